This is an optimization exercise on Yosys and OpenROAD, whose aim is small area, not a production implementation. Only simulation tests tie the RTL to the original design; equivalence was not proved. Order is by start time. A run may have started before the one above it ended, and the first run may already hold edits. Some runs may be left out. An edit can pass the tests and still lose a function that they never use. Power is estimated from default activity; no workload was simulated.

<file path="flow/constraint.sdc">
create_clock -name core_clock -period 8.0 [get_ports {clk}]
set_input_delay 1.6000 -clock core_clock [delete_from_list [all_inputs] [get_ports {clk}]]
set_output_delay 1.6000 -clock core_clock [all_outputs]
set_load 0.01 [all_outputs]
</file>
<file path="flow/config.mk">
export PLATFORM = sky130hd
export DESIGN_NAME = MDC_NTT
export DESIGN_NICKNAME = MDC_NTT
export VERILOG_FILES = /design/flow/design.v
export SDC_FILE = /design/flow/constraint.sdc
export NUM_CORES = 4
export LEC_CHECK = 0
export CAP_MARGIN = 20
export CORE_MARGIN = 2
export CORE_UTILIZATION = 40
export SLEW_MARGIN = 20
</file>
<file path="flow/design.v">
module MDC_NTT(
    input clk,
    input rst,
    input mode,
    input en,
    input [11:0] i1,
    input [11:0] i2,
    output [11:0] o1,
    output [11:0] o2,
    output done
    );
    integer i;
    reg [119:0] count;
    (* max_fanout = 5 *) reg reg_count111;
    (* max_fanout = 5 *) reg reg_count117;
    always @(posedge clk) begin
        if(!rst) begin
            for (i=0; i<119 ;i=i+1 ) begin
                count[i] <= 0;
            end
            reg_count111 <= 0;
            reg_count117 <= 0;
        end
        else begin
            if(mode==0) begin
                count[0] <= en;
                for (i=0; i<110; i=i+1) begin
                    count[i+1] <= count[i];
                end
                reg_count111 <= count[110];
            end
            else begin
                count[0] <= en;
                for (i=0; i<116; i=i+1) begin
                    count[i+1] <= count[i];
                end
                reg_count117 <= count[116];
            end
        end
    end
    assign done = (mode==0)?reg_count111:reg_count117;
    wire [11:0] pipe0_o1, pipe0_o2;
    PIPE#(32) PIPE0(clk, rst, mode, en|done,i1, i2, pipe0_o1, pipe0_o2);
    wire [11:0] pipe1_i1,pipe1_i2, pipe1_o1, pipe1_o2;
    assign pipe1_i1 = pipe0_o1;
    assign pipe1_i2 = pipe0_o2;
    PIPE#(16) PIPE1(clk, rst, mode, en|done,pipe1_i1, pipe1_i2, pipe1_o1, pipe1_o2);
    wire [11:0] pipe2_i1,pipe2_i2, pipe2_o1, pipe2_o2;
    assign pipe2_i1 = pipe1_o1;
    assign pipe2_i2 = pipe1_o2;
    PIPE#(8) PIPE2(clk, rst, mode, en|done,pipe2_i1, pipe2_i2, pipe2_o1, pipe2_o2);
    wire [11:0] pipe3_i1,pipe3_i2, pipe3_o1, pipe3_o2;
    assign pipe3_i1 = pipe2_o1;
    assign pipe3_i2 = pipe2_o2;
    PIPE#(4) PIPE3(clk, rst, mode,en|done, pipe3_i1, pipe3_i2, pipe3_o1, pipe3_o2);
    wire [11:0] pipe4_i1,pipe4_i2, pipe4_o1, pipe4_o2;
    assign pipe4_i1 = pipe3_o1;
    assign pipe4_i2 = pipe3_o2;
    PIPE#(2) PIPE4(clk, rst, mode,en|done, pipe4_i1, pipe4_i2, pipe4_o1, pipe4_o2);
    wire [11:0] pipe5_i1,pipe5_i2, pipe5_o1, pipe5_o2;
    assign pipe5_i1 = pipe4_o1;
    assign pipe5_i2 = pipe4_o2;
    PIPE#(1) PIPE5(clk, rst, mode,en|done, pipe5_i1, pipe5_i2, pipe5_o1, pipe5_o2);
    wire [11:0] pipeEND_i1, pipeEND_i2;
    assign pipeEND_i1 = pipe5_o1;
    assign pipeEND_i2 = pipe5_o2;
    PIPE_END PIPE_END(clk, rst, mode,en|done, pipeEND_i1, pipeEND_i2, o1, o2);
endmodule
module PIPE#(
    parameter  PARA_D_NUM=32
)(
    input clk,
    input rst,
    input mode,  
    input en,
    input [11:0] i1,
    input [11:0] i2,
    output [11:0] o1,
    output [11:0] o2
    );
    localparam integer PN = (PARA_D_NUM==32)?0:(PARA_D_NUM==16)?1:(PARA_D_NUM==8)?2:
                            (PARA_D_NUM==4)?3:(PARA_D_NUM==2)?4:5;
    localparam [5:0] DN_NTT  = PARA_D_NUM;
    localparam [5:0] DN_INTT = (PN==0)?1:(PN==1)?1:(PN==2)?2:(PN==3)?4:(PN==4)?8:16;
    localparam [6:0] CS_NTT  = (PN==0)?7:(PN==1)?(7+32+7):(PN==2)?(7+32+7+16+7):
                               (PN==3)?(7+32+7+16+7+8+7):(PN==4)?(7+32+7+16+7+8+7+4+7):
                               (7+32+7+16+7+8+7+4+7+2+7);
    localparam [6:0] CS_INTT = (PN==0)?7:(PN==1)?(7+1+7):(PN==2)?(7+1+7+2+7):
                               (PN==3)?(7+1+7+2+7+4+7):(PN==4)?(7+1+7+2+7+4+7+8+7):
                               (7+1+7+2+7+4+7+8+7+16+7);
    localparam [6:0] LO_N = 7'd1 << PN;
    localparam [6:0] HI_N = (7'd2 << PN) - 7'd1;
    localparam [6:0] LO_I = 7'd64 >> PN;
    localparam [6:0] HI_I = (8'd128 >> PN) - 8'd1;
    reg [6:0] w_raddr;
    wire [11:0] BF_w;
    wire [11:0] BF_o1, BF_o2;
    wire [11:0] D_ntt_1i, D_ntt_1o;  
    wire [11:0] D_ntt_2i, D_ntt_2o;
    wire [11:0] D_intt_1i, D_intt_1o;
    wire [11:0] D_intt_2i, D_intt_2o;
    reg C2_mode;
    wire [11:0] C2_i1, C2_i2, C2_o1, C2_o2;
    reg[5:0] D_NUM;
    always @(posedge clk) begin
        if(!rst) begin
            D_NUM <= (mode==0)?DN_NTT:DN_INTT;
        end
    end
    reg[6:0] COUNT_START_C2;
    always @(posedge clk) begin
        if(!rst) begin
            COUNT_START_C2 <= (mode==0)?CS_NTT:CS_INTT;
        end
    end
    reg [6:0] begin_C2;  
    reg [6:0] begin_BF2;  
    reg [6:0] count_C2; 
    reg [5:0] count_BF2;
    always @(posedge clk) begin
        if(!rst) begin
            begin_C2 <= 0;
            count_C2 <= 0;
            C2_mode <= 0;
        end
        else begin
            if(en==1) begin
                if(begin_C2==COUNT_START_C2) begin  
                        begin_C2 <= begin_C2;
                        if(mode==0) begin
                            if(count_C2==D_NUM-1) count_C2<=0;
                            else count_C2 <= count_C2 + 1; 
                            if(count_C2==D_NUM-1) C2_mode <= ~C2_mode;
                            else C2_mode <= C2_mode;
                        end
                        else begin
                            if(PARA_D_NUM==32) C2_mode <= ~C2_mode;
                            else begin
                                if(count_C2==2*D_NUM-1) count_C2<=0;
                                else count_C2 <= count_C2 + 1; 
                                if(count_C2==2*D_NUM-1) C2_mode <= ~C2_mode;
                                else C2_mode <= C2_mode;
                            end
                        end
                end
                else begin_C2 <= begin_C2 + 1;
            end
        end
    end
    assign D_ntt_1i = (mode==0)?BF_o2:0;
    assign D_ntt_2i = (mode==0)?C2_o1:0;
    assign D_intt_1i = (mode==0)?0:BF_o2;
    assign D_intt_2i = (mode==0)?0:C2_o1;
    assign C2_i1 = BF_o1;
    assign C2_i2 = (mode==0)?D_ntt_1o:D_intt_1o;
    assign o1 = (mode==0)?D_ntt_2o:D_intt_2o;
    assign o2 = C2_o2;
    wire cnt_hit = (count_BF2==D_NUM*2-2);
    wire [6:0] w_inc = w_raddr + 7'd1;
    wire [6:0] w_dec = w_raddr - 7'd1;
    wire [6:0] w_next_ntt = (w_raddr==HI_N & cnt_hit) ? LO_N : (cnt_hit ? w_inc : w_raddr);
    wire [6:0] w_next_intt;
    generate
        if (PN==0) begin : g_first
            assign w_next_intt = (w_raddr==7'd64) ? 7'd127 : w_dec;
        end else begin : g_other
            assign w_next_intt = (w_raddr==LO_I & cnt_hit) ? HI_I : (cnt_hit ? w_dec : w_raddr);
        end
    endgenerate
    always @(posedge clk) begin
        if(!rst) begin
            begin_BF2 <= 0;
            count_BF2 <= 0;
            w_raddr <= (mode==0)?LO_N:HI_I;
        end
        else begin
            if(en==1) begin
                if(begin_BF2==(COUNT_START_C2-7)) begin
                    if(count_BF2==D_NUM*2-1) count_BF2 <= 0;
                    else count_BF2 <= count_BF2 + 1;
                    begin_BF2 <= begin_BF2;
                    w_raddr <= (mode==0)?w_next_ntt:w_next_intt;
                end
                else begin 
                    w_raddr <= w_raddr;
                    count_BF2 <= count_BF2;
                    begin_BF2 <= begin_BF2 + 1;
                end
            end
        end
    end
    wire bug;
    assign bug = (mode==1&PARA_D_NUM==32)?1:0;  
    BROM BROM(clk, w_raddr,BF_w);
    BF BF(bug,clk,rst,mode, en,BF_w, i1, i2, BF_o1, BF_o2);
    D#(PARA_D_NUM) ntt_D1(clk, en,D_ntt_1i, D_ntt_1o);
    D#(PARA_D_NUM) ntt_D2(clk, en,D_ntt_2i, D_ntt_2o);
    D#(32/PARA_D_NUM) intt_D1(clk,en, D_intt_1i, D_intt_1o);
    D#(32/PARA_D_NUM) intt_D2(clk, en,D_intt_2i, D_intt_2o);
    C2 C2(C2_mode, C2_i1, C2_i2, C2_o1, C2_o2);
endmodule
`timescale 1ns / 1ps
module PIPE_END(
    input clk,
    input rst,
    input mode,
    input en,
    input [11:0] i1,
    input [11:0] i2,
    output [11:0] o1,
    output [11:0] o2
);
    reg [6:0] w_raddr;
    wire [11:0] BF_w;
    reg [6:0] begin_BF2, count_BF2;
    always @(posedge clk) begin
        if(!rst) begin
            begin_BF2 <= 0;
            count_BF2 <= 0;
            w_raddr <= (mode==0)?64:1;
        end
        else begin
            if(en==1) begin
                if(mode==0) begin
                    if(begin_BF2==(7*6+32+16+8+4+2)) begin
                        begin_BF2 <= begin_BF2;
                        if(w_raddr == 127) w_raddr <= 64;
                        else w_raddr <= w_raddr + 1;
                    end
                    else begin_BF2 <= begin_BF2 + 1;
                end
                else w_raddr <= w_raddr;
            end
        end
    end
    BROM BROM(clk, w_raddr,BF_w);
    wire [11:0] ntt_o1, ntt_o2;
    BF BF(1'b0,clk, rst, mode, en,BF_w, i1, i2, ntt_o1, ntt_o2);
    reg [11:0] intt_i1, intt_i2;
    wire [11:0] intt_o1, intt_o2;
    always @(posedge clk) begin
        if(en==1) begin
            intt_i1 <= ntt_o1;
            intt_i2 <= ntt_o2;
        end
    end
    modmul modmul1(clk, en, 12'd3303, intt_i1, intt_o1);
    modmul modmul2(clk, en, 12'd3303, intt_i2, intt_o2);
    assign o1 = (mode==0)?ntt_o1:intt_o1;
    assign o2 = (mode==0)?ntt_o2:intt_o2;
endmodule
module BF(
    input bug, 
    input clk,
    input rst,
    input mode,  
    input en,
    input [11:0] w,
    input [11:0] i1,
    input [11:0] i2,
    output [11:0] o1,
    output [11:0] o2
    );
    reg [11:0] add_sub1, add_sub2;
    wire [11:0] add_tmp, sub_tmp;
    reg [11:0] mul1,mul2;
    wire [11:0] mul_tmp;
    reg [11:0] tmp_w;
    reg [11:0] tmp0,tmp1,tmp2,tmp3,tmp4,tmp5;
    always @(posedge clk) begin
        if(!rst) begin
        end
        else begin
            if(en==1) begin
                if(mode==0) begin
                    mul1 <= i2;
                    mul2 <= w; 
                    add_sub1 <= tmp5;
                    add_sub2 <= mul_tmp;
                end
                else begin
                    add_sub1 <= i2;
                    add_sub2 <= i1;
                    mul1 <= (bug==1)?w:tmp_w;
                    mul2 <= sub_tmp;
                end
            end
        end
    end
    assign o1 = (mode==0)?add_tmp:tmp5;
    assign o2 = (mode==0)?sub_tmp:mul_tmp;
    always @(posedge clk) begin
        if(!rst) tmp_w <= 0;
        else begin
            if(en==1) tmp_w <= w;
        end
    end
    always @(posedge clk) begin
        if(!rst) begin
            tmp0 <= 0;
            tmp1 <= 0;
            tmp2 <= 0;
            tmp3 <= 0;
            tmp4 <= 0;
            tmp5 <= 0;
        end
        else begin
            if(en==1) begin
                if(mode==0) begin
                    tmp0 <= i1;
                    tmp1 <= tmp0;
                    tmp2 <= tmp1;
                    tmp3 <= tmp2;
                    tmp4 <= tmp3;
                    tmp5 <= tmp4;
                end
                else begin
                    tmp0 <= add_tmp;
                    tmp1 <= tmp0;
                    tmp2 <= tmp1;
                    tmp3 <= tmp2;
                    tmp4 <= tmp3;
                    tmp5 <= tmp4;
                end
            end
        end
    end
    modadd modadd(add_sub1, add_sub2, add_tmp);
    modsub modsub(add_sub1, add_sub2, sub_tmp);
    modmul modmul(clk, en,mul1, mul2, mul_tmp);
endmodule
module BROM(
    input clk,
    input [6:0] raddr,
    output [11:0] w
    );
    (* ram_style="distributed"*) reg [11:0] Mem_w[0:127];
    reg [11:0] reg_w;
    always @(posedge clk) begin
        reg_w <= Mem_w[raddr];
    end
    assign w = reg_w;
    initial $readmemh("twiddle.hex", Mem_w);
endmodule
`timescale 1ns / 1ps
module C2(
    input mode,
    input [11:0] i1,
    input [11:0] i2,
    output [11:0] o1,
    output [11:0] o2
    );
    assign o1 = (mode==0)?i1:i2;
    assign o2 = (mode==0)?i2:i1;
endmodule
`timescale 1ns / 1ps
module D#(
    parameter LEN=32
)(
    input clk,
    input en,
    input [11:0] D_i,
    output [11:0] D_o
    );
    reg [11:0] D_store[0:LEN-1];
    integer i;
    always @(posedge clk) begin
        if(en==1) begin
            D_store[0] <= D_i;
            for (i = 0; i< LEN-1; i=i+1) begin
                D_store[i+1] <= D_store[i];
            end
        end
    end
    assign D_o = D_store[LEN-1];
endmodule
module modadd(input [11:0] A,B,
              output[11:0] C);
wire        [12:0] R;
wire signed [13:0] Rq;
assign R = A + B;
assign Rq= R - 13'd3329;
assign C = (Rq[13] == 0) ? Rq[11:0] : R[11:0];
endmodule
module modsub(input [11:0] A,B,
              output[11:0] C);
wire signed [12:0] R;
wire signed [12:0] Rq;
assign R = A - B;
assign Rq= R + 13'd3329;
assign C = (R[12] == 0) ? R[11:0] : Rq[11:0];
endmodule
module modmul(
    input clk,
    input en,
    input [11:0] a,
    input [11:0] b,
    output [11:0] c
);
    wire [11:0] q;
    wire [23:0] w_tmp;
    reg [23:0] r_tmp;
    always @(posedge clk) begin
        if(en==1) r_tmp <= w_tmp; 
    end
    mul mul(clk, a, b, w_tmp);
    reduc reduc(clk,en, r_tmp, c, q);
endmodule
module reduc(
	input clk,
	input en,
	input [23:0] c,
	output reg [11:0] d,
	output reg [10:0] q
);
wire [11:0] c0;
wire [9:0] c1;
wire [5:0] c2;
wire [3:0] c3;
reg [14:0] c_reg;
reg [12:0] sum;
reg [14:0] p_mux;
reg [14:0] diff;
reg [12:0] diff2;
wire [12:0] diff2p;
reg [10:0] sum_r1, sum_r2, sum_r3;
reg [2:0] delta_r2, delta_r3;
wire [11:0] q_d;
assign c0 = c[23:12];
assign c1 = c[23:14];
assign c2 = c[23:18];
assign c3 = c[23:20];
always @(posedge clk) begin
	if(en==1) begin
		sum <= c0+c1-c2-c3;
		c_reg <= c[14:0];
	end
end
always @(posedge clk) begin
	if(en==1) begin
		diff <= c_reg - sum - {sum[6:0],8'h0} - {sum[4:0],10'h0} - {sum[3:0],11'h0};
		sum_r1 <= sum[10:0];
	end
end
always @* begin
		case(diff[14:12])
			3'h 0 : p_mux = 0;
			3'h 1 : p_mux = 15'h 72ff;
			3'h 5 : p_mux = 15'h 2703;
			3'h 6 : p_mux = 15'h 2703;
			3'h 7 : p_mux = 15'h 1a02;
			default : p_mux = 0;
		endcase
end
always @(posedge clk) begin
	if(en==1) begin
		diff2 <= diff + p_mux;
		sum_r2 <= sum_r1;
		delta_r2 <= {diff[14],diff[13]&diff[12],diff[13]^diff[12]};
	end
end
assign diff2p = diff2 - 12'h d01;
always @(posedge clk) begin
	if(en==1) begin
		if(diff2p[12])
			d <= diff2;
		else
			d <= diff2p;
		sum_r3 <= sum_r2;
		delta_r3 <= delta_r2 + {2'b0,~diff2p[12]};
	end
end
assign q_d = 12'h 680 - d;
always @(posedge clk) begin
	if(en==1)
		q <= sum_r3 + {{9{delta_r3[2]}},delta_r3[1:0]} + q_d[11];
end
endmodule
(*use_dsp="no"*)
module mul(
    input clk,
    input [11:0] a,
    input [11:0] b,
    output [23:0] c
    );
    assign c = a*b;
endmodule
</file>
<file path="flow/twiddle.hex">
001
6c1
a14
cd9
a52
276
769
350
426
77f
0c1
31d
ae2
cbc
239
6d2
128
98f
53b
5c4
be6
038
8c0
535
592
82e
217
b42
959
b3f
7b6
335
121
14b
cb5
6dc
4ad
900
8e5
807
28a
7b9
9d1
278
b31
021
528
77b
90f
59b
327
1c4
59e
b34
5fe
962
a57
a39
5c9
288
9aa
c26
4cb
38e
011
ac9
247
a59
665
2d3
8f0
44c
581
a66
cd1
0e9
2f4
86c
bc7
bea
6a7
673
ae5
6fd
737
3b8
5b5
a7f
3ab
904
985
954
2dd
921
10c
281
630
8fa
7f5
c94
177
9f5
82a
66d
427
13f
ad5
2f5
833
231
9a2
a22
af4
444
193
402
477
866
ad7
376
6ba
4bc
752
405
83e
b77
375
86a
</file>
<file path="flow/run.sh">
#!/bin/bash
# synth_recipe.tcl (not shown) runs the flow's synth.tcl, then flattens the netlist and writes it again
# the make line also repeats each setting of config.mk as NAME=value (left out here)
make -C /OpenROAD-flow-scripts/flow DESIGN_CONFIG=/design/flow/config.mk WORK_HOME=/design/flow/orfs CLKGATE_MAP_FILE= SYNTH_SCRIPT=/design/flow/synth_recipe.tcl finish
</file>
==> results.json, run 1 <==
{
  "status": "finished clean",
  "numCtsBuffers": 550,
  "fin_setup_tns_ps": 0,
  "vdd_drop_max_mv": 0.892,
  "hold_depth": 0,
  "final_cells": 30100,
  "cts.sinks": 5217,
  "grtUsageTotal": 0.177,
  "io_buffers": 52,
  "layout-drive-gt1-share": 0.0621,
  "clk_pin_slew_worst_paths_ps": 60,
  "cts.repair.resized": 0,
  "grt_overflow": 0,
  "syn_inst": 21200,
  "nNetsFinal": 23500,
  "rsz0062_at_grt": "no",
  "dp_hpwl_microns": 415000,
  "clk_latency_ps": 1070,
  "reg2regPathDepth": 20,
  "drtPass1Iterations": 6,
  "dieArea_sq_mm": 0.658,
  "place_congestion": 0.901,
  "drc": 0,
  "hp-class": "register to register",
  "finalClockSkew_ps": 59.8,
  "synth_area_sq_mm": 0.261,
  "start_util": 0.401,
  "r2r-start": "PIPE_END.BF.mul1[5]",
  "critPathCaptureType": "primary output",
  "fp-row-count": 296,
  "wl_per_cell_microns": 19.9,
  "final_area_sq_mm": 0.289,
  "critical-path-top-delay-family": "compound AO/OA/AOI/OAI gates",
  "fin_crit_ps": 7050,
  "worstMarginPinSlew_ps": 1100,
  "cts_root_buffer": "clkbuf_16",
  "grt_pass1_wl_microns": 925000,
  "die_w_microns": 811,
  "grt_pass1_vias": 156000,
  "post-cts-setup-buffers": 0,
  "antenna_left": 0,
  "yosys_warnings": 25,
  "ys_seq_area_frac": 0.564,
  "critical_path_class": "register to primary output",
  "synth.avg_cell_area_sq_um": 12.3,
  "synth-seq-cells": 5217,
  "min-delay-start": "PIPE3.intt_D2.D_store[5][1]",
  "maxSlewViolCount": 0,
  "reg2reg_slack_ps": 1690,
  "coreArea_sq_mm": 0.650,
  "max_cap_violations": 0,
  "cp_num_buf_inv": 1,
  "leakage_nw": 112,
  "num_vias": 157000,
  "placed_cell_area_sq_mm": 0.270,
  "grt_max_degree": 215,
  "clock_path_buffers": 4,
  "synth_cell_type_count": 124,
  "finalSetupViolCount": 0,
  "crit_fanout": 9,
  "holdBufCountCts": 0,
  "crit_chain": "ha_1 -> fa_1 -> nand2b_1 -> a2111oi_0 -> nand4b_1 -> a41o_1 -> a221oi_1 -> nand2_1 -> nand2_1 -> xor2_1 -> mux2_2 -> clkdlybuf4s50_1",
  "hold_violations": 0,
  "nFillCells": 59100,
  "slowest_stage": "a221oi_1",
  "r2r_end": "PIPE_END.BF.modmul.r_tmp[22]",
  "async_flop_share": 0,
  "die_y_microns": 811,
  "ys.flop_type": "edfxtp_1",
  "io_pins": 53,
  "avgViaCountPerCell": 5.20,
  "crit_path_start_kind": "register",
  "htreeDepth": 6,
  "dp.cells": 29100,
  "crit_end": "o1[2]",
  "timing.final.crit_share": 0.882,
  "drt_iter0_markers": 13200,
  "wl_microns": 598000,
  "area_growth_pct": 10.7,
  "finalPower_mw": 119,
  "cts_tree": "yes",
  "antenna_found_initial": 14,
  "worstPathArrival_ps": 5450,
  "crit_top_cell": "nand2_1",
  "max_freq_mhz": 142,
  "crit_required_ps": 6400,
  "power_density_mw_per_mm2": 412,
  "cp.depth": 12,
  "synth_edf_count": 4263,
  "slowest_delay_ps": 730,
  "maxSlewHeadroom": 0.268,
  "crit_start": "PIPE_END.BF.add_sub1[0]"
}
cells in the final DEF (no fill, tap or decap), types with 678 or more instances in the layout:
| cell type | instances |
|---|---|
| o21ai_0 | 753 |
| xnor2_1 | 678 |
| inv_1 | 2069 |
| fa_1 | 1022 |
| nand2_1 | 1574 |
| a21oi_1 | 986 |
| ha_1 | 1431 |
| edfxtp_1 | 4263 |
| dfxtp_1 | 949 |
| nor2_1 | 1450 |
layer usage:
| layer | track usage | vias up | share of wire |
|---|---|---|---|
| met5 | 0 | - | 0.000040 |
| met4 | 0.0580 | 4 | 0.034 |
| met3 | 0.0208 | 959 | 0.046 |
| met2 | 0.301 | 3824 | 0.48 |
| met1 | 0.238 | 77500 | 0.44 |
| li1 | - | 74400 | - |
cells by family after synthesis:
logic type      count (synthesis)  synth area share
compound gates               3794            0.0985
fa+ha+maj                    2454             0.147
buf+inv                      3041            0.0441
simple gates                 5218            0.0943
xor+xnor                     1038            0.0349
mux                           404            0.0170
flops                        5217             0.564
worst min-delay path by stage:
stage / slack, ps / endpoint
5_1_grt: 390 / PIPE3.intt_D2.D_store[6][1]
2_1_floorplan: 400 / PIPE0.BF.modmul.reduc.c_reg[0]
3_5_place_dp: 400 / PIPE0.BF.modmul.reduc.c_reg[4]
4_1_cts: 380 / PIPE3.intt_D2.D_store[6][1]
3_3_place_gp: 400 / PIPE5.intt_D2.D_store[12][4]
6_report: 380 / PIPE3.intt_D2.D_store[6][1]
power breakdown:
group	leakage [nW]	internal, mW	switching, mW	total (mW)
Combinational	53.8	23.8	29.7	53.6
Clock	8.84	14.6	10.9	25.6
Sequential	49.6	37.1	2.55	39.7
Total	112	75.6	43.2	119
through the flow:
step / hold WS (ps) / setup WS (ps) / util
after floorplan: 400 / -4130 / -
after global placement: 400 / 1500 / 0.416
after detailed placement: 405 / 1690 / 0.416
after CTS: 382 / 607 / 0.444
after global routing: 388 / 569 / 0.444
final: 381 / 947 / 0.444
Yosys cell counts, types with 125 or more instances:
cell type | number | area [sq um]
o211ai_1 | 125 | 938
a21oi_1 | 986 | 4930
dfxtp_1 | 954 | 19100
xnor2_1 | 678 | 5940
ha_1 | 1431 | 17900
a21o_1 | 176 | 1320
and2_1 | 665 | 4160
mux2_2 | 153 | 1720
xor2_1 | 359 | 3140
nand2_1 | 1575 | 5910
a211oi_1 | 128 | 961
clkbuf_1 | 801 | 3010
inv_1 | 2072 | 7780
nand3_1 | 285 | 1430
nand2b_1 | 153 | 957
a22o_1 | 520 | 4550
nor2_1 | 1456 | 5470
fa_1 | 1022 | 20500
mux2i_1 | 235 | 2350
nor3_1 | 335 | 1680
nor2b_1 | 198 | 1240
edfxtp_1 | 4263 | 128000
o21ai_0 | 759 | 3800
final cells by class:
class,instances,area (sq um),area share
clock buffer,697,14800,0.0512
inverter,2088,7870,0.0273
tap,8642,10800,0.0375
multi-input combinational,12900,102000,0.354
timing repair buffer,248,2390,0.00827
sequential,5217,147000,0.510
antenna,5,12.5,0.0000434
clock inverter,304,3420,0.0118
==> run 2: changes to the inputs <==
==> flow/design.v (replaced) <==
module MDC_NTT(
    input clk,
    input rst,
    input mode,
    input en,
    input [11:0] i1,
    input [11:0] i2,
    output [11:0] o1,
    output [11:0] o2,
    output done
    );
    reg [6:0] cnt;
    reg       run;
    reg       done_r;
    reg       m;         
    always @(posedge clk) begin
        if (!rst) m <= mode;
    end
    always @(posedge clk) begin
        if (!rst) begin
            cnt    <= 7'd0;
            run    <= 1'b0;
            done_r <= 1'b0;
        end else begin
            if (run | en) cnt <= cnt + 7'd1;
            run <= run | en;
            if (cnt == LAST) done_r <= en;
        end
    end
    assign done = done_r;
    localparam integer LAT = 3;
    function [5:0] s_ntt(input integer L);
        s_ntt = LAT*L + 64 - (64 >> L);
    endfunction
    function [5:0] s_intt(input integer L);
        s_intt = LAT*L + (1 << L) - 1;
    endfunction
    function [5:0] bf_off(input integer k, input m);
        bf_off = m ? s_intt(6 - k) : s_ntt(k);
    endfunction
    function [5:0] c_off(input integer k, input m);
        c_off = m ? s_intt(5 - k) + LAT : s_ntt(k) + LAT;
    endfunction
    localparam [6:0] LAST = 7*LAT + 63 - 1;    
    wire [11:0] bf_i1 [0:6];
    wire [11:0] bf_i2 [0:6];
    wire [11:0] bf_o1 [0:6];
    wire [11:0] bf_o2 [0:6];
    wire [11:0] c_i1 [0:5];
    wire [11:0] c_i2 [0:5];
    wire [11:0] c_o1 [0:5];
    wire [11:0] c_o2 [0:5];
    genvar k;
    generate
        for (k = 0; k < 7; k = k + 1) begin : g_bf
            wire [5:0] ph  = cnt[5:0] - bf_off(k, m);
            wire [5:0] g   = ph >> (6 - k);
            wire [5:0] idx = m ? ~g : g;
            if (k == 0) begin : g_in0
                assign bf_i1[k] = m ? c_o1[0] : i1;
                assign bf_i2[k] = m ? c_o2[0] : i2;
            end else if (k == 6) begin : g_in6
                assign bf_i1[k] = m ? i1 : c_o1[5];
                assign bf_i2[k] = m ? i2 : c_o2[5];
            end else begin : g_in
                assign bf_i1[k] = m ? c_o1[k] : c_o1[k-1];
                assign bf_i2[k] = m ? c_o2[k] : c_o2[k-1];
            end
            BF #(k) bf(.clk(clk), .mode(m), .widx(idx),
                       .a1(bf_i1[k]), .a2(bf_i2[k]), .o1(bf_o1[k]), .o2(bf_o2[k]));
        end
        for (k = 0; k < 6; k = k + 1) begin : g_c
            wire [5:0] ph = cnt[5:0] - c_off(k, m);
            wire sel = ph[5 - k];
            assign c_i1[k] = m ? bf_o1[k+1] : bf_o1[k];
            assign c_i2[k] = m ? bf_o2[k+1] : bf_o2[k];
            C2 #(32 >> k) c(.clk(clk), .sel(sel), .i1(c_i1[k]), .i2(c_i2[k]),
                            .o1(c_o1[k]), .o2(c_o2[k]));
        end
    endgenerate
    assign o1 = m ? bf_o1[0] : bf_o1[6];
    assign o2 = m ? bf_o2[0] : bf_o2[6];
endmodule
module BF #(
    parameter K = 1
)(
    input             clk,
    input             mode,
    input      [5:0]  widx,
    input      [11:0] a1,
    input      [11:0] a2,
    output reg [11:0] o1,
    output reg [11:0] o2
);
    reg  [11:0] x_r, side_r, side2_r;
    reg  [12:0] plo_r;
    reg  [11:0] qe_r;
    wire [11:0] t, s, d;
    modadd add(.h(mode), .a(mode ? a1 : side2_r), .b(mode ? a2 : t), .c(s));
    modsub sub(.h(mode), .a(mode ? a2 : side2_r), .b(mode ? a1 : t), .c(d));
    wire [11:0] w_r;
    generate
        if (K == 0) begin : g_w0
            assign w_r = 12'd1729;
        end else if (K <= 3) begin : g_wi
            reg [K-1:0] i_q;
            always @(posedge clk) i_q <= widx[K-1:0];
            tw_rom #(K) rom(.idx({{(6-K){1'b0}}, i_q}), .w(w_r));
        end else begin : g_w
            reg [11:0] w_q;
            wire [11:0] w;
            tw_rom #(K) rom(.idx(widx), .w(w));
            always @(posedge clk) w_q <= w;
            assign w_r = w_q;
        end
    endgenerate
    always @(posedge clk) begin
        x_r    <= mode ? d : a2;
        side_r <= mode ? s : a1;
    end
    wire [23:0] p = x_r * w_r;
    wire [11:0] qe;
    reduc_q rq(.p(p), .qe(qe));
    always @(posedge clk) begin
        plo_r   <= p[12:0];
        qe_r    <= qe;
        side2_r <= side_r;
    end
    reduc_r rr(.plo(plo_r), .qe(qe_r), .r(t));
    always @(posedge clk) begin
        o1 <= mode ? side2_r : s;
        o2 <= mode ? t : d;
    end
endmodule
module tw_rom #(parameter K = 1) (
    input  [5:0]  idx,
    output reg [11:0] w
);
    generate
        if (K == 1) begin : g_k1
            always @* begin
                case (idx[0:0])
                    1'd0: w = 12'd2580;
                    1'd1: w = 12'd3289;
                    default: w = 12'd0;
                endcase
            end
        end
        else if (K == 2) begin : g_k2
            always @* begin
                case (idx[1:0])
                    2'd0: w = 12'd2642;
                    2'd1: w = 12'd630;
                    2'd2: w = 12'd1897;
                    2'd3: w = 12'd848;
                    default: w = 12'd0;
                endcase
            end
        end
        else if (K == 3) begin : g_k3
            always @* begin
                case (idx[2:0])
                    3'd0: w = 12'd1062;
                    3'd1: w = 12'd1919;
                    3'd2: w = 12'd193;
                    3'd3: w = 12'd797;
                    3'd4: w = 12'd2786;
                    3'd5: w = 12'd3260;
                    3'd6: w = 12'd569;
                    3'd7: w = 12'd1746;
                    default: w = 12'd0;
                endcase
            end
        end
        else if (K == 4) begin : g_k4
            always @* begin
                case (idx[3:0])
                    4'd0: w = 12'd296;
                    4'd1: w = 12'd2447;
                    4'd2: w = 12'd1339;
                    4'd3: w = 12'd1476;
                    4'd4: w = 12'd3046;
                    4'd5: w = 12'd56;
                    4'd6: w = 12'd2240;
                    4'd7: w = 12'd1333;
                    4'd8: w = 12'd1426;
                    4'd9: w = 12'd2094;
                    4'd10: w = 12'd535;
                    4'd11: w = 12'd2882;
                    4'd12: w = 12'd2393;
                    4'd13: w = 12'd2879;
                    4'd14: w = 12'd1974;
                    4'd15: w = 12'd821;
                    default: w = 12'd0;
                endcase
            end
        end
        else if (K == 5) begin : g_k5
            always @* begin
                case (idx[4:0])
                    5'd0: w = 12'd289;
                    5'd1: w = 12'd331;
                    5'd2: w = 12'd3253;
                    5'd3: w = 12'd1756;
                    5'd4: w = 12'd1197;
                    5'd5: w = 12'd2304;
                    5'd6: w = 12'd2277;
                    5'd7: w = 12'd2055;
                    5'd8: w = 12'd650;
                    5'd9: w = 12'd1977;
                    5'd10: w = 12'd2513;
                    5'd11: w = 12'd632;
                    5'd12: w = 12'd2865;
                    5'd13: w = 12'd33;
                    5'd14: w = 12'd1320;
                    5'd15: w = 12'd1915;
                    5'd16: w = 12'd2319;
                    5'd17: w = 12'd1435;
                    5'd18: w = 12'd807;
                    5'd19: w = 12'd452;
                    5'd20: w = 12'd1438;
                    5'd21: w = 12'd2868;
                    5'd22: w = 12'd1534;
                    5'd23: w = 12'd2402;
                    5'd24: w = 12'd2647;
                    5'd25: w = 12'd2617;
                    5'd26: w = 12'd1481;
                    5'd27: w = 12'd648;
                    5'd28: w = 12'd2474;
                    5'd29: w = 12'd3110;
                    5'd30: w = 12'd1227;
                    5'd31: w = 12'd910;
                    default: w = 12'd0;
                endcase
            end
        end
        else if (K == 6) begin : g_k6
            always @* begin
                case (idx[5:0])
                    6'd0: w = 12'd17;
                    6'd1: w = 12'd2761;
                    6'd2: w = 12'd583;
                    6'd3: w = 12'd2649;
                    6'd4: w = 12'd1637;
                    6'd5: w = 12'd723;
                    6'd6: w = 12'd2288;
                    6'd7: w = 12'd1100;
                    6'd8: w = 12'd1409;
                    6'd9: w = 12'd2662;
                    6'd10: w = 12'd3281;
                    6'd11: w = 12'd233;
                    6'd12: w = 12'd756;
                    6'd13: w = 12'd2156;
                    6'd14: w = 12'd3015;
                    6'd15: w = 12'd3050;
                    6'd16: w = 12'd1703;
                    6'd17: w = 12'd1651;
                    6'd18: w = 12'd2789;
                    6'd19: w = 12'd1789;
                    6'd20: w = 12'd1847;
                    6'd21: w = 12'd952;
                    6'd22: w = 12'd1461;
                    6'd23: w = 12'd2687;
                    6'd24: w = 12'd939;
                    6'd25: w = 12'd2308;
                    6'd26: w = 12'd2437;
                    6'd27: w = 12'd2388;
                    6'd28: w = 12'd733;
                    6'd29: w = 12'd2337;
                    6'd30: w = 12'd268;
                    6'd31: w = 12'd641;
                    6'd32: w = 12'd1584;
                    6'd33: w = 12'd2298;
                    6'd34: w = 12'd2037;
                    6'd35: w = 12'd3220;
                    6'd36: w = 12'd375;
                    6'd37: w = 12'd2549;
                    6'd38: w = 12'd2090;
                    6'd39: w = 12'd1645;
                    6'd40: w = 12'd1063;
                    6'd41: w = 12'd319;
                    6'd42: w = 12'd2773;
                    6'd43: w = 12'd757;
                    6'd44: w = 12'd2099;
                    6'd45: w = 12'd561;
                    6'd46: w = 12'd2466;
                    6'd47: w = 12'd2594;
                    6'd48: w = 12'd2804;
                    6'd49: w = 12'd1092;
                    6'd50: w = 12'd403;
                    6'd51: w = 12'd1026;
                    6'd52: w = 12'd1143;
                    6'd53: w = 12'd2150;
                    6'd54: w = 12'd2775;
                    6'd55: w = 12'd886;
                    6'd56: w = 12'd1722;
                    6'd57: w = 12'd1212;
                    6'd58: w = 12'd1874;
                    6'd59: w = 12'd1029;
                    6'd60: w = 12'd2110;
                    6'd61: w = 12'd2935;
                    6'd62: w = 12'd885;
                    6'd63: w = 12'd2154;
                    default: w = 12'd0;
                endcase
            end
        end
    endgenerate
endmodule
module C2 #(
    parameter LEN = 32
)(
    input         clk,
    input         sel,
    input  [11:0] i1,
    input  [11:0] i2,
    output [11:0] o1,
    output [11:0] o2
);
    wire [11:0] u, c1;
    D #(LEN) d1(.clk(clk), .D_i(i2), .D_o(u));
    assign c1 = sel ? u : i1;
    assign o2 = sel ? i1 : u;
    D #(LEN) d2(.clk(clk), .D_i(c1), .D_o(o1));
endmodule
module D #(
    parameter LEN = 32
)(
    input         clk,
    input  [11:0] D_i,
    output [11:0] D_o
);
    reg [11:0] D_store [0:LEN-1];
    integer i;
    always @(posedge clk) begin
        D_store[0] <= D_i;
        for (i = 0; i < LEN-1; i = i + 1)
            D_store[i+1] <= D_store[i];
    end
    assign D_o = D_store[LEN-1];
endmodule
module modadd(
    input         h,
    input  [11:0] a,
    input  [11:0] b,
    output [11:0] c
);
    wire [12:0] s  = a + b;
    wire [13:0] sm = {1'b0, s} - 14'd3329;
    wire [13:0] sp = {1'b0, s} + 14'd3329;
    wire [11:0] cf = sm[13] ? s[11:0] : sm[11:0];
    wire [11:0] ch = !s[0] ? s[12:1] : (sm[13] ? sp[12:1] : sm[12:1]);
    assign c = h ? ch : cf;
endmodule
module modsub(
    input         h,
    input  [11:0] a,
    input  [11:0] b,
    output [11:0] c
);
    wire [12:0] d   = {1'b0, a} - {1'b0, b};
    wire [13:0] dp  = {d[12], d} + 14'd3329;
    wire [13:0] dpp = {d[12], d} + 14'd6658;
    wire [11:0] cf  = d[12] ? dp[11:0] : d[11:0];
    wire [11:0] ch  = d[0] ? dp[12:1] : (d[12] ? dpp[12:1] : d[12:1]);
    assign c = h ? ch : cf;
endmodule
module reduc_q(
    input  [23:0] p,
    output [11:0] qe
);
    wire [14:0] acc = p[23:10] + p[23:12] - p[23:16] - p[23:18] + 15'd1;
    assign qe = acc[13:2];
endmodule
module reduc_r(
    input  [12:0] plo,
    input  [11:0] qe,
    output [11:0] r
);
    wire [12:0] rr = plo - qe - {qe[4:0], 8'd0} - {qe[2:0], 10'd0} - {qe[1:0], 11'd0};
    wire [12:0] rq = rr + 13'd3329;
    assign r = rr[12] ? rq[11:0] : rr[11:0];
endmodule
--- a/flow/config.mk
+++ b/flow/config.mk
@@ -7,5 +7,8 @@
 export LEC_CHECK = 0
 export CAP_MARGIN = 20
 export CORE_MARGIN = 2
-export CORE_UTILIZATION = 40
+export CORE_UTILIZATION = 65
+export CTS_BUF_LIST = sky130_fd_sc_hd__clkbuf_8
+export PLACE_DENSITY = 0.75
+export SETUP_SLACK_MARGIN = 0.3
 export SLEW_MARGIN = 20
removed: flow/twiddle.hex
==> results.json, run 2 <==
{
  "dp_hpwl_microns": 239000,
  "dp.cells": 14500,
  "hp-class": "register to register",
  "final_util": 0.743,
  "slowest_stage": "fa_1",
  "critPathCaptureType": "register",
  "cts.sinks": 2168,
  "clk_pin_slew_worst_paths_ps": 70,
  "final_common_cell": "dfxtp_1",
  "maxSlewHeadroom": 0.291,
  "fp-row-count": 155,
  "multi_input_area_sq_mm": 0.0687,
  "finalClockSkew_ps": 124,
  "synth.avg_cell_area_sq_um": 9.75,
  "synth_area_leaders": "dfxtp_1 (37%), fa_1 (12%), ha_1 (11%), inv_1 (4.7%), xnor2_1 (3.9%)",
  "slowest_delay_ps": 600,
  "synth_cell_type_count": 114,
  "failed_checks": "setup timing",
  "crit_top_cell": "fa_1",
  "synth_edf_count": 1,
  "holdBufCountCts": 0,
  "htreeDepth": 5,
  "die_w_microns": 428,
  "nFillCells": 12400,
  "numCtsBuffers": 338,
  "yosys.area.top_type": "dfxtp_1",
  "regArea_sq_mm": 0.0435,
  "area_growth_pct": 13.5,
  "grt_pass1_wl_microns": 492000,
  "clk_latency_ps": 1090,
  "yosysMostFrequentCell": "dfxtp_1",
  "fin_ws_ps": -171,
  "place_congestion": 0.969,
  "clock_path_buffers": 4,
  "coreArea_sq_mm": 0.179,
  "start_util": 0.655,
  "rsz0062_at_grt": "yes",
  "max_freq_mhz": 122,
  "grt_max_degree": 172,
  "max_cap_violations": 0,
  "worstMarginPinSlew_ps": 1060,
  "ys.flop_type": "dfxtp_1",
  "critical_path_class": "register to register",
  "drc": 0,
  "hold_violations": 0,
  "io_buffers": 52,
  "antenna_found_initial": 29,
  "yosys_warnings": 26,
  "grt_pass1_vias": 88600,
  "antenna_left": 0,
  "cts_tree": "yes",
  "ys_seq_area_frac": 0.371,
  "yosys-top-cells-count": "dfxtp_1 (2167), inv_1 (1476), nand2_1 (1142)",
  "grtUsageTotal": 0.340,
  "maxSlewViolCount": 0,
  "drtPass1Iterations": 6,
  "cts_root_buffer": "clkbuf_8",
  "synth_area_sq_mm": 0.117,
  "synth-seq-cells": 2168,
  "grt_overflow": 0,
  "syn_inst": 12000,
  "async_flop_share": 0,
  "final_cells": 15200,
  "die_y_microns": 428,
  "finalSetupViolCount": 11,
  "drt_iter0_markers": 6946,
  "crit_required_ps": 8990,
  "top_regs": "g_c.c.d1.D_store x756, g_c.c.d2.D_store x756, g_bf.bf.plo_r x91",
  "avgViaCountPerCell": 5.71,
  "num_vias": 86700,
  "layout-drive-gt1-share": 0.142,
  "status": "failed layout checks",
  "timing.final.crit_share": 1.02,
  "dieArea_sq_mm": 0.183,
  "fin_crit_ps": 8170,
  "wl_microns": 317000,
  "worstPathArrival_ps": 9160,
  "crit_path_start_kind": "register",
  "yosysTopAreaCellShare": 0.371,
  "crit_fanout": 26,
  "final_cell_mix": "dfxtp_1 (2110), inv_1 (1521), nand2_1 (1131)",
  "io_pins": 53,
  "nNetsFinal": 14400,
  "wl_per_cell_microns": 20.9
}
## run 2: cell type report
cell class                 count  area share
tap                         2355      0.0222
sequential                  2168       0.328
antenna                       15    0.000283
inverter                    1486      0.0421
clock inverter               158     0.00837
multi-input combinational   7965       0.518
timing repair buffer         614      0.0378
clock buffer                 420      0.0435
## run 2: kinds of logic after synthesis
kind of cell               share of synthesized area
and+or+nand+nor                                0.116
DFF                                            0.371
AOI/OAI and AO/OA                              0.116
buffers and inverters                         0.0605
adders and majority gates                      0.235
xor gates and xnor gates                      0.0590
muxes                                         0.0416
other                                      0.0000642
## run 2: critical path, delay by kind of cell, from the launching register on
kind | cells | cell delay [ps]
AO/OA/AOI/OAI | 10 | 2350
XOR/XNOR | 3 | 490
adder cells (fa/ha/maj) | 9 | 4110
buffers and inverters | 6 | 440
flip-flops | 1 | 330
AND/OR/NAND/NOR | 4 | 400
## run 2: worst paths after layout
| path | slack, ps | from | cells after the start | to |
|---|---|---|---|---|
| setup / recovery | -170 | g_bf[1].bf.genblk1.g_wi.i_q | 32 | g_bf[1].bf.qe_r[11] |
| hold / removal | 260 | g_c[1].c.d1.D_store[14][3] | 0 | g_c[1].c.d1.D_store[15][3] |
| setup reg to reg | -170 | g_bf[1].bf.genblk1.g_wi.i_q | 32 | g_bf[1].bf.qe_r[11] |
| hold reg to reg | 260 | g_c[1].c.d1.D_store[14][3] | 0 | g_c[1].c.d1.D_store[15][3] |
## run 2: metrics by stage
step / setup TNS (ps) / hold slack, ps / area (sq um) / worst slack, ps
floorplan: 0 / 310 / 117000 / 47.6
global placement: -443 / 310 / 123000 / -215
detailed placement: -2560 / 312 / 123000 / -419
CTS: -20.5 / 249 / 131000 / -20.5
global route: -8940 / 250 / 133000 / -670
finish: -656 / 262 / 133000 / -171
## run 2: what timing repair did
| action | CTS | global route |
|---|---|---|
| pin swaps | 125 | 154 |
| setup endpoints to repair | 48 | 165 |
| gates resized for setup | 250 | 232 |
| setup buffers | 74 | 46 |
## run 2: per-layer routing
metal / up-vias / track usage / wire length, microns
met5: - / 0 / 84
met4: 14 / 0.164 / 16800
met3: 795 / 0.0496 / 19400
met2: 3020 / 0.568 / 151000
met1: 41900 / 0.434 / 130000
li1: 40900 / - / -
Power of run 2 is not shown: default switching activity piles up to over one toggle a cycle in this logic, so the estimate is an artifact.
==> run 3: changes to the inputs <==
--- a/flow/config.mk
+++ b/flow/config.mk
@@ -7,8 +7,6 @@
 export LEC_CHECK = 0
 export CAP_MARGIN = 20
 export CORE_MARGIN = 2
-export CORE_UTILIZATION = 65
-export CTS_BUF_LIST = sky130_fd_sc_hd__clkbuf_8
-export PLACE_DENSITY = 0.75
+export CORE_UTILIZATION = 50
 export SETUP_SLACK_MARGIN = 0.3
 export SLEW_MARGIN = 20
==> results.json, run 3 <==
{
  "cts_root_buffer": "clkbuf_16",
  "grt_max_degree": 157,
  "layout-drive-gt1-share": 0.144,
  "yosysMostFrequentCell": "dfxtp_1",
  "hp-class": "register to register",
  "htreeDepth": 4,
  "yosys.area.top_type": "dfxtp_1",
  "fin_ws_ps": -66.9,
  "ys_seq_area_frac": 0.371,
  "final_cell_mix": "dfxtp_1 (2099), inv_1 (1432), nand2_1 (1121)",
  "maxSlewViolCount": 0,
  "top_regs": "g_c.c.d1.D_store x756, g_c.c.d2.D_store x756, g_bf.bf.plo_r x91",
  "wl_per_cell_microns": 19.4,
  "area_growth_pct": 15.7,
  "critical_path_class": "register to register",
  "grt_overflow": 0,
  "crit_required_ps": 8800,
  "async_flop_share": 0,
  "clk_pin_slew_worst_paths_ps": 60,
  "worst_hold_slack_ps": 248,
  "wl_microns": 306000,
  "drc": 0,
  "grt_pass1_vias": 83900,
  "nNetsFinal": 14300,
  "failed_checks": "setup timing",
  "num_vias": 84000,
  "avgViaCountPerCell": 5.32,
  "timing.final.crit_share": 1.01,
  "cts_tree": "yes",
  "yosysTopAreaCellShare": 0.371,
  "grtUsageTotal": 0.255,
  "io_pins": 53,
  "finalClockSkew_ps": 108,
  "antenna_left": 0,
  "slowest_stage": "fa_1",
  "slowest_delay_ps": 560,
  "dieArea_sq_mm": 0.238,
  "clock_path_buffers": 3,
  "syn_inst": 12000,
  "dp_hpwl_microns": 241000,
  "io_buffers": 52,
  "coreArea_sq_mm": 0.233,
  "maxSlewHeadroom": 0.273,
  "max_freq_mhz": 124,
  "crit_top_cell": "fa_1",
  "antenna_found_initial": 16,
  "crit_fanout": 3,
  "fin_crit_ps": 8070,
  "cts.sinks": 2168,
  "worstPathArrival_ps": 8870,
  "start_util": 0.503,
  "critPathCaptureType": "register",
  "max_cap_violations": 0,
  "status": "failed layout checks",
  "post-place-ws_ps": -240,
  "critical-path-top-delay-family": "adder cells",
  "rsz0062_at_grt": "yes",
  "crit_path_start_kind": "register",
  "drt_iter0_markers": 5720,
  "yosys_warnings": 26,
  "synth.avg_cell_area_sq_um": 9.75,
  "drtPass1Iterations": 8,
  "synth_area_sq_mm": 0.117,
  "yosys-top-cells-count": "dfxtp_1 (2167), inv_1 (1476), nand2_1 (1142)",
  "clk_latency_ps": 910,
  "synth_area_leaders": "dfxtp_1 (37%), fa_1 (12%), ha_1 (11%), inv_1 (4.7%), xnor2_1 (3.9%)",
  "hold_violations": 0,
  "numCtsBuffers": 215,
  "worstMarginPinSlew_ps": 1090,
  "place_congestion": 0.933,
  "die_y_microns": 488,
  "grt_pass1_wl_microns": 477000,
  "final_common_cell": "dfxtp_1",
  "finalSetupViolCount": 2,
  "fp-row-count": 177,
  "die_w_microns": 488,
  "cp_num_buf_inv": 7,
  "synth_edf_count": 1,
  "synth-seq-cells": 2168,
  "synth_cell_type_count": 114,
  "ys.flop_type": "dfxtp_1",
  "nFillCells": 20000
}
## run 3: routing by layer
metal  global-route usage  wire [microns]  vias up
met4               0.0807            9910        8
li1                     -               -    40800
met2                0.415          141000     1869
met1                0.351          140000    40800
met3               0.0343           15200      476
met5                    0              44        -
## run 3: repair_timing
item,in CTS,in global routing
resized for setup,235,308
cloned,2,1
pin swaps,130,202
setup endpoints to repair,50,181
buffers inserted,59,57
hold buffers,0,0
## run 3: kinds of logic after synthesis
group / Yosys count / synth area share
AND/OR/NAND/NOR: 2888 / 0.116
adder cells (fa/ha/maj): 1762 / 0.235
other: 2 / 0.0000642
AO/OA/AOI/OAI: 2070 / 0.116
flip-flops: 2168 / 0.371
XOR/XNOR: 783 / 0.0590
buffers and inverters: 1870 / 0.0605
multiplexers: 451 / 0.0416
## run 3: path summary, 6_finish.rpt
kind,cells after the start,startpoint,end,slack [ps]
min,0,g_c[3].c.d2.D_store[2][11],g_c[3].c.d2.D_store[3][11],250
max reg2reg,33,g_bf[3].bf.w_r[5],g_bf[3].bf.qe_r[11],-70
min reg2reg,0,g_c[3].c.d2.D_store[2][11],g_c[3].c.d2.D_store[3][11],250
max,33,g_bf[3].bf.w_r[5],g_bf[3].bf.qe_r[11],-70
## run 3: stage by stage
stage / util / instances / cell area, sq um / setup TNS, ps
2_1_floorplan: - / 12000 / 117000 / 0
3_3_place_gp: 0.535 / 15200 / 124000 / -421
3_5_place_dp: 0.535 / 15200 / 124000 / -1640
4_1_cts: 0.574 / 15700 / 133000 / -132
5_1_grt: 0.582 / 15800 / 135000 / -3280
6_report: 0.582 / 15800 / 135000 / -116
## run 3: layout make-up
type / instances / area [sq um] / share of cell area
flip-flops and latches: 2168 / 43600 / 0.322
diodes: 13 / 32.5 / 0.000240
inverters: 1486 / 5590 / 0.0413
multi-input cells: 7965 / 69000 / 0.509
repair buffers: 701 / 5710 / 0.0422
clock buffers: 282 / 6050 / 0.0447
well taps: 3043 / 3810 / 0.0281
clock inverters: 120 / 1650 / 0.0122
Power of run 3 is left out for the same reason.
==> run 4: changes to the inputs <==
--- a/flow/design.v
+++ b/flow/design.v
@@ -28,7 +28,7 @@
         end
     end
     assign done = done_r;
-    localparam integer LAT = 3;
+    localparam integer LAT = 4;
     function [5:0] s_ntt(input integer L);
         s_ntt = LAT*L + 64 - (64 >> L);
     endfunction
@@ -92,43 +92,62 @@
     output reg [11:0] o1,
     output reg [11:0] o2
 );
-    reg  [11:0] x_r, side_r, side2_r;
-    reg  [12:0] plo_r;
-    reg  [11:0] qe_r;
+    reg  [11:0] x_r, side_r, side2_r, side3_r;
+    reg  [23:0] p_r;
+    reg  [12:0] rr_r;
     wire [11:0] t, s, d;
-    modadd add(.h(mode), .a(mode ? a1 : side2_r), .b(mode ? a2 : t), .c(s));
-    modsub sub(.h(mode), .a(mode ? a2 : side2_r), .b(mode ? a1 : t), .c(d));
-    wire [11:0] w_r;
+    modadd add(.a(mode ? a1 : side3_r), .b(mode ? a2 : t), .c(s));
+    modsub sub(.a(mode ? a2 : side3_r), .b(mode ? a1 : t), .c(d));
+    wire [11:0] w;
     generate
         if (K == 0) begin : g_w0
-            assign w_r = 12'd1729;
-        end else if (K <= 3) begin : g_wi
+            reg m_q;                         
+            always @(posedge clk) m_q <= mode;
+            assign w = m_q ? 12'd1652 : 12'd1729;
+        end else begin : g_wi
             reg [K-1:0] i_q;
             always @(posedge clk) i_q <= widx[K-1:0];
-            tw_rom #(K) rom(.idx({{(6-K){1'b0}}, i_q}), .w(w_r));
-        end else begin : g_w
-            reg [11:0] w_q;
-            wire [11:0] w;
-            tw_rom #(K) rom(.idx(widx), .w(w));
-            always @(posedge clk) w_q <= w;
-            assign w_r = w_q;
+            tw_rom #(K) rom(.idx({{(6-K){1'b0}}, i_q}), .w(w));
         end
     endgenerate
     always @(posedge clk) begin
         x_r    <= mode ? d : a2;
         side_r <= mode ? s : a1;
     end
-    wire [23:0] p = x_r * w_r;
-    wire [11:0] qe;
-    reduc_q rq(.p(p), .qe(qe));
     always @(posedge clk) begin
-        plo_r   <= p[12:0];
-        qe_r    <= qe;
+        p_r     <= x_r * w;
         side2_r <= side_r;
     end
-    reduc_r rr(.plo(plo_r), .qe(qe_r), .r(t));
+    wire [11:0] qe;
+    wire [12:0] rr;
+    reduc_q rq(.p(p_r), .qe(qe));
+    reduc_d rd(.plo(p_r[12:0]), .qe(qe), .rr(rr));
+    always @(posedge clk) begin
+        rr_r    <= rr;
+        side3_r <= side2_r;
+    end
+    reduc_c rc(.rr(rr_r), .r(t));
+    wire [11:0] o1_intt;
+    generate
+        if (K == 0) begin : g_sc
+            wire [23:0] v = 24'd86554 - {side2_r, 4'd0} - {side2_r, 3'd0} - {side2_r, 1'b0};
+            wire [11:0] qv;
+            reduc_q rqv(.p(v), .qe(qv));
+            reg  [12:0] vlo_r;
+            reg  [4:0]  qv_r;
+            always @(posedge clk) begin
+                vlo_r <= v[12:0];
+                qv_r  <= qv[4:0];
+            end
+            wire [12:0] rv;
+            reduc_d rdv(.plo(vlo_r), .qe({7'd0, qv_r}), .rr(rv));
+            reduc_c rcv(.rr(rv), .r(o1_intt));
+        end else begin : g_nsc
+            assign o1_intt = side3_r;
+        end
+    endgenerate
     always @(posedge clk) begin
-        o1 <= mode ? side2_r : s;
+        o1 <= mode ? o1_intt : s;
         o2 <= mode ? t : d;
     end
 endmodule
@@ -340,30 +359,22 @@
     assign D_o = D_store[LEN-1];
 endmodule
 module modadd(
-    input         h,
     input  [11:0] a,
     input  [11:0] b,
     output [11:0] c
 );
     wire [12:0] s  = a + b;
-    wire [13:0] sm = {1'b0, s} - 14'd3329;
-    wire [13:0] sp = {1'b0, s} + 14'd3329;
-    wire [11:0] cf = sm[13] ? s[11:0] : sm[11:0];
-    wire [11:0] ch = !s[0] ? s[12:1] : (sm[13] ? sp[12:1] : sm[12:1]);
-    assign c = h ? ch : cf;
+    wire [13:0] sq = {1'b0, s} - 14'd3329;
+    assign c = sq[13] ? s[11:0] : sq[11:0];
 endmodule
 module modsub(
-    input         h,
     input  [11:0] a,
     input  [11:0] b,
     output [11:0] c
 );
-    wire [12:0] d   = {1'b0, a} - {1'b0, b};
-    wire [13:0] dp  = {d[12], d} + 14'd3329;
-    wire [13:0] dpp = {d[12], d} + 14'd6658;
-    wire [11:0] cf  = d[12] ? dp[11:0] : d[11:0];
-    wire [11:0] ch  = d[0] ? dp[12:1] : (d[12] ? dpp[12:1] : d[12:1]);
-    assign c = h ? ch : cf;
+    wire [12:0] d  = {1'b0, a} - {1'b0, b};
+    wire [12:0] dq = d + 13'd3329;
+    assign c = d[12] ? dq[11:0] : d[11:0];
 endmodule
 module reduc_q(
     input  [23:0] p,
@@ -372,12 +383,17 @@
     wire [14:0] acc = p[23:10] + p[23:12] - p[23:16] - p[23:18] + 15'd1;
     assign qe = acc[13:2];
 endmodule
-module reduc_r(
+module reduc_d(
     input  [12:0] plo,
     input  [11:0] qe,
+    output [12:0] rr
+);
+    assign rr = plo - qe - {qe[4:0], 8'd0} - {qe[2:0], 10'd0} - {qe[1:0], 11'd0};
+endmodule
+module reduc_c(
+    input  [12:0] rr,
     output [11:0] r
 );
-    wire [12:0] rr = plo - qe - {qe[4:0], 8'd0} - {qe[2:0], 10'd0} - {qe[1:0], 11'd0};
     wire [12:0] rq = rr + 13'd3329;
     assign r = rr[12] ? rq[11:0] : rr[11:0];
 endmodule
--- a/flow/config.mk
+++ b/flow/config.mk
@@ -7,6 +7,7 @@
 export LEC_CHECK = 0
 export CAP_MARGIN = 20
 export CORE_MARGIN = 2
-export CORE_UTILIZATION = 50
-export SETUP_SLACK_MARGIN = 0.3
+export CORE_UTILIZATION = 65
+export CTS_BUF_LIST = sky130_fd_sc_hd__clkbuf_8
+export PLACE_DENSITY = 0.75
 export SLEW_MARGIN = 20
==> results.json, run 4 <==
{
  "final_common_cell": "dfxtp_1",
  "critical-path-top-delay-family": "compound AO/OA/AOI/OAI gates",
  "synth.avg_cell_area_sq_um": 10.0,
  "final_area_sq_mm": 0.129,
  "regArea_sq_mm": 0.0471,
  "drtPass1Iterations": 7,
  "maxSlewViolCount": 0,
  "cts.repair.resized": 0,
  "grtUsageTotal": 0.316,
  "yosys-top-cells-count": "dfxtp_1 (2352), inv_1 (1524), nand2_1 (1116)",
  "worstPathArrival_ps": 7490,
  "finalSetupViolCount": 0,
  "grt_overflow": 0,
  "critPathCaptureType": "register",
  "post-cts-setup-buffers": 0,
  "fin_crit_ps": 6620,
  "holdBufCountCts": 0,
  "synth_area_sq_mm": 0.119,
  "drc": 0,
  "antenna_left": 0,
  "clk_latency_ps": 1110,
  "timing.final.crit_share": 0.828,
  "cts_root_buffer": "clkbuf_8",
  "io_pins": 53,
  "numCtsBuffers": 370,
  "cts.sinks": 2353,
  "synth_cell_type_count": 111,
  "num_vias": 81300,
  "yosys_warnings": 26,
  "max_freq_mhz": 151,
  "clock_path_buffers": 4,
  "nNetsFinal": 13800,
  "wl_met1_microns": 125000,
  "slowest_stage": "buf_4",
  "ys_seq_area_frac": 0.397,
  "wl_microns": 291000,
  "synth-seq-cells": 2353,
  "yosysMostFrequentCell": "dfxtp_1",
  "wl_met2_microns": 134000,
  "area_growth_pct": 8.99,
  "clk_pin_slew_worst_paths_ps": 70,
  "crit_path_start_kind": "register",
  "crit_fanout": 69,
  "slowest_delay_ps": 750,
  "ys.flop_type": "dfxtp_1",
  "fp-row-count": 156,
  "dieArea_sq_mm": 0.186,
  "cts_tree": "yes",
  "synth_edf_count": 1,
  "yosys.area.top_type": "dfxtp_1",
  "finalClockSkew_ps": 146,
  "drt_iter0_markers": 6035,
  "critical_path_class": "register to register",
  "highest_layer": "met5",
  "placed_cell_area_sq_mm": 0.121,
  "hold_violations": 0,
  "wl_met3_microns": 17700,
  "syn_inst": 11800,
  "top_regs": "g_c.c.d1.D_store x756, g_c.c.d2.D_store x756, g_bf.bf.p_r x167",
  "layout-drive-gt1-share": 0.0812,
  "fin_setup_tns_ps": 0,
  "avgViaCountPerCell": 5.56,
  "async_flop_share": 0,
  "maxSlewHeadroom": 0.269,
  "die_y_microns": 431,
  "multi_input_area_sq_mm": 0.0646,
  "grt_pass1_vias": 82300,
  "wl_per_cell_microns": 19.9,
  "yosysTopAreaCellShare": 0.397,
  "io_buffers": 52,
  "hp-class": "register to register",
  "crit_required_ps": 8870,
  "final_cell_mix": "dfxtp_1 (2351), inv_1 (1610), nand2_1 (1116)",
  "worstMarginPinSlew_ps": 1090,
  "coreArea_sq_mm": 0.181,
  "rsz0062_at_grt": "no",
  "place_congestion": 0.990,
  "status": "finished clean",
  "start_util": 0.655,
  "crit_chain": "buf_4 -> fa_1 -> nand2b_1 -> a21oi_1 -> xor2_4 -> nand2_1 -> nand3_1 -> o21ai_0 -> ha_1 -> inv_1 -> fa_1 -> a211oi_1 -> o21ai_0 -> a21oi_1 -> o21ai_0 -> o41ai_2 -> inv_1 -> a211oi_1 -> xnor2_1 -> a21oi_1",
  "grt_pass1_wl_microns": 458000,
  "cp_num_buf_inv": 3,
  "max_cap_violations": 0,
  "htreeDepth": 5,
  "antenna_found_initial": 27,
  "synth_area_leaders": "dfxtp_1 (40%), fa_1 (13%), ha_1 (11%), inv_1 (4.8%), nand2_1 (3.5%)",
  "die_w_microns": 431,
  "dp_hpwl_microns": 226000,
  "grt_max_degree": 177,
  "nFillCells": 13200
}
## run 4: metrics by stage
step           cells  hold WS [ps]   util  setup slack [ps]
6_report       14600           255  0.714              1380
4_1_cts        14600           244  0.714              1420
3_3_place_gp   13900           310  0.670              1610
3_5_place_dp   13900           312  0.670              1470
2_1_floorplan  11800           310      -              1700
5_1_grt        14600           259  0.714               917
## run 4: cell type report
type,instances,share of cell area
diodes,13,0.000252
clock buffers,467,0.0498
clock inverters,182,0.0107
inverters,1528,0.0445
multi-input cells,7589,0.500
flip-flops and latches,2353,0.365
well taps,2370,0.0230
repair buffers,103,0.00734
## run 4: logic make-up (layout without fill, tap and decap cells)
logic type	after synthesis	count (layout)	synth area share
multiplexers	381	381	0.0348
XOR/XNOR	722	722	0.0535
buffers and inverters	1875	2280	0.0595
adder cells (fa/ha/maj)	1870	1870	0.247
other	2	26	0.0000634
AO/OA/AOI/OAI	1787	1787	0.0977
AND/OR/NAND/NOR	2816	2816	0.110
flip-flops	2353	2353	0.397
## run 4: path summary, 6_finish.rpt
check / to / slack [ps] / startpoint / cells after the start
worst min-delay path: g_bf[1].bf.side2_r[0] / 250 / g_bf[1].bf.side_r[0] / 0
worst min register to register: g_bf[1].bf.side2_r[0] / 250 / g_bf[1].bf.side_r[0] / 0
worst max-delay path: g_bf[1].bf.o2[11] / 1380 / m / 20
worst max register to register: g_bf[1].bf.o2[11] / 1380 / m / 20
## run 4: per-layer routing
layer | global-route usage | vias to the layer above
li1 | - | 38900
met1 | 0.416 | 39200
met2 | 0.512 | 2518
met3 | 0.0479 | 610
met4 | 0.151 | 10
met5 | 0 | -
Power of run 4 is left out for the same reason.
==> run 5: changes to the inputs <==
--- a/flow/config.mk
+++ b/flow/config.mk
@@ -7,7 +7,7 @@
 export LEC_CHECK = 0
 export CAP_MARGIN = 20
 export CORE_MARGIN = 2
-export CORE_UTILIZATION = 65
+export CORE_UTILIZATION = 75
 export CTS_BUF_LIST = sky130_fd_sc_hd__clkbuf_8
-export PLACE_DENSITY = 0.75
+export PLACE_DENSITY = 0.85
 export SLEW_MARGIN = 20
==> results.json, run 5 <==
{
  "max_cap_violations": 0,
  "nFillCells": 9023,
  "num_vias": 84600,
  "yosysMostFrequentCell": "dfxtp_1",
  "antenna_left": 0,
  "synth_xor_area_frac": 0.0535,
  "dieArea_sq_mm": 0.161,
  "final_common_cell": "dfxtp_1",
  "min-delay-start": "g_c[1].c.d2.D_store[12][11]",
  "final_area_sq_mm": 0.129,
  "reg2regPathDepth": 20,
  "finalClockSkew_ps": 99.5,
  "synth_simple_gate_area_frac": 0.110,
  "yosys.area.top_type": "dfxtp_1",
  "synth_area_sq_mm": 0.119,
  "final_cells": 14200,
  "clock_path_buffers": 4,
  "synth_cell_type_count": 111,
  "drtPass1Iterations": 7,
  "ys.flop_type": "dfxtp_1",
  "slowest_delay_ps": 760,
  "drt_iter0_markers": 8358,
  "start_util": 0.757,
  "post-cts-setup-buffers": 0,
  "cts.repair.resized": 0,
  "crit_chain": "inv_8 -> ha_1 -> a21o_1 -> a21o_1 -> a21oi_1 -> xnor2_2 -> buf_4 -> nand2_1 -> a31oi_1 -> ha_1 -> fa_1 -> a21o_1 -> a221oi_1 -> xnor2_1 -> nand3b_1 -> a2111oi_2 -> o41ai_4 -> nand4_1 -> xnor2_1 -> mux2i_1",
  "top_regs": "g_c.c.d1.D_store x756, g_c.c.d2.D_store x756, g_bf.bf.p_r x167",
  "fin_setup_tns_ps": 0,
  "grt_pass1_wl_microns": 478000,
  "grt_pass1_vias": 87000,
  "r2r_end": "g_bf[0].bf.o1[4]",
  "synth_area_leaders": "dfxtp_1 (40%), fa_1 (13%), ha_1 (11%), inv_1 (4.8%), nand2_1 (3.5%)",
  "hold_depth": 0,
  "synth_top_family_by_area": "adder cells",
  "slowest_stage": "a21oi_1",
  "crit_start": "m",
  "hold_path_end": "g_c[1].c.d2.D_store[13][11]",
  "maxSlewHeadroom": 0.165,
  "syn_inst": 11800,
  "yosys-top-cells-count": "dfxtp_1 (2352), inv_1 (1524), nand2_1 (1116)",
  "crit_top_cell": "a21o_1",
  "grt_max_degree": 175,
  "wl_per_cell_microns": 21.6,
  "synth-seq-cells": 2353,
  "place_congestion": 0.998,
  "cts_root_buffer": "clkbuf_8",
  "status": "finished clean",
  "critical-path-top-delay-family": "compound AO/OA/AOI/OAI gates",
  "holdBufCountCts": 0,
  "yosys_warnings": 26,
  "numCtsBuffers": 359,
  "htreeDepth": 5,
  "io_pins": 53,
  "worstMarginPinSlew_ps": 1250,
  "cp_num_buf_inv": 2,
  "placed_cell_area_sq_mm": 0.121,
  "grt_overflow": 0,
  "ys_seq_area_frac": 0.397,
  "die_w_microns": 402,
  "timing.final.crit_share": 0.859,
  "synth_edf_count": 1,
  "avgViaCountPerCell": 5.94,
  "hold_violations": 0,
  "final_cell_mix": "dfxtp_1 (2351), inv_1 (1604), nand2_1 (1116)",
  "synth_adder_area_share": 0.247,
  "crit_fanout": 108,
  "grtUsageTotal": 0.380,
  "rsz0062_at_grt": "no",
  "fin_ws_ps": 1130,
  "layout-drive-gt1-share": 0.0784,
  "cts.sinks": 2353,
  "clk_pin_slew_worst_paths_ps": 70,
  "io_buffers": 52,
  "synth.avg_cell_area_sq_um": 10.0,
  "worstPathArrival_ps": 7760,
  "area_growth_pct": 8.49,
  "hp-class": "register to register",
  "critical_path_class": "register to register",
  "max_freq_mhz": 146,
  "drc": 0,
  "fp-row-count": 145,
  "antenna_found_initial": 26,
  "finalSetupViolCount": 0,
  "crit_required_ps": 8890,
  "dp.cells": 13600,
  "multi_input_area_sq_mm": 0.0646,
  "nNetsFinal": 13800,
  "reg2reg_slack_ps": 1130,
  "regArea_sq_mm": 0.0471,
  "r2r-start": "m",
  "die_y_microns": 402,
  "async_flop_share": 0,
  "crit_path_start_kind": "register",
  "coreArea_sq_mm": 0.157,
  "critPathCaptureType": "register",
  "synth_mux_area_frac": 0.0348,
  "wl_microns": 307000,
  "maxSlewViolCount": 0,
  "clk_latency_ps": 1100,
  "fin_crit_ps": 6870,
  "cts_tree": "yes",
  "yosysTopAreaCellShare": 0.397,
  "synth-compound-area-share": 0.0977,
  "dp_hpwl_microns": 230000,
  "post-place-ws_ps": 1260
}
[run 5: logic make-up after synthesis]
kind of cell / Yosys count
AND/OR/NAND/NOR: 2816
flip-flops: 2353
buffers and inverters: 1875
adder cells (fa/ha/maj): 1870
AO/OA/AOI/OAI: 1787
XOR/XNOR: 722
multiplexers: 381
other: 2
[run 5: cell type report]
cell class	count	area share
repair buffers	87	0.00638
well taps	2058	0.0200
multi-input cells	7589	0.502
clock buffers	453	0.0485
inverters	1528	0.0447
clock inverters	166	0.0115
flip-flops and latches	2353	0.366
diodes	13	0.000253
[run 5: worst max-delay path by stage]
stage	end	slack (ps)	cells after the start
2_1_floorplan	g_bf[0].bf.o2[7]	1700	27
3_3_place_gp	g_bf[0].bf.side_r[5]	1460	20
3_5_place_dp	g_bf[0].bf.o1[4]	1260	20
4_1_cts	g_bf[0].bf.o1[4]	1210	20
5_1_grt	g_bf[1].bf.o2[7]	780	20
6_report	g_bf[0].bf.o1[4]	1130	20
[run 5: routing by layer]
metal / global-route usage / up-vias / wire [microns]
met1: 0.488 / 40700 / 120000
met4: 0.204 / 18 / 18100
met5: 0 / - / 110
li1: - / 38800 / -
met2: 0.605 / 4030 / 140000
met3: 0.0795 / 1053 / 28300
[run 5: stage by stage]
stage,hold slack (ps),util
final,271,0.821
after global routing,280,0.821
after CTS,259,0.821
after detailed placement,312,0.772
after global placement,309,0.772
after floorplan,310,-
Power of run 5 is left out for the same reason.
==> run 6: changes to the inputs <==
--- a/flow/config.mk
+++ b/flow/config.mk
@@ -7,7 +7,9 @@
 export LEC_CHECK = 0
 export CAP_MARGIN = 20
 export CORE_MARGIN = 2
-export CORE_UTILIZATION = 75
-export CTS_BUF_LIST = sky130_fd_sc_hd__clkbuf_8
-export PLACE_DENSITY = 0.85
+export CORE_UTILIZATION = 70
+export CTS_BUF_LIST = sky130_fd_sc_hd__clkbuf_16
+export CTS_CLUSTER_DIAMETER = 100
+export CTS_CLUSTER_SIZE = 30
+export PLACE_DENSITY = 0.8
 export SLEW_MARGIN = 20
==> results.json, run 6 <==
{
  "status": "finished clean",
  "drc": 0,
  "syn_inst": 11800,
  "dieArea_sq_mm": 0.173,
  "layout-drive-gt1-share": 0.0465,
  "avgViaCountPerCell": 5.82,
  "numCtsBuffers": 93,
  "maxSlewHeadroom": 0.212,
  "antenna_left": 0,
  "critical-path-top-delay-family": "adder cells",
  "cp_num_buf_inv": 3,
  "grtUsageTotal": 0.346,
  "clock_path_buffers": 3,
  "fin_setup_tns_ps": 0,
  "maxSlewViolCount": 0,
  "max_cap_violations": 0,
  "synth.avg_cell_area_sq_um": 10.0,
  "wl_per_cell_microns": 21.4,
  "final_area_sq_mm": 0.124,
  "crit_path_start_kind": "register",
  "yosys_warnings": 26,
  "slowest_stage": "a2111oi_0",
  "synth-seq-cells": 2353,
  "final_common_cell": "dfxtp_1",
  "io_buffers": 52,
  "num_vias": 81000,
  "place_congestion": 1.00,
  "area_growth_pct": 4.55,
  "timing.final.crit_share": 0.863,
  "drtPass1Iterations": 8,
  "finalSetupViolCount": 0,
  "ys.flop_type": "dfxtp_1",
  "grt_max_degree": 186,
  "cts_root_buffer": "clkbuf_16",
  "hp-class": "register to register",
  "top_regs": "g_c.c.d1.D_store x756, g_c.c.d2.D_store x756, g_bf.bf.p_r x167",
  "post-cts-setup-buffers": 0,
  "fin_crit_ps": 6910,
  "nNetsFinal": 13600,
  "rsz0062_at_grt": "no",
  "yosysTopAreaCellShare": 0.397,
  "cts_tree": "yes",
  "yosys.area.top_type": "dfxtp_1",
  "clk_latency_ps": 800,
  "synth_area_leaders": "dfxtp_1 (40%), fa_1 (13%), ha_1 (11%), inv_1 (4.8%), nand2_1 (3.5%)",
  "critical_path_class": "register to register",
  "slowest_delay_ps": 540,
  "die_y_microns": 415,
  "finalClockSkew_ps": 44.1,
  "coreArea_sq_mm": 0.169,
  "wl_microns": 298000,
  "crit_required_ps": 8660,
  "synth_cell_type_count": 111,
  "antenna_found_initial": 23,
  "yosys-top-cells-count": "dfxtp_1 (2352), inv_1 (1524), nand2_1 (1116)",
  "hold_violations": 0,
  "final_cell_mix": "dfxtp_1 (2351), inv_1 (1527), nand2_1 (1116)",
  "die_w_microns": 415,
  "nFillCells": 11800,
  "synth_edf_count": 1,
  "cts.repair.resized": 0,
  "grt_pass1_wl_microns": 464000,
  "grt_pass1_vias": 82300,
  "yosysMostFrequentCell": "dfxtp_1",
  "cts.sinks": 2353,
  "ys_seq_area_frac": 0.397,
  "io_pins": 53,
  "synth_area_sq_mm": 0.119,
  "dp_hpwl_microns": 235000,
  "htreeDepth": 3,
  "crit_top_cell": "fa_1",
  "worstMarginPinSlew_ps": 1170,
  "clk_pin_slew_worst_paths_ps": 120,
  "fp-row-count": 151,
  "holdBufCountCts": 0,
  "max_freq_mhz": 145,
  "worstPathArrival_ps": 7570,
  "start_util": 0.703,
  "drt_iter0_markers": 7048,
  "async_flop_share": 0,
  "critPathCaptureType": "register",
  "grt_overflow": 0,
  "crit_fanout": 7,
  "placed_cell_area_sq_mm": 0.121,
  "crit_chain": "ha_1 -> fa_1 -> inv_1 -> ha_1 -> a21o_1 -> a21o_1 -> a21oi_1 -> o21ai_0 -> a41oi_1 -> o21ai_0 -> nor4_1 -> nor3_1 -> xnor2_1 -> fa_1 -> fa_1 -> inv_1 -> fa_1 -> inv_1 -> ha_1 -> and4_1 -> a2111oi_0 -> xnor2_1"
}
==> run 6: final timing paths <==
| kind | from | to | slack, ps | cells after the start |
|---|---|---|---|---|
| worst max-delay path | g_bf[0].bf.p_r[18] | g_bf[0].bf.rr_r[12] | 1090 | 22 |
| worst min register to register | g_c[0].c.d1.D_store[12][6] | g_c[0].c.d1.D_store[13][6] | 310 | 0 |
| worst max register to register | g_bf[0].bf.p_r[18] | g_bf[0].bf.rr_r[12] | 1090 | 22 |
| worst min-delay path | g_c[0].c.d1.D_store[12][6] | g_c[0].c.d1.D_store[13][6] | 310 | 0 |
==> run 6: kinds of logic after synthesis <==
| kind of cell | after synthesis | share of synthesized area |
|---|---|---|
| other cells | 2 | 0.0000634 |
| fa+ha+maj | 1870 | 0.247 |
| flops | 2353 | 0.397 |
| xor+xnor | 722 | 0.0535 |
| compound gates | 1787 | 0.0977 |
| mux | 381 | 0.0348 |
| simple gates | 2816 | 0.110 |
| buf+inv | 1875 | 0.0595 |
==> run 6: final cells by class <==
cell class,count,area [sq um],share of cell area
flip-flops and latches,2353,47100,0.380
multi-input cells,7589,64600,0.521
well taps,2218,2780,0.0224
inverters,1528,5740,0.0463
clock buffers,95,2380,0.0192
diodes,7,17.5,0.000141
clock inverters,24,344,0.00278
repair buffers,103,957,0.00772
==> run 6: metrics by stage <==
| step | util | setup slack [ps] | hold WS (ps) | cells |
|---|---|---|---|---|
| global route | 0.734 | 799 | 319 | 13900 |
| finish | 0.734 | 1090 | 307 | 13900 |
| floorplan | - | 1700 | 310 | 11800 |
| CTS | 0.734 | 1110 | 313 | 13900 |
| detailed placement | 0.718 | 1390 | 312 | 13800 |
| global placement | 0.718 | 1580 | 309 | 13800 |
==> run 6: worst reg2reg max path, cell delays in order (launching register included) <==
cell	delay (ps)
dfxtp_1	470
ha_1	310
fa_1	490
inv_1	40
ha_1	270
a21o_1	160
a21o_1	190
a21oi_1	280
o21ai_0	230
a41oi_1	470
o21ai_0	280
nor4_1	400
nor3_1	140
xnor2_1	210
fa_1	470
fa_1	500
inv_1	50
fa_1	470
inv_1	50
ha_1	370
and4_1	220
a2111oi_0	540
xnor2_1	160
==> run 6: routing by layer <==
layer | wire (microns) | global-route usage | part of all wire | up-vias
li1 | - | - | - | 38100
met1 | 124000 | 0.457 | 0.42 | 39400
met2 | 140000 | 0.575 | 0.47 | 2798
met3 | 18900 | 0.0437 | 0.063 | 604
met4 | 15100 | 0.152 | 0.051 | 10
met5 | 79 | 0 | 0.00027 | -
Power of run 6 is left out for the same reason.
==> run 7: changes to the inputs <==
--- a/flow/config.mk
+++ b/flow/config.mk
@@ -10,6 +10,6 @@
 export CORE_UTILIZATION = 70
 export CTS_BUF_LIST = sky130_fd_sc_hd__clkbuf_16
 export CTS_CLUSTER_DIAMETER = 100
-export CTS_CLUSTER_SIZE = 30
+export CTS_CLUSTER_SIZE = 24
 export PLACE_DENSITY = 0.8
 export SLEW_MARGIN = 20
==> results.json, run 7 <==
{
  "rsz0062_at_grt": "no",
  "max_freq_mhz": 146,
  "synth_area_leaders": "dfxtp_1 (40%), fa_1 (13%), ha_1 (11%), inv_1 (4.8%), nand2_1 (3.5%)",
  "die_y_microns": 415,
  "grt.busiest_layer": "met2",
  "worstMarginPinSlew_ps": 1110,
  "dp_hpwl_microns": 235000,
  "critPathCaptureType": "register",
  "coreArea_sq_mm": 0.169,
  "cts_root_buffer": "clkbuf_16",
  "slowest_delay_ps": 560,
  "final_cells": 13900,
  "max_cap_violations": 0,
  "grt_use_met3": 0.0458,
  "drc": 0,
  "status": "finished clean",
  "dp.cells": 13800,
  "synth-seq-cells": 2353,
  "maxSlewViolCount": 0,
  "crit_path_start_kind": "register",
  "grt_pass1_vias": 82600,
  "start_util": 0.703,
  "finalClockSkew_ps": 78.8,
  "place_congestion": 1.00,
  "die_w_microns": 415,
  "grt_overflow": 0,
  "drtPass1Iterations": 8,
  "critical_path_class": "register to register",
  "synth_edf_count": 1,
  "finalSetupViolCount": 0,
  "async_flop_share": 0,
  "antenna_found_initial": 24,
  "worstPathArrival_ps": 7560,
  "area_growth_pct": 4.88,
  "yosys_warnings": 26,
  "dieArea_sq_mm": 0.173,
  "fin_crit_ps": 6870,
  "use_met2": 0.576,
  "synth_cell_type_count": 111,
  "clk_latency_ps": 840,
  "final_cell_mix": "dfxtp_1 (2351), inv_1 (1525), nand2_1 (1116)",
  "synth.avg_cell_area_sq_um": 10.0,
  "io_pins": 53,
  "cts_tree": "yes",
  "ys.flop_type": "dfxtp_1",
  "syn_inst": 11800,
  "hold_violations": 0,
  "clk_pin_slew_worst_paths_ps": 110,
  "multi_input_area_sq_mm": 0.0646,
  "crit_fanout": 7,
  "cts.repair.resized": 0,
  "use_met1": 0.453,
  "wl_per_cell_microns": 21.4,
  "hp-class": "register to register",
  "yosys-top-cells-count": "dfxtp_1 (2352), inv_1 (1524), nand2_1 (1116)",
  "numCtsBuffers": 111,
  "wl_microns": 298000,
  "yosys.area.top_type": "dfxtp_1",
  "fin_setup_tns_ps": 0,
  "antenna_left": 0,
  "top_regs": "g_c.c.d1.D_store x756, g_c.c.d2.D_store x756, g_bf.bf.p_r x167",
  "drt_iter0_markers": 6850,
  "yosysTopAreaCellShare": 0.397,
  "cts.sinks": 2353,
  "nNetsFinal": 13600,
  "grtUsageTotal": 0.345,
  "layout-drive-gt1-share": 0.0477,
  "regArea_sq_mm": 0.0471,
  "synth_area_sq_mm": 0.119,
  "fp-row-count": 151,
  "ys_seq_area_frac": 0.397,
  "nFillCells": 11800,
  "yosysMostFrequentCell": "dfxtp_1",
  "holdBufCountCts": 0,
  "crit_required_ps": 8690,
  "worst_hold_slack_ps": 284,
  "grt_pass1_wl_microns": 463000,
  "maxSlewHeadroom": 0.258,
  "htreeDepth": 3,
  "post-cts-setup-buffers": 0,
  "avgViaCountPerCell": 5.83,
  "slowest_stage": "a2111oi_0",
  "clock_path_buffers": 3,
  "final_common_cell": "dfxtp_1",
  "crit_chain": "ha_1 -> fa_1 -> inv_1 -> ha_1 -> a21o_1 -> a21o_1 -> a21oi_1 -> o21ai_0 -> a41oi_1 -> o21ai_0 -> nor4_1 -> nor3_1 -> xnor2_1 -> fa_1 -> fa_1 -> inv_1 -> fa_1 -> inv_1 -> ha_1 -> and4_1 -> a2111oi_0 -> xnor2_1",
  "io_buffers": 52,
  "num_vias": 81200,
  "timing.final.crit_share": 0.859,
  "grt_max_degree": 186,
  "crit_top_cell": "fa_1"
}
run 7: cell counts after synthesis:
Identical to the previous run, type by type.
run 7: layer usage:
layer | share of wire | wire, microns
met3 | 0.066 | 19700
met5 | 0.00021 | 63
met2 | 0.47 | 140000
met1 | 0.41 | 123000
met4 | 0.050 | 14800
run 7: cells by family after synthesis:
logic type,synth area share
fa+ha+maj,0.247
buf+inv,0.0595
simple gates,0.110
compound gates,0.0977
flops,0.397
other cells,0.0000634
xor+xnor,0.0535
mux,0.0348
run 7: cell type report:
class / instances / area share
clock inverter: 20 / 0.00266
timing repair buffer: 103 / 0.00770
antenna: 12 / 0.000242
tap: 2218 / 0.0223
clock buffer: 111 / 0.0223
multi-input combinational: 7589 / 0.520
sequential: 2353 / 0.379
inverter: 1528 / 0.0462
run 7: worst paths after layout:
kind	start	end	slack, ps	depth (start not counted)
setup / recovery	g_bf[0].bf.p_r[18]	g_bf[0].bf.rr_r[12]	1130	22
hold / removal	g_c[1].c.d2.D_store[5][0]	g_c[1].c.d2.D_store[6][0]	280	0
setup reg to reg	g_bf[0].bf.p_r[18]	g_bf[0].bf.rr_r[12]	1130	22
hold reg to reg	g_c[1].c.d2.D_store[5][0]	g_c[1].c.d2.D_store[6][0]	280	0
run 7: through the flow:
stage                     area (sq um)  setup slack, ps  utilization
after floorplan                 119000             1700            -
after global placement          121000             1580        0.718
after detailed placement        121000             1390        0.718
after CTS                       124000             1180        0.736
after global routing            124000              749        0.737
final                           124000             1130        0.737
run 7: critical path, delay by kind of cell, from the launching register on:
family / cells / cell delay (ps)
AOI/OAI and AO/OA: 7 / 2090
adders and majority gates: 7 / 2880
xor gates and xnor gates: 2 / 380
DFF: 1 / 470
and+or+nand+nor: 3 / 790
buffers and inverters: 3 / 140
Power of run 7 is left out for the same reason.
==> run 8: changes to the inputs <==
--- a/flow/design.v
+++ b/flow/design.v
@@ -28,6 +28,7 @@
         end
     end
     assign done = done_r;
+    wire [6:0] cnt_nx = !rst ? 7'd0 : ((run | en) ? cnt + 7'd1 : cnt);
     localparam integer LAT = 4;
     function [5:0] s_ntt(input integer L);
         s_ntt = LAT*L + 64 - (64 >> L);
@@ -42,12 +43,10 @@
         c_off = m ? s_intt(5 - k) + LAT : s_ntt(k) + LAT;
     endfunction
     localparam [6:0] LAST = 7*LAT + 63 - 1;    
+    wire [11:0] bf_n1 [0:6];
+    wire [11:0] bf_n2 [0:6];
     wire [11:0] bf_i1 [0:6];
     wire [11:0] bf_i2 [0:6];
-    wire [11:0] bf_o1 [0:6];
-    wire [11:0] bf_o2 [0:6];
-    wire [11:0] c_i1 [0:5];
-    wire [11:0] c_i2 [0:5];
     wire [11:0] c_o1 [0:5];
     wire [11:0] c_o2 [0:5];
     genvar k;
@@ -56,30 +55,45 @@
             wire [5:0] ph  = cnt[5:0] - bf_off(k, m);
             wire [5:0] g   = ph >> (6 - k);
             wire [5:0] idx = m ? ~g : g;
+            wire [11:0] a1n, a2n, a1i, a2i;
             if (k == 0) begin : g_in0
-                assign bf_i1[k] = m ? c_o1[0] : i1;
-                assign bf_i2[k] = m ? c_o2[0] : i2;
-            end else if (k == 6) begin : g_in6
-                assign bf_i1[k] = m ? i1 : c_o1[5];
-                assign bf_i2[k] = m ? i2 : c_o2[5];
-            end else begin : g_in
-                assign bf_i1[k] = m ? c_o1[k] : c_o1[k-1];
-                assign bf_i2[k] = m ? c_o2[k] : c_o2[k-1];
+                assign a1n = i1;
+                assign a2n = i2;
+            end else begin : g_inn
+                assign a1n = c_o1[k-1];
+                assign a2n = c_o2[k-1];
+            end
+            if (k == 6) begin : g_in6
+                assign a1i = i1;
+                assign a2i = i2;
+            end else begin : g_ini
+                assign a1i = c_o1[k];
+                assign a2i = c_o2[k];
             end
             BF #(k) bf(.clk(clk), .mode(m), .widx(idx),
-                       .a1(bf_i1[k]), .a2(bf_i2[k]), .o1(bf_o1[k]), .o2(bf_o2[k]));
+                       .a1n(a1n), .a2n(a2n), .a1i(a1i), .a2i(a2i),
+                       .n1(bf_n1[k]), .n2(bf_n2[k]), .i1(bf_i1[k]), .i2(bf_i2[k]));
         end
         for (k = 0; k < 6; k = k + 1) begin : g_c
-            wire [5:0] ph = cnt[5:0] - c_off(k, m);
-            wire sel = ph[5 - k];
-            assign c_i1[k] = m ? bf_o1[k+1] : bf_o1[k];
-            assign c_i2[k] = m ? bf_o2[k+1] : bf_o2[k];
-            C2 #(32 >> k) c(.clk(clk), .sel(sel), .i1(c_i1[k]), .i2(c_i2[k]),
+            wire [5:0] ph = cnt_nx[5:0] - c_off(k, m);
+            reg sel;
+            always @(posedge clk) sel <= ph[5 - k];
+            reg [11:0] y1, y2;
+            always @(posedge clk) begin
+                y1 <= m ? bf_i1[k+1] : bf_n1[k];
+                y2 <= m ? bf_i2[k+1] : bf_n2[k];
+            end
+            C2 #(32 >> k) c(.clk(clk), .sel(sel), .i1(y1), .i2(y2),
                             .o1(c_o1[k]), .o2(c_o2[k]));
         end
     endgenerate
-    assign o1 = m ? bf_o1[0] : bf_o1[6];
-    assign o2 = m ? bf_o2[0] : bf_o2[6];
+    reg [11:0] r1, r2;
+    always @(posedge clk) begin
+        r1 <= m ? bf_i1[0] : bf_n1[6];
+        r2 <= m ? bf_i2[0] : bf_n2[6];
+    end
+    assign o1 = r1;
+    assign o2 = r2;
 endmodule
 module BF #(
     parameter K = 1
@@ -87,23 +101,27 @@
     input             clk,
     input             mode,
     input      [5:0]  widx,
-    input      [11:0] a1,
-    input      [11:0] a2,
-    output reg [11:0] o1,
-    output reg [11:0] o2
+    input      [11:0] a1n,
+    input      [11:0] a2n,
+    input      [11:0] a1i,
+    input      [11:0] a2i,
+    output     [11:0] n1,
+    output     [11:0] n2,
+    output     [11:0] i1,
+    output     [11:0] i2
 );
+    reg mb;
+    always @(posedge clk) mb <= mode;
     reg  [11:0] x_r, side_r, side2_r, side3_r;
     reg  [23:0] p_r;
     reg  [12:0] rr_r;
     wire [11:0] t, s, d;
-    modadd add(.a(mode ? a1 : side3_r), .b(mode ? a2 : t), .c(s));
-    modsub sub(.a(mode ? a2 : side3_r), .b(mode ? a1 : t), .c(d));
+    modadd add(.a(mb ? a1i : side3_r), .b(mb ? a2i : t), .c(s));
+    modsub sub(.a(mb ? a2i : side3_r), .b(mb ? a1i : t), .c(d));
     wire [11:0] w;
     generate
         if (K == 0) begin : g_w0
-            reg m_q;                         
-            always @(posedge clk) m_q <= mode;
-            assign w = m_q ? 12'd1652 : 12'd1729;
+            assign w = mb ? 12'd1652 : 12'd1729;
         end else begin : g_wi
             reg [K-1:0] i_q;
             always @(posedge clk) i_q <= widx[K-1:0];
@@ -111,11 +129,13 @@
         end
     endgenerate
     always @(posedge clk) begin
-        x_r    <= mode ? d : a2;
-        side_r <= mode ? s : a1;
+        x_r    <= mb ? d : a2n;
+        side_r <= mb ? s : a1n;
     end
+    wire [23:0] p;
+    mul12 mul(.a(x_r), .b(w), .p(p));
     always @(posedge clk) begin
-        p_r     <= x_r * w;
+        p_r     <= p;
         side2_r <= side_r;
     end
     wire [11:0] qe;
@@ -146,10 +166,10 @@
             assign o1_intt = side3_r;
         end
     endgenerate
-    always @(posedge clk) begin
-        o1 <= mode ? o1_intt : s;
-        o2 <= mode ? t : d;
-    end
+    assign n1 = s;
+    assign n2 = d;
+    assign i1 = o1_intt;
+    assign i2 = t;
 endmodule
 module tw_rom #(parameter K = 1) (
     input  [5:0]  idx,
@@ -397,3 +417,908 @@
     wire [12:0] rq = rr + 13'd3329;
     assign r = rr[12] ? rq[11:0] : rr[11:0];
 endmodule
+module mul12(input [11:0] a, input [11:0] b, output [23:0] p);
+  wire w1;
+  assign w1 = a[0] & b[0];
+  wire w2;
+  assign w2 = a[0] & b[1];
+  wire w3;
+  assign w3 = a[0] & b[2];
+  wire w4;
+  assign w4 = a[0] & b[3];
+  wire w5;
+  assign w5 = a[0] & b[4];
+  wire w6;
+  assign w6 = a[0] & b[5];
+  wire w7;
+  assign w7 = a[0] & b[6];
+  wire w8;
+  assign w8 = a[0] & b[7];
+  wire w9;
+  assign w9 = a[0] & b[8];
+  wire w10;
+  assign w10 = a[0] & b[9];
+  wire w11;
+  assign w11 = a[0] & b[10];
+  wire w12;
+  assign w12 = a[0] & b[11];
+  wire w13;
+  assign w13 = a[1] & b[0];
+  wire w14;
+  assign w14 = a[1] & b[1];
+  wire w15;
+  assign w15 = a[1] & b[2];
+  wire w16;
+  assign w16 = a[1] & b[3];
+  wire w17;
+  assign w17 = a[1] & b[4];
+  wire w18;
+  assign w18 = a[1] & b[5];
+  wire w19;
+  assign w19 = a[1] & b[6];
+  wire w20;
+  assign w20 = a[1] & b[7];
+  wire w21;
+  assign w21 = a[1] & b[8];
+  wire w22;
+  assign w22 = a[1] & b[9];
+  wire w23;
+  assign w23 = a[1] & b[10];
+  wire w24;
+  assign w24 = a[1] & b[11];
+  wire w25;
+  assign w25 = a[2] & b[0];
+  wire w26;
+  assign w26 = a[2] & b[1];
+  wire w27;
+  assign w27 = a[2] & b[2];
+  wire w28;
+  assign w28 = a[2] & b[3];
+  wire w29;
+  assign w29 = a[2] & b[4];
+  wire w30;
+  assign w30 = a[2] & b[5];
+  wire w31;
+  assign w31 = a[2] & b[6];
+  wire w32;
+  assign w32 = a[2] & b[7];
+  wire w33;
+  assign w33 = a[2] & b[8];
+  wire w34;
+  assign w34 = a[2] & b[9];
+  wire w35;
+  assign w35 = a[2] & b[10];
+  wire w36;
+  assign w36 = a[2] & b[11];
+  wire w37;
+  assign w37 = a[3] & b[0];
+  wire w38;
+  assign w38 = a[3] & b[1];
+  wire w39;
+  assign w39 = a[3] & b[2];
+  wire w40;
+  assign w40 = a[3] & b[3];
+  wire w41;
+  assign w41 = a[3] & b[4];
+  wire w42;
+  assign w42 = a[3] & b[5];
+  wire w43;
+  assign w43 = a[3] & b[6];
+  wire w44;
+  assign w44 = a[3] & b[7];
+  wire w45;
+  assign w45 = a[3] & b[8];
+  wire w46;
+  assign w46 = a[3] & b[9];
+  wire w47;
+  assign w47 = a[3] & b[10];
+  wire w48;
+  assign w48 = a[3] & b[11];
+  wire w49;
+  assign w49 = a[4] & b[0];
+  wire w50;
+  assign w50 = a[4] & b[1];
+  wire w51;
+  assign w51 = a[4] & b[2];
+  wire w52;
+  assign w52 = a[4] & b[3];
+  wire w53;
+  assign w53 = a[4] & b[4];
+  wire w54;
+  assign w54 = a[4] & b[5];
+  wire w55;
+  assign w55 = a[4] & b[6];
+  wire w56;
+  assign w56 = a[4] & b[7];
+  wire w57;
+  assign w57 = a[4] & b[8];
+  wire w58;
+  assign w58 = a[4] & b[9];
+  wire w59;
+  assign w59 = a[4] & b[10];
+  wire w60;
+  assign w60 = a[4] & b[11];
+  wire w61;
+  assign w61 = a[5] & b[0];
+  wire w62;
+  assign w62 = a[5] & b[1];
+  wire w63;
+  assign w63 = a[5] & b[2];
+  wire w64;
+  assign w64 = a[5] & b[3];
+  wire w65;
+  assign w65 = a[5] & b[4];
+  wire w66;
+  assign w66 = a[5] & b[5];
+  wire w67;
+  assign w67 = a[5] & b[6];
+  wire w68;
+  assign w68 = a[5] & b[7];
+  wire w69;
+  assign w69 = a[5] & b[8];
+  wire w70;
+  assign w70 = a[5] & b[9];
+  wire w71;
+  assign w71 = a[5] & b[10];
+  wire w72;
+  assign w72 = a[5] & b[11];
+  wire w73;
+  assign w73 = a[6] & b[0];
+  wire w74;
+  assign w74 = a[6] & b[1];
+  wire w75;
+  assign w75 = a[6] & b[2];
+  wire w76;
+  assign w76 = a[6] & b[3];
+  wire w77;
+  assign w77 = a[6] & b[4];
+  wire w78;
+  assign w78 = a[6] & b[5];
+  wire w79;
+  assign w79 = a[6] & b[6];
+  wire w80;
+  assign w80 = a[6] & b[7];
+  wire w81;
+  assign w81 = a[6] & b[8];
+  wire w82;
+  assign w82 = a[6] & b[9];
+  wire w83;
+  assign w83 = a[6] & b[10];
+  wire w84;
+  assign w84 = a[6] & b[11];
+  wire w85;
+  assign w85 = a[7] & b[0];
+  wire w86;
+  assign w86 = a[7] & b[1];
+  wire w87;
+  assign w87 = a[7] & b[2];
+  wire w88;
+  assign w88 = a[7] & b[3];
+  wire w89;
+  assign w89 = a[7] & b[4];
+  wire w90;
+  assign w90 = a[7] & b[5];
+  wire w91;
+  assign w91 = a[7] & b[6];
+  wire w92;
+  assign w92 = a[7] & b[7];
+  wire w93;
+  assign w93 = a[7] & b[8];
+  wire w94;
+  assign w94 = a[7] & b[9];
+  wire w95;
+  assign w95 = a[7] & b[10];
+  wire w96;
+  assign w96 = a[7] & b[11];
+  wire w97;
+  assign w97 = a[8] & b[0];
+  wire w98;
+  assign w98 = a[8] & b[1];
+  wire w99;
+  assign w99 = a[8] & b[2];
+  wire w100;
+  assign w100 = a[8] & b[3];
+  wire w101;
+  assign w101 = a[8] & b[4];
+  wire w102;
+  assign w102 = a[8] & b[5];
+  wire w103;
+  assign w103 = a[8] & b[6];
+  wire w104;
+  assign w104 = a[8] & b[7];
+  wire w105;
+  assign w105 = a[8] & b[8];
+  wire w106;
+  assign w106 = a[8] & b[9];
+  wire w107;
+  assign w107 = a[8] & b[10];
+  wire w108;
+  assign w108 = a[8] & b[11];
+  wire w109;
+  assign w109 = a[9] & b[0];
+  wire w110;
+  assign w110 = a[9] & b[1];
+  wire w111;
+  assign w111 = a[9] & b[2];
+  wire w112;
+  assign w112 = a[9] & b[3];
+  wire w113;
+  assign w113 = a[9] & b[4];
+  wire w114;
+  assign w114 = a[9] & b[5];
+  wire w115;
+  assign w115 = a[9] & b[6];
+  wire w116;
+  assign w116 = a[9] & b[7];
+  wire w117;
+  assign w117 = a[9] & b[8];
+  wire w118;
+  assign w118 = a[9] & b[9];
+  wire w119;
+  assign w119 = a[9] & b[10];
+  wire w120;
+  assign w120 = a[9] & b[11];
+  wire w121;
+  assign w121 = a[10] & b[0];
+  wire w122;
+  assign w122 = a[10] & b[1];
+  wire w123;
+  assign w123 = a[10] & b[2];
+  wire w124;
+  assign w124 = a[10] & b[3];
+  wire w125;
+  assign w125 = a[10] & b[4];
+  wire w126;
+  assign w126 = a[10] & b[5];
+  wire w127;
+  assign w127 = a[10] & b[6];
+  wire w128;
+  assign w128 = a[10] & b[7];
+  wire w129;
+  assign w129 = a[10] & b[8];
+  wire w130;
+  assign w130 = a[10] & b[9];
+  wire w131;
+  assign w131 = a[10] & b[10];
+  wire w132;
+  assign w132 = a[10] & b[11];
+  wire w133;
+  assign w133 = a[11] & b[0];
+  wire w134;
+  assign w134 = a[11] & b[1];
+  wire w135;
+  assign w135 = a[11] & b[2];
+  wire w136;
+  assign w136 = a[11] & b[3];
+  wire w137;
+  assign w137 = a[11] & b[4];
+  wire w138;
+  assign w138 = a[11] & b[5];
+  wire w139;
+  assign w139 = a[11] & b[6];
+  wire w140;
+  assign w140 = a[11] & b[7];
+  wire w141;
+  assign w141 = a[11] & b[8];
+  wire w142;
+  assign w142 = a[11] & b[9];
+  wire w143;
+  assign w143 = a[11] & b[10];
+  wire w144;
+  assign w144 = a[11] & b[11];
+  wire w145;
+  wire w146;
+  assign w145 = w3 ^ w14 ^ w25;
+  assign w146 = (w3 & w14) | (w3 & w25) | (w14 & w25);
+  wire w147;
+  wire w148;
+  assign w147 = w4 ^ w15 ^ w26;
+  assign w148 = (w4 & w15) | (w4 & w26) | (w15 & w26);
+  wire w149;
+  wire w150;
+  assign w149 = w5 ^ w16 ^ w27;
+  assign w150 = (w5 & w16) | (w5 & w27) | (w16 & w27);
+  wire w151;
+  wire w152;
+  assign w151 = w38 ^ w49;
+  assign w152 = w38 & w49;
+  wire w153;
+  wire w154;
+  assign w153 = w6 ^ w17 ^ w28;
+  assign w154 = (w6 & w17) | (w6 & w28) | (w17 & w28);
+  wire w155;
+  wire w156;
+  assign w155 = w39 ^ w50 ^ w61;
+  assign w156 = (w39 & w50) | (w39 & w61) | (w50 & w61);
+  wire w157;
+  wire w158;
+  assign w157 = w7 ^ w18 ^ w29;
+  assign w158 = (w7 & w18) | (w7 & w29) | (w18 & w29);
+  wire w159;
+  wire w160;
+  assign w159 = w40 ^ w51 ^ w62;
+  assign w160 = (w40 & w51) | (w40 & w62) | (w51 & w62);
+  wire w161;
+  wire w162;
+  assign w161 = w8 ^ w19 ^ w30;
+  assign w162 = (w8 & w19) | (w8 & w30) | (w19 & w30);
+  wire w163;
+  wire w164;
+  assign w163 = w41 ^ w52 ^ w63;
+  assign w164 = (w41 & w52) | (w41 & w63) | (w52 & w63);
+  wire w165;
+  wire w166;
+  assign w165 = w74 ^ w85;
+  assign w166 = w74 & w85;
+  wire w167;
+  wire w168;
+  assign w167 = w9 ^ w20 ^ w31;
+  assign w168 = (w9 & w20) | (w9 & w31) | (w20 & w31);
+  wire w169;
+  wire w170;
+  assign w169 = w42 ^ w53 ^ w64;
+  assign w170 = (w42 & w53) | (w42 & w64) | (w53 & w64);
+  wire w171;
+  wire w172;
+  assign w171 = w75 ^ w86 ^ w97;
+  assign w172 = (w75 & w86) | (w75 & w97) | (w86 & w97);
+  wire w173;
+  wire w174;
+  assign w173 = w10 ^ w21 ^ w32;
+  assign w174 = (w10 & w21) | (w10 & w32) | (w21 & w32);
+  wire w175;
+  wire w176;
+  assign w175 = w43 ^ w54 ^ w65;
+  assign w176 = (w43 & w54) | (w43 & w65) | (w54 & w65);
+  wire w177;
+  wire w178;
+  assign w177 = w76 ^ w87 ^ w98;
+  assign w178 = (w76 & w87) | (w76 & w98) | (w87 & w98);
+  wire w179;
+  wire w180;
+  assign w179 = w11 ^ w22 ^ w33;
+  assign w180 = (w11 & w22) | (w11 & w33) | (w22 & w33);
+  wire w181;
+  wire w182;
+  assign w181 = w44 ^ w55 ^ w66;
+  assign w182 = (w44 & w55) | (w44 & w66) | (w55 & w66);
+  wire w183;
+  wire w184;
+  assign w183 = w77 ^ w88 ^ w99;
+  assign w184 = (w77 & w88) | (w77 & w99) | (w88 & w99);
+  wire w185;
+  wire w186;
+  assign w185 = w110 ^ w121;
+  assign w186 = w110 & w121;
+  wire w187;
+  wire w188;
+  assign w187 = w12 ^ w23 ^ w34;
+  assign w188 = (w12 & w23) | (w12 & w34) | (w23 & w34);
+  wire w189;
+  wire w190;
+  assign w189 = w45 ^ w56 ^ w67;
+  assign w190 = (w45 & w56) | (w45 & w67) | (w56 & w67);
+  wire w191;
+  wire w192;
+  assign w191 = w78 ^ w89 ^ w100;
+  assign w192 = (w78 & w89) | (w78 & w100) | (w89 & w100);
+  wire w193;
+  wire w194;
+  assign w193 = w111 ^ w122 ^ w133;
+  assign w194 = (w111 & w122) | (w111 & w133) | (w122 & w133);
+  wire w195;
+  wire w196;
+  assign w195 = w24 ^ w35 ^ w46;
+  assign w196 = (w24 & w35) | (w24 & w46) | (w35 & w46);
+  wire w197;
+  wire w198;
+  assign w197 = w57 ^ w68 ^ w79;
+  assign w198 = (w57 & w68) | (w57 & w79) | (w68 & w79);
+  wire w199;
+  wire w200;
+  assign w199 = w90 ^ w101 ^ w112;
+  assign w200 = (w90 & w101) | (w90 & w112) | (w101 & w112);
+  wire w201;
+  wire w202;
+  assign w201 = w123 ^ w134;
+  assign w202 = w123 & w134;
+  wire w203;
+  wire w204;
+  assign w203 = w36 ^ w47 ^ w58;
+  assign w204 = (w36 & w47) | (w36 & w58) | (w47 & w58);
+  wire w205;
+  wire w206;
+  assign w205 = w69 ^ w80 ^ w91;
+  assign w206 = (w69 & w80) | (w69 & w91) | (w80 & w91);
+  wire w207;
+  wire w208;
+  assign w207 = w102 ^ w113 ^ w124;
+  assign w208 = (w102 & w113) | (w102 & w124) | (w113 & w124);
+  wire w209;
+  wire w210;
+  assign w209 = w48 ^ w59 ^ w70;
+  assign w210 = (w48 & w59) | (w48 & w70) | (w59 & w70);
+  wire w211;
+  wire w212;
+  assign w211 = w81 ^ w92 ^ w103;
+  assign w212 = (w81 & w92) | (w81 & w103) | (w92 & w103);
+  wire w213;
+  wire w214;
+  assign w213 = w114 ^ w125 ^ w136;
+  assign w214 = (w114 & w125) | (w114 & w136) | (w125 & w136);
+  wire w215;
+  wire w216;
+  assign w215 = w60 ^ w71 ^ w82;
+  assign w216 = (w60 & w71) | (w60 & w82) | (w71 & w82);
+  wire w217;
+  wire w218;
+  assign w217 = w93 ^ w104 ^ w115;
+  assign w218 = (w93 & w104) | (w93 & w115) | (w104 & w115);
+  wire w219;
+  wire w220;
+  assign w219 = w126 ^ w137;
+  assign w220 = w126 & w137;
+  wire w221;
+  wire w222;
+  assign w221 = w72 ^ w83 ^ w94;
+  assign w222 = (w72 & w83) | (w72 & w94) | (w83 & w94);
+  wire w223;
+  wire w224;
+  assign w223 = w105 ^ w116 ^ w127;
+  assign w224 = (w105 & w116) | (w105 & w127) | (w116 & w127);
+  wire w225;
+  wire w226;
+  assign w225 = w84 ^ w95 ^ w106;
+  assign w226 = (w84 & w95) | (w84 & w106) | (w95 & w106);
+  wire w227;
+  wire w228;
+  assign w227 = w117 ^ w128 ^ w139;
+  assign w228 = (w117 & w128) | (w117 & w139) | (w128 & w139);
+  wire w229;
+  wire w230;
+  assign w229 = w96 ^ w107 ^ w118;
+  assign w230 = (w96 & w107) | (w96 & w118) | (w107 & w118);
+  wire w231;
+  wire w232;
+  assign w231 = w129 ^ w140;
+  assign w232 = w129 & w140;
+  wire w233;
+  wire w234;
+  assign w233 = w108 ^ w119 ^ w130;
+  assign w234 = (w108 & w119) | (w108 & w130) | (w119 & w130);
+  wire w235;
+  wire w236;
+  assign w235 = w120 ^ w131 ^ w142;
+  assign w236 = (w120 & w131) | (w120 & w142) | (w131 & w142);
+  wire w237;
+  wire w238;
+  assign w237 = w146 ^ w147 ^ w37;
+  assign w238 = (w146 & w147) | (w146 & w37) | (w147 & w37);
+  wire w239;
+  wire w240;
+  assign w239 = w148 ^ w149 ^ w151;
+  assign w240 = (w148 & w149) | (w148 & w151) | (w149 & w151);
+  wire w241;
+  wire w242;
+  assign w241 = w150 ^ w152 ^ w153;
+  assign w242 = (w150 & w152) | (w150 & w153) | (w152 & w153);
+  wire w243;
+  wire w244;
+  assign w243 = w154 ^ w156 ^ w157;
+  assign w244 = (w154 & w156) | (w154 & w157) | (w156 & w157);
+  wire w245;
+  wire w246;
+  assign w245 = w159 ^ w73;
+  assign w246 = w159 & w73;
+  wire w247;
+  wire w248;
+  assign w247 = w158 ^ w160 ^ w161;
+  assign w248 = (w158 & w160) | (w158 & w161) | (w160 & w161);
+  wire w249;
+  wire w250;
+  assign w249 = w163 ^ w165;
+  assign w250 = w163 & w165;
+  wire w251;
+  wire w252;
+  assign w251 = w162 ^ w164 ^ w166;
+  assign w252 = (w162 & w164) | (w162 & w166) | (w164 & w166);
+  wire w253;
+  wire w254;
+  assign w253 = w167 ^ w169 ^ w171;
+  assign w254 = (w167 & w169) | (w167 & w171) | (w169 & w171);
+  wire w255;
+  wire w256;
+  assign w255 = w168 ^ w170 ^ w172;
+  assign w256 = (w168 & w170) | (w168 & w172) | (w170 & w172);
+  wire w257;
+  wire w258;
+  assign w257 = w173 ^ w175 ^ w177;
+  assign w258 = (w173 & w175) | (w173 & w177) | (w175 & w177);
+  wire w259;
+  wire w260;
+  assign w259 = w174 ^ w176 ^ w178;
+  assign w260 = (w174 & w176) | (w174 & w178) | (w176 & w178);
+  wire w261;
+  wire w262;
+  assign w261 = w179 ^ w181 ^ w183;
+  assign w262 = (w179 & w181) | (w179 & w183) | (w181 & w183);
+  wire w263;
+  wire w264;
+  assign w263 = w180 ^ w182 ^ w184;
+  assign w264 = (w180 & w182) | (w180 & w184) | (w182 & w184);
+  wire w265;
+  wire w266;
+  assign w265 = w186 ^ w187 ^ w189;
+  assign w266 = (w186 & w187) | (w186 & w189) | (w187 & w189);
+  wire w267;
+  wire w268;
+  assign w267 = w191 ^ w193;
+  assign w268 = w191 & w193;
+  wire w269;
+  wire w270;
+  assign w269 = w188 ^ w190 ^ w192;
+  assign w270 = (w188 & w190) | (w188 & w192) | (w190 & w192);
+  wire w271;
+  wire w272;
+  assign w271 = w194 ^ w195 ^ w197;
+  assign w272 = (w194 & w195) | (w194 & w197) | (w195 & w197);
+  wire w273;
+  wire w274;
+  assign w273 = w199 ^ w201;
+  assign w274 = w199 & w201;
+  wire w275;
+  wire w276;
+  assign w275 = w196 ^ w198 ^ w200;
+  assign w276 = (w196 & w198) | (w196 & w200) | (w198 & w200);
+  wire w277;
+  wire w278;
+  assign w277 = w202 ^ w203 ^ w205;
+  assign w278 = (w202 & w203) | (w202 & w205) | (w203 & w205);
+  wire w279;
+  wire w280;
+  assign w279 = w207 ^ w135;
+  assign w280 = w207 & w135;
+  wire w281;
+  wire w282;
+  assign w281 = w204 ^ w206 ^ w208;
+  assign w282 = (w204 & w206) | (w204 & w208) | (w206 & w208);
+  wire w283;
+  wire w284;
+  assign w283 = w209 ^ w211 ^ w213;
+  assign w284 = (w209 & w211) | (w209 & w213) | (w211 & w213);
+  wire w285;
+  wire w286;
+  assign w285 = w210 ^ w212 ^ w214;
+  assign w286 = (w210 & w212) | (w210 & w214) | (w212 & w214);
+  wire w287;
+  wire w288;
+  assign w287 = w215 ^ w217 ^ w219;
+  assign w288 = (w215 & w217) | (w215 & w219) | (w217 & w219);
+  wire w289;
+  wire w290;
+  assign w289 = w216 ^ w218 ^ w220;
+  assign w290 = (w216 & w218) | (w216 & w220) | (w218 & w220);
+  wire w291;
+  wire w292;
+  assign w291 = w221 ^ w223 ^ w138;
+  assign w292 = (w221 & w223) | (w221 & w138) | (w223 & w138);
+  wire w293;
+  wire w294;
+  assign w293 = w222 ^ w224 ^ w225;
+  assign w294 = (w222 & w224) | (w222 & w225) | (w224 & w225);
+  wire w295;
+  wire w296;
+  assign w295 = w226 ^ w228 ^ w229;
+  assign w296 = (w226 & w228) | (w226 & w229) | (w228 & w229);
+  wire w297;
+  wire w298;
+  assign w297 = w230 ^ w232 ^ w233;
+  assign w298 = (w230 & w232) | (w230 & w233) | (w232 & w233);
+  wire w299;
+  wire w300;
+  assign w299 = w236 ^ w132 ^ w143;
+  assign w300 = (w236 & w132) | (w236 & w143) | (w132 & w143);
+  wire w301;
+  wire w302;
+  assign w301 = w240 ^ w241 ^ w155;
+  assign w302 = (w240 & w241) | (w240 & w155) | (w241 & w155);
+  wire w303;
+  wire w304;
+  assign w303 = w242 ^ w243 ^ w245;
+  assign w304 = (w242 & w243) | (w242 & w245) | (w243 & w245);
+  wire w305;
+  wire w306;
+  assign w305 = w244 ^ w246 ^ w247;
+  assign w306 = (w244 & w246) | (w244 & w247) | (w246 & w247);
+  wire w307;
+  wire w308;
+  assign w307 = w248 ^ w250 ^ w251;
+  assign w308 = (w248 & w250) | (w248 & w251) | (w250 & w251);
+  wire w309;
+  wire w310;
+  assign w309 = w252 ^ w254 ^ w255;
+  assign w310 = (w252 & w254) | (w252 & w255) | (w254 & w255);
+  wire w311;
+  wire w312;
+  assign w311 = w257 ^ w109;
+  assign w312 = w257 & w109;
+  wire w313;
+  wire w314;
+  assign w313 = w256 ^ w258 ^ w259;
+  assign w314 = (w256 & w258) | (w256 & w259) | (w258 & w259);
+  wire w315;
+  wire w316;
+  assign w315 = w261 ^ w185;
+  assign w316 = w261 & w185;
+  wire w317;
+  wire w318;
+  assign w317 = w260 ^ w262 ^ w263;
+  assign w318 = (w260 & w262) | (w260 & w263) | (w262 & w263);
+  wire w319;
+  wire w320;
+  assign w319 = w265 ^ w267;
+  assign w320 = w265 & w267;
+  wire w321;
+  wire w322;
+  assign w321 = w264 ^ w266 ^ w268;
+  assign w322 = (w264 & w266) | (w264 & w268) | (w266 & w268);
+  wire w323;
+  wire w324;
+  assign w323 = w269 ^ w271 ^ w273;
+  assign w324 = (w269 & w271) | (w269 & w273) | (w271 & w273);
+  wire w325;
+  wire w326;
+  assign w325 = w270 ^ w272 ^ w274;
+  assign w326 = (w270 & w272) | (w270 & w274) | (w272 & w274);
+  wire w327;
+  wire w328;
+  assign w327 = w275 ^ w277 ^ w279;
+  assign w328 = (w275 & w277) | (w275 & w279) | (w277 & w279);
+  wire w329;
+  wire w330;
+  assign w329 = w276 ^ w278 ^ w280;
+  assign w330 = (w276 & w278) | (w276 & w280) | (w278 & w280);
+  wire w331;
+  wire w332;
+  assign w331 = w281 ^ w283;
+  assign w332 = w281 & w283;
+  wire w333;
+  wire w334;
+  assign w333 = w282 ^ w284 ^ w285;
+  assign w334 = (w282 & w284) | (w282 & w285) | (w284 & w285);
+  wire w335;
+  wire w336;
+  assign w335 = w286 ^ w288 ^ w289;
+  assign w336 = (w286 & w288) | (w286 & w289) | (w288 & w289);
+  wire w337;
+  wire w338;
+  assign w337 = w290 ^ w292 ^ w293;
+  assign w338 = (w290 & w292) | (w290 & w293) | (w292 & w293);
+  wire w339;
+  wire w340;
+  assign w339 = w294 ^ w295 ^ w231;
+  assign w340 = (w294 & w295) | (w294 & w231) | (w295 & w231);
+  wire w341;
+  wire w342;
+  assign w341 = w296 ^ w297 ^ w141;
+  assign w342 = (w296 & w297) | (w296 & w141) | (w297 & w141);
+  wire w343;
+  wire w344;
+  assign w343 = w298 ^ w234 ^ w235;
+  assign w344 = (w298 & w234) | (w298 & w235) | (w234 & w235);
+  wire w345;
+  wire w346;
+  assign w345 = w304 ^ w305 ^ w249;
+  assign w346 = (w304 & w305) | (w304 & w249) | (w305 & w249);
+  wire w347;
+  wire w348;
+  assign w347 = w306 ^ w307 ^ w253;
+  assign w348 = (w306 & w307) | (w306 & w253) | (w307 & w253);
+  wire w349;
+  wire w350;
+  assign w349 = w308 ^ w309 ^ w311;
+  assign w350 = (w308 & w309) | (w308 & w311) | (w309 & w311);
+  wire w351;
+  wire w352;
+  assign w351 = w310 ^ w312 ^ w313;
+  assign w352 = (w310 & w312) | (w310 & w313) | (w312 & w313);
+  wire w353;
+  wire w354;
+  assign w353 = w314 ^ w316 ^ w317;
+  assign w354 = (w314 & w316) | (w314 & w317) | (w316 & w317);
+  wire w355;
+  wire w356;
+  assign w355 = w318 ^ w320 ^ w321;
+  assign w356 = (w318 & w320) | (w318 & w321) | (w320 & w321);
+  wire w357;
+  wire w358;
+  assign w357 = w322 ^ w324 ^ w325;
+  assign w358 = (w322 & w324) | (w322 & w325) | (w324 & w325);
+  wire w359;
+  wire w360;
+  assign w359 = w326 ^ w328 ^ w329;
+  assign w360 = (w326 & w328) | (w326 & w329) | (w328 & w329);
+  wire w361;
+  wire w362;
+  assign w361 = w330 ^ w332 ^ w333;
+  assign w362 = (w330 & w332) | (w330 & w333) | (w332 & w333);
+  wire w363;
+  wire w364;
+  assign w363 = w334 ^ w335 ^ w291;
+  assign w364 = (w334 & w335) | (w334 & w291) | (w335 & w291);
+  wire w365;
+  wire w366;
+  assign w365 = w336 ^ w337 ^ w227;
+  assign w366 = (w336 & w337) | (w336 & w227) | (w337 & w227);
+  wire w367;
+  wire w368;
+  assign w367 = w350 ^ w351 ^ w315;
+  assign w368 = (w350 & w351) | (w350 & w315) | (w351 & w315);
+  wire w369;
+  wire w370;
+  assign w369 = w352 ^ w353 ^ w319;
+  assign w370 = (w352 & w353) | (w352 & w319) | (w353 & w319);
+  wire w371;
+  wire w372;
+  assign w371 = w354 ^ w355 ^ w323;
+  assign w372 = (w354 & w355) | (w354 & w323) | (w355 & w323);
+  wire w373;
+  wire w374;
+  assign w373 = w356 ^ w357 ^ w327;
+  assign w374 = (w356 & w357) | (w356 & w327) | (w357 & w327);
+  wire w375;
+  wire w376;
+  assign w375 = w358 ^ w359 ^ w331;
+  assign w376 = (w358 & w359) | (w358 & w331) | (w359 & w331);
+  wire w377;
+  wire w378;
+  assign w377 = w360 ^ w361 ^ w287;
+  assign w378 = (w360 & w361) | (w360 & w287) | (w361 & w287);
+  wire w379;
+  wire w380;
+  assign w379 = w366 ^ w338 ^ w339;
+  assign w380 = (w366 & w338) | (w366 & w339) | (w338 & w339);
+  wire w381;
+  wire w382;
+  assign w381 = w378 ^ w362 ^ w363;
+  assign w382 = (w378 & w362) | (w378 & w363) | (w362 & w363);
+  wire w383;
+  wire w384;
+  assign w383 = w380 ^ w340 ^ w341;
+  assign w384 = (w380 & w340) | (w380 & w341) | (w340 & w341);
+  wire w385;
+  wire w386;
+  assign w385 = w382 ^ w364 ^ w365;
+  assign w386 = (w382 & w364) | (w382 & w365) | (w364 & w365);
+  wire w387;
+  wire w388;
+  assign w387 = w384 ^ w342 ^ w343;
+  assign w388 = (w384 & w342) | (w384 & w343) | (w342 & w343);
+  wire w389;
+  wire w390;
+  assign w389 = w388 ^ w344 ^ w299;
+  assign w390 = (w388 & w344) | (w388 & w299) | (w344 & w299);
+  wire w391;
+  wire w392;
+  assign w391 = w390 ^ w300 ^ w144;
+  assign w392 = (w390 & w300) | (w390 & w144) | (w300 & w144);
+  wire [23:0] r0 = {w392,w391,w389,w387,w383,w386,w385,w381,w376,w374,w372,w370,w368,w367,w348,w346,w345,w302,w301,w238,w237,w145,w2,w1};
+  wire [23:0] r1 = {1'b0,1'b0,1'b0,1'b0,1'b0,w379,1'b0,1'b0,w377,w375,w373,w371,w369,1'b0,w349,w347,1'b0,w303,1'b0,w239,1'b0,1'b0,w13,1'b0};
+  wire co;
+  bk24 fa(.a(r0), .b(r1), .ci(1'b0), .s(p), .co(co));
+endmodule
+module bk24(input [23:0] a, input [23:0] b, input ci, output [23:0] s, output co);
+  wire [23:0] p = a ^ b;
+  wire [23:0] g0 = a & b;
+  wire gc0 = g0[0] | (p[0] & ci);
+  wire G1 = g0[1] | (p[1] & gc0);
+  wire P1 = p[1] & p[0];
+  wire G2 = g0[3] | (p[3] & g0[2]);
+  wire P2 = p[3] & p[2];
+  wire G3 = g0[5] | (p[5] & g0[4]);
+  wire P3 = p[5] & p[4];
+  wire G4 = g0[7] | (p[7] & g0[6]);
+  wire P4 = p[7] & p[6];
+  wire G5 = g0[9] | (p[9] & g0[8]);
+  wire P5 = p[9] & p[8];
+  wire G6 = g0[11] | (p[11] & g0[10]);
+  wire P6 = p[11] & p[10];
+  wire G7 = g0[13] | (p[13] & g0[12]);
+  wire P7 = p[13] & p[12];
+  wire G8 = g0[15] | (p[15] & g0[14]);
+  wire P8 = p[15] & p[14];
+  wire G9 = g0[17] | (p[17] & g0[16]);
+  wire P9 = p[17] & p[16];
+  wire G10 = g0[19] | (p[19] & g0[18]);
+  wire P10 = p[19] & p[18];
+  wire G11 = g0[21] | (p[21] & g0[20]);
+  wire P11 = p[21] & p[20];
+  wire G12 = g0[23] | (p[23] & g0[22]);
+  wire P12 = p[23] & p[22];
+  wire G13 = G2 | (P2 & G1);
+  wire P13 = P2 & P1;
+  wire G14 = G4 | (P4 & G3);
+  wire P14 = P4 & P3;
+  wire G15 = G6 | (P6 & G5);
+  wire P15 = P6 & P5;
+  wire G16 = G8 | (P8 & G7);
+  wire P16 = P8 & P7;
+  wire G17 = G10 | (P10 & G9);
+  wire P17 = P10 & P9;
+  wire G18 = G12 | (P12 & G11);
+  wire P18 = P12 & P11;
+  wire G19 = G14 | (P14 & G13);
+  wire P19 = P14 & P13;
+  wire G20 = G16 | (P16 & G15);
+  wire P20 = P16 & P15;
+  wire G21 = G18 | (P18 & G17);
+  wire P21 = P18 & P17;
+  wire G22 = G20 | (P20 & G19);
+  wire P22 = P20 & P19;
+  wire G23 = g0[2] | (p[2] & G1);
+  wire P23 = p[2] & P1;
+  wire G24 = g0[4] | (p[4] & G13);
+  wire P24 = p[4] & P13;
+  wire G25 = G3 | (P3 & G13);
+  wire P25 = P3 & P13;
+  wire G26 = g0[6] | (p[6] & G25);
+  wire P26 = p[6] & P25;
+  wire G27 = g0[8] | (p[8] & G19);
+  wire P27 = p[8] & P19;
+  wire G28 = G5 | (P5 & G19);
+  wire P28 = P5 & P19;
+  wire G29 = g0[10] | (p[10] & G28);
+  wire P29 = p[10] & P28;
+  wire G30 = G15 | (P15 & G19);
+  wire P30 = P15 & P19;
+  wire G31 = g0[12] | (p[12] & G30);
+  wire P31 = p[12] & P30;
+  wire G32 = G7 | (P7 & G30);
+  wire P32 = P7 & P30;
+  wire G33 = g0[14] | (p[14] & G32);
+  wire P33 = p[14] & P32;
+  wire G34 = g0[16] | (p[16] & G22);
+  wire P34 = p[16] & P22;
+  wire G35 = G9 | (P9 & G22);
+  wire P35 = P9 & P22;
+  wire G36 = g0[18] | (p[18] & G35);
+  wire P36 = p[18] & P35;
+  wire G37 = G17 | (P17 & G22);
+  wire P37 = P17 & P22;
+  wire G38 = g0[20] | (p[20] & G37);
+  wire P38 = p[20] & P37;
+  wire G39 = G11 | (P11 & G37);
+  wire P39 = P11 & P37;
+  wire G40 = g0[22] | (p[22] & G39);
+  wire P40 = p[22] & P39;
+  wire G41 = G21 | (P21 & G22);
+  wire P41 = P21 & P22;
+  wire [24:0] c;
+  assign c[0] = ci;
+  assign c[1] = gc0;
+  assign c[2] = G1;
+  assign c[3] = G23;
+  assign c[4] = G13;
+  assign c[5] = G24;
+  assign c[6] = G25;
+  assign c[7] = G26;
+  assign c[8] = G19;
+  assign c[9] = G27;
+  assign c[10] = G28;
+  assign c[11] = G29;
+  assign c[12] = G30;
+  assign c[13] = G31;
+  assign c[14] = G32;
+  assign c[15] = G33;
+  assign c[16] = G22;
+  assign c[17] = G34;
+  assign c[18] = G35;
+  assign c[19] = G36;
+  assign c[20] = G37;
+  assign c[21] = G38;
+  assign c[22] = G39;
+  assign c[23] = G40;
+  assign c[24] = G41;
+  assign s = p ^ c[23:0];
+  assign co = c[24];
+endmodule
==> results.json, run 8 <==
{
  "yosysTopAreaCellShare": 0.412,
  "post-place-ws_ps": 1470,
  "crit_required_ps": 8680,
  "num_vias": 74000,
  "reg2regPathDepth": 20,
  "maxSlewViolCount": 0,
  "crit_top_cell": "fa_1",
  "reg2reg_slack_ps": 990,
  "multi_input_area_sq_mm": 0.0604,
  "cts.sinks": 2359,
  "yosys_warnings": 26,
  "drt_iter0_markers": 5579,
  "hold_violations": 0,
  "cts.repair.resized": 0,
  "use_met1": 0.425,
  "timing.final.crit_share": 0.877,
  "fin_crit_ps": 7010,
  "numCtsBuffers": 112,
  "slowest_delay_ps": 840,
  "coreArea_sq_mm": 0.163,
  "wl_per_cell_microns": 20.7,
  "grt.busiest_layer": "met2",
  "synth.avg_cell_area_sq_um": 10.5,
  "die_y_microns": 408,
  "regArea_sq_mm": 0.0472,
  "critPathCaptureType": "register",
  "antenna_left": 0,
  "use_met2": 0.559,
  "grt_max_degree": 188,
  "ys.flop_type": "dfxtp_1",
  "grt_use_met3": 0.0370,
  "dp_hpwl_microns": 204000,
  "finalClockSkew_ps": 76.6,
  "final_util": 0.740,
  "area_growth_pct": 5.06,
  "grtUsageTotal": 0.326,
  "final_cell_mix": "dfxtp_1 (2356), inv_1 (1572), ha_1 (889)",
  "dieArea_sq_mm": 0.167,
  "syn_inst": 10900,
  "yosysMostFrequentCell": "dfxtp_1",
  "clk_latency_ps": 800,
  "fp-row-count": 148,
  "top_regs": "g_c.c.d1.D_store x756, g_c.c.d2.D_store x756, g_bf.bf.p_r x168",
  "synth_area_sq_mm": 0.115,
  "io_pins": 53,
  "finalSetupViolCount": 0,
  "crit_chain": "clkinv_1 -> nor2_1 -> fa_1 -> inv_1 -> fa_1 -> inv_1 -> fa_1 -> inv_1 -> fa_1 -> inv_1 -> fa_1 -> ha_1 -> a31o_2 -> a21o_1 -> a2111oi_0 -> nor3_1 -> a41oi_1 -> nor4b_1 -> ha_1 -> xnor2_1",
  "die_w_microns": 408,
  "rsz0062_at_grt": "no",
  "async_flop_share": 0,
  "clk_pin_slew_worst_paths_ps": 100,
  "worst_hold_slack_ps": 278,
  "yosys-top-cells-count": "dfxtp_1 (2358), inv_1 (1568), ha_1 (889)",
  "fin_ws_ps": 987,
  "cts_tree": "yes",
  "clock_path_buffers": 3,
  "worstPathArrival_ps": 7690,
  "grt_overflow": 0,
  "max_freq_mhz": 143,
  "synth_edf_count": 1,
  "holdBufCountCts": 0,
  "worstMarginPinSlew_ps": 1130,
  "slowest_stage": "a2111oi_0",
  "synth_cell_type_count": 96,
  "ys_seq_area_frac": 0.413,
  "start_util": 0.704,
  "drc": 0,
  "drtPass1Iterations": 6,
  "hold_depth": 0,
  "max_cap_violations": 0,
  "maxSlewHeadroom": 0.241,
  "synth-seq-cells": 2359,
  "hp-class": "register to register",
  "avgViaCountPerCell": 5.68,
  "crit_path_start_kind": "register",
  "wl_microns": 270000,
  "critical_path_class": "register to register",
  "antenna_found_initial": 10,
  "htreeDepth": 3,
  "yosys.area.top_type": "dfxtp_1",
  "grt_pass1_vias": 76800,
  "final_common_cell": "dfxtp_1",
  "nNetsFinal": 12600,
  "nFillCells": 11100,
  "grt_pass1_wl_microns": 426000,
  "crit_fanout": 17,
  "synth_area_leaders": "dfxtp_1 (41%), fa_1 (15%), ha_1 (9.7%), inv_1 (5.1%), xnor2_1 (3.2%)",
  "cts_root_buffer": "clkbuf_16",
  "layout-drive-gt1-share": 0.0462,
  "post-cts-setup-buffers": 0,
  "status": "finished clean",
  "place_congestion": 0.945,
  "io_buffers": 52,
  "fin_setup_tns_ps": 0
}
==> run 8: changes by cell type in the layout (fill, tap and decap cells not counted), moves of 36 or more <==
cell,delta
a31oi_1,-135
and2_1,+146
and3_1,-49
fa_1,+103
ha_1,-198
inv_1,+47
mux2i_1,+41
nand2_1,-472
nand2b_1,-36
nor2_1,-60
o21ai_0,-110
o21bai_1,-48
xnor2_1,-59
==> run 8: routing by layer <==
layer / wire [microns] / part of all wire
met1: 113000 / 0.42
met2: 132000 / 0.49
met3: 13700 / 0.051
met4: 11600 / 0.043
met5: 14 / 0.000052
==> run 8: critical path, delay by kind of cell (launching register included) <==
family / cells / cell delay [ps]
adders and majority gates: 7 / 2840
buffers and inverters: 5 / 720
xor gates and xnor gates: 1 / 120
DFF: 1 / 690
and+or+nand+nor: 3 / 850
AOI/OAI and AO/OA: 4 / 1680
==> run 8: final cells by class <==
class	instances	area share
clock buffer	112	0.0233
antenna	5	0.000104
timing repair buffer	94	0.00716
clock inverter	22	0.00312
sequential	2359	0.393
inverter	1573	0.0492
multi-input combinational	6705	0.502
tap	2175	0.0226
==> run 8: cells by family after synthesis <==
| group | count (synthesis) | synth area share |
|---|---|---|
| simple gates | 2348 | 0.101 |
| buf+inv | 1871 | 0.0614 |
| flops | 2359 | 0.413 |
| other cells | 2 | 0.0000656 |
| mux | 399 | 0.0375 |
| fa+ha+maj | 1775 | 0.252 |
| xor+xnor | 675 | 0.0516 |
| compound gates | 1495 | 0.0843 |
==> run 8: final timing paths <==
path / from / to
min: g_c[1].c.d2.D_store[10][2] / g_c[1].c.d2.D_store[11][2]
max reg2reg: g_bf[1].bf.g_wi.i_q / g_bf[1].bf.p_r[23]
max: g_bf[1].bf.g_wi.i_q / g_bf[1].bf.p_r[23]
min reg2reg: g_c[1].c.d2.D_store[10][2] / g_c[1].c.d2.D_store[11][2]
==> run 8: per-stage QoR <==
stage | cells | cell area (sq um)
global route | 13000 | 120000
floorplan | 10900 | 115000
detailed placement | 12900 | 117000
global placement | 12900 | 117000
CTS | 13000 | 120000
finish | 13000 | 120000
Power of run 8 is left out for the same reason.
==> run 9: changes to the inputs <==
--- a/flow/config.mk
+++ b/flow/config.mk
@@ -10,6 +10,6 @@
 export CORE_UTILIZATION = 70
 export CTS_BUF_LIST = sky130_fd_sc_hd__clkbuf_16
 export CTS_CLUSTER_DIAMETER = 100
-export CTS_CLUSTER_SIZE = 24
+export CTS_CLUSTER_SIZE = 27
 export PLACE_DENSITY = 0.8
 export SLEW_MARGIN = 20
==> results.json, run 9 <==
{
  "status": "finished clean",
  "final_common_cell": "dfxtp_1",
  "nNetsFinal": 12600,
  "synth_area_sq_mm": 0.115,
  "synth_adder_area_share": 0.252,
  "dieArea_sq_mm": 0.167,
  "holdBufCountCts": 0,
  "cts_root_buffer": "clkbuf_16",
  "crit_fanout": 4,
  "cp_num_buf_inv": 3,
  "grt_pass1_wl_microns": 425000,
  "max_freq_mhz": 136,
  "clk_latency_ps": 800,
  "synth-compound-area-share": 0.0843,
  "yosys_warnings": 26,
  "grt_max_degree": 188,
  "crit_chain": "ha_1 -> fa_1 -> inv_1 -> ha_1 -> a21o_1 -> a21oi_1 -> nor2b_1 -> o21ai_0 -> a211oi_1 -> o31ai_1 -> o21bai_1 -> a21oi_1 -> xnor2_1 -> fa_1 -> fa_1 -> inv_1 -> fa_1 -> inv_1 -> ha_1 -> and4_1 -> a2111oi_0 -> xnor2_1",
  "grtUsageTotal": 0.324,
  "synth_simple_gate_area_frac": 0.101,
  "io_pins": 53,
  "die_w_microns": 408,
  "crit_required_ps": 8660,
  "syn_inst": 10900,
  "wl_per_cell_microns": 20.6,
  "layout-drive-gt1-share": 0.0461,
  "cts.sinks": 2359,
  "synth_mux_area_frac": 0.0375,
  "async_flop_share": 0,
  "worstMarginPinSlew_ps": 1160,
  "hp-class": "register to register",
  "synth_cell_type_count": 96,
  "critPathCaptureType": "register",
  "crit_path_start_kind": "register",
  "fin_crit_ps": 7360,
  "yosysMostFrequentCell": "dfxtp_1",
  "synth_area_leaders": "dfxtp_1 (41%), fa_1 (15%), ha_1 (9.7%), inv_1 (5.1%), xnor2_1 (3.2%)",
  "critical-path-top-delay-family": "adder cells",
  "crit_top_cell": "fa_1",
  "grt_pass1_vias": 77100,
  "max_cap_violations": 0,
  "top_regs": "g_c.c.d1.D_store x756, g_c.c.d2.D_store x756, g_bf.bf.p_r x168",
  "antenna_left": 0,
  "place_congestion": 0.945,
  "wl_microns": 269000,
  "synth_top_family_by_area": "adder cells",
  "clock_path_buffers": 3,
  "num_vias": 73900,
  "start_util": 0.704,
  "finalSetupViolCount": 0,
  "maxSlewHeadroom": 0.223,
  "synth_xor_area_frac": 0.0516,
  "yosys-top-cells-count": "dfxtp_1 (2358), inv_1 (1568), ha_1 (889)",
  "die_y_microns": 408,
  "fp-row-count": 148,
  "grt_overflow": 0,
  "post-cts-setup-buffers": 0,
  "maxSlewViolCount": 0,
  "coreArea_sq_mm": 0.163,
  "dp_hpwl_microns": 204000,
  "finalClockSkew_ps": 66.4,
  "timing.final.crit_share": 0.920,
  "clk_pin_slew_worst_paths_ps": 110,
  "final_cell_mix": "dfxtp_1 (2356), inv_1 (1570), ha_1 (889)",
  "htreeDepth": 3,
  "fin_setup_tns_ps": 0,
  "worstPathArrival_ps": 8020,
  "hold_violations": 0,
  "antenna_found_initial": 14,
  "slowest_stage": "a2111oi_0",
  "ys_seq_area_frac": 0.413,
  "critical_path_class": "register to register",
  "synth.avg_cell_area_sq_um": 10.5,
  "drtPass1Iterations": 6,
  "synth-seq-cells": 2359,
  "ys.flop_type": "dfxtp_1",
  "cts_tree": "yes",
  "io_buffers": 52,
  "yosysTopAreaCellShare": 0.412,
  "cts.repair.resized": 0,
  "drc": 0,
  "drt_iter0_markers": 5612,
  "slowest_delay_ps": 760,
  "area_growth_pct": 4.88,
  "synth_edf_count": 1,
  "avgViaCountPerCell": 5.66,
  "numCtsBuffers": 103,
  "rsz0062_at_grt": "no",
  "yosys.area.top_type": "dfxtp_1"
}
## run 9: cell counts after synthesis
No cell type changed its count.
## run 9: layer usage
metal	track usage	vias to the layer above	wire (microns)
met1	0.418	36100	112000
met4	0.129	8	12200
met5	0	-	48
met3	0.0383	675	13800
li1	-	34800	-
met2	0.558	2221	131000
## run 9: logic make-up after synthesis
family                   Yosys count
adder cells (fa/ha/maj)         1775
multiplexers                     399
XOR/XNOR                         675
AO/OA/AOI/OAI                   1495
flip-flops                      2359
other                              2
buffers and inverters           1871
AND/OR/NAND/NOR                 2348
## run 9: worst reg2reg max path: stages, from the launching register on
cell and delay [ps]:
dfxtp_1 430, ha_1 300, fa_1 510, inv_1 50, ha_1 280, a21o_1 210
a21oi_1 290, nor2b_1 120, o21ai_0 320, a211oi_1 180, o31ai_1 540, o21bai_1 230
a21oi_1 270, xnor2_1 240, fa_1 530, fa_1 550, inv_1 80, fa_1 500
inv_1 50, ha_1 380, and4_1 240, a2111oi_0 760, xnor2_1 170
## run 9: cell type report
class,count,area (sq um)
diodes,3,7.51
multi-input cells,6705,60400
inverters,1573,5920
flip-flops and latches,2359,47200
clock buffers,103,2580
well taps,2175,2720
clock inverters,29,409
fillers,11200,42500
repair buffers,94,861
## run 9: path summary, 6_finish.rpt
kind / slack, ps / startpoint / cells after the start / endpoint
setup / recovery: 640 / g_bf[1].bf.p_r[18] / 22 / g_bf[1].bf.rr_r[12]
setup reg to reg: 640 / g_bf[1].bf.p_r[18] / 22 / g_bf[1].bf.rr_r[12]
hold reg to reg: 290 / g_c[2].c.d2.D_store[5][4] / 0 / g_c[2].c.d2.D_store[6][4]
hold / removal: 290 / g_c[2].c.d2.D_store[5][4] / 0 / g_c[2].c.d2.D_store[6][4]
## run 9: through the flow
| step | util | hold slack, ps | setup slack, ps | cells | instance area [sq um] |
|---|---|---|---|---|---|
| 6_report | 0.739 | 290 | 639 | 13000 | 120000 |
| 2_1_floorplan | - | 310 | 2350 | 10900 | 115000 |
| 3_3_place_gp | 0.720 | 310 | 1890 | 12900 | 117000 |
| 5_1_grt | 0.739 | 310 | 489 | 13000 | 120000 |
| 4_1_cts | 0.739 | 287 | 796 | 13000 | 120000 |
| 3_5_place_dp | 0.720 | 312 | 1470 | 12900 | 117000 |
Power of run 9 is left out for the same reason.
==> run 10: changes to the inputs <==
--- a/flow/design.v
+++ b/flow/design.v
@@ -384,8 +384,9 @@
     output [11:0] c
 );
     wire [12:0] s  = a + b;
-    wire [13:0] sq = {1'b0, s} - 14'd3329;
-    assign c = sq[13] ? s[11:0] : sq[11:0];
+    wire [12:0] sq = s + 13'd4863;                   
+    wire        ge = s[12] | (s[11:0] >= 12'd3329);
+    assign c = ge ? sq[11:0] : s[11:0];
 endmodule
 module modsub(
     input  [11:0] a,
@@ -400,7 +401,9 @@
     input  [23:0] p,
     output [11:0] qe
 );
-    wire [14:0] acc = p[23:10] + p[23:12] - p[23:16] - p[23:18] + 15'd1;
+    wire [14:0] a   = p[23:10] + p[23:12];
+    wire [14:0] b   = p[23:16] + p[23:18];
+    wire [14:0] acc = a + ~b + 15'd2;
     assign qe = acc[13:2];
 endmodule
 module reduc_d(
@@ -408,7 +411,8 @@
     input  [11:0] qe,
     output [12:0] rr
 );
-    assign rr = plo - qe - {qe[4:0], 8'd0} - {qe[2:0], 10'd0} - {qe[1:0], 11'd0};
+    wire [12:0] m = qe + {qe[4:0], 8'd0} + {qe[2:0], 10'd0} + {qe[1:0], 11'd0};
+    assign rr = plo + ~m + 13'd1;
 endmodule
 module reduc_c(
     input  [12:0] rr,
==> results.json, run 10 <==
{
  "final_area_sq_mm": 0.118,
  "timing.final.crit_share": 0.823,
  "yosys_warnings": 26,
  "holdBufCountCts": 0,
  "clk_latency_ps": 790,
  "crit_top_cell": "fa_1",
  "layout-drive-gt1-share": 0.0435,
  "max_cap_violations": 0,
  "start_util": 0.703,
  "cts_tree": "yes",
  "reg2regPathDepth": 21,
  "synth_cell_type_count": 90,
  "synth-seq-cells": 2359,
  "crit_fanout": 13,
  "grt_pass1_wl_microns": 409000,
  "clk_pin_slew_worst_paths_ps": 100,
  "rsz0062_at_grt": "no",
  "wl_microns": 260000,
  "crit_required_ps": 8680,
  "cts_root_buffer": "clkbuf_16",
  "reg2reg_slack_ps": 1420,
  "max_freq_mhz": 152,
  "hold_depth": 0,
  "numCtsBuffers": 102,
  "fin_crit_ps": 6580,
  "nFillCells": 11200,
  "num_vias": 73000,
  "area_growth_pct": 4.99,
  "critPathCaptureType": "register",
  "worstPathArrival_ps": 7260,
  "placed_cell_area_sq_mm": 0.115,
  "grt_pass1_vias": 74400,
  "htreeDepth": 3,
  "synth_top_family_by_area": "adder cells",
  "io_buffers": 52,
  "critical-path-top-delay-family": "adder cells",
  "r2r_end": "g_bf[2].bf.p_r[19]",
  "top_regs": "g_c.c.d1.D_store x756, g_c.c.d2.D_store x756, g_bf.bf.p_r x168",
  "r2r-start": "g_bf[2].bf.g_wi.i_q[0]",
  "wl_per_cell_microns": 20.3,
  "antenna_left": 0,
  "cts.sinks": 2359,
  "async_flop_share": 0,
  "coreArea_sq_mm": 0.160,
  "synth_mux_area_frac": 0.0367,
  "finalSetupViolCount": 0,
  "fp-row-count": 147,
  "final_util": 0.738,
  "synth_area_sq_mm": 0.113,
  "ys_seq_area_frac": 0.420,
  "worst_hold_slack_ps": 272,
  "yosysTopAreaCellShare": 0.419,
  "synth_simple_gate_area_frac": 0.0993,
  "crit_chain": "inv_1 -> ha_1 -> nor2_1 -> nor2_1 -> and2_1 -> fa_1 -> fa_1 -> fa_1 -> inv_1 -> fa_1 -> inv_1 -> fa_1 -> ha_1 -> o211ai_1 -> o21ai_0 -> o41ai_1 -> o21bai_1 -> a21o_1 -> and3_1 -> fa_1 -> xnor2_1",
  "dieArea_sq_mm": 0.164,
  "maxSlewHeadroom": 0.229,
  "die_w_microns": 405,
  "synth-compound-area-share": 0.0945,
  "drt_iter0_markers": 6014,
  "yosys-top-cells-count": "dfxtp_1 (2358), inv_1 (1310), ha_1 (843)",
  "hold_path_end": "g_c[2].c.d2.D_store[5][1]",
  "fin_setup_tns_ps": 0,
  "antenna_found_initial": 10,
  "crit_path_start_kind": "register",
  "slowest_stage": "o41ai_1",
  "min-delay-start": "g_c[2].c.d2.D_store[4][1]",
  "avgViaCountPerCell": 5.72,
  "synth_area_leaders": "dfxtp_1 (42%), fa_1 (15%), ha_1 (9.4%), inv_1 (4.4%), xnor2_1 (3.3%)",
  "hold_violations": 0,
  "grt_overflow": 0,
  "die_y_microns": 405,
  "hp-class": "register to register",
  "grtUsageTotal": 0.320,
  "synth_edf_count": 1,
  "syn_inst": 10700,
  "slowest_delay_ps": 600,
  "final_common_cell": "dfxtp_1",
  "status": "finished clean",
  "yosys.area.top_type": "dfxtp_1",
  "nNetsFinal": 12300,
  "maxSlewViolCount": 0,
  "synth.avg_cell_area_sq_um": 10.6,
  "place_congestion": 0.960,
  "cp_num_buf_inv": 3,
  "clock_path_buffers": 3,
  "post-cts-setup-buffers": 0,
  "yosysMostFrequentCell": "dfxtp_1",
  "drc": 0,
  "drtPass1Iterations": 9,
  "ys.flop_type": "dfxtp_1",
  "dp_hpwl_microns": 200000,
  "critical_path_class": "register to register",
  "final_cell_mix": "dfxtp_1 (2357), inv_1 (1312), ha_1 (843)",
  "worstMarginPinSlew_ps": 1140,
  "grt_max_degree": 159,
  "synth_adder_area_share": 0.243,
  "cts.repair.resized": 0,
  "io_pins": 53,
  "synth_xor_area_frac": 0.0532,
  "finalClockSkew_ps": 77.6
}
[run 10: changes by cell type after synthesis, moves of 21 or more]
cell      previous run  this run
nand2_1            644       672
o21bai_1            26        65
inv_1             1568      1310
fa_1               886       837
and3_1              55        33
or3_1               27        48
nor2_1             581       557
nor2b_1            119        93
a21oi_1            493       520
a21o_1              85       110
ha_1               889       843
[run 10: cell families (layout without fill, tap and decap cells)]
family	Yosys count	in the layout
muxes	381	381
buffers and inverters	1614	1535
DFF	2359	2359
AOI/OAI and AO/OA	1635	1635
xor gates and xnor gates	682	682
and+or+nand+nor	2312	2312
adders and majority gates	1680	1680
other	2	16
[run 10: metrics by stage]
step | std cells | setup WS, ps
4_1_cts | 12800 | 1460
6_report | 12800 | 1420
3_3_place_gp | 12600 | 1470
2_1_floorplan | 10700 | 1940
3_5_place_dp | 12600 | 1420
5_1_grt | 12800 | 1040
[run 10: layer usage]
metal | up-vias | track usage | routed length, microns
met5 | - | 0 | 16
met4 | 2 | 0.117 | 11000
met3 | 583 | 0.0444 | 16400
met2 | 2347 | 0.530 | 121000
met1 | 35600 | 0.429 | 111000
li1 | 34500 | - | -
[run 10: worst max-delay path by stage]
stage / from / to / slack, ps / cells after the start
final: g_bf[2].bf.g_wi.i_q[0] / g_bf[2].bf.p_r[19] / 1420 / 21
after global routing: g_bf[4].bf.p_r[18] / g_bf[4].bf.rr_r[12] / 1040 / 28
after CTS: g_bf[4].bf.p_r[18] / g_bf[4].bf.rr_r[12] / 1460 / 28
after detailed placement: g_bf[4].bf.p_r[18] / g_bf[4].bf.rr_r[12] / 1420 / 28
after global placement: g_bf[4].bf.p_r[18] / g_bf[4].bf.rr_r[12] / 1470 / 28
after floorplan: g_bf[4].bf.p_r[18] / g_bf[4].bf.rr_r[12] / 1940 / 28
[run 10: worst reg2reg max path, stage by stage (launching register included)]
cell	delay (ps)
dfxtp_1	340
inv_1	100
ha_1	500
nor2_1	190
nor2_1	480
and2_1	230
fa_1	440
fa_1	450
fa_1	510
inv_1	50
fa_1	470
inv_1	50
fa_1	450
ha_1	330
o211ai_1	100
o21ai_0	130
o41ai_1	600
o21bai_1	130
a21o_1	230
and3_1	190
fa_1	380
xnor2_1	140
[run 10: layout make-up]
| class | count | area [sq um] | share of cell area |
|---|---|---|---|
| clock buffers | 103 | 2580 | 0.0218 |
| multi-input cells | 6704 | 59400 | 0.502 |
| repair buffers | 93 | 891 | 0.00754 |
| inverters | 1315 | 4950 | 0.0419 |
| well taps | 2160 | 2700 | 0.0229 |
| diodes | 2 | 5.00 | 0.0000424 |
| flip-flops and latches | 2359 | 47200 | 0.400 |
| clock inverters | 24 | 423 | 0.00358 |
Power of run 10 is left out for the same reason.
==> run 11: changes to the inputs <==
--- a/flow/design.v
+++ b/flow/design.v
@@ -712,508 +712,459 @@
   assign w144 = a[11] & b[11];
   wire w145;
   wire w146;
-  assign w145 = w3 ^ w14 ^ w25;
-  assign w146 = (w3 & w14) | (w3 & w25) | (w14 & w25);
+  assign w145 = w10 ^ w21;
+  assign w146 = w10 & w21;
   wire w147;
   wire w148;
-  assign w147 = w4 ^ w15 ^ w26;
-  assign w148 = (w4 & w15) | (w4 & w26) | (w15 & w26);
+  assign w147 = w11 ^ w22 ^ w33;
+  assign w148 = (w11 & w22) | (w11 & w33) | (w22 & w33);
   wire w149;
   wire w150;
-  assign w149 = w5 ^ w16 ^ w27;
-  assign w150 = (w5 & w16) | (w5 & w27) | (w16 & w27);
+  assign w149 = w44 ^ w55;
+  assign w150 = w44 & w55;
   wire w151;
   wire w152;
-  assign w151 = w38 ^ w49;
-  assign w152 = w38 & w49;
+  assign w151 = w12 ^ w23 ^ w34;
+  assign w152 = (w12 & w23) | (w12 & w34) | (w23 & w34);
   wire w153;
   wire w154;
-  assign w153 = w6 ^ w17 ^ w28;
-  assign w154 = (w6 & w17) | (w6 & w28) | (w17 & w28);
+  assign w153 = w45 ^ w56 ^ w67;
+  assign w154 = (w45 & w56) | (w45 & w67) | (w56 & w67);
   wire w155;
   wire w156;
-  assign w155 = w39 ^ w50 ^ w61;
-  assign w156 = (w39 & w50) | (w39 & w61) | (w50 & w61);
+  assign w155 = w78 ^ w89;
+  assign w156 = w78 & w89;
   wire w157;
   wire w158;
-  assign w157 = w7 ^ w18 ^ w29;
-  assign w158 = (w7 & w18) | (w7 & w29) | (w18 & w29);
+  assign w157 = w24 ^ w35 ^ w46;
+  assign w158 = (w24 & w35) | (w24 & w46) | (w35 & w46);
   wire w159;
   wire w160;
-  assign w159 = w40 ^ w51 ^ w62;
-  assign w160 = (w40 & w51) | (w40 & w62) | (w51 & w62);
+  assign w159 = w57 ^ w68 ^ w79;
+  assign w160 = (w57 & w68) | (w57 & w79) | (w68 & w79);
   wire w161;
   wire w162;
-  assign w161 = w8 ^ w19 ^ w30;
-  assign w162 = (w8 & w19) | (w8 & w30) | (w19 & w30);
+  assign w161 = w90 ^ w101;
+  assign w162 = w90 & w101;
   wire w163;
   wire w164;
-  assign w163 = w41 ^ w52 ^ w63;
-  assign w164 = (w41 & w52) | (w41 & w63) | (w52 & w63);
+  assign w163 = w36 ^ w47 ^ w58;
+  assign w164 = (w36 & w47) | (w36 & w58) | (w47 & w58);
   wire w165;
   wire w166;
-  assign w165 = w74 ^ w85;
-  assign w166 = w74 & w85;
+  assign w165 = w69 ^ w80 ^ w91;
+  assign w166 = (w69 & w80) | (w69 & w91) | (w80 & w91);
   wire w167;
   wire w168;
-  assign w167 = w9 ^ w20 ^ w31;
-  assign w168 = (w9 & w20) | (w9 & w31) | (w20 & w31);
+  assign w167 = w48 ^ w59 ^ w70;
+  assign w168 = (w48 & w59) | (w48 & w70) | (w59 & w70);
   wire w169;
   wire w170;
-  assign w169 = w42 ^ w53 ^ w64;
-  assign w170 = (w42 & w53) | (w42 & w64) | (w53 & w64);
+  assign w169 = w7 ^ w18;
+  assign w170 = w7 & w18;
   wire w171;
   wire w172;
-  assign w171 = w75 ^ w86 ^ w97;
-  assign w172 = (w75 & w86) | (w75 & w97) | (w86 & w97);
+  assign w171 = w8 ^ w19 ^ w30;
+  assign w172 = (w8 & w19) | (w8 & w30) | (w19 & w30);
   wire w173;
   wire w174;
-  assign w173 = w10 ^ w21 ^ w32;
-  assign w174 = (w10 & w21) | (w10 & w32) | (w21 & w32);
+  assign w173 = w41 ^ w52;
+  assign w174 = w41 & w52;
   wire w175;
   wire w176;
-  assign w175 = w43 ^ w54 ^ w65;
-  assign w176 = (w43 & w54) | (w43 & w65) | (w54 & w65);
+  assign w175 = w9 ^ w20 ^ w31;
+  assign w176 = (w9 & w20) | (w9 & w31) | (w20 & w31);
   wire w177;
   wire w178;
-  assign w177 = w76 ^ w87 ^ w98;
-  assign w178 = (w76 & w87) | (w76 & w98) | (w87 & w98);
+  assign w177 = w42 ^ w53 ^ w64;
+  assign w178 = (w42 & w53) | (w42 & w64) | (w53 & w64);
   wire w179;
   wire w180;
-  assign w179 = w11 ^ w22 ^ w33;
-  assign w180 = (w11 & w22) | (w11 & w33) | (w22 & w33);
+  assign w179 = w75 ^ w86;
+  assign w180 = w75 & w86;
   wire w181;
   wire w182;
-  assign w181 = w44 ^ w55 ^ w66;
-  assign w182 = (w44 & w55) | (w44 & w66) | (w55 & w66);
+  assign w181 = w145 ^ w32 ^ w43;
+  assign w182 = (w145 & w32) | (w145 & w43) | (w32 & w43);
   wire w183;
   wire w184;
-  assign w183 = w77 ^ w88 ^ w99;
-  assign w184 = (w77 & w88) | (w77 & w99) | (w88 & w99);
+  assign w183 = w54 ^ w65 ^ w76;
+  assign w184 = (w54 & w65) | (w54 & w76) | (w65 & w76);
   wire w185;
   wire w186;
-  assign w185 = w110 ^ w121;
-  assign w186 = w110 & w121;
+  assign w185 = w87 ^ w98 ^ w109;
+  assign w186 = (w87 & w98) | (w87 & w109) | (w98 & w109);
   wire w187;
   wire w188;
-  assign w187 = w12 ^ w23 ^ w34;
-  assign w188 = (w12 & w23) | (w12 & w34) | (w23 & w34);
+  assign w187 = w147 ^ w149 ^ w66;
+  assign w188 = (w147 & w149) | (w147 & w66) | (w149 & w66);
   wire w189;
   wire w190;
-  assign w189 = w45 ^ w56 ^ w67;
-  assign w190 = (w45 & w56) | (w45 & w67) | (w56 & w67);
+  assign w189 = w77 ^ w88 ^ w99;
+  assign w190 = (w77 & w88) | (w77 & w99) | (w88 & w99);
   wire w191;
   wire w192;
-  assign w191 = w78 ^ w89 ^ w100;
-  assign w192 = (w78 & w89) | (w78 & w100) | (w89 & w100);
+  assign w191 = w110 ^ w121 ^ w146;
+  assign w192 = (w110 & w121) | (w110 & w146) | (w121 & w146);
   wire w193;
   wire w194;
-  assign w193 = w111 ^ w122 ^ w133;
-  assign w194 = (w111 & w122) | (w111 & w133) | (w122 & w133);
+  assign w193 = w151 ^ w153 ^ w155;
+  assign w194 = (w151 & w153) | (w151 & w155) | (w153 & w155);
   wire w195;
   wire w196;
-  assign w195 = w24 ^ w35 ^ w46;
-  assign w196 = (w24 & w35) | (w24 & w46) | (w35 & w46);
+  assign w195 = w100 ^ w111 ^ w122;
+  assign w196 = (w100 & w111) | (w100 & w122) | (w111 & w122);
   wire w197;
   wire w198;
-  assign w197 = w57 ^ w68 ^ w79;
-  assign w198 = (w57 & w68) | (w57 & w79) | (w68 & w79);
+  assign w197 = w133 ^ w148 ^ w150;
+  assign w198 = (w133 & w148) | (w133 & w150) | (w148 & w150);
   wire w199;
   wire w200;
-  assign w199 = w90 ^ w101 ^ w112;
-  assign w200 = (w90 & w101) | (w90 & w112) | (w101 & w112);
+  assign w199 = w157 ^ w159 ^ w161;
+  assign w200 = (w157 & w159) | (w157 & w161) | (w159 & w161);
   wire w201;
   wire w202;
-  assign w201 = w123 ^ w134;
-  assign w202 = w123 & w134;
+  assign w201 = w112 ^ w123 ^ w134;
+  assign w202 = (w112 & w123) | (w112 & w134) | (w123 & w134);
   wire w203;
   wire w204;
-  assign w203 = w36 ^ w47 ^ w58;
-  assign w204 = (w36 & w47) | (w36 & w58) | (w47 & w58);
+  assign w203 = w152 ^ w154 ^ w156;
+  assign w204 = (w152 & w154) | (w152 & w156) | (w154 & w156);
   wire w205;
   wire w206;
-  assign w205 = w69 ^ w80 ^ w91;
-  assign w206 = (w69 & w80) | (w69 & w91) | (w80 & w91);
+  assign w205 = w163 ^ w165 ^ w102;
+  assign w206 = (w163 & w165) | (w163 & w102) | (w165 & w102);
   wire w207;
   wire w208;
-  assign w207 = w102 ^ w113 ^ w124;
-  assign w208 = (w102 & w113) | (w102 & w124) | (w113 & w124);
+  assign w207 = w113 ^ w124 ^ w135;
+  assign w208 = (w113 & w124) | (w113 & w135) | (w124 & w135);
   wire w209;
   wire w210;
-  assign w209 = w48 ^ w59 ^ w70;
-  assign w210 = (w48 & w59) | (w48 & w70) | (w59 & w70);
+  assign w209 = w158 ^ w160 ^ w162;
+  assign w210 = (w158 & w160) | (w158 & w162) | (w160 & w162);
   wire w211;
   wire w212;
-  assign w211 = w81 ^ w92 ^ w103;
-  assign w212 = (w81 & w92) | (w81 & w103) | (w92 & w103);
+  assign w211 = w167 ^ w81 ^ w92;
+  assign w212 = (w167 & w81) | (w167 & w92) | (w81 & w92);
   wire w213;
   wire w214;
-  assign w213 = w114 ^ w125 ^ w136;
-  assign w214 = (w114 & w125) | (w114 & w136) | (w125 & w136);
+  assign w213 = w103 ^ w114 ^ w125;
+  assign w214 = (w103 & w114) | (w103 & w125) | (w114 & w125);
   wire w215;
   wire w216;
-  assign w215 = w60 ^ w71 ^ w82;
-  assign w216 = (w60 & w71) | (w60 & w82) | (w71 & w82);
+  assign w215 = w136 ^ w164 ^ w166;
+  assign w216 = (w136 & w164) | (w136 & w166) | (w164 & w166);
   wire w217;
   wire w218;
-  assign w217 = w93 ^ w104 ^ w115;
-  assign w218 = (w93 & w104) | (w93 & w115) | (w104 & w115);
+  assign w217 = w60 ^ w71 ^ w82;
+  assign w218 = (w60 & w71) | (w60 & w82) | (w71 & w82);
   wire w219;
   wire w220;
-  assign w219 = w126 ^ w137;
-  assign w220 = w126 & w137;
+  assign w219 = w93 ^ w104 ^ w115;
+  assign w220 = (w93 & w104) | (w93 & w115) | (w104 & w115);
   wire w221;
   wire w222;
-  assign w221 = w72 ^ w83 ^ w94;
-  assign w222 = (w72 & w83) | (w72 & w94) | (w83 & w94);
+  assign w221 = w126 ^ w137 ^ w168;
+  assign w222 = (w126 & w137) | (w126 & w168) | (w137 & w168);
   wire w223;
   wire w224;
-  assign w223 = w105 ^ w116 ^ w127;
-  assign w224 = (w105 & w116) | (w105 & w127) | (w116 & w127);
+  assign w223 = w72 ^ w83 ^ w94;
+  assign w224 = (w72 & w83) | (w72 & w94) | (w83 & w94);
   wire w225;
   wire w226;
-  assign w225 = w84 ^ w95 ^ w106;
-  assign w226 = (w84 & w95) | (w84 & w106) | (w95 & w106);
+  assign w225 = w105 ^ w116 ^ w127;
+  assign w226 = (w105 & w116) | (w105 & w127) | (w116 & w127);
   wire w227;
   wire w228;
-  assign w227 = w117 ^ w128 ^ w139;
-  assign w228 = (w117 & w128) | (w117 & w139) | (w128 & w139);
+  assign w227 = w84 ^ w95 ^ w106;
+  assign w228 = (w84 & w95) | (w84 & w106) | (w95 & w106);
   wire w229;
   wire w230;
-  assign w229 = w96 ^ w107 ^ w118;
-  assign w230 = (w96 & w107) | (w96 & w118) | (w107 & w118);
+  assign w229 = w5 ^ w16;
+  assign w230 = w5 & w16;
   wire w231;
   wire w232;
-  assign w231 = w129 ^ w140;
-  assign w232 = w129 & w140;
+  assign w231 = w6 ^ w17 ^ w28;
+  assign w232 = (w6 & w17) | (w6 & w28) | (w17 & w28);
   wire w233;
   wire w234;
-  assign w233 = w108 ^ w119 ^ w130;
-  assign w234 = (w108 & w119) | (w108 & w130) | (w119 & w130);
+  assign w233 = w39 ^ w50;
+  assign w234 = w39 & w50;
   wire w235;
   wire w236;
-  assign w235 = w120 ^ w131 ^ w142;
-  assign w236 = (w120 & w131) | (w120 & w142) | (w131 & w142);
+  assign w235 = w169 ^ w29 ^ w40;
+  assign w236 = (w169 & w29) | (w169 & w40) | (w29 & w40);
   wire w237;
   wire w238;
-  assign w237 = w146 ^ w147 ^ w37;
-  assign w238 = (w146 & w147) | (w146 & w37) | (w147 & w37);
+  assign w237 = w51 ^ w62 ^ w73;
+  assign w238 = (w51 & w62) | (w51 & w73) | (w62 & w73);
   wire w239;
   wire w240;
-  assign w239 = w148 ^ w149 ^ w151;
-  assign w240 = (w148 & w149) | (w148 & w151) | (w149 & w151);
+  assign w239 = w171 ^ w173 ^ w63;
+  assign w240 = (w171 & w173) | (w171 & w63) | (w173 & w63);
   wire w241;
   wire w242;
-  assign w241 = w150 ^ w152 ^ w153;
-  assign w242 = (w150 & w152) | (w150 & w153) | (w152 & w153);
+  assign w241 = w74 ^ w85 ^ w170;
+  assign w242 = (w74 & w85) | (w74 & w170) | (w85 & w170);
   wire w243;
   wire w244;
-  assign w243 = w154 ^ w156 ^ w157;
-  assign w244 = (w154 & w156) | (w154 & w157) | (w156 & w157);
+  assign w243 = w175 ^ w177 ^ w179;
+  assign w244 = (w175 & w177) | (w175 & w179) | (w177 & w179);
   wire w245;
   wire w246;
-  assign w245 = w159 ^ w73;
-  assign w246 = w159 & w73;
+  assign w245 = w97 ^ w172 ^ w174;
+  assign w246 = (w97 & w172) | (w97 & w174) | (w172 & w174);
   wire w247;
   wire w248;
-  assign w247 = w158 ^ w160 ^ w161;
-  assign w248 = (w158 & w160) | (w158 & w161) | (w160 & w161);
+  assign w247 = w181 ^ w183 ^ w185;
+  assign w248 = (w181 & w183) | (w181 & w185) | (w183 & w185);
   wire w249;
   wire w250;
-  assign w249 = w163 ^ w165;
-  assign w250 = w163 & w165;
+  assign w249 = w176 ^ w178 ^ w180;
+  assign w250 = (w176 & w178) | (w176 & w180) | (w178 & w180);
   wire w251;
   wire w252;
-  assign w251 = w162 ^ w164 ^ w166;
-  assign w252 = (w162 & w164) | (w162 & w166) | (w164 & w166);
+  assign w251 = w187 ^ w189 ^ w191;
+  assign w252 = (w187 & w189) | (w187 & w191) | (w189 & w191);
   wire w253;
   wire w254;
-  assign w253 = w167 ^ w169 ^ w171;
-  assign w254 = (w167 & w169) | (w167 & w171) | (w169 & w171);
+  assign w253 = w182 ^ w184 ^ w186;
+  assign w254 = (w182 & w184) | (w182 & w186) | (w184 & w186);
   wire w255;
   wire w256;
-  assign w255 = w168 ^ w170 ^ w172;
-  assign w256 = (w168 & w170) | (w168 & w172) | (w170 & w172);
+  assign w255 = w193 ^ w195 ^ w197;
+  assign w256 = (w193 & w195) | (w193 & w197) | (w195 & w197);
   wire w257;
   wire w258;
-  assign w257 = w173 ^ w175 ^ w177;
-  assign w258 = (w173 & w175) | (w173 & w177) | (w175 & w177);
+  assign w257 = w188 ^ w190 ^ w192;
+  assign w258 = (w188 & w190) | (w188 & w192) | (w190 & w192);
   wire w259;
   wire w260;
-  assign w259 = w174 ^ w176 ^ w178;
-  assign w260 = (w174 & w176) | (w174 & w178) | (w176 & w178);
+  assign w259 = w199 ^ w201 ^ w203;
+  assign w260 = (w199 & w201) | (w199 & w203) | (w201 & w203);
   wire w261;
   wire w262;
-  assign w261 = w179 ^ w181 ^ w183;
-  assign w262 = (w179 & w181) | (w179 & w183) | (w181 & w183);
+  assign w261 = w194 ^ w196 ^ w198;
+  assign w262 = (w194 & w196) | (w194 & w198) | (w196 & w198);
   wire w263;
   wire w264;
-  assign w263 = w180 ^ w182 ^ w184;
-  assign w264 = (w180 & w182) | (w180 & w184) | (w182 & w184);
+  assign w263 = w205 ^ w207 ^ w209;
+  assign w264 = (w205 & w207) | (w205 & w209) | (w207 & w209);
   wire w265;
   wire w266;
-  assign w265 = w186 ^ w187 ^ w189;
-  assign w266 = (w186 & w187) | (w186 & w189) | (w187 & w189);
+  assign w265 = w200 ^ w202 ^ w204;
+  assign w266 = (w200 & w202) | (w200 & w204) | (w202 & w204);
   wire w267;
   wire w268;
-  assign w267 = w191 ^ w193;
-  assign w268 = w191 & w193;
+  assign w267 = w211 ^ w213 ^ w215;
+  assign w268 = (w211 & w213) | (w211 & w215) | (w213 & w215);
   wire w269;
   wire w270;
-  assign w269 = w188 ^ w190 ^ w192;
-  assign w270 = (w188 & w190) | (w188 & w192) | (w190 & w192);
+  assign w269 = w206 ^ w208 ^ w210;
+  assign w270 = (w206 & w208) | (w206 & w210) | (w208 & w210);
   wire w271;
   wire w272;
-  assign w271 = w194 ^ w195 ^ w197;
-  assign w272 = (w194 & w195) | (w194 & w197) | (w195 & w197);
+  assign w271 = w217 ^ w219 ^ w221;
+  assign w272 = (w217 & w219) | (w217 & w221) | (w219 & w221);
   wire w273;
   wire w274;
-  assign w273 = w199 ^ w201;
-  assign w274 = w199 & w201;
+  assign w273 = w212 ^ w214 ^ w216;
+  assign w274 = (w212 & w214) | (w212 & w216) | (w214 & w216);
   wire w275;
   wire w276;
-  assign w275 = w196 ^ w198 ^ w200;
-  assign w276 = (w196 & w198) | (w196 & w200) | (w198 & w200);
+  assign w275 = w223 ^ w225 ^ w138;
+  assign w276 = (w223 & w225) | (w223 & w138) | (w225 & w138);
   wire w277;
   wire w278;
-  assign w277 = w202 ^ w203 ^ w205;
-  assign w278 = (w202 & w203) | (w202 & w205) | (w203 & w205);
+  assign w277 = w218 ^ w220 ^ w222;
+  assign w278 = (w218 & w220) | (w218 & w222) | (w220 & w222);
   wire w279;
   wire w280;
-  assign w279 = w207 ^ w135;
-  assign w280 = w207 & w135;
+  assign w279 = w227 ^ w117 ^ w128;
+  assign w280 = (w227 & w117) | (w227 & w128) | (w117 & w128);
   wire w281;
   wire w282;
-  assign w281 = w204 ^ w206 ^ w208;
-  assign w282 = (w204 & w206) | (w204 & w208) | (w206 & w208);
+  assign w281 = w139 ^ w224 ^ w226;
+  assign w282 = (w139 & w224) | (w139 & w226) | (w224 & w226);
   wire w283;
   wire w284;
-  assign w283 = w209 ^ w211 ^ w213;
-  assign w284 = (w209 & w211) | (w209 & w213) | (w211 & w213);
+  assign w283 = w96 ^ w107 ^ w118;
+  assign w284 = (w96 & w107) | (w96 & w118) | (w107 & w118);
   wire w285;
   wire w286;
-  assign w285 = w210 ^ w212 ^ w214;
-  assign w286 = (w210 & w212) | (w210 & w214) | (w212 & w214);
+  assign w285 = w129 ^ w140 ^ w228;
+  assign w286 = (w129 & w140) | (w129 & w228) | (w140 & w228);
   wire w287;
   wire w288;
-  assign w287 = w215 ^ w217 ^ w219;
-  assign w288 = (w215 & w217) | (w215 & w219) | (w217 & w219);
+  assign w287 = w108 ^ w119 ^ w130;
+  assign w288 = (w108 & w119) | (w108 & w130) | (w119 & w130);
   wire w289;
   wire w290;
-  assign w289 = w216 ^ w218 ^ w220;
-  assign w290 = (w216 & w218) | (w216 & w220) | (w218 & w220);
+  assign w289 = w4 ^ w15;
+  assign w290 = w4 & w15;
   wire w291;
   wire w292;
-  assign w291 = w221 ^ w223 ^ w138;
-  assign w292 = (w221 & w223) | (w221 & w138) | (w223 & w138);
+  assign w291 = w229 ^ w27 ^ w38;
+  assign w292 = (w229 & w27) | (w229 & w38) | (w27 & w38);
   wire w293;
   wire w294;
-  assign w293 = w222 ^ w224 ^ w225;
-  assign w294 = (w222 & w224) | (w222 & w225) | (w224 & w225);
+  assign w293 = w231 ^ w233 ^ w61;
+  assign w294 = (w231 & w233) | (w231 & w61) | (w233 & w61);
   wire w295;
   wire w296;
-  assign w295 = w226 ^ w228 ^ w229;
-  assign w296 = (w226 & w228) | (w226 & w229) | (w228 & w229);
+  assign w295 = w235 ^ w237 ^ w232;
+  assign w296 = (w235 & w237) | (w235 & w232) | (w237 & w232);
   wire w297;
   wire w298;
-  assign w297 = w230 ^ w232 ^ w233;
-  assign w298 = (w230 & w232) | (w230 & w233) | (w232 & w233);
+  assign w297 = w239 ^ w241 ^ w236;
+  assign w298 = (w239 & w241) | (w239 & w236) | (w241 & w236);
   wire w299;
   wire w300;
-  assign w299 = w236 ^ w132 ^ w143;
-  assign w300 = (w236 & w132) | (w236 & w143) | (w132 & w143);
+  assign w299 = w243 ^ w245 ^ w240;
+  assign w300 = (w243 & w245) | (w243 & w240) | (w245 & w240);
   wire w301;
   wire w302;
-  assign w301 = w240 ^ w241 ^ w155;
-  assign w302 = (w240 & w241) | (w240 & w155) | (w241 & w155);
+  assign w301 = w247 ^ w249 ^ w244;
+  assign w302 = (w247 & w249) | (w247 & w244) | (w249 & w244);
   wire w303;
   wire w304;
-  assign w303 = w242 ^ w243 ^ w245;
-  assign w304 = (w242 & w243) | (w242 & w245) | (w243 & w245);
+  assign w303 = w251 ^ w253 ^ w248;
+  assign w304 = (w251 & w253) | (w251 & w248) | (w253 & w248);
   wire w305;
   wire w306;
-  assign w305 = w244 ^ w246 ^ w247;
-  assign w306 = (w244 & w246) | (w244 & w247) | (w246 & w247);
+  assign w305 = w255 ^ w257 ^ w252;
+  assign w306 = (w255 & w257) | (w255 & w252) | (w257 & w252);
   wire w307;
   wire w308;
-  assign w307 = w248 ^ w250 ^ w251;
-  assign w308 = (w248 & w250) | (w248 & w251) | (w250 & w251);
+  assign w307 = w259 ^ w261 ^ w256;
+  assign w308 = (w259 & w261) | (w259 & w256) | (w261 & w256);
   wire w309;
   wire w310;
-  assign w309 = w252 ^ w254 ^ w255;
-  assign w310 = (w252 & w254) | (w252 & w255) | (w254 & w255);
+  assign w309 = w263 ^ w265 ^ w260;
+  assign w310 = (w263 & w265) | (w263 & w260) | (w265 & w260);
   wire w311;
   wire w312;
-  assign w311 = w257 ^ w109;
-  assign w312 = w257 & w109;
+  assign w311 = w267 ^ w269 ^ w264;
+  assign w312 = (w267 & w269) | (w267 & w264) | (w269 & w264);
   wire w313;
   wire w314;
-  assign w313 = w256 ^ w258 ^ w259;
-  assign w314 = (w256 & w258) | (w256 & w259) | (w258 & w259);
+  assign w313 = w271 ^ w273 ^ w268;
+  assign w314 = (w271 & w273) | (w271 & w268) | (w273 & w268);
   wire w315;
   wire w316;
-  assign w315 = w261 ^ w185;
-  assign w316 = w261 & w185;
+  assign w315 = w275 ^ w277 ^ w272;
+  assign w316 = (w275 & w277) | (w275 & w272) | (w277 & w272);
   wire w317;
   wire w318;
-  assign w317 = w260 ^ w262 ^ w263;
-  assign w318 = (w260 & w262) | (w260 & w263) | (w262 & w263);
+  assign w317 = w279 ^ w281 ^ w276;
+  assign w318 = (w279 & w281) | (w279 & w276) | (w281 & w276);
   wire w319;
   wire w320;
-  assign w319 = w265 ^ w267;
-  assign w320 = w265 & w267;
+  assign w319 = w283 ^ w285 ^ w280;
+  assign w320 = (w283 & w285) | (w283 & w280) | (w285 & w280);
   wire w321;
   wire w322;
-  assign w321 = w264 ^ w266 ^ w268;
-  assign w322 = (w264 & w266) | (w264 & w268) | (w266 & w268);
+  assign w321 = w287 ^ w141 ^ w284;
+  assign w322 = (w287 & w141) | (w287 & w284) | (w141 & w284);
   wire w323;
   wire w324;
-  assign w323 = w269 ^ w271 ^ w273;
-  assign w324 = (w269 & w271) | (w269 & w273) | (w271 & w273);
+  assign w323 = w120 ^ w131 ^ w142;
+  assign w324 = (w120 & w131) | (w120 & w142) | (w131 & w142);
   wire w325;
   wire w326;
-  assign w325 = w270 ^ w272 ^ w274;
-  assign w326 = (w270 & w272) | (w270 & w274) | (w272 & w274);
+  assign w325 = w3 ^ w14;
+  assign w326 = w3 & w14;
   wire w327;
   wire w328;
-  assign w327 = w275 ^ w277 ^ w279;
-  assign w328 = (w275 & w277) | (w275 & w279) | (w277 & w279);
+  assign w327 = w289 ^ w26 ^ w37;
+  assign w328 = (w289 & w26) | (w289 & w37) | (w26 & w37);
   wire w329;
   wire w330;
-  assign w329 = w276 ^ w278 ^ w280;
-  assign w330 = (w276 & w278) | (w276 & w280) | (w278 & w280);
+  assign w329 = w291 ^ w49 ^ w290;
+  assign w330 = (w291 & w49) | (w291 & w290) | (w49 & w290);
   wire w331;
   wire w332;
-  assign w331 = w281 ^ w283;
-  assign w332 = w281 & w283;
+  assign w331 = w293 ^ w230 ^ w292;
+  assign w332 = (w293 & w230) | (w293 & w292) | (w230 & w292);
   wire w333;
   wire w334;
-  assign w333 = w282 ^ w284 ^ w285;
-  assign w334 = (w282 & w284) | (w282 & w285) | (w284 & w285);
+  assign w333 = w295 ^ w234 ^ w294;
+  assign w334 = (w295 & w234) | (w295 & w294) | (w234 & w294);
   wire w335;
   wire w336;
-  assign w335 = w286 ^ w288 ^ w289;
-  assign w336 = (w286 & w288) | (w286 & w289) | (w288 & w289);
+  assign w335 = w297 ^ w238 ^ w296;
+  assign w336 = (w297 & w238) | (w297 & w296) | (w238 & w296);
   wire w337;
   wire w338;
-  assign w337 = w290 ^ w292 ^ w293;
-  assign w338 = (w290 & w292) | (w290 & w293) | (w292 & w293);
+  assign w337 = w299 ^ w242 ^ w298;
+  assign w338 = (w299 & w242) | (w299 & w298) | (w242 & w298);
   wire w339;
   wire w340;
-  assign w339 = w294 ^ w295 ^ w231;
-  assign w340 = (w294 & w295) | (w294 & w231) | (w295 & w231);
+  assign w339 = w301 ^ w246 ^ w300;
+  assign w340 = (w301 & w246) | (w301 & w300) | (w246 & w300);
   wire w341;
   wire w342;
-  assign w341 = w296 ^ w297 ^ w141;
-  assign w342 = (w296 & w297) | (w296 & w141) | (w297 & w141);
+  assign w341 = w303 ^ w250 ^ w302;
+  assign w342 = (w303 & w250) | (w303 & w302) | (w250 & w302);
   wire w343;
   wire w344;
-  assign w343 = w298 ^ w234 ^ w235;
-  assign w344 = (w298 & w234) | (w298 & w235) | (w234 & w235);
+  assign w343 = w305 ^ w254 ^ w304;
+  assign w344 = (w305 & w254) | (w305 & w304) | (w254 & w304);
   wire w345;
   wire w346;
-  assign w345 = w304 ^ w305 ^ w249;
-  assign w346 = (w304 & w305) | (w304 & w249) | (w305 & w249);
+  assign w345 = w307 ^ w258 ^ w306;
+  assign w346 = (w307 & w258) | (w307 & w306) | (w258 & w306);
   wire w347;
   wire w348;
-  assign w347 = w306 ^ w307 ^ w253;
-  assign w348 = (w306 & w307) | (w306 & w253) | (w307 & w253);
+  assign w347 = w309 ^ w262 ^ w308;
+  assign w348 = (w309 & w262) | (w309 & w308) | (w262 & w308);
   wire w349;
   wire w350;
-  assign w349 = w308 ^ w309 ^ w311;
-  assign w350 = (w308 & w309) | (w308 & w311) | (w309 & w311);
+  assign w349 = w311 ^ w266 ^ w310;
+  assign w350 = (w311 & w266) | (w311 & w310) | (w266 & w310);
   wire w351;
   wire w352;
-  assign w351 = w310 ^ w312 ^ w313;
-  assign w352 = (w310 & w312) | (w310 & w313) | (w312 & w313);
+  assign w351 = w313 ^ w270 ^ w312;
+  assign w352 = (w313 & w270) | (w313 & w312) | (w270 & w312);
   wire w353;
   wire w354;
-  assign w353 = w314 ^ w316 ^ w317;
-  assign w354 = (w314 & w316) | (w314 & w317) | (w316 & w317);
+  assign w353 = w315 ^ w274 ^ w314;
+  assign w354 = (w315 & w274) | (w315 & w314) | (w274 & w314);
   wire w355;
   wire w356;
-  assign w355 = w318 ^ w320 ^ w321;
-  assign w356 = (w318 & w320) | (w318 & w321) | (w320 & w321);
+  assign w355 = w317 ^ w278 ^ w316;
+  assign w356 = (w317 & w278) | (w317 & w316) | (w278 & w316);
   wire w357;
   wire w358;
-  assign w357 = w322 ^ w324 ^ w325;
-  assign w358 = (w322 & w324) | (w322 & w325) | (w324 & w325);
+  assign w357 = w319 ^ w282 ^ w318;
+  assign w358 = (w319 & w282) | (w319 & w318) | (w282 & w318);
   wire w359;
   wire w360;
-  assign w359 = w326 ^ w328 ^ w329;
-  assign w360 = (w326 & w328) | (w326 & w329) | (w328 & w329);
+  assign w359 = w321 ^ w286 ^ w320;
+  assign w360 = (w321 & w286) | (w321 & w320) | (w286 & w320);
   wire w361;
   wire w362;
-  assign w361 = w330 ^ w332 ^ w333;
-  assign w362 = (w330 & w332) | (w330 & w333) | (w332 & w333);
+  assign w361 = w323 ^ w288 ^ w322;
+  assign w362 = (w323 & w288) | (w323 & w322) | (w288 & w322);
   wire w363;
   wire w364;
-  assign w363 = w334 ^ w335 ^ w291;
-  assign w364 = (w334 & w335) | (w334 & w291) | (w335 & w291);
-  wire w365;
-  wire w366;
-  assign w365 = w336 ^ w337 ^ w227;
-  assign w366 = (w336 & w337) | (w336 & w227) | (w337 & w227);
-  wire w367;
-  wire w368;
-  assign w367 = w350 ^ w351 ^ w315;
-  assign w368 = (w350 & w351) | (w350 & w315) | (w351 & w315);
-  wire w369;
-  wire w370;
-  assign w369 = w352 ^ w353 ^ w319;
-  assign w370 = (w352 & w353) | (w352 & w319) | (w353 & w319);
-  wire w371;
-  wire w372;
-  assign w371 = w354 ^ w355 ^ w323;
-  assign w372 = (w354 & w355) | (w354 & w323) | (w355 & w323);
-  wire w373;
-  wire w374;
-  assign w373 = w356 ^ w357 ^ w327;
-  assign w374 = (w356 & w357) | (w356 & w327) | (w357 & w327);
-  wire w375;
-  wire w376;
-  assign w375 = w358 ^ w359 ^ w331;
-  assign w376 = (w358 & w359) | (w358 & w331) | (w359 & w331);
-  wire w377;
-  wire w378;
-  assign w377 = w360 ^ w361 ^ w287;
-  assign w378 = (w360 & w361) | (w360 & w287) | (w361 & w287);
-  wire w379;
-  wire w380;
-  assign w379 = w366 ^ w338 ^ w339;
-  assign w380 = (w366 & w338) | (w366 & w339) | (w338 & w339);
-  wire w381;
-  wire w382;
-  assign w381 = w378 ^ w362 ^ w363;
-  assign w382 = (w378 & w362) | (w378 & w363) | (w362 & w363);
-  wire w383;
-  wire w384;
-  assign w383 = w380 ^ w340 ^ w341;
-  assign w384 = (w380 & w340) | (w380 & w341) | (w340 & w341);
-  wire w385;
-  wire w386;
-  assign w385 = w382 ^ w364 ^ w365;
-  assign w386 = (w382 & w364) | (w382 & w365) | (w364 & w365);
-  wire w387;
-  wire w388;
-  assign w387 = w384 ^ w342 ^ w343;
-  assign w388 = (w384 & w342) | (w384 & w343) | (w342 & w343);
-  wire w389;
-  wire w390;
-  assign w389 = w388 ^ w344 ^ w299;
-  assign w390 = (w388 & w344) | (w388 & w299) | (w344 & w299);
-  wire w391;
-  wire w392;
-  assign w391 = w390 ^ w300 ^ w144;
-  assign w392 = (w390 & w300) | (w390 & w144) | (w300 & w144);
-  wire [23:0] r0 = {w392,w391,w389,w387,w383,w386,w385,w381,w376,w374,w372,w370,w368,w367,w348,w346,w345,w302,w301,w238,w237,w145,w2,w1};
-  wire [23:0] r1 = {1'b0,1'b0,1'b0,1'b0,1'b0,w379,1'b0,1'b0,w377,w375,w373,w371,w369,1'b0,w349,w347,1'b0,w303,1'b0,w239,1'b0,1'b0,w13,1'b0};
+  assign w363 = w132 ^ w143 ^ w324;
+  assign w364 = (w132 & w143) | (w132 & w324) | (w143 & w324);
+  wire [23:0] r0 = {1'b0,w144,w363,w361,w359,w357,w355,w353,w351,w349,w347,w345,w343,w341,w339,w337,w335,w333,w331,w329,w327,w325,w2,w1};
+  wire [23:0] r1 = {1'b0,w364,w362,w360,w358,w356,w354,w352,w350,w348,w346,w344,w342,w340,w338,w336,w334,w332,w330,w328,w326,w25,w13,1'b0};
+  wire [8:0] rc;
+  assign rc[0] = 1'b0;
+  genvar gi;
+  generate for (gi = 0; gi < 8; gi = gi + 1) begin : rp
+    assign p[gi] = r0[gi] ^ r1[gi] ^ rc[gi];
+    assign rc[gi+1] = (r0[gi] & r1[gi]) | (rc[gi] & (r0[gi] ^ r1[gi]));
+  end endgenerate
   wire co;
-  bk24 fa(.a(r0), .b(r1), .ci(1'b0), .s(p), .co(co));
+  bk16 fa(.a(r0[23:8]), .b(r1[23:8]), .ci(rc[8]), .s(p[23:8]), .co(co));
 endmodule
-module bk24(input [23:0] a, input [23:0] b, input ci, output [23:0] s, output co);
-  wire [23:0] p = a ^ b;
-  wire [23:0] g0 = a & b;
+module bk16(input [15:0] a, input [15:0] b, input ci, output [15:0] s, output co);
+  wire [15:0] p = a ^ b;
+  wire [15:0] g0 = a & b;
   wire gc0 = g0[0] | (p[0] & ci);
   wire G1 = g0[1] | (p[1] & gc0);
   wire P1 = p[1] & p[0];
@@ -1231,98 +1182,60 @@
   wire P7 = p[13] & p[12];
   wire G8 = g0[15] | (p[15] & g0[14]);
   wire P8 = p[15] & p[14];
-  wire G9 = g0[17] | (p[17] & g0[16]);
-  wire P9 = p[17] & p[16];
-  wire G10 = g0[19] | (p[19] & g0[18]);
-  wire P10 = p[19] & p[18];
-  wire G11 = g0[21] | (p[21] & g0[20]);
-  wire P11 = p[21] & p[20];
-  wire G12 = g0[23] | (p[23] & g0[22]);
-  wire P12 = p[23] & p[22];
-  wire G13 = G2 | (P2 & G1);
-  wire P13 = P2 & P1;
-  wire G14 = G4 | (P4 & G3);
-  wire P14 = P4 & P3;
-  wire G15 = G6 | (P6 & G5);
-  wire P15 = P6 & P5;
-  wire G16 = G8 | (P8 & G7);
-  wire P16 = P8 & P7;
-  wire G17 = G10 | (P10 & G9);
-  wire P17 = P10 & P9;
-  wire G18 = G12 | (P12 & G11);
-  wire P18 = P12 & P11;
-  wire G19 = G14 | (P14 & G13);
-  wire P19 = P14 & P13;
-  wire G20 = G16 | (P16 & G15);
-  wire P20 = P16 & P15;
-  wire G21 = G18 | (P18 & G17);
-  wire P21 = P18 & P17;
-  wire G22 = G20 | (P20 & G19);
-  wire P22 = P20 & P19;
-  wire G23 = g0[2] | (p[2] & G1);
-  wire P23 = p[2] & P1;
-  wire G24 = g0[4] | (p[4] & G13);
-  wire P24 = p[4] & P13;
-  wire G25 = G3 | (P3 & G13);
-  wire P25 = P3 & P13;
-  wire G26 = g0[6] | (p[6] & G25);
-  wire P26 = p[6] & P25;
-  wire G27 = g0[8] | (p[8] & G19);
-  wire P27 = p[8] & P19;
-  wire G28 = G5 | (P5 & G19);
-  wire P28 = P5 & P19;
-  wire G29 = g0[10] | (p[10] & G28);
-  wire P29 = p[10] & P28;
-  wire G30 = G15 | (P15 & G19);
-  wire P30 = P15 & P19;
-  wire G31 = g0[12] | (p[12] & G30);
-  wire P31 = p[12] & P30;
-  wire G32 = G7 | (P7 & G30);
-  wire P32 = P7 & P30;
-  wire G33 = g0[14] | (p[14] & G32);
-  wire P33 = p[14] & P32;
-  wire G34 = g0[16] | (p[16] & G22);
-  wire P34 = p[16] & P22;
-  wire G35 = G9 | (P9 & G22);
-  wire P35 = P9 & P22;
-  wire G36 = g0[18] | (p[18] & G35);
-  wire P36 = p[18] & P35;
-  wire G37 = G17 | (P17 & G22);
-  wire P37 = P17 & P22;
-  wire G38 = g0[20] | (p[20] & G37);
-  wire P38 = p[20] & P37;
-  wire G39 = G11 | (P11 & G37);
-  wire P39 = P11 & P37;
-  wire G40 = g0[22] | (p[22] & G39);
-  wire P40 = p[22] & P39;
-  wire G41 = G21 | (P21 & G22);
-  wire P41 = P21 & P22;
-  wire [24:0] c;
+  wire G9 = G2 | (P2 & G1);
+  wire P9 = P2 & P1;
+  wire G10 = G4 | (P4 & G3);
+  wire P10 = P4 & P3;
+  wire G11 = G6 | (P6 & G5);
+  wire P11 = P6 & P5;
+  wire G12 = G8 | (P8 & G7);
+  wire P12 = P8 & P7;
+  wire G13 = G10 | (P10 & G9);
+  wire P13 = P10 & P9;
+  wire G14 = G12 | (P12 & G11);
+  wire P14 = P12 & P11;
+  wire G15 = G14 | (P14 & G13);
+  wire P15 = P14 & P13;
+  wire G16 = g0[2] | (p[2] & G1);
+  wire P16 = p[2] & P1;
+  wire G17 = g0[4] | (p[4] & G9);
+  wire P17 = p[4] & P9;
+  wire G18 = G3 | (P3 & G9);
+  wire P18 = P3 & P9;
+  wire G19 = g0[6] | (p[6] & G18);
+  wire P19 = p[6] & P18;
+  wire G20 = g0[8] | (p[8] & G13);
+  wire P20 = p[8] & P13;
+  wire G21 = G5 | (P5 & G13);
+  wire P21 = P5 & P13;
+  wire G22 = g0[10] | (p[10] & G21);
+  wire P22 = p[10] & P21;
+  wire G23 = G11 | (P11 & G13);
+  wire P23 = P11 & P13;
+  wire G24 = g0[12] | (p[12] & G23);
+  wire P24 = p[12] & P23;
+  wire G25 = G7 | (P7 & G23);
+  wire P25 = P7 & P23;
+  wire G26 = g0[14] | (p[14] & G25);
+  wire P26 = p[14] & P25;
+  wire [16:0] c;
   assign c[0] = ci;
   assign c[1] = gc0;
   assign c[2] = G1;
-  assign c[3] = G23;
-  assign c[4] = G13;
-  assign c[5] = G24;
-  assign c[6] = G25;
-  assign c[7] = G26;
-  assign c[8] = G19;
-  assign c[9] = G27;
-  assign c[10] = G28;
-  assign c[11] = G29;
-  assign c[12] = G30;
-  assign c[13] = G31;
-  assign c[14] = G32;
-  assign c[15] = G33;
-  assign c[16] = G22;
-  assign c[17] = G34;
-  assign c[18] = G35;
-  assign c[19] = G36;
-  assign c[20] = G37;
-  assign c[21] = G38;
-  assign c[22] = G39;
-  assign c[23] = G40;
-  assign c[24] = G41;
-  assign s = p ^ c[23:0];
-  assign co = c[24];
+  assign c[3] = G16;
+  assign c[4] = G9;
+  assign c[5] = G17;
+  assign c[6] = G18;
+  assign c[7] = G19;
+  assign c[8] = G13;
+  assign c[9] = G20;
+  assign c[10] = G21;
+  assign c[11] = G22;
+  assign c[12] = G23;
+  assign c[13] = G24;
+  assign c[14] = G25;
+  assign c[15] = G26;
+  assign c[16] = G15;
+  assign s = p ^ c[15:0];
+  assign co = c[16];
 endmodule
==> results.json, run 11 <==
{
  "status": "finished clean",
  "dp_hpwl_microns": 203000,
  "ys_seq_area_frac": 0.423,
  "yosys_warnings": 26,
  "start_util": 0.705,
  "slowest_delay_ps": 580,
  "syn_inst": 10500,
  "avgViaCountPerCell": 5.80,
  "numCtsBuffers": 103,
  "crit_fanout": 4,
  "crit_required_ps": 8730,
  "max_cap_violations": 0,
  "grt_pass1_vias": 74200,
  "fin_ws_ps": 287,
  "drtPass1Iterations": 7,
  "antenna_left": 0,
  "worstMarginPinSlew_ps": 1130,
  "grt_overflow": 0,
  "yosysTopAreaCellShare": 0.423,
  "hold_violations": 0,
  "grtUsageTotal": 0.331,
  "post-cts-setup-buffers": 0,
  "finalSetupViolCount": 0,
  "antenna_found_initial": 16,
  "crit_path_start_kind": "register",
  "cts_tree": "yes",
  "synth-seq-cells": 2359,
  "grt_max_degree": 175,
  "synth_cell_type_count": 92,
  "yosysMostFrequentCell": "dfxtp_1",
  "critical-path-top-delay-family": "adder cells",
  "hp-class": "register to register",
  "top_regs": "g_c.c.d1.D_store x756, g_c.c.d2.D_store x756, g_bf.bf.p_r x168",
  "worstPathArrival_ps": 8450,
  "coreArea_sq_mm": 0.158,
  "layout-drive-gt1-share": 0.0470,
  "yosys.area.top_type": "dfxtp_1",
  "critical_path_class": "register to register",
  "synth_area_leaders": "dfxtp_1 (42%), fa_1 (15%), ha_1 (8.9%), inv_1 (4.3%), xnor2_1 (3.1%)",
  "final_common_cell": "dfxtp_1",
  "htreeDepth": 3,
  "drc": 0,
  "clock_path_buffers": 3,
  "die_y_microns": 403,
  "reg2reg_slack_ps": 290,
  "crit_top_cell": "xnor2_1",
  "area_growth_pct": 4.99,
  "num_vias": 72600,
  "grt_pass1_wl_microns": 418000,
  "max_freq_mhz": 130,
  "clk_latency_ps": 810,
  "fp-row-count": 146,
  "die_w_microns": 403,
  "synth_edf_count": 1,
  "clk_pin_slew_worst_paths_ps": 110,
  "final_cell_mix": "dfxtp_1 (2356), inv_1 (1279), fa_1 (830)",
  "synth.avg_cell_area_sq_um": 10.6,
  "cts_root_buffer": "clkbuf_16",
  "slowest_stage": "fa_1",
  "cts.sinks": 2359,
  "io_pins": 53,
  "post-place-ws_ps": 1080,
  "cts.repair.resized": 0,
  "maxSlewHeadroom": 0.247,
  "maxSlewViolCount": 0,
  "cp_num_buf_inv": 1,
  "holdBufCountCts": 0,
  "synth_area_sq_mm": 0.112,
  "async_flop_share": 0,
  "fin_setup_tns_ps": 0,
  "place_congestion": 0.951,
  "timing.final.crit_share": 0.964,
  "nNetsFinal": 12100,
  "fin_crit_ps": 7710,
  "io_buffers": 52,
  "drt_iter0_markers": 6066,
  "critPathCaptureType": "register",
  "wl_per_cell_microns": 21.4,
  "finalClockSkew_ps": 78.3,
  "wl_microns": 268000,
  "yosys-top-cells-count": "dfxtp_1 (2358), inv_1 (1276), fa_1 (830)",
  "rsz0062_at_grt": "no",
  "ys.flop_type": "dfxtp_1",
  "dieArea_sq_mm": 0.163
}
==> run 11: logic make-up (layout without fill, tap and decap cells) <==
group           after synthesis  after routing  share of synthesized area
xor+xnor                    648            648                     0.0510
fa+ha+maj                  1624           1624                      0.238
other cells                   2             12                  0.0000672
mux                         398            398                     0.0383
flops                      2359           2359                      0.423
simple gates               2252           2252                      0.100
compound gates             1628           1628                     0.0966
buf+inv                    1576           1514                     0.0530
==> run 11: per-layer routing <==
layer / global-route usage / part of all wire
met2: 0.552 / 0.48
met5: 0 / 0.00013
met4: 0.137 / 0.047
met3: 0.0452 / 0.060
met1: 0.435 / 0.42
==> run 11: area by class of cell <==
class,count,area (sq um)
Sequential cell,2359,47200
Tap cell,2072,2590
Clock inverter,24,428
Clock buffer,103,2580
Inverter,1281,4820
Fill cell,10700,41100
Multi-Input combinational cell,6561,58600
Antenna cell,1,2.50
Timing Repair Buffer,106,963
==> run 11: path summary, 6_finish.rpt <==
check | to | startpoint | cells after the start
max | g_bf[1].bf.rr_r[12] | g_bf[1].bf.p_r[19] | 26
min | g_bf[3].bf.side3_r[7] | g_bf[3].bf.side2_r[7] | 0
max reg2reg | g_bf[1].bf.rr_r[12] | g_bf[1].bf.p_r[19] | 26
min reg2reg | g_bf[3].bf.side3_r[7] | g_bf[3].bf.side2_r[7] | 0
==> run 11: stage by stage <==
| stage | util | cell area [sq um] | hold slack, ps | std cells |
|---|---|---|---|---|
| after CTS | 0.740 | 117000 | 275 | 12500 |
| after detailed placement | 0.721 | 114000 | 312 | 12400 |
| final | 0.740 | 117000 | 275 | 12500 |
| after global routing | 0.740 | 117000 | 271 | 12500 |
| after global placement | 0.721 | 114000 | 310 | 12400 |
| after floorplan | - | 112000 | 310 | 10500 |
Power of run 11 is left out for the same reason.
==> run 12: changes to the inputs <==
--- a/flow/config.mk
+++ b/flow/config.mk
@@ -9,7 +9,7 @@
 export CORE_MARGIN = 2
 export CORE_UTILIZATION = 70
 export CTS_BUF_LIST = sky130_fd_sc_hd__clkbuf_16
-export CTS_CLUSTER_DIAMETER = 100
-export CTS_CLUSTER_SIZE = 27
+export CTS_CLUSTER_DIAMETER = 60
+export CTS_CLUSTER_SIZE = 32
 export PLACE_DENSITY = 0.8
 export SLEW_MARGIN = 20
==> results.json, run 12 <==
{
  "final_cell_mix": "dfxtp_1 (2356), inv_1 (1280), fa_1 (830)",
  "drtPass1Iterations": 8,
  "nNetsFinal": 12100,
  "yosysTopAreaCellShare": 0.423,
  "status": "finished clean",
  "critPathCaptureType": "register",
  "io_buffers": 52,
  "cts.repair.resized": 0,
  "crit_top_cell": "xnor2_1",
  "final_util": 0.753,
  "crit_fanout": 4,
  "fin_setup_tns_ps": 0,
  "slowest_delay_ps": 610,
  "maxSlewViolCount": 0,
  "hold_violations": 0,
  "timing.final.crit_share": 0.944,
  "yosys_warnings": 26,
  "finalSetupViolCount": 0,
  "ys.flop_type": "dfxtp_1",
  "yosysMostFrequentCell": "dfxtp_1",
  "dp.cells": 12400,
  "synth_cell_type_count": 92,
  "synth_edf_count": 1,
  "clk_pin_slew_worst_paths_ps": 110,
  "avgViaCountPerCell": 5.79,
  "antenna_left": 0,
  "critical_path_class": "register to register",
  "clk_latency_ps": 830,
  "worstMarginPinSlew_ps": 1090,
  "start_util": 0.705,
  "synth_area_leaders": "dfxtp_1 (42%), fa_1 (15%), ha_1 (8.9%), inv_1 (4.3%), xnor2_1 (3.1%)",
  "num_vias": 73000,
  "final_cells": 12600,
  "drc": 0,
  "maxSlewHeadroom": 0.270,
  "dieArea_sq_mm": 0.163,
  "nFillCells": 10400,
  "rsz0062_at_grt": "no",
  "numCtsBuffers": 133,
  "yosys.area.top_type": "dfxtp_1",
  "htreeDepth": 4,
  "hp-class": "register to register",
  "multi_input_area_sq_mm": 0.0586,
  "grt_pass1_vias": 74900,
  "top_regs": "g_c.c.d1.D_store x756, g_c.c.d2.D_store x756, g_bf.bf.p_r x168",
  "fin_crit_ps": 7550,
  "grt_max_degree": 175,
  "fp-row-count": 146,
  "grtUsageTotal": 0.334,
  "crit_path_start_kind": "register",
  "cts_tree": "yes",
  "clock_path_buffers": 3,
  "wl_microns": 270000,
  "async_flop_share": 0,
  "syn_inst": 10500,
  "die_y_microns": 403,
  "max_cap_violations": 0,
  "post-cts-setup-buffers": 0,
  "worstPathArrival_ps": 8300,
  "synth_area_sq_mm": 0.112,
  "drt_iter0_markers": 5920,
  "synth-seq-cells": 2359,
  "antenna_found_initial": 13,
  "slowest_stage": "fa_1",
  "place_congestion": 0.951,
  "final_common_cell": "dfxtp_1",
  "max_freq_mhz": 132,
  "dp_hpwl_microns": 203000,
  "ys_seq_area_frac": 0.423,
  "coreArea_sq_mm": 0.158,
  "crit_required_ps": 8750,
  "finalClockSkew_ps": 63.2,
  "regArea_sq_mm": 0.0472,
  "yosys-top-cells-count": "dfxtp_1 (2358), inv_1 (1276), fa_1 (830)",
  "synth.avg_cell_area_sq_um": 10.6,
  "layout-drive-gt1-share": 0.0558,
  "io_pins": 53,
  "area_growth_pct": 6.74,
  "die_w_microns": 403,
  "wl_per_cell_microns": 21.4,
  "grt_overflow": 0,
  "holdBufCountCts": 0,
  "grt_pass1_wl_microns": 421000,
  "cts.sinks": 2359,
  "cts_root_buffer": "clkbuf_16"
}
run 12: through the flow:
| stage | setup WS [ps] | instance area [sq um] | hold slack [ps] |
|---|---|---|---|
| finish | 450 | 119000 | 299 |
| floorplan | 1570 | 112000 | 310 |
| CTS | 587 | 119000 | 301 |
| detailed placement | 1080 | 114000 | 312 |
| global route | 313 | 119000 | 303 |
| global placement | 1230 | 114000 | 310 |
run 12: metal layers:
metal	share of wire	vias up	track usage	wire, microns
met3	0.063	725	0.0474	17100
met1	0.41	35700	0.436	111000
met2	0.48	2519	0.556	129000
met5	0.00023	-	0	61
li1	-	34100	-	-
met4	0.048	10	0.146	13000
run 12: final timing paths:
check | cells after the start | startpoint | slack (ps) | end
worst max-delay path | 26 | g_bf[1].bf.p_r[19] | 450 | g_bf[1].bf.rr_r[12]
worst min-delay path | 0 | g_c[0].c.d2.D_store[19][10] | 300 | g_c[0].c.d2.D_store[20][10]
worst max register to register | 26 | g_bf[1].bf.p_r[19] | 450 | g_bf[1].bf.rr_r[12]
worst min register to register | 0 | g_c[0].c.d2.D_store[19][10] | 300 | g_c[0].c.d2.D_store[20][10]
run 12: layout make-up:
class / count / area share
Multi-Input combinational cell: 6561 / 0.492
Sequential cell: 2359 / 0.396
Inverter: 1281 / 0.0405
Clock buffer: 136 / 0.0286
Tap cell: 2072 / 0.0217
Clock inverter: 89 / 0.0129
Timing Repair Buffer: 106 / 0.00808
Antenna cell: 7 / 0.000147
run 12: critical path, delay by kind of cell (launching register included):
family | cells | cell delay, ps
compound gates | 7 | 2110
simple gates | 3 | 390
flops | 1 | 500
buf+inv | 1 | 60
fa+ha+maj | 7 | 2760
xor+xnor | 8 | 1650
run 12: kinds of logic (layout without fill, tap and decap cells):
kind of cell | count (synthesis) | after routing | share of synthesized area
compound gates | 1628 | 1628 | 0.0966
xor+xnor | 648 | 648 | 0.0510
fa+ha+maj | 1624 | 1624 | 0.238
buf+inv | 1576 | 1612 | 0.0530
flops | 2359 | 2359 | 0.423
mux | 398 | 398 | 0.0383
other cells | 2 | 18 | 0.0000672
simple gates | 2252 | 2252 | 0.100
Power of run 12 is left out for the same reason.
==> run 13: changes to the inputs <==
--- a/flow/design.v
+++ b/flow/design.v
@@ -42,7 +42,7 @@
     function [5:0] c_off(input integer k, input m);
         c_off = m ? s_intt(5 - k) + LAT : s_ntt(k) + LAT;
     endfunction
-    localparam [6:0] LAST = 7*LAT + 63 - 1;    
+    localparam [6:0] LAST = 7*LAT + 63 - 2;    
     wire [11:0] bf_n1 [0:6];
     wire [11:0] bf_n2 [0:6];
     wire [11:0] bf_i1 [0:6];
@@ -87,13 +87,8 @@
                             .o1(c_o1[k]), .o2(c_o2[k]));
         end
     endgenerate
-    reg [11:0] r1, r2;
-    always @(posedge clk) begin
-        r1 <= m ? bf_i1[0] : bf_n1[6];
-        r2 <= m ? bf_i2[0] : bf_n2[6];
-    end
-    assign o1 = r1;
-    assign o2 = r2;
+    assign o1 = m ? bf_i1[0] : bf_n1[6];
+    assign o2 = m ? bf_i2[0] : bf_n2[6];
 endmodule
 module BF #(
     parameter K = 1
--- a/flow/config.mk
+++ b/flow/config.mk
@@ -9,7 +9,7 @@
 export CORE_MARGIN = 2
 export CORE_UTILIZATION = 70
 export CTS_BUF_LIST = sky130_fd_sc_hd__clkbuf_16
-export CTS_CLUSTER_DIAMETER = 60
-export CTS_CLUSTER_SIZE = 32
+export CTS_CLUSTER_DIAMETER = 100
+export CTS_CLUSTER_SIZE = 27
 export PLACE_DENSITY = 0.8
 export SLEW_MARGIN = 20
==> results.json, run 13 <==
{
  "final_area_sq_mm": 0.117,
  "maxSlewViolCount": 0,
  "hold_violations": 0,
  "worstMarginPinSlew_ps": 1110,
  "critPathCaptureType": "primary output",
  "async_flop_share": 0,
  "dp_hpwl_microns": 203000,
  "cts_tree": "yes",
  "synth-seq-cells": 2335,
  "numCtsBuffers": 100,
  "cp_num_buf_inv": 3,
  "area_growth_pct": 4.85,
  "grt_overflow": 0,
  "avgViaCountPerCell": 5.75,
  "synth_cell_type_count": 101,
  "fin_setup_tns_ps": 0,
  "yosysMostFrequentCell": "dfxtp_1",
  "hp-class": "register to register",
  "clock_path_buffers": 3,
  "synth.avg_cell_area_sq_um": 10.6,
  "critical-path-top-delay-family": "compound AO/OA/AOI/OAI gates",
  "fin_crit_ps": 7640,
  "max_freq_mhz": 131,
  "cts.repair.resized": 0,
  "clk_pin_slew_worst_paths_ps": 110,
  "io_pins": 53,
  "yosysTopAreaCellShare": 0.419,
  "io_buffers": 52,
  "grtUsageTotal": 0.331,
  "synth_area_sq_mm": 0.111,
  "worstPathArrival_ps": 6040,
  "die_w_microns": 403,
  "placed_cell_area_sq_mm": 0.114,
  "slowest_delay_ps": 530,
  "coreArea_sq_mm": 0.158,
  "maxSlewHeadroom": 0.257,
  "reg2reg_slack_ps": 620,
  "dieArea_sq_mm": 0.162,
  "holdBufCountCts": 0,
  "grt_pass1_vias": 73900,
  "yosys.area.top_type": "dfxtp_1",
  "antenna_left": 0,
  "finalSetupViolCount": 0,
  "crit_chain": "clkdlybuf4s50_1 -> mux2_2 -> ha_1 -> fa_1 -> a211oi_1 -> o21bai_1 -> a211o_1 -> a211oi_2 -> nand4b_1 -> a41oi_2 -> buf_4 -> nor2_1 -> xnor2_1 -> mux2_2 -> clkdlybuf4s50_1",
  "crit_path_start_kind": "primary input",
  "nNetsFinal": 12100,
  "syn_inst": 10500,
  "grt_pass1_wl_microns": 416000,
  "rsz0062_at_grt": "no",
  "drt_iter0_markers": 5650,
  "worst_hold_slack_ps": 282,
  "layout-drive-gt1-share": 0.0439,
  "htreeDepth": 3,
  "cts.sinks": 2335,
  "synth_area_leaders": "dfxtp_1 (42%), fa_1 (15%), ha_1 (8.9%), inv_1 (4.3%), xnor2_1 (3.1%)",
  "drtPass1Iterations": 6,
  "yosys_warnings": 26,
  "final_common_cell": "dfxtp_1",
  "post-place-ws_ps": 392,
  "top_regs": "g_c.c.d1.D_store x756, g_c.c.d2.D_store x756, g_bf.bf.p_r x168",
  "ys_seq_area_frac": 0.420,
  "timing.final.crit_share": 0.955,
  "start_util": 0.704,
  "drc": 0,
  "synth_edf_count": 1,
  "yosys-top-cells-count": "dfxtp_1 (2334), inv_1 (1285), fa_1 (830)",
  "antenna_found_initial": 10,
  "fp-row-count": 146,
  "finalClockSkew_ps": 74.0,
  "crit_fanout": 10,
  "nFillCells": 10900,
  "place_congestion": 0.970,
  "die_y_microns": 403,
  "fin_ws_ps": 359,
  "status": "finished clean",
  "final_cell_mix": "dfxtp_1 (2332), inv_1 (1284), fa_1 (830)",
  "grt_max_degree": 192,
  "post-cts-setup-buffers": 0,
  "cts_root_buffer": "clkbuf_16",
  "ys.flop_type": "dfxtp_1",
  "slowest_stage": "clkdlybuf4s50_1",
  "wl_microns": 266000,
  "max_cap_violations": 0,
  "crit_required_ps": 6400,
  "clk_latency_ps": 810,
  "wl_per_cell_microns": 21.2,
  "num_vias": 72200,
  "critical_path_class": "primary input to primary output"
}
-- run 13: cell count changes in the layout (fill, tap and decap cells not counted), sizes merged, moves of 13 or more --
cell,change
nand3,+35
a21oi,+30
o21a,-29
nand2,+25
clkbuf,-33
nor4,+14
inv,-26
dfxtp,-24
o21bai,+16
clkinv,-34
a2111oi,-13
-- run 13: metal layers --
layer	share of wire	vias to the layer above	track usage
met2	0.48	2257	0.554
met5	0.00020	-	0
met3	0.061	604	0.0476
met4	0.042	8	0.120
met1	0.42	35300	0.440
li1	-	34000	-
-- run 13: worst register-to-register path: cells and delay by family, from the launching register on --
| family | cells | cell delay [ps] |
|---|---|---|
| adder cells (fa/ha/maj) | 8 | 2930 |
| AO/OA/AOI/OAI | 7 | 1640 |
| XOR/XNOR | 8 | 1560 |
| flip-flops | 1 | 470 |
| AND/OR/NAND/NOR | 2 | 340 |
| buffers and inverters | 4 | 310 |
-- run 13: logic make-up after synthesis --
kind of cell               Yosys count  synth area share
AOI/OAI and AO/OA                 1595            0.0931
muxes                              391            0.0380
adders and majority gates         1624             0.238
buffers and inverters             1590            0.0538
DFF                               2335             0.420
and+or+nand+nor                   2361             0.106
other                                2         0.0000674
xor gates and xnor gates           647            0.0509
-- run 13: worst paths after layout --
kind,to,depth (start not counted),startpoint
worst min-delay path,g_c[0].c.d2.D_store[2][7],0,g_c[0].c.d2.D_store[1][7]
worst max-delay path,o1[7],15,i1[0]
worst max register to register,g_bf[1].bf.rr_r[12],29,g_bf[1].bf.p_r[18]
worst min register to register,g_c[0].c.d2.D_store[2][7],0,g_c[0].c.d2.D_store[1][7]
-- run 13: per-stage QoR --
| step | util | cells |
|---|---|---|
| after floorplan | - | 10600 |
| after global placement | 0.720 | 12400 |
| after detailed placement | 0.720 | 12400 |
| after CTS | 0.738 | 12500 |
| after global routing | 0.738 | 12500 |
| final | 0.738 | 12500 |
-- run 13: cell type report --
class | count | area (sq um) | area share
multi-input combinational | 6629 | 58800 | 0.503
sequential | 2335 | 46800 | 0.400
clock buffer | 102 | 2550 | 0.0219
antenna | 4 | 10.0 | 0.0000857
tap | 2072 | 2590 | 0.0222
inverter | 1288 | 4850 | 0.0415
timing repair buffer | 97 | 908 | 0.00778
clock inverter | 19 | 355 | 0.00304
Power of run 13 is left out for the same reason.
==> run 14: changes to the inputs <==
--- a/flow/design.v
+++ b/flow/design.v
@@ -42,7 +42,7 @@
     function [5:0] c_off(input integer k, input m);
         c_off = m ? s_intt(5 - k) + LAT : s_ntt(k) + LAT;
     endfunction
-    localparam [6:0] LAST = 7*LAT + 63 - 2;    
+    localparam [6:0] LAST = 7*LAT + 63 - 1;    
     wire [11:0] bf_n1 [0:6];
     wire [11:0] bf_n2 [0:6];
     wire [11:0] bf_i1 [0:6];
@@ -87,8 +87,13 @@
                             .o1(c_o1[k]), .o2(c_o2[k]));
         end
     endgenerate
-    assign o1 = m ? bf_i1[0] : bf_n1[6];
-    assign o2 = m ? bf_i2[0] : bf_n2[6];
+    reg [11:0] r1, r2;
+    always @(posedge clk) begin
+        r1 <= m ? bf_i1[0] : bf_n1[6];
+        r2 <= m ? bf_i2[0] : bf_n2[6];
+    end
+    assign o1 = r1;
+    assign o2 = r2;
 endmodule
 module BF #(
     parameter K = 1
--- a/flow/config.mk
+++ b/flow/config.mk
@@ -10,6 +10,6 @@
 export CORE_UTILIZATION = 70
 export CTS_BUF_LIST = sky130_fd_sc_hd__clkbuf_16
 export CTS_CLUSTER_DIAMETER = 100
-export CTS_CLUSTER_SIZE = 27
+export CTS_CLUSTER_SIZE = 30
 export PLACE_DENSITY = 0.8
 export SLEW_MARGIN = 20
==> results.json, run 14 <==
{
  "status": "finished clean",
  "hp-class": "register to register",
  "dp_hpwl_microns": 203000,
  "dieArea_sq_mm": 0.163,
  "slowest_stage": "fa_1",
  "die_w_microns": 403,
  "io_pins": 53,
  "start_util": 0.705,
  "antenna_found_initial": 11,
  "crit_top_cell": "xnor2_1",
  "cts_tree": "yes",
  "synth_area_leaders": "dfxtp_1 (42%), fa_1 (15%), ha_1 (8.9%), inv_1 (4.3%), xnor2_1 (3.1%)",
  "coreArea_sq_mm": 0.158,
  "maxSlewHeadroom": 0.267,
  "max_freq_mhz": 127,
  "synth_edf_count": 1,
  "max_cap_violations": 0,
  "cts.repair.resized": 0,
  "worstMarginPinSlew_ps": 1100,
  "yosysMostFrequentCell": "dfxtp_1",
  "antenna_left": 0,
  "critical_path_class": "register to register",
  "ys_seq_area_frac": 0.423,
  "io_buffers": 52,
  "top_regs": "g_c.c.d1.D_store x756, g_c.c.d2.D_store x756, g_bf.bf.p_r x168",
  "fin_setup_tns_ps": 0,
  "holdBufCountCts": 0,
  "wl_per_cell_microns": 21.4,
  "grt_overflow": 0,
  "r2r-start": "g_bf[1].bf.p_r[19]",
  "clk_pin_slew_worst_paths_ps": 110,
  "fp-row-count": 146,
  "yosys.area.top_type": "dfxtp_1",
  "yosys_warnings": 26,
  "crit_path_start_kind": "register",
  "layout-drive-gt1-share": 0.0462,
  "yosys-top-cells-count": "dfxtp_1 (2358), inv_1 (1276), fa_1 (830)",
  "area_growth_pct": 4.77,
  "hold_path_end": "g_c[0].c.d2.D_store[4][0]",
  "yosysTopAreaCellShare": 0.423,
  "hold_depth": 0,
  "critical-path-top-delay-family": "adder cells",
  "finalClockSkew_ps": 69.0,
  "htreeDepth": 3,
  "maxSlewViolCount": 0,
  "worstPathArrival_ps": 8610,
  "crit_required_ps": 8720,
  "critPathCaptureType": "register",
  "clk_latency_ps": 800,
  "slowest_delay_ps": 590,
  "grt_pass1_vias": 74300,
  "min-delay-start": "g_c[0].c.d2.D_store[3][0]",
  "grtUsageTotal": 0.331,
  "cts_root_buffer": "clkbuf_16",
  "fin_crit_ps": 7890,
  "post-cts-setup-buffers": 0,
  "drt_iter0_markers": 5910,
  "final_util": 0.739,
  "synth_area_sq_mm": 0.112,
  "cp.depth": 26,
  "synth-seq-cells": 2359,
  "grt_max_degree": 175,
  "crit_fanout": 4,
  "avgViaCountPerCell": 5.81,
  "final_common_cell": "dfxtp_1",
  "drtPass1Iterations": 6,
  "die_y_microns": 403,
  "r2r_end": "g_bf[1].bf.rr_r[12]",
  "cts.sinks": 2359,
  "reg2regPathDepth": 26,
  "timing.final.crit_share": 0.986,
  "nNetsFinal": 12100,
  "cp_num_buf_inv": 1,
  "clock_path_buffers": 3,
  "num_vias": 72600,
  "drc": 0,
  "final_cell_mix": "dfxtp_1 (2356), inv_1 (1278), fa_1 (830)",
  "synth_cell_type_count": 92,
  "hold_violations": 0,
  "grt_pass1_wl_microns": 418000,
  "syn_inst": 10500,
  "numCtsBuffers": 94,
  "synth.avg_cell_area_sq_um": 10.6,
  "place_congestion": 0.951,
  "finalSetupViolCount": 0,
  "wl_microns": 268000,
  "ys.flop_type": "dfxtp_1",
  "rsz0062_at_grt": "no",
  "async_flop_share": 0,
  "reg2reg_slack_ps": 110
}
==> run 14: cell types whose count changed in the layout (fill, tap and decap cells not counted), moves of 13 or more <==
| cell | change |
|---|---|
| o21a_1 | +29 |
| o21bai_1 | -16 |
| a21oi_1 | -30 |
| dfxtp_1 | +24 |
| nand2_1 | -24 |
| nand3_1 | -35 |
| o31ai_1 | -13 |
==> run 14: kinds of logic (layout without fill, tap and decap cells) <==
family	after synthesis	after routing	synth area share
other	2	13	0.0000672
buffers and inverters	1576	1505	0.0530
DFF	2359	2359	0.423
muxes	398	398	0.0383
xor gates and xnor gates	648	648	0.0510
and+or+nand+nor	2252	2252	0.100
AOI/OAI and AO/OA	1628	1628	0.0966
adders and majority gates	1624	1624	0.238
==> run 14: cell type report <==
class                   count  area (sq um)
inverters                1281          4820
fillers                 10800         41400
clock inverters            24           397
repair buffers            106           963
well taps                2072          2590
diodes                      2          5.00
flip-flops and latches   2359         47200
clock buffers              94          2350
multi-input cells        6561         58600
==> run 14: metal layers <==
layer / global-route usage / wire length (microns) / vias to the layer above
met5: 0 / 0 / -
met4: 0.140 / 12800 / 0
met3: 0.0438 / 15800 / 675
met2: 0.552 / 128000 / 2432
met1: 0.436 / 111000 / 35600
li1: - / - / 33900
==> run 14: worst max-delay path by stage <==
| stage | from | end | slack [ps] |
|---|---|---|---|
| finish | g_bf[1].bf.p_r[19] | g_bf[1].bf.rr_r[12] | 110 |
| global route | g_bf[1].bf.p_r[19] | g_bf[1].bf.rr_r[12] | 30 |
| CTS | g_bf[1].bf.p_r[19] | g_bf[1].bf.rr_r[12] | 360 |
| detailed placement | g_bf[2].bf.g_wi.i_q[0] | g_bf[2].bf.p_r[22] | 1080 |
| global placement | g_bf[2].bf.g_wi.i_q[0] | g_bf[2].bf.p_r[22] | 1230 |
| floorplan | g_bf[6].bf.mb | g_bf[0].bf.p_r[21] | 1570 |
==> run 14: stage by stage <==
| stage | instances | instance area (sq um) | setup slack (ps) | hold WS [ps] |
|---|---|---|---|---|
| 2_1_floorplan | 10500 | 112000 | 1570 | 310 |
| 3_3_place_gp | 12400 | 114000 | 1230 | 310 |
| 3_5_place_dp | 12400 | 114000 | 1080 | 312 |
| 4_1_cts | 12500 | 117000 | 359 | 281 |
| 5_1_grt | 12500 | 117000 | 25.6 | 277 |
| 6_report | 12500 | 117000 | 112 | 278 |
Power of run 14 is left out for the same reason.

re-timing with driven ports:
No port has a modelled driver above. Below, the same layouts with a new extraction and two added sets of constraints. Step 1 assumes that a clkbuf_16 drives the clock port and a buf_2 every other input. Step 2 also shifts input and output timing later by t, the mid clock arrival at the registers, as if the neighbouring blocks saw the same clock. Three values: ideal, step 1, step 2; two values: the first two.
run	shift t [ns]	setup WS [ns]	worst slew at a driven data input, ns	pins driven straight from the clock port
run 1	1.179	0.947 / 0.805 / 1.688	0.13	1
run 2	1.123	-0.171 / -0.171 / -0.171	0.19	1
run 3	0.939	-0.067 / -0.067 / -0.067	0.10	1
run 4	1.128	1.376 / 1.295 / 1.376	0.21	1
run 5	1.136	1.131 / 1.131 / 1.131	0.12	1
run 6	0.871	1.095 / 1.095 / 1.095	0.25	1
run 7	0.893	1.131 / 1.131 / 1.131	0.22	1
run 8	0.848	0.987 / 0.987 / 0.987	0.09	1
run 9	0.852	0.639 / 0.639 / 0.639	0.09	1
run 10	0.841	1.419 / 1.419 / 1.419	0.10	1
run 11	0.856	0.287 / 0.287 / 0.287	0.17	1
run 12	0.884	0.450 / 0.450 / 0.450	0.17	1
run 13	0.858	0.359 / 0.332 / 0.332	0.06	1
run 14	0.839	0.112 / 0.112 / 0.112	0.17	1
The setup slack of run 13, which loses most, moves by -0.027 ns with the drivers and by -0.027 ns with both steps.
